From an optimization exercise on the open Yosys and OpenROAD flow, aimed at small area, a short achievable clock period and few clock cycles per item; shortcuts taken in it are not production practice. At most, simulation tests tie the RTL to the original design; equivalence was not proved. Order is by start time. A run may have started before the one above it ended, and the first run may already hold edits. Not every run is shown, and edits may drop behaviour that the tests do not exercise. No functional check of the RTL was part of runs 2 to 4, 9, 13, 14 and 16. Power figures rest on the tool's default switching activity, not on a simulated workload.

**design/flow/config.mk**
```make
export PLATFORM = sky130hd
export DESIGN_NAME = sha256
export DESIGN_NICKNAME = sha256
export VERILOG_FILES = /design/flow/design.v
export SDC_FILE = /design/flow/constraint.sdc
export NUM_CORES = 4
export LEC_CHECK = 0
export CAP_MARGIN = 20
export CORE_MARGIN = 2
export CORE_UTILIZATION = 25
export PLACE_DENSITY = 0.4
export SLEW_MARGIN = 20
```
**design/flow/constraint.sdc**
```tcl
create_clock -name core_clock -period 12.0 [get_ports {clk}]
set_input_delay 2.4000 -clock core_clock [delete_from_list [all_inputs] [get_ports {clk}]]
set_output_delay 2.4000 -clock core_clock [all_outputs]
set_load 0.01 [all_outputs]
```
**design/flow/design.v**
```verilog
module sha256(
    input clk,
    input reset,
    input [71:0] input_number,
    output done,
    output [255:0] hash,
    output [71:0] answer_number
);
    localparam [6:0] IDLE = 7'h7f;
    localparam [31:0] IV0 = 32'h6a09e667, IV1 = 32'hbb67ae85,
                      IV2 = 32'h3c6ef372, IV3 = 32'ha54ff53a,
                      IV4 = 32'h510e527f, IV5 = 32'h9b05688c,
                      IV6 = 32'h1f83d9ab, IV7 = 32'h5be0cd19;
    reg [71:0]  msg;             
    reg         done_r;
    reg [6:0]   cnt;
    reg         ph_pre, ph_rnd, ph_fin, ph_wmsg;
    reg [31:0]  a, b, c, d, e, f, g, h;
    reg [31:0]  hkw;             
    reg [31:0]  w [0:15];        
    assign done = done_r;
    assign hash = {e, f, g, h, a, b, c, d};
    assign answer_number = msg;
    function [31:0] kc(input [6:0] i);
        case (i)
          7'd0: kc = 32'h428a2f98; 7'd1: kc = 32'h71374491; 7'd2: kc = 32'hb5c0fbcf; 7'd3: kc = 32'he9b5dba5;
          7'd4: kc = 32'h3956c25b; 7'd5: kc = 32'h59f111f1; 7'd6: kc = 32'h923f82a4; 7'd7: kc = 32'hab1c5ed5;
          7'd8: kc = 32'hd807aa98; 7'd9: kc = 32'h12835b01; 7'd10: kc = 32'h243185be; 7'd11: kc = 32'h550c7dc3;
          7'd12: kc = 32'h72be5d74; 7'd13: kc = 32'h80deb1fe; 7'd14: kc = 32'h9bdc06a7; 7'd15: kc = 32'hc19bf174;
          7'd16: kc = 32'he49b69c1; 7'd17: kc = 32'hefbe4786; 7'd18: kc = 32'h0fc19dc6; 7'd19: kc = 32'h240ca1cc;
          7'd20: kc = 32'h2de92c6f; 7'd21: kc = 32'h4a7484aa; 7'd22: kc = 32'h5cb0a9dc; 7'd23: kc = 32'h76f988da;
          7'd24: kc = 32'h983e5152; 7'd25: kc = 32'ha831c66d; 7'd26: kc = 32'hb00327c8; 7'd27: kc = 32'hbf597fc7;
          7'd28: kc = 32'hc6e00bf3; 7'd29: kc = 32'hd5a79147; 7'd30: kc = 32'h06ca6351; 7'd31: kc = 32'h14292967;
          7'd32: kc = 32'h27b70a85; 7'd33: kc = 32'h2e1b2138; 7'd34: kc = 32'h4d2c6dfc; 7'd35: kc = 32'h53380d13;
          7'd36: kc = 32'h650a7354; 7'd37: kc = 32'h766a0abb; 7'd38: kc = 32'h81c2c92e; 7'd39: kc = 32'h92722c85;
          7'd40: kc = 32'ha2bfe8a1; 7'd41: kc = 32'ha81a664b; 7'd42: kc = 32'hc24b8b70; 7'd43: kc = 32'hc76c51a3;
          7'd44: kc = 32'hd192e819; 7'd45: kc = 32'hd6990624; 7'd46: kc = 32'hf40e3585; 7'd47: kc = 32'h106aa070;
          7'd48: kc = 32'h19a4c116; 7'd49: kc = 32'h1e376c08; 7'd50: kc = 32'h2748774c; 7'd51: kc = 32'h34b0bcb5;
          7'd52: kc = 32'h391c0cb3; 7'd53: kc = 32'h4ed8aa4a; 7'd54: kc = 32'h5b9cca4f; 7'd55: kc = 32'h682e6ff3;
          7'd56: kc = 32'h748f82ee; 7'd57: kc = 32'h78a5636f; 7'd58: kc = 32'h84c87814; 7'd59: kc = 32'h8cc70208;
          7'd60: kc = 32'h90befffa; 7'd61: kc = 32'ha4506ceb; 7'd62: kc = 32'hbef9a3f7; 7'd63: kc = 32'hc67178f2;
          7'd64: kc = IV7; 7'd65: kc = IV6; 7'd66: kc = IV5; 7'd67: kc = IV4;
          default: kc = 32'h0;
        endcase
    endfunction
    function [31:0] ivd(input [1:0] i);
        case (i)
          2'd1: ivd = IV3; 2'd2: ivd = IV2; 2'd3: ivd = IV1; default: ivd = IV0;
        endcase
    endfunction
    function [31:0] rotr(input [31:0] x, input integer n);
        rotr = (x >> n) | (x << (32 - n));
    endfunction
    wire [31:0] S0  = rotr(a, 2) ^ rotr(a, 13) ^ rotr(a, 22);
    wire [31:0] S1  = rotr(e, 6) ^ rotr(e, 11) ^ rotr(e, 25);
    wire [31:0] ch  = (e & f) ^ (~e & g);
    wire [31:0] maj = (a & b) | (c & (a | b));
    wire [31:0] a1s = hkw ^ ch ^ maj;
    wire [31:0] a1c = ((hkw & ch) | (maj & (hkw | ch))) << 1;
    wire [31:0] a2s = a1s ^ a1c ^ S1;
    wire [31:0] a2c = ((a1s & a1c) | (S1 & (a1s | a1c))) << 1;
    wire [31:0] a3s = a2s ^ a2c ^ S0;
    wire [31:0] a3c = ((a2s & a2c) | (S0 & (a2s | a2c))) << 1;
    wire [31:0] a_new = a3s + a3c;
    wire [31:0] ex  = ph_fin ? ivd(cnt[1:0]) : hkw;
    wire [31:0] ey  = ch & {32{~ph_fin}};
    wire [31:0] ez  = S1 & {32{~ph_fin}};
    wire [31:0] e1s = ex ^ ey ^ d;
    wire [31:0] e1c = ((ex & ey) | (d & (ex | ey))) << 1;
    wire [31:0] e2s = e1s ^ e1c ^ ez;
    wire [31:0] e2c = ((e1s & e1c) | (ez & (e1s | e1c))) << 1;
    wire [31:0] e_new = e2s + e2c;
    wire [31:0] s0w = rotr(w[14], 7) ^ rotr(w[14], 18) ^ (w[14] >> 3);
    wire [31:0] s1w = rotr(w[1], 17) ^ rotr(w[1], 19) ^ (w[1] >> 10);
    wire [31:0] w1s = w[6] ^ w[15] ^ s0w;
    wire [31:0] w1c = ((w[6] & w[15]) | (s0w & (w[6] | w[15]))) << 1;
    wire [31:0] w2s = w1s ^ w1c ^ s1w;
    wire [31:0] w2c = ((w1s & w1c) | (s1w & (w1s | w1c))) << 1;
    wire [31:0] w_sched = w2s + w2c;
    reg [31:0] w_msg;
    always @(*) begin
        case (cnt[3:0])
          4'd0:  w_msg = msg[39:8];
          4'd1:  w_msg = {msg[7:0], 8'h80, 16'h0};
          4'd14: w_msg = 32'd72;
          default: w_msg = 32'h0;
        endcase
    end
    wire [31:0] w0_next = (cnt == IDLE) ? input_number[71:40]
                        : ph_wmsg ? w_msg : w_sched;
    wire [31:0] hx = ph_pre ? IV7 : g;
    wire [31:0] hy = kc(cnt);
    wire [31:0] hz = w[0] & {32{~cnt[6]}};
    wire [31:0] hkw_next = hx + hy + hz;
    integer j;
    always @(posedge clk) begin
        for (j = 15; j > 0; j = j - 1) w[j] <= w[j-1];
        w[0] <= w0_next;
        hkw <= hkw_next;
    end
    always @(posedge clk) begin
        if (ph_pre) begin
            a <= IV0; b <= IV1; c <= IV2; d <= IV3;
            e <= IV4; f <= IV5; g <= IV6; h <= IV7;
        end else if (ph_rnd | ph_fin) begin
            a <= ph_fin ? hkw : a_new;
            b <= a; c <= b; d <= c;
            e <= e_new;
            f <= e; g <= f; h <= g;
        end
    end
    wire start = (input_number != msg);
    wire [6:0] cnt_next = start ? 7'd0 : (cnt == 7'd68 || cnt == IDLE) ? IDLE : cnt + 7'd1;
    always @(posedge clk or posedge reset) begin
        if (reset) begin
            msg <= 72'h0;
            done_r <= 1'b0;
            cnt <= IDLE;
            ph_pre <= 1'b0;
            ph_rnd <= 1'b0;
            ph_fin <= 1'b0;
            ph_wmsg <= 1'b0;
        end else begin
            msg <= input_number;
            done_r <= start ? 1'b0 : (cnt == 7'd68) ? 1'b1 : done_r;
            cnt <= cnt_next;
            ph_pre  <= (cnt_next == 7'd0);
            ph_rnd  <= (cnt_next >= 7'd1) && (cnt_next <= 7'd64);
            ph_fin  <= (cnt_next >= 7'd65) && (cnt_next <= 7'd68);
            ph_wmsg <= (cnt_next <= 7'd14);
        end
    end
endmodule
```
**design/flow/run.sh**
```bash
#!/bin/bash
# synth_recipe.tcl (not shown) runs the flow's synth.tcl, then flattens the netlist and writes it again
# the make line also repeats each setting of config.mk as NAME=value (left out here)
make -C /OpenROAD-flow-scripts/flow DESIGN_CONFIG=/design/flow/config.mk WORK_HOME=/design/flow/orfs CLKGATE_MAP_FILE= SYNTH_SCRIPT=/design/flow/synth_recipe.tcl finish
```
==> results of run 1 <==
==> path summary, 6_finish.rpt <==
kind / startpoint / slack [ns] / end / cells past startpoint
min in group asynchronous: reset / 1.99 / msg[52] / 2
setup / recovery: cnt[1] / 4.92 / hkw[27] / 21
max in group asynchronous: reset / 8.74 / msg[57] / 3
hold reg to reg: w[10][22] / 0.31 / w[11][22] / 0
hold / removal: w[10][22] / 0.31 / w[11][22] / 0
setup reg to reg: cnt[1] / 4.92 / hkw[27] / 21
==> through the flow <==
step           instance area, um2  total power [mW]  cells  utilization  setup slack, ns
2_1_floorplan               42700             4.571   4499            -            6.588
3_5_place_dp                49220             5.241   6948       0.2904            5.112
5_1_grt                     52660             8.847   7137       0.3108            4.497
3_3_place_gp                49220             5.251   6948       0.2904            5.227
6_report                    52670             8.408   7140       0.3108            4.924
4_1_cts                     52660             8.498   7135       0.3107            5.043
==> registers in the layout, summed over array words and instances (netlist names) <==
name and count:
d 32, a 32, w 512, hkw 32, done_r 1, g 32
e 32, ph_fin 1, ph_rnd 1, msg 72, cnt 7, h 32
ph_wmsg 1, b 32, ph_pre 1, f 32, c 32
==> placed cells by master (no fill, tap or decap), drive strengths merged, types with 16 or more instances in the layout <==
cell	netlist	routed
or3	16	16
or2	28	28
nand3	132	132
dfrtp	77	77
and3	25	25
mux2i	39	39
nand4	21	21
o21ai	161	161
nor3	65	65
a31oi	48	48
nor2	205	205
o31ai	17	17
nand2b	21	21
o21a	25	25
nor2b	40	40
clkinv	1	28
xnor2	271	271
fa	248	248
a21oi	311	311
a21o	63	63
nor4	22	22
maj3	16	16
dfxtp	800	800
nand2	628	628
buf	34	79
ha	143	143
a211oi	50	50
mux2	18	18
a22oi	21	21
and2	27	27
clkbuf	216	146
o211ai	42	42
inv	359	363
clkdlybuf4s50	0	402
xor2	147	147
==> metal layers <==
| metal | part of all wire | GRT usage |
|---|---|---|
| met1 | 0.45 | 0.2950 |
| met2 | 0.47 | 0.3538 |
| met3 | 0.048 | 0.02831 |
| met4 | 0.030 | 0.06442 |
| met5 | 0.000068 | 0 |
==> cells by family after synthesis <==
logic type	after synthesis
flops	884
buf+inv	610
mux	61
xor+xnor	418
simple gates	1256
fa+ha+maj	407
compound gates	863
==> layout make-up <==
cell class | count | area (um2)
clock buffers | 146 | 2938
well taps | 2218 | 2775
repair buffers | 481 | 4642
clock inverters | 41 | 504.2
multi-input cells | 3005 | 22310
flip-flops and latches | 884 | 18140
inverters | 360 | 1358
fillers | 17600 | 116800
diodes | 5 | 12.51
==> report_power, final <==
group | internal, mW | switching [mW] | total, mW | leakage [nW]
registers | 3.06 | 0.118 | 3.18 | 7.63
logic | 0.824 | 1.21 | 2.03 | 12.1
clock network | 1.85 | 1.35 | 3.20 | 1.69
total | 5.73 | 2.68 | 8.41 | 21.4
==> results.cfg, run 1 <==
[run_status]
status = complete, no violations

[critical_path]
worstSetupPathType = reg -> reg
cp_slowest_stage_delay_ns = 0.98
start_kind = flip-flop
crit_buf_inv = 3
end_kind = flip-flop
crit_chain = inv_1 > ha_1 > inv_1 > nand2_1 > a21oi_1 > o311ai_0 > o311a_1 > o21ai_0 > fa_1 > inv_1 > ha_1 > fa_1 > a21oi_1 > nor2_1 > o31ai_1 > a21oi_1 > o31ai_4 > o21ai_2 > a21o_1 > a21oi_2 > xnor2_1
slowest_stage = ha_1
crit_fanout = 18
cp.arrival_ns = 7.73
required_ns = 12.65
crit_family = compound AO/OA/AOI/OAI gates

[routing]
drt_iter0_drc = 3032
vias_per_cell = 4.730
drtAntennaViolNets = 0
wl_per_cell_um = 26.81
drt-total-wl_um = 191400
drt-pass1-iter-count = 6
vias = 33770
drcViolationCount = 0

[synth]
synth_flop_cell = dfxtp_1
synth_top_cells_by_count = dfxtp_1, nand2_1, inv_1
ys_types = 88
synth_compound_area_frac = 0.1276
synth_top_family_by_area = adder cells
synth.ff_latch_count = 884
yosysMostFrequentCell = dfxtp_1
ys_warn_count = 2
yosysTopAreaCellShare = 0.3751
syn_area_per_cell_um2 = 9.491
ys_seq_area_frac = 0.4245
synth_edf_count = 0
synth_largest_area_cell = dfxtp_1
synth_xor_area_frac = 0.08574
yosys.area_share.simple = 0.1305
synthAdderAreaFrac = 0.1619
syn_inst = 4499
synthArstFlopShare = 0.09502
synthMuxAreaShare = 0.01600
synthTopCellsByArea = dfxtp_1, fa_1, xnor2_1, nand2_1, dfrtp_1
synth_area_um2 = 42700

[sta]
finalMaxSlewViolations = 0
setup_violations = 0
totalNegativeSetupSlack_ns = 0
slew_headroom = 0.2254
finalHoldViolations = 0
finClkSkew_ns = 0.03622
max_freq_ghz = 0.1413
rsz0062_at_grt = no
min_period_ns = 7.076
fin_crit_sh = 0.5897
hold_slack_ns = 0.3120
tightest_slew_ns = 1.150

[global_routing]
grt_max_degree = 145
grt_antenna_before_repair = 8
grt_pass1_wl_um = 266900
grt.overflow.total = 0
gr-usage-all-layers = 0.2159
grt_pass1_vias = 33470

[die]
dieArea_um2 = 174100
rows = 151
die_w_um = 417.3
fp.dieH_um = 417.3
core_region_area_um2 = 169500
ios = 403
initial_core_util = 0.2520

[flow_run]
drv_cap = 0

[cts]
cts.sinks = 884
tritoncts = done
clkLatencyLatePin_ns = 0.74
htreeDepth = 3
cts_resized = 0
clkTransAtPathRegs_ns = 0.07
post-cts-setup-buffers = 0
postCtsHoldBufs = 0
clk_path_buf_depth = 3
cts-root-buf = clkbuf_16
cts_buffers = 101

[layout]
drive_gt1_frac = 0.06671
nNetsFinal = 5298
syn_to_final_growth_pct = 23.36

[worst_hold_path]
hold_class = reg -> reg

[power]
vdd.ir_drop.worst_v = 0.0001227
p_leak_nw = 21.44
p_per_area_nw_per_um2 = 159.6

[placed_design]
routabilityCongestion = 0.9246
io_buffers = 402
hpwl_um = 149300
Testbench counts, summed over its fixed seeds: cycles 26,880, items 384.
==> run 2: changes to the inputs <==
--- a/design/flow/design.v
+++ b/design/flow/design.v
@@ -18,4 +18,6 @@
     reg [31:0]  a, b, c, d, e, f, g, h;
     reg [31:0]  hkw;             
+    reg [31:0]  kr;              
+    reg [3:0]   fsel;            
     reg [31:0]  w [0:15];        
     assign done = done_r;
@@ -44,9 +46,6 @@
         endcase
     endfunction
-    function [31:0] ivd(input [1:0] i);
-        case (i)
-          2'd1: ivd = IV3; 2'd2: ivd = IV2; 2'd3: ivd = IV1; default: ivd = IV0;
-        endcase
-    endfunction
+    wire [31:0] ivd = ({32{fsel[0]}} & IV3) | ({32{fsel[1]}} & IV2) |
+                      ({32{fsel[2]}} & IV1) | ({32{fsel[3]}} & IV0);
     function [31:0] rotr(input [31:0] x, input integer n);
         rotr = (x >> n) | (x << (32 - n));
@@ -63,5 +62,5 @@
     wire [31:0] a3c = ((a2s & a2c) | (S0 & (a2s | a2c))) << 1;
     wire [31:0] a_new = a3s + a3c;
-    wire [31:0] ex  = ph_fin ? ivd(cnt[1:0]) : hkw;
+    wire [31:0] ex  = ph_fin ? ivd : hkw;
     wire [31:0] ey  = ch & {32{~ph_fin}};
     wire [31:0] ez  = S1 & {32{~ph_fin}};
@@ -90,5 +89,5 @@
                         : ph_wmsg ? w_msg : w_sched;
     wire [31:0] hx = ph_pre ? IV7 : g;
-    wire [31:0] hy = kc(cnt);
+    wire [31:0] hy = kr;
     wire [31:0] hz = w[0] & {32{~cnt[6]}};
     wire [31:0] hkw_next = hx + hy + hz;
@@ -98,4 +97,5 @@
         w[0] <= w0_next;
         hkw <= hkw_next;
+        kr <= kc(cnt + 7'd1);    
     end
     always @(posedge clk) begin
@@ -121,4 +121,5 @@
             ph_fin <= 1'b0;
             ph_wmsg <= 1'b0;
+            fsel <= 4'b0;
         end else begin
             msg <= input_number;
@@ -129,4 +130,5 @@
             ph_fin  <= (cnt_next >= 7'd65) && (cnt_next <= 7'd68);
             ph_wmsg <= (cnt_next <= 7'd14);
+            fsel <= {cnt_next == 7'd68, cnt_next == 7'd67, cnt_next == 7'd66, cnt_next == 7'd65};
         end
     end
--- a/design/flow/config.mk
+++ b/design/flow/config.mk
@@ -8,5 +8,6 @@
 export CAP_MARGIN = 20
 export CORE_MARGIN = 2
-export CORE_UTILIZATION = 25
-export PLACE_DENSITY = 0.4
+export CORE_UTILIZATION = 50
+export PLACE_DENSITY = 0.6
+export SETUP_SLACK_MARGIN = 5
 export SLEW_MARGIN = 20
==> run 2 against run 1 <==
Global-route usage is 14 points higher. Clock-buffer cell count is 20 lower. Die area is 48% lower. Sequential cell count is 36 higher. Still clean. Design area is 1.0% lower. Synthesized area is 3.2% higher.
==> results.cfg, run 2 <==
[run_status]
status = complete, no violations

[sta]
setup_violations = 0
max_freq_ghz = 0.1748
rsz0062_at_grt = no
finClkSkew_ns = 0.04705
totalNegativeSetupSlack_ns = 0
finalMaxSlewViolations = 0
slew_headroom = 0.1381
fin_crit_sh = 0.4767
tightest_slew_ns = 1.284
min_period_ns = 5.720
finalHoldViolations = 0
worst_slack_ns = 6.280

[critical_path]
end_kind = flip-flop
crit_fanout = 7
crit_family = adder cells
required_ns = 12.54
cpMostUsedCell = fa_1
cp_slowest_stage_delay_ns = 0.70
start_kind = flip-flop
cp.arrival_ns = 6.26
worstSetupPathType = reg -> reg
crit_chain = mux2i_1 > fa_1 > fa_1 > fa_1 > inv_1 > ha_1 > inv_1 > fa_1 > nor2b_1 > o31ai_1 > a21oi_1 > o21ai_1 > o41a_1 > o21ai_2 > a31oi_1 > o21bai_1 > xnor2_1 > a21oi_1
crit_buf_inv = 2
slowest_stage = mux2i_1

[die]
fp.dieH_um = 300.9
rows = 108
core_region_area_um2 = 87020
ios = 403
initial_core_util = 0.5066
dieArea_um2 = 90560
die_w_um = 300.9

[synth]
syn_area_per_cell_um2 = 9.528
synthTopCellsByArea = dfxtp_1, fa_1, xnor2_1, nand2_1, dfrtp_1
ys_warn_count = 2
synth_area_um2 = 44090
ys_seq_area_frac = 0.4280
synth_edf_count = 0
yosysTopAreaCellShare = 0.3778
yosysMostFrequentCell = dfxtp_1
ys_types = 97
synth_largest_area_cell = dfxtp_1
synth_flop_cell = dfxtp_1
syn_inst = 4627
synth_top_cells_by_count = dfxtp_1, nand2_1, inv_1
synth.ff_latch_count = 920
synthArstFlopShare = 0.09565

[layout]
drive_gt1_frac = 0.05759
final_core_util = 0.5990
largest_reg_flops = 512
final_common_cell = dfxtp_1
syn_to_final_growth_pct = 18.25
top_register = w
final_cell_mix = dfxtp_1, nand2_1, clkdlybuf4s50_1
reg_top3 = w x512, msg x72
nNetsFinal = 5362

[power]
vdd.ir_drop.worst_v = 0.0001571
p_per_area_nw_per_um2 = 161.1
p_leak_nw = 21.89

[flow_run]
drv_cap = 0

[global_routing]
grt_pass1_vias = 32780
grt_antenna_before_repair = 9
grt.overflow.total = 0
gr-usage-all-layers = 0.3589
grt_pass1_wl_um = 235600
grt_max_degree = 104

[placed_design]
pre_cts_ws_ns = 6.441
io_buffers = 402
hpwl_um = 127000
routabilityCongestion = 0.9859

[routing]
vias_per_cell = 5.734
drt-pass1-iter-count = 6
drt_iter0_drc = 4433
drcViolationCount = 0
drtAntennaViolNets = 0
drt-total-wl_um = 164600
vias = 35120
wl_per_cell_um = 26.88

[cts]
htreeDepth = 3
clk_path_buf_depth = 3
cts_buffers = 93
tritoncts = done
post-cts-setup-buffers = 0
postCtsHoldBufs = 0
clkTransAtPathRegs_ns = 0.07
cts.sinks = 920
cts_resized = 0
cts-root-buf = clkbuf_16
clkLatencyLatePin_ns = 0.70

[worst_hold_path]
hold_class = reg -> reg
==> run 2: metal layers <==
metal	up-vias	part of all wire	track usage
li1	15820	-	-
met1	17080	0.45	0.5429
met2	1932	0.41	0.5038
met3	283	0.11	0.08968
met4	8	0.031	0.1014
met5	-	0.00032	0
==> run 2: report_power, final <==
group	internal (mW)	switching [mW]	total (mW)
sequential	3.18	0.108	3.29
combinational	0.875	1.25	2.12
clock	1.71	1.28	2.99
==> run 2: cell families after synthesis <==
| logic type | after synthesis | share of synthesized area |
|---|---|---|
| adders and majority gates | 411 | 0.1583 |
| buffers and inverters | 654 | 0.05611 |
| muxes | 46 | 0.01118 |
| AOI/OAI and AO/OA | 929 | 0.1349 |
| DFF | 920 | 0.4280 |
| xor gates and xnor gates | 441 | 0.08795 |
| and+or+nand+nor | 1226 | 0.1236 |
==> run 2: stage by stage <==
step                      cells  cell area, um2  hold WS [ns]  total power [mW]
after floorplan            4627           44090        0.3096             4.778
after global placement     5953           48930        0.3097             5.396
after detailed placement   5953           48930        0.3121             5.388
after CTS                  6121           52120        0.3109             8.374
after global routing       6121           52120        0.3142             8.753
final                      6124           52130        0.3132             8.401
==> run 2: cell type report <==
cell class / instances / area (um2)
well taps: 1155 / 1445
multi-input cells: 3053 / 22840
repair buffers: 444 / 4339
flip-flops and latches: 920 / 18870
clock buffers: 126 / 2674
inverters: 381 / 1435
clock inverters: 42 / 514.2
fillers: 7683 / 34890
diodes: 3 / 7.507
==> run 2: final timing paths <==
path | from | slack, ns | cells after the start | to
worst max register to register | e[1] | 6.28 | 18 | a[31]
worst min register to register | w[4][2] | 0.31 | 0 | w[5][2]
worst min-delay path | w[4][2] | 0.31 | 0 | w[5][2]
min in group asynchronous | reset | 2.04 | 2 | msg[46]
max in group asynchronous | reset | 8.67 | 3 | ph_pre
worst max-delay path | e[1] | 6.28 | 18 | a[31]
==> run 3: changes to the inputs <==
==> design/flow/flow/run.sh (new file) <==
#!/bin/bash
set -uo pipefail
cd "$(dirname "$0")/.."
bash standard.sh \
  "BUFFER_PORTS_ARGS=-buffer_cell sky130_fd_sc_hd__buf_1" \
  SETUP_SLACK_MARGIN=7.5 \
  finish > standard.log 2>&1
==> design/flow/standard.sh (new file) <==
#!/bin/bash
# synth_recipe.tcl (not shown) runs the flow's synth.tcl, then flattens the netlist and writes it again
# the make line also repeats each setting of config.mk as NAME=value (left out here)
make -C /OpenROAD-flow-scripts/flow DESIGN_CONFIG=/design/flow/config.mk WORK_HOME=/design/flow/orfs CLKGATE_MAP_FILE= SYNTH_SCRIPT=/design/flow/synth_recipe.tcl "${@:-finish}"
--- a/design/flow/config.mk
+++ b/design/flow/config.mk
@@ -10,4 +10,3 @@
 export CORE_UTILIZATION = 50
 export PLACE_DENSITY = 0.6
-export SETUP_SLACK_MARGIN = 5
 export SLEW_MARGIN = 20
removed: design/flow/run.sh
==> run 3 against run 2 <==
Critical endpoint is now a[30]. Non-clock buffer count increased by 97. Wire length increased by 0.33%. Power increased by 4.1%. Global-route usage decreased by 0.30 points. Fmax increased by 19%. Worst setup slack improved by 0.92 ns. Design area decreased by 0.25%. Die area unchanged. Critical path depth unchanged. Still clean on timing, DRC and antenna. Clock power increased by 1%.
==> results.cfg, run 3 <==
[synth]
synth_edf_count = 0
ys_warn_count = 2
synthTopCellsByArea = dfxtp_1, fa_1, xnor2_1, nand2_1, dfrtp_1
synthArstFlopShare = 0.09565
synth_top_cells_by_count = dfxtp_1, nand2_1, inv_1
syn_area_per_cell_um2 = 9.528
synth_area_um2 = 44090
synth_largest_area_cell = dfxtp_1
yosysMostFrequentCell = dfxtp_1
yosysTopAreaCellShare = 0.3778
synth.ff_latch_count = 920
synth_flop_cell = dfxtp_1
ys_seq_area_frac = 0.4280
syn_inst = 4627
ys_types = 97

[global_routing]
grt_max_degree = 186
gr-usage-all-layers = 0.3559
grt_antenna_before_repair = 3
grt_pass1_wl_um = 234900
grt_pass1_vias = 33350
grt.overflow.total = 0

[run_status]
status = complete, no violations

[cts]
cts.sinks = 920
htreeDepth = 3
postCtsHoldBufs = 0
tritoncts = done
cts-root-buf = clkbuf_16
clk_path_buf_depth = 3
cts_buffers = 91
clkLatencyLatePin_ns = 0.69
clkTransAtPathRegs_ns = 0.06

[worst_hold_path]
hp-start = w[11][20]
hold_end = w[12][20]
hold_class = reg -> reg
whs_path_depth = 0

[sta]
totalNegativeSetupSlack_ns = 0
worst_slack_ns = 7.199
setup_violations = 0
max_freq_ghz = 0.2083
fin_crit_sh = 0.4001
finalHoldViolations = 0
rsz0062_at_grt = yes
finClkSkew_ns = 0.07928
tightest_slew_ns = 1.036
slew_headroom = 0.3090
finalMaxSlewViolations = 0
min_period_ns = 4.801

[critical_path]
r2r_slack_ns = 7.20
worstSetupPathType = reg -> reg
end_kind = flip-flop
start_kind = flip-flop
crit_fanout = 3
required_ns = 12.49
r2r-start = e[2]
cp.arrival_ns = 5.30
r2r_end = a[30]
r2r_cells = 18

[layout]
nNetsFinal = 5457
reg_top3 = w x512, msg x72
top_register = w
largest_reg_flops = 512
final.fill_count = 7701
final_common_cell = dfxtp_1
syn_to_final_growth_pct = 17.95
final_cell_mix = dfxtp_1, nand2_1, buf_1
drive_gt1_frac = 0.1258

[die]
dieArea_um2 = 90560
fp.dieH_um = 300.9
core_region_area_um2 = 87020
initial_core_util = 0.5066
rows = 108
die_w_um = 300.9
ios = 403

[routing]
drt-pass1-iter-count = 8
drcViolationCount = 0
vias = 35670
wl_per_cell_um = 26.55
drt_iter0_drc = 4775
drtAntennaViolNets = 0
vias_per_cell = 5.734
drt-total-wl_um = 165200

[power]
p_leak_nw = 21.58
vdd.ir_drop.worst_v = 0.0001430
p_per_area_nw_per_um2 = 168.1

[placed_design]
pre_cts_ws_ns = 6.252
hpwl_um = 124100
io_buffers = 402
routabilityCongestion = 0.9818

[flow_run]
drv_cap = 0
## run 3: changes by cell type in the layout (fill, tap and decap cells not counted), sizes merged
cell	previous run	this run
bufbuf	0	2
diode	3	1
clkinvlp	4	6
inv	379	382
bufinv	6	10
clkbuf	126	123
clkinv	34	32
buf	42	536
clkdlybuf4s50	402	0
## run 3: routing by layer
metal / vias up / GRT usage / share of wire
li1: 16020 / - / -
met1: 17540 / 0.5348 / 0.44
met2: 1853 / 0.5136 / 0.42
met3: 256 / 0.08405 / 0.11
met4: 0 / 0.08718 / 0.028
met5: - / 0 / 0
## run 3: worst max-delay path, cell delays in order, from the launching register on
cell and delay [ns]:
dfxtp_4 0.36, mux2i_4 0.24, fa_1 0.55, inv_1 0.05
fa_1 0.52, inv_2 0.05, fa_1 0.54, inv_2 0.06
ha_4 0.21, a211o_1 0.32, o211ai_4 0.12, a21oi_4 0.10
a2111oi_4 0.35, o21bai_2 0.16, a311o_1 0.36, a221oi_2 0.29
nor3b_1 0.08, a31oi_1 0.15, o21ai_1 0.08
## run 3: per-stage QoR
step | cells | hold WS [ns] | power [mW] | utilization | instance area [um2]
floorplan | 4627 | 0.3096 | 4.783 | - | 44170
global placement | 5965 | 0.3096 | 5.392 | 0.5349 | 46540
detailed placement | 5965 | 0.3121 | 5.381 | 0.5349 | 46540
CTS | 6185 | 0.2899 | 8.552 | 0.5885 | 51210
global route | 6219 | 0.2859 | 9.117 | 0.5975 | 51990
finish | 6220 | 0.2875 | 8.742 | 0.5975 | 52000
## run 3: worst max-delay path by stage
stage	startpoint	end	slack, ns	depth (start not counted)
floorplan	ph_fin	e[29]	7.37	20
global placement	ph_fin	e[29]	6.42	17
detailed placement	ph_fin	e[29]	6.25	17
CTS	g[1]	a[31]	7.19	19
global route	g[1]	a[31]	7.05	19
finish	e[2]	a[30]	7.20	18
## run 3: layout make-up
cell class,count,area (um2),share of cell area
clock buffers,120,2537,0.04880
repair buffers,541,2836,0.05455
diodes,1,2.502,0.00004813
inverters,381,1444,0.02777
multi-input cells,3053,23910,0.4599
clock inverters,49,708.2,0.01362
well taps,1155,1445,0.02779
flip-flops and latches,920,19110,0.3676
## run 3: where the power goes
group          leakage, nW  internal (mW)  total, mW  switching (mW)
registers             7.94           3.17       3.28           0.105
clock network         1.58           1.74       3.03            1.29
logic                 12.1           1.04       2.44            1.39
total                 21.6           5.95       8.74            2.79
## run 3: cells by family after synthesis
logic type | Yosys count | share of synthesized area
AND/OR/NAND/NOR | 1226 | 0.1236
AO/OA/AOI/OAI | 929 | 0.1349
flip-flops | 920 | 0.4280
buffers and inverters | 654 | 0.05611
XOR/XNOR | 441 | 0.08795
adder cells (fa/ha/maj) | 411 | 0.1583
multiplexers | 46 | 0.01118
## run 3: what timing repair did
item                       4_1_cts  5_1_grt
buffers inserted                49       31
setup endpoints to repair       96       56
gates resized for setup        262      118
gates cloned                     2        3
pin swaps                       45       73
==> run 4: changes to the inputs <==
--- a/design/flow/config.mk
+++ b/design/flow/config.mk
@@ -6,4 +6,5 @@
 export NUM_CORES = 4
 export LEC_CHECK = 0
+export ABC_AREA = 1
 export CAP_MARGIN = 20
 export CORE_MARGIN = 2
==> run 4 against run 3 <==
Critical path depth is 1 higher. First-iteration DRC count grew 16%. Fmax grew 7.1%. Largest power group unchanged. Synthesized cell count is 22% higher. Still clean on timing, DRC and antenna.
==> results.cfg, run 4 <==
[die]
rows = 111
initial_core_util = 0.5045
fp.dieH_um = 307.9
die_w_um = 307.9
dieArea_um2 = 94790
ios = 403
core_region_area_um2 = 91520

[layout]
drive_gt1_frac = 0.06197
final_cell_mix = nand2_1, inv_1, dfxtp_1
syn_to_final_growth_pct = 13.84
reg_top3 = w x512, msg x72
final.fill_count = 8568
nNetsFinal = 6442
top_register = w
final_common_cell = nand2_1
fin_area_um2 = 52560
largest_reg_flops = 512

[synth]
synth_top_cells_by_count = nand2_1, dfxtp_1, inv_1
yosysMostFrequentCell = nand2_1
ys_seq_area_frac = 0.4086
synth_edf_count = 0
synth_area_um2 = 46170
synthTopCellsByArea = dfxtp_1, fa_1, nand2_1, inv_1, o21ai_0
synth_largest_area_cell = dfxtp_1
syn_area_per_cell_um2 = 8.188
syn_inst = 5639
synth_flop_cell = dfxtp_1
ys_warn_count = 2
synthArstFlopShare = 0.09565
ys_types = 61
synth.ff_latch_count = 920
yosysTopAreaCellShare = 0.3607

[sta]
finClkSkew_ns = 0.05225
hold_slack_ns = 0.2911
fin_crit_sh = 0.3737
setup_violations = 0
finalHoldViolations = 0
totalNegativeSetupSlack_ns = 0
tightest_slew_ns = 1.141
min_period_ns = 4.484
finalMaxSlewViolations = 0
rsz0062_at_grt = yes
max_freq_ghz = 0.2230
slew_headroom = 0.2395

[global_routing]
grt_antenna_before_repair = 6
grt.overflow.total = 0
grt_pass1_vias = 37220
grtUsageMet3 = 0.1055
grt_pass1_wl_um = 254000
grt_busiest_layer = met1
gr-usage-met2 = 0.5225
grt_max_degree = 196
gr-usage-all-layers = 0.3693
met1_usage = 0.5394

[critical_path]
worstSetupPathType = reg -> reg
required_ns = 12.59
r2r_slack_ns = 7.52
cp.arrival_ns = 5.07
crit_fanout = 5
start_kind = flip-flop
end_kind = flip-flop

[flow_run]
drv_cap = 0

[power]
vdd.ir_drop.worst_v = 0.0001251
p_per_area_nw_per_um2 = 172.1
p_leak_nw = 24.18

[cts]
clkLatencyLatePin_ns = 0.72
clk_path_buf_depth = 3
cts.sinks = 920
tritoncts = done
htreeDepth = 3
cts-root-buf = clkbuf_16
postCtsHoldBufs = 0
cts_buffers = 97
clkTransAtPathRegs_ns = 0.06

[worst_hold_path]
hold_class = reg -> reg

[run_status]
status = complete, no violations

[routing]
drt_iter0_drc = 5557
vias_per_cell = 5.537
vias = 40080
drt-total-wl_um = 178800
drcViolationCount = 0
wl_per_cell_um = 24.70
drtAntennaViolNets = 0
drt-pass1-iter-count = 8

[placed_design]
place_area_um2 = 48580
hpwl_um = 139100
io_buffers = 402
routabilityCongestion = 1.028
==> run 4: per-layer routing <==
layer / wire, um / vias to the layer above / part of all wire
met5: 13 / - / 0.000073
met4: 5887 / 2 / 0.033
met3: 20390 / 316 / 0.11
met2: 74560 / 2187 / 0.42
met1: 77980 / 19140 / 0.44
li1: - / 18440 / -
==> run 4: worst max-delay path: stages, from the launching register on <==
cell,delay [ns]
dfxtp_2,0.45
inv_2,0.16
or2_2,0.32
nand2_1,0.19
fa_1,0.47
fa_1,0.52
inv_1,0.05
fa_1,0.51
inv_1,0.05
ha_1,0.37
inv_1,0.12
o21ai_0,0.16
a21oi_2,0.23
nor2_1,0.07
nor3_2,0.21
nand3_1,0.21
inv_1,0.09
nand2_1,0.06
nand3_1,0.06
a21oi_1,0.07
==> run 4: final timing paths <==
kind	startpoint	to	cells past startpoint
max in group asynchronous	reset	ph_pre	3
worst max register to register	g[24]	a[31]	19
min in group asynchronous	reset	msg[15]	2
worst min register to register	w[2][16]	w[3][16]	0
worst min-delay path	w[2][16]	w[3][16]	0
worst max-delay path	g[24]	a[31]	19
==> run 4: repair_timing <==
item,CTS,global route
pin swaps,0,2
setup buffers,5,4
gates cloned,1,0
resized for setup,43,98
endpoints found under the setup margin,61,50
==> run 4: area by class of cell <==
type / instances / area (um2) / area share
diodes: 2 / 5.005 / 0.00009522
clock buffers: 124 / 2700 / 0.05137
clock inverters: 53 / 808.3 / 0.01538
inverters: 841 / 3176 / 0.06042
multi-input cells: 3668 / 23520 / 0.4475
flip-flops and latches: 920 / 18930 / 0.3601
well taps: 1186 / 1484 / 0.02823
repair buffers: 445 / 1939 / 0.03690
==> run 4: stage by stage <==
stage	cells	power, mW	setup slack (ns)	utilization
global placement	7050	5.746	6.451	0.5308
CTS	7233	8.980	7.485	0.5713
detailed placement	7050	5.746	6.409	0.5308
floorplan	5639	4.918	7.857	-
finish	7239	9.047	7.516	0.5743
global route	7237	9.444	7.482	0.5742
==> run 4: cell families after synthesis <==
kind of cell,share of synthesized area
mux,0.0004336
compound gates,0.1197
xor+xnor,0.06642
fa+ha+maj,0.1509
buf+inv,0.08726
flops,0.4086
simple gates,0.1667
==> run 4: where the power goes <==
part | switching, mW | internal (mW) | total [mW]
clock | 1.36 | 1.87 | 3.23
combinational | 1.68 | 0.840 | 2.52
sequential | 0.117 | 3.18 | 3.30
total | 3.16 | 5.89 | 9.05
==> run 5: changes to the inputs <==
==> design/flow/design.v (replaced) <==
module sha256(
    input clk,
    input reset,
    input [71:0] input_number,
    output done,
    output [255:0] hash,
    output [71:0] answer_number
);
    localparam [31:0] IV0 = 32'h6a09e667, IV1 = 32'hbb67ae85,
                      IV2 = 32'h3c6ef372, IV3 = 32'ha54ff53a,
                      IV4 = 32'h510e527f, IV5 = 32'h9b05688c,
                      IV6 = 32'h1f83d9ab, IV7 = 32'h5be0cd19;
    reg [71:0]  msg;             
    reg         done_r;
    reg [7:0]   lo;              
    reg [8:0]   hi;              
    reg         ph_pre, ph_rnd, ph_fin, ph_wmsg, idle;
    reg [31:0]  a, b, c, d, e, f, g, h;
    reg [31:0]  hkw;             
    reg [31:0]  w [0:15];        
    assign done = done_r;
    assign hash = {e, f, g, h, a, b, c, d};
    assign answer_number = msg;
    wire [31:0] kc;
    assign kc[0] = (hi[0] & (lo[1] | lo[2] | lo[3] | lo[4] | lo[5] | lo[7])) | (hi[1] & (lo[1] | lo[3] | lo[6])) | (hi[2] & (lo[0] | lo[4])) | (hi[3] & (lo[1] | lo[3] | lo[4] | lo[5] | lo[6] | lo[7])) | (hi[4] & (lo[0] | lo[3] | lo[5] | lo[7])) | (hi[5] & (lo[0] | lo[1] | lo[3] | lo[4] | lo[6])) | (hi[6] & (lo[3] | lo[4] | lo[6] | lo[7])) | (hi[7] & (lo[1] | lo[5] | lo[6])) | (hi[8] & (lo[0] | lo[1] | lo[3]));
    assign kc[1] = (hi[0] & (lo[2] | lo[4])) | (hi[1] & (lo[2] | lo[3] | lo[5] | lo[6])) | (hi[2] & (lo[1] | lo[2] | lo[4] | lo[5] | lo[7])) | (hi[3] & (lo[0] | lo[3] | lo[4] | lo[5] | lo[7])) | (hi[4] & (lo[3] | lo[5] | lo[6])) | (hi[5] & (lo[1] | lo[3])) | (hi[6] & (lo[0] | lo[4] | lo[5] | lo[6] | lo[7])) | (hi[7] & (lo[0] | lo[1] | lo[4] | lo[5] | lo[6] | lo[7])) | (hi[8] & (lo[1] | lo[3]));
    assign kc[2] = (hi[0] & (lo[2] | lo[3] | lo[6] | lo[7])) | (hi[1] & (lo[2] | lo[4] | lo[5] | lo[6] | lo[7])) | (hi[2] & (lo[1] | lo[2] | lo[3] | lo[4] | lo[6])) | (hi[3] & (lo[1] | lo[3] | lo[5] | lo[7])) | (hi[4] & (lo[0] | lo[2] | lo[4] | lo[6] | lo[7])) | (hi[5] & (lo[5] | lo[6])) | (hi[6] & (lo[0] | lo[2] | lo[3] | lo[6])) | (hi[7] & (lo[0] | lo[1] | lo[2] | lo[6])) | (hi[8] & (lo[2] | lo[3]));
    assign kc[3] = (hi[0] & (lo[0] | lo[2] | lo[4])) | (hi[1] & (lo[0] | lo[2] | lo[5])) | (hi[2] & (lo[3] | lo[4] | lo[5] | lo[6] | lo[7])) | (hi[3] & (lo[1] | lo[2])) | (hi[4] & (lo[1] | lo[2] | lo[5] | lo[6])) | (hi[5] & (lo[1] | lo[4])) | (hi[6] & (lo[1] | lo[2] | lo[5] | lo[6])) | (hi[7] & (lo[0] | lo[1] | lo[3] | lo[4] | lo[5])) | (hi[8] & (lo[0] | lo[1] | lo[2] | lo[3]));
    assign kc[4] = (hi[0] & (lo[0] | lo[1] | lo[4] | lo[5] | lo[7])) | (hi[1] & (lo[0] | lo[2] | lo[4] | lo[5] | lo[7])) | (hi[2] & (lo[6] | lo[7])) | (hi[3] & (lo[0] | lo[4] | lo[6])) | (hi[4] & (lo[1] | lo[2] | lo[3] | lo[4] | lo[5])) | (hi[5] & (lo[2] | lo[4] | lo[7])) | (hi[6] & (lo[0] | lo[3] | lo[4] | lo[7])) | (hi[7] & (lo[2] | lo[4] | lo[6] | lo[7])) | (hi[8] & (lo[0] | lo[3]));
    assign kc[5] = (hi[0] & (lo[3] | lo[5] | lo[6])) | (hi[1] & (lo[2] | lo[4] | lo[5] | lo[6] | lo[7])) | (hi[2] & (lo[4] | lo[5])) | (hi[3] & (lo[1] | lo[4] | lo[7])) | (hi[4] & (lo[1] | lo[2] | lo[5] | lo[6])) | (hi[5] & (lo[0] | lo[2] | lo[3] | lo[5] | lo[7])) | (hi[6] & (lo[3] | lo[4] | lo[7])) | (hi[7] & (lo[0] | lo[1] | lo[4] | lo[5] | lo[6] | lo[7])) | (hi[8] & (lo[1] | lo[3]));
    assign kc[6] = (hi[0] & (lo[2] | lo[4] | lo[5] | lo[7])) | (hi[1] & (lo[3] | lo[4] | lo[5] | lo[7])) | (hi[2] & (lo[0] | lo[2] | lo[3] | lo[4] | lo[6] | lo[7])) | hi[3] | (hi[4] & (lo[2] | lo[4])) | (hi[5] & (lo[1] | lo[2] | lo[7])) | (hi[6] & (lo[2] | lo[5] | lo[6] | lo[7])) | (hi[7] & (lo[0] | lo[1] | lo[4] | lo[5] | lo[6] | lo[7])) | (hi[8] & (lo[3]));
    assign kc[7] = (hi[0] & (lo[0] | lo[1] | lo[2] | lo[3] | lo[5] | lo[6] | lo[7])) | (hi[1] & (lo[0] | lo[2] | lo[3] | lo[5] | lo[6])) | (hi[2] & (lo[0] | lo[1] | lo[2] | lo[3] | lo[5] | lo[6] | lo[7])) | (hi[3] & (lo[2] | lo[3] | lo[4])) | (hi[4] & (lo[0] | lo[2] | lo[5] | lo[7])) | (hi[5] & (lo[0] | lo[3] | lo[6])) | (hi[6] & (lo[3] | lo[4] | lo[7])) | (hi[7] & (lo[0] | lo[4] | lo[5] | lo[6] | lo[7])) | (hi[8] & (lo[1] | lo[2]));
    assign kc[8] = (hi[0] & (lo[0] | lo[2] | lo[3] | lo[5])) | (hi[1] & (lo[1] | lo[2] | lo[3] | lo[4] | lo[5] | lo[7])) | (hi[2] & (lo[0] | lo[1] | lo[2] | lo[3] | lo[6])) | (hi[3] & (lo[0] | lo[2] | lo[3] | lo[4] | lo[5] | lo[6] | lo[7])) | (hi[4] & (lo[1] | lo[2] | lo[3] | lo[4] | lo[6])) | (hi[5] & (lo[2] | lo[3] | lo[6])) | (hi[6] & (lo[0] | lo[2] | lo[7])) | (hi[7] & (lo[1] | lo[4] | lo[6])) | (hi[8] & (lo[0] | lo[1]));
    assign kc[9] = (hi[0] & (lo[0] | lo[2] | lo[3] | lo[4] | lo[6] | lo[7])) | (hi[1] & (lo[0] | lo[1] | lo[6])) | (hi[2] & (lo[1])) | (hi[3] & (lo[1] | lo[2] | lo[3] | lo[4] | lo[6])) | (hi[4] & (lo[0] | lo[4] | lo[5])) | (hi[5] & (lo[1] | lo[2] | lo[5])) | (hi[6] & (lo[2] | lo[5] | lo[6] | lo[7])) | (hi[7] & (lo[0] | lo[1] | lo[3] | lo[4] | lo[6])) | (hi[8] & (lo[3]));
    assign kc[10] = (hi[0] & (lo[0] | lo[1] | lo[7])) | (hi[1] & (lo[2] | lo[3] | lo[4] | lo[6])) | (hi[2] & (lo[1] | lo[2] | lo[4] | lo[5])) | (hi[3] & (lo[1] | lo[2] | lo[3])) | (hi[4] & (lo[2] | lo[3] | lo[7])) | (hi[5] & (lo[1] | lo[5] | lo[6])) | (hi[6] & (lo[1] | lo[2] | lo[3] | lo[4] | lo[7])) | (hi[7] & (lo[4] | lo[5])) | (hi[8] & (lo[0]));
    assign kc[11] = (hi[0] & (lo[0] | lo[2] | lo[3] | lo[7])) | (hi[1] & (lo[0] | lo[1] | lo[3] | lo[4])) | (hi[2] & (lo[0] | lo[2] | lo[4] | lo[6] | lo[7])) | (hi[3] & (lo[3] | lo[4] | lo[7])) | (hi[4] & (lo[0] | lo[2] | lo[3] | lo[5] | lo[6] | lo[7])) | (hi[5] & (lo[0] | lo[2] | lo[4])) | (hi[6] & (lo[1] | lo[3] | lo[4] | lo[5] | lo[6] | lo[7])) | (hi[7] & (lo[2] | lo[4] | lo[5] | lo[7])) | (hi[8] & (lo[0] | lo[1] | lo[2]));
    assign kc[12] = (hi[0] & (lo[2] | lo[3] | lo[5] | lo[7])) | (hi[1] & (lo[1] | lo[3] | lo[4] | lo[5] | lo[7])) | (hi[2] & (lo[2])) | (hi[3] & (lo[0] | lo[3] | lo[5])) | (hi[4] & (lo[4])) | (hi[5] & (lo[3] | lo[6])) | (hi[6] & (lo[2] | lo[3])) | (hi[7] & (lo[2] | lo[4] | lo[7])) | (hi[8] & (lo[1] | lo[3]));
    assign kc[13] = (hi[0] & (lo[0] | lo[2])) | (hi[1] & (lo[0] | lo[3] | lo[5] | lo[7])) | (hi[2] & (lo[0] | lo[3] | lo[4] | lo[6])) | (hi[3] & (lo[2] | lo[3] | lo[6] | lo[7])) | (hi[4] & (lo[1] | lo[2] | lo[4] | lo[7])) | (hi[5] & (lo[0] | lo[1] | lo[4] | lo[6] | lo[7])) | (hi[6] & (lo[1] | lo[2] | lo[3] | lo[5] | lo[7])) | (hi[7] & (lo[1] | lo[2] | lo[4] | lo[5] | lo[6] | lo[7])) | (hi[8] & (lo[2]));
    assign kc[14] = (hi[0] & (lo[1] | lo[2] | lo[3] | lo[4] | lo[7])) | (hi[1] & (lo[1] | lo[3] | lo[4] | lo[7])) | (hi[2] & (lo[0] | lo[1])) | (hi[3] & (lo[0] | lo[1] | lo[3] | lo[6])) | (hi[4] & (lo[2] | lo[4] | lo[6])) | (hi[5] & (lo[0] | lo[1] | lo[3] | lo[4])) | (hi[6] & (lo[0] | lo[1] | lo[2] | lo[6] | lo[7])) | (hi[7] & (lo[1] | lo[2] | lo[4] | lo[5] | lo[7])) | (hi[8] & (lo[0] | lo[1] | lo[2] | lo[3]));
    assign kc[15] = (hi[0] & (lo[2] | lo[3] | lo[4] | lo[6])) | (hi[1] & (lo[0] | lo[2] | lo[5] | lo[7])) | (hi[2] & (lo[2] | lo[3] | lo[5] | lo[6] | lo[7])) | (hi[3] & (lo[1] | lo[5])) | (hi[4] & (lo[6])) | (hi[5] & (lo[0] | lo[2] | lo[4] | lo[7])) | (hi[6] & (lo[0] | lo[3] | lo[5] | lo[6])) | (hi[7] & (lo[0] | lo[4] | lo[6])) | (hi[8] & (lo[0] | lo[1]));
    assign kc[16] = (hi[0] & (lo[1] | lo[3] | lo[5] | lo[6])) | (hi[1] & (lo[0] | lo[1] | lo[2] | lo[7])) | (hi[2] & (lo[0] | lo[2] | lo[4] | lo[7])) | (hi[3] & (lo[1] | lo[2] | lo[3] | lo[5] | lo[7])) | (hi[4] & (lo[0] | lo[1])) | (hi[5] & (lo[0] | lo[2] | lo[5])) | (hi[6] & (lo[1])) | (hi[7] & (lo[0] | lo[1] | lo[3] | lo[6] | lo[7])) | (hi[8] & (lo[1] | lo[2]));
    assign kc[17] = (hi[0] & (lo[0] | lo[1] | lo[4] | lo[6])) | (hi[1] & (lo[0] | lo[1] | lo[4] | lo[5] | lo[7])) | (hi[2] & (lo[0] | lo[1])) | (hi[3] & (lo[0] | lo[2] | lo[5] | lo[6])) | (hi[4] & (lo[0] | lo[1] | lo[4] | lo[5] | lo[6] | lo[7])) | (hi[5] & (lo[0] | lo[1] | lo[2] | lo[4] | lo[6] | lo[7])) | (hi[6] & (lo[1] | lo[7])) | (hi[7] & (lo[0] | lo[3] | lo[4])) | (hi[8] & (lo[1] | lo[3]));
    assign kc[18] = (hi[0] & (lo[1] | lo[3] | lo[4] | lo[6] | lo[7])) | (hi[1] & (lo[0] | lo[3] | lo[4] | lo[5] | lo[6])) | (hi[2] & (lo[1] | lo[3] | lo[5])) | (hi[3] & (lo[0] | lo[5])) | (hi[4] & (lo[0] | lo[2])) | (hi[5] & (lo[0] | lo[3] | lo[6])) | (hi[6] & (lo[0] | lo[1] | lo[4] | lo[6] | lo[7])) | (hi[7] & (lo[0] | lo[1] | lo[3] | lo[4])) | (hi[8] & (lo[2] | lo[3]));
    assign kc[19] = (hi[0] & (lo[0] | lo[6] | lo[7])) | (hi[1] & (lo[3] | lo[4] | lo[5] | lo[6] | lo[7])) | (hi[2] & (lo[0] | lo[1] | lo[3] | lo[4] | lo[7])) | (hi[3] & (lo[0] | lo[3] | lo[6] | lo[7])) | (hi[4] & (lo[1] | lo[2] | lo[3] | lo[4] | lo[5])) | (hi[5] & (lo[0] | lo[1] | lo[2] | lo[3] | lo[5] | lo[6] | lo[7])) | (hi[6] & (lo[2] | lo[4] | lo[5] | lo[6] | lo[7])) | (hi[7] & (lo[0] | lo[2] | lo[4] | lo[6])) | (hi[8] & (lo[3]));
    assign kc[20] = (hi[0] & (lo[1] | lo[3] | lo[4] | lo[5] | lo[6] | lo[7])) | (hi[1] & (lo[2] | lo[4] | lo[5] | lo[6] | lo[7])) | (hi[2] & (lo[0] | lo[1] | lo[5] | lo[6] | lo[7])) | (hi[3] & (lo[0] | lo[1] | lo[3])) | (hi[4] & (lo[0] | lo[1] | lo[3] | lo[7])) | (hi[5] & (lo[0] | lo[1] | lo[4] | lo[5])) | (hi[6] & (lo[1] | lo[3] | lo[4] | lo[5] | lo[6])) | (hi[7] & (lo[4] | lo[5] | lo[6] | lo[7]));
    assign kc[21] = (hi[0] & (lo[1] | lo[3] | lo[5] | lo[6])) | (hi[1] & (lo[2] | lo[4])) | (hi[2] & (lo[1] | lo[4] | lo[5] | lo[6] | lo[7])) | (hi[3] & (lo[0] | lo[1] | lo[4] | lo[5] | lo[7])) | (hi[4] & (lo[0] | lo[2] | lo[3] | lo[5] | lo[7])) | (hi[5] & (lo[0] | lo[3] | lo[7])) | (hi[6] & (lo[0] | lo[1] | lo[3] | lo[7])) | (hi[7] & (lo[1] | lo[4] | lo[6] | lo[7])) | (hi[8] & (lo[0]));
    assign kc[22] = (hi[0] & (lo[2] | lo[4] | lo[5])) | (hi[1] & (lo[5] | lo[6])) | (hi[2] & (lo[2] | lo[4] | lo[5] | lo[7])) | (hi[3] & (lo[3] | lo[4] | lo[6])) | (hi[4] & (lo[5] | lo[6] | lo[7])) | (hi[5] & (lo[2] | lo[3] | lo[7])) | (hi[6] & (lo[2] | lo[5])) | (hi[7] & (lo[2] | lo[3] | lo[5] | lo[6] | lo[7])) | (hi[8] & (lo[0]));
    assign kc[23] = (hi[0] & (lo[0] | lo[2] | lo[3] | lo[5])) | (hi[1] & (lo[1] | lo[4] | lo[5] | lo[6] | lo[7])) | (hi[2] & (lo[0] | lo[1] | lo[2] | lo[4] | lo[6] | lo[7])) | (hi[3] & (lo[4] | lo[5] | lo[6])) | (hi[4] & (lo[0] | lo[6])) | (hi[5] & (lo[0] | lo[4] | lo[5])) | (hi[6] & (lo[0] | lo[3] | lo[5] | lo[6])) | (hi[7] & (lo[0] | lo[1] | lo[2] | lo[3] | lo[4] | lo[6])) | (hi[8] & (lo[0] | lo[1]));
    assign kc[24] = (hi[0] & (lo[1] | lo[2] | lo[3] | lo[4] | lo[5] | lo[7])) | (hi[1] & (lo[3] | lo[6] | lo[7])) | (hi[2] & (lo[1] | lo[2] | lo[4])) | (hi[3] & (lo[3] | lo[5])) | (hi[4] & (lo[0] | lo[2] | lo[3] | lo[4] | lo[6])) | (hi[5] & (lo[3] | lo[4])) | (hi[6] & (lo[0] | lo[2] | lo[4] | lo[6])) | (hi[8] & (lo[0] | lo[1] | lo[2] | lo[3]));
    assign kc[25] = (hi[0] & (lo[0] | lo[6] | lo[7])) | (hi[1] & (lo[1] | lo[4] | lo[6])) | (hi[2] & (lo[1] | lo[2] | lo[5] | lo[7])) | (hi[3] & (lo[3] | lo[4] | lo[6])) | (hi[4] & (lo[0] | lo[1] | lo[3] | lo[5] | lo[7])) | (hi[5] & (lo[0] | lo[2] | lo[3] | lo[5])) | (hi[6] & (lo[1] | lo[2] | lo[5] | lo[6])) | (hi[7] & (lo[6] | lo[7])) | (hi[8] & (lo[0] | lo[1] | lo[2]));
    assign kc[26] = (hi[0] & (lo[2])) | (hi[1] & (lo[2] | lo[3])) | (hi[2] & (lo[0] | lo[1] | lo[2] | lo[3] | lo[4] | lo[6] | lo[7])) | (hi[3] & (lo[3] | lo[4] | lo[5] | lo[6] | lo[7])) | (hi[4] & (lo[0] | lo[1] | lo[2] | lo[4] | lo[5])) | (hi[5] & (lo[3] | lo[5] | lo[6])) | (hi[6] & (lo[1] | lo[2] | lo[3] | lo[5])) | (hi[7] & (lo[0] | lo[2] | lo[3] | lo[5] | lo[6] | lo[7])) | (hi[8] & (lo[1]));
    assign kc[27] = (hi[0] & (lo[3] | lo[4] | lo[5] | lo[7])) | (hi[1] & (lo[0] | lo[6])) | (hi[2] & (lo[1] | lo[2] | lo[4] | lo[5] | lo[6])) | (hi[3] & (lo[0] | lo[1] | lo[3])) | (hi[4] & (lo[1] | lo[2])) | (hi[5] & (lo[1])) | (hi[6] & (lo[0] | lo[1] | lo[4] | lo[5] | lo[6] | lo[7])) | (hi[7] & (lo[1] | lo[3] | lo[6])) | (hi[8] & (lo[0] | lo[1] | lo[2]));
    assign kc[28] = (hi[0] & (lo[1] | lo[2] | lo[4] | lo[5] | lo[6])) | (hi[1] & (lo[0] | lo[1] | lo[3] | lo[4] | lo[6])) | (hi[2] & (lo[6] | lo[7])) | (hi[3] & (lo[0] | lo[2] | lo[3] | lo[5] | lo[7])) | (hi[4] & (lo[3] | lo[5] | lo[7])) | (hi[5] & (lo[4] | lo[5] | lo[6] | lo[7])) | (hi[6] & (lo[0] | lo[1] | lo[3] | lo[4] | lo[6])) | (hi[7] & (lo[0] | lo[1] | lo[4] | lo[6])) | (hi[8] & (lo[0] | lo[1] | lo[2] | lo[3]));
    assign kc[29] = (hi[0] & (lo[1] | lo[2] | lo[3] | lo[4] | lo[7])) | (hi[1] & (lo[2] | lo[4])) | (hi[2] & (lo[0] | lo[1] | lo[3] | lo[4] | lo[7])) | (hi[3] & (lo[1] | lo[2] | lo[3])) | (hi[4] & (lo[0] | lo[1] | lo[4] | lo[5])) | (hi[5] & (lo[0] | lo[1] | lo[6])) | (hi[6] & (lo[2] | lo[3] | lo[4] | lo[7])) | (hi[7] & (lo[0] | lo[1] | lo[5] | lo[6]));
    assign kc[30] = (hi[0] & (lo[0] | lo[1] | lo[3] | lo[5])) | (hi[1] & (lo[0] | lo[3] | lo[4] | lo[7])) | (hi[2] & (lo[0] | lo[1] | lo[5] | lo[6] | lo[7])) | (hi[3] & (lo[4] | lo[5])) | (hi[4] & (lo[2] | lo[3] | lo[4] | lo[5])) | (hi[5] & (lo[2] | lo[3] | lo[4] | lo[5] | lo[6])) | (hi[6] & (lo[5] | lo[6] | lo[7])) | (hi[7] & (lo[0] | lo[1] | lo[7])) | (hi[8] & (lo[0] | lo[3]));
    assign kc[31] = (hi[0] & (lo[2] | lo[3] | lo[6] | lo[7])) | (hi[1] & (lo[0] | lo[5] | lo[6] | lo[7])) | (hi[2] & (lo[0] | lo[1])) | (hi[3] & (lo[0] | lo[1] | lo[2] | lo[3] | lo[4] | lo[5])) | (hi[4] & (lo[6] | lo[7])) | (hi[5] & (lo[0] | lo[1] | lo[2] | lo[3] | lo[4] | lo[5] | lo[6])) | (hi[7] & (lo[2] | lo[3] | lo[4] | lo[5] | lo[6] | lo[7])) | (hi[8] & (lo[2]));
    function [31:0] rotr(input [31:0] x, input integer n);
        rotr = (x >> n) | (x << (32 - n));
    endfunction
    function [31:0] add_bk(input [31:0] x, input [31:0] y);
        reg [31:0] gg, pp, G, P;
        integer i, l, st;
        begin
            gg = x & y; pp = x ^ y;
            G = gg; P = pp;
            for (l = 0; l < 5; l = l + 1) begin
                st = 1 << l;
                for (i = 31; i >= 0; i = i - 1) if (i % (2*st) == 2*st - 1) begin
                    G[i] = G[i] | (P[i] & G[i-st]);
                    P[i] = P[i] & P[i-st];
                end
            end
            for (l = 3; l >= 0; l = l - 1) begin
                st = 1 << l;
                for (i = 31; i >= 0; i = i - 1) if (i >= 3*st - 1 && i % (2*st) == st - 1) begin
                    G[i] = G[i] | (P[i] & G[i-st]);
                    P[i] = P[i] & P[i-st];
                end
            end
            add_bk = pp ^ {G[30:0], 1'b0};
        end
    endfunction
    wire [31:0] S0  = rotr(a, 2) ^ rotr(a, 13) ^ rotr(a, 22);
    wire [31:0] S1  = rotr(e, 6) ^ rotr(e, 11) ^ rotr(e, 25);
    wire [31:0] ch  = (e & f) ^ (~e & g);
    wire [31:0] maj = (a & b) | (c & (a | b));
    wire [31:0] t1s = hkw ^ ch ^ S1;
    wire [31:0] t1c = ((hkw & ch) | (S1 & (hkw | ch))) << 1;
    wire [31:0] a2s = t1s ^ t1c ^ maj;
    wire [31:0] a2c = ((t1s & t1c) | (maj & (t1s | t1c))) << 1;
    wire [31:0] a3s = a2s ^ a2c ^ S0;
    wire [31:0] a3c = ((a2s & a2c) | (S0 & (a2s | a2c))) << 1;
    wire [31:0] a_new = a3s + a3c;
    wire [31:0] ivd = ({32{lo[1]}} & IV3) | ({32{lo[2]}} & IV2) |
                      ({32{lo[3]}} & IV1) | ({32{lo[4]}} & IV0);
    wire [31:0] ex  = ph_fin ? ivd : t1s;
    wire [31:0] ey  = t1c & {32{~ph_fin}};
    wire [31:0] e2s = ex ^ ey ^ d;
    wire [31:0] e2c = ((ex & ey) | (d & (ex | ey))) << 1;
    wire [31:0] e_new = e2s + e2c;
    wire [31:0] s0w = rotr(w[14], 7) ^ rotr(w[14], 18) ^ (w[14] >> 3);
    wire [31:0] s1w = rotr(w[1], 17) ^ rotr(w[1], 19) ^ (w[1] >> 10);
    wire [31:0] w1s = w[6] ^ w[15] ^ s0w;
    wire [31:0] w1c = ((w[6] & w[15]) | (s0w & (w[6] | w[15]))) << 1;
    wire [31:0] w2s = w1s ^ w1c ^ s1w;
    wire [31:0] w2c = ((w1s & w1c) | (s1w & (w1s | w1c))) << 1;
    wire [31:0] w_sched = w2s + w2c;
    wire [31:0] w_msg = ({32{hi[0] & lo[0]}} & msg[39:8]) |
                        ({32{hi[0] & lo[1]}} & {msg[7:0], 8'h80, 16'h0}) |
                        ({32{hi[1] & lo[6]}} & 32'd72);
    wire [31:0] w0_next = idle ? input_number[71:40]
                        : ph_wmsg ? w_msg : w_sched;
    wire [31:0] hx = ph_pre ? IV7 : g;
    wire [31:0] hz = w[0] & {32{~hi[8]}};
    wire [31:0] h1s = hx ^ kc ^ hz;
    wire [31:0] h1c = ((hx & kc) | (hz & (hx | kc))) << 1;
    wire [31:0] hkw_next = h1s + h1c;
    integer j;
    always @(posedge clk) begin
        for (j = 15; j > 0; j = j - 1) w[j] <= w[j-1];
        w[0] <= w0_next;
        hkw <= hkw_next;
    end
    always @(posedge clk) begin
        if (ph_pre) begin
            a <= IV0; b <= IV1; c <= IV2; d <= IV3;
            e <= IV4; f <= IV5; g <= IV6; h <= IV7;
        end else if (ph_rnd | ph_fin) begin
            a <= ph_fin ? hkw : a_new;
            b <= a; c <= b; d <= c;
            e <= e_new;
            f <= e; g <= f; h <= g;
        end
    end
    wire start = (input_number != msg);
    wire c64 = hi[8] & lo[0];
    wire c68 = hi[8] & lo[4];
    always @(posedge clk) begin
        if (start) begin
            lo <= 8'd1;
            hi <= 9'd1;
        end else begin
            lo <= {lo[6:0], lo[7]};
            if (lo[7]) hi <= {hi[7:0], hi[8]};
        end
    end
    always @(posedge clk or posedge reset) begin
        if (reset) begin
            msg <= 72'h0;
            done_r <= 1'b0;
            ph_pre <= 1'b0;
            ph_rnd <= 1'b0;
            ph_fin <= 1'b0;
            ph_wmsg <= 1'b0;
            idle <= 1'b1;
        end else begin
            msg <= input_number;
            done_r <= start ? 1'b0 : (ph_fin & c68) ? 1'b1 : done_r;
            ph_pre <= start;
            ph_rnd <= ~start & (ph_pre | (ph_rnd & ~c64));
            ph_fin <= ~start & ((ph_rnd & c64) | (ph_fin & ~c68));
            idle <= ~start & (idle | (ph_fin & c68));
            ph_wmsg <= start | (~start & (ph_pre | ph_rnd) & (hi[0] | (hi[1] & ~lo[6] & ~lo[7])));
        end
    end
endmodule
--- a/design/flow/config.mk
+++ b/design/flow/config.mk
@@ -9,5 +9,7 @@
 export CAP_MARGIN = 20
 export CORE_MARGIN = 2
-export CORE_UTILIZATION = 50
-export PLACE_DENSITY = 0.6
+export CORE_UTILIZATION = 60
+export CTS_BUF_LIST = sky130_fd_sc_hd__clkbuf_8
+export CTS_CLUSTER_SIZE = 30
+export PLACE_DENSITY = 0.7
 export SLEW_MARGIN = 20
==> run 5 against run 4 <==
Clock power fell by 16%. Highest routed layer unchanged. Worst setup slack gained 0.039 ns. Critical endpoint is now e[25]. Clock skew increased by 0.022 ns.
==> results.cfg, run 5 <==
[routing]
wl_per_cell_um = 26.07
drtAntennaViolNets = 0
drt-total-wl_um = 169000
vias = 39060
drcViolationCount = 0
drt-pass1-iter-count = 9
vias_per_cell = 6.025
drt_iter0_drc = 5761

[power]
p_switching_mw = 3.037
p_per_area_nw_per_um2 = 171.1
p_sw_frac = 0.3662
p_total_mw = 8.293
internal-power_mw = 5.257
p_leak_nw = 21.65
combPwrFrac = 0.287
vdd.ir_drop.worst_v = 0.0001688
seqPwrFrac = 0.385
pwr-share-clk = 0.328

[critical_path]
crit_chain = buf_16 > clkinv_1 > buf_8 > nor2_2 > nand2_1 > o21ai_0 > fa_1 > inv_1 > ha_1 > a21oi_1 > a21boi_0 > a21boi_0 > nand3_1 > nand2_1 > nand3_1 > nand2_1 > inv_1
slowest_stage = fa_1
crit_fanout = 59
end_kind = flip-flop
cp_slowest_stage_delay_ns = 0.48
cpMostUsedCell = nand2_1
r2r-start = ph_fin
r2r_end = e[25]
crit_family = compound AO/OA/AOI/OAI gates
r2r_cells = 17
cp.arrival_ns = 5.19
r2r_slack_ns = 7.55
crit_buf_inv = 5
required_ns = 12.74
worstSetupPathType = reg -> reg
start_kind = flip-flop

[worst_hold_path]
hold_end = w[9][22]
hp-start = w[8][22]
whs_path_depth = 0
hold_class = reg -> reg

[layout]
drive_gt1_frac = 0.07109
final.fill_count = 5630
top_register = w
post_layout_nonfiller_instances = 6484
largest_reg_flops = 512
fin_area_um2 = 48470
syn_to_final_growth_pct = 12.59
final_common_cell = nand2_1
final_core_util = 0.6804
nNetsFinal = 5850
reg_top3 = w x512, msg x72
final_cell_mix = nand2_1, dfxtp_1, inv_1

[global_routing]
met1_usage = 0.5944
gr-usage-met2 = 0.6519
grt_antenna_before_repair = 4
grt_pass1_wl_um = 241600
gr-usage-all-layers = 0.4452
grt_busiest_layer = met2
grt.overflow.total = 0
grtUsageMet3 = 0.1471
grt_max_degree = 137
grt_pass1_vias = 37190

[sta]
slew_headroom = 0.2455
hold_slack_ns = 0.2824
max_freq_ghz = 0.2250
worst_slack_ns = 7.555
finalMaxSlewViolations = 0
setup_violations = 0
tightest_slew_ns = 1.132
fin_crit_sh = 0.3704
rsz0062_at_grt = yes
finalHoldViolations = 0
totalNegativeSetupSlack_ns = 0
min_period_ns = 4.445
finClkSkew_ns = 0.07391

[synth]
yosysMostFrequentCell = nand2_1
synth_largest_area_cell = dfxtp_1
ys_types = 65
synth_top_cells_by_count = nand2_1, dfxtp_1, inv_1
yosysTopAreaCellShare = 0.3799
syn_area_per_cell_um2 = 8.492
synthArstFlopShare = 0.08715
synth_flop_cell = dfxtp_1
ys_seq_area_frac = 0.4253
synth.ff_latch_count = 895
synth_edf_count = 0
syn_inst = 5070
synth_area_um2 = 43050
synthTopCellsByArea = dfxtp_1, fa_1, nand2_1, inv_1, dfrtp_1
ys_warn_count = 2

[placed_design]
dp_cells = 6234
place_area_um2 = 45080
pre_cts_ws_ns = 6.907
hpwl_um = 127500
routabilityCongestion = 1.105
io_buffers = 402

[cts]
cts_buffers = 139
clk_path_buf_depth = 3
tritoncts = done
htreeDepth = 4
clkTransAtPathRegs_ns = 0.07
clkLatencyLatePin_ns = 0.86
cts.sinks = 895
cts-root-buf = clkbuf_8

[run_status]
status = complete, no violations

[die]
ios = 403
core_region_area_um2 = 71240
rows = 98
fp.dieH_um = 271.9
dieArea_um2 = 73920
initial_core_util = 0.6043
die_w_um = 271.9

[flow_run]
drv_cap = 0
## run 5: cell types whose count changed in the layout (fill, tap and decap cells not counted), moves of 27 or more
| cell | change |
|---|---|
| nor2_1 | -80 |
| fa_1 | -33 |
| clkbuf_8 | +143 |
| clkbuf_16 | -97 |
| o21ai_0 | -49 |
| a31oi_1 | -27 |
| nand2_1 | -169 |
| inv_1 | -141 |
| nand4_1 | +29 |
## run 5: how the worst max path moves through the flow
stage | slack, ns | cells past startpoint | startpoint | end
finish | 7.55 | 17 | ph_fin | e[25]
detailed placement | 6.91 | 18 | ph_fin | e[27]
global route | 7.42 | 18 | e[5] | a[16]
floorplan | 7.61 | 1 | reset | done_r
CTS | 7.52 | 23 | e[26] | a[29]
global placement | 6.93 | 17 | ph_fin | e[25]
## run 5: worst reg2reg max path, cell delays in order, from the launching register on
cell,delay (ns)
dfrtp_2,0.40
buf_16,0.21
clkinv_1,0.17
buf_8,0.22
nor2_2,0.47
nand2_1,0.32
o21ai_0,0.24
fa_1,0.48
inv_1,0.07
ha_1,0.32
a21oi_1,0.36
a21boi_0,0.38
a21boi_0,0.33
nand3_1,0.12
nand2_1,0.06
nand3_1,0.06
nand2_1,0.11
inv_1,0.04
## run 5: area by class of cell
class                   count  area (um2)  area share
multi-input cells        3300       21610      0.4457
flip-flops and latches    895       18370      0.3790
inverters                 661        2506     0.05170
clock buffers             159        2188     0.04514
repair buffers            437        1837     0.03789
well taps                 950        1189     0.02452
clock inverters            75       757.0     0.01562
diodes                      6       15.01   0.0003097
repair inverters            1       5.005   0.0001032
## run 5: kinds of logic (layout without fill, tap and decap cells)
group | after synthesis | after routing | synth area share
simple gates | 1656 | 1656 | 0.1613
compound gates | 895 | 895 | 0.1140
flops | 895 | 895 | 0.4253
buf+inv | 875 | 1333 | 0.07832
fa+ha+maj | 370 | 370 | 0.1437
xor+xnor | 366 | 366 | 0.07446
mux | 13 | 13 | 0.003022
other cells | 0 | 6 | 0
## run 5: timing repair
action | in CTS | in global routing
buffers inserted | 0 | 8
resized for setup | 18 | 90
pin swaps | 0 | 4
gates cloned | 0 | 2
endpoints found under the setup margin | 37 | 64
hold buffers | 0 | 0
## run 5: power groups by stage
stage	Sequential (mW)	Clock (mW)	Combinational, mW
5_1_grt	3.19	2.86	2.56
2_1_floorplan	3.21	0	1.50
6_report	3.19	2.72	2.38
4_1_cts	3.19	2.73	2.26
3_3_place_gp	3.24	0	2.19
3_5_place_dp	3.25	0	2.22
## run 5: per-layer routing
layer	part of all wire	vias up
met4	0.059	4
li1	-	16850
met2	0.42	3027
met3	0.14	673
met1	0.38	18510
met5	0.00011	-
Testbench counts for the RTL of run 5, summed over its fixed seeds: cycles 26,880, items 384.
==> run 6: changes to the inputs <==
--- a/design/flow/config.mk
+++ b/design/flow/config.mk
@@ -9,7 +9,5 @@
 export CAP_MARGIN = 20
 export CORE_MARGIN = 2
-export CORE_UTILIZATION = 60
-export CTS_BUF_LIST = sky130_fd_sc_hd__clkbuf_8
-export CTS_CLUSTER_SIZE = 30
-export PLACE_DENSITY = 0.7
+export CORE_UTILIZATION = 50
+export PLACE_DENSITY = 0.6
 export SLEW_MARGIN = 20
==> run 6 against run 5 <==
Combinational power barely moved. Clock skew fell by 0.017 ns. Register-to-register slack barely moved. Sequential share of layout area fell by 0.53 points. Global-route usage fell by 6.5 points. Highest routed layer unchanged. Fmax barely moved. Via count fell by 4.0%. Non-clock buffer count rose by 11. Largest cell class unchanged. Final cell count rose by 2.1%. Critical path type unchanged. Largest power group unchanged.
==> results.cfg, run 6 <==
[global_routing]
grt_max_degree = 111
gr-usage-all-layers = 0.3805
grt_pass1_vias = 35430
grt_antenna_before_repair = 5
grt_pass1_wl_um = 246800
grt.overflow.total = 0

[routing]
drt-total-wl_um = 171400
vias = 37500
drt-pass1-iter-count = 8
vias_per_cell = 5.667
drcViolationCount = 0
wl_per_cell_um = 25.91
drtAntennaViolNets = 0
drt_iter0_drc = 5205

[critical_path]
cp_slowest_stage_delay_ns = 0.62
cpMostUsedCell = fa_1
cp.arrival_ns = 5.09
end_kind = flip-flop
r2r-start = g[23]
startpoint = g[23]
slowest_stage = fa_1
crit_chain = inv_1 > o21ai_1 > fa_1 > fa_1 > fa_1 > ha_1 > nand2_1 > nor2_1 > inv_1 > nor2_1 > and3_1 > nand2_1 > nand4_1 > nand3_1 > a21oi_1
r2r_slack_ns = 7.56
crit_fanout = 5
r2r_end = a[26]
r2r_cells = 15
required_ns = 12.65
setup.worst_path.end = a[26]
start_kind = flip-flop
worstSetupPathType = reg -> reg

[sta]
slew_headroom = 0.2754
finalHoldViolations = 0
tightest_slew_ns = 1.087
finClkSkew_ns = 0.05667
totalNegativeSetupSlack_ns = 0
min_period_ns = 4.444
rsz0062_at_grt = yes
max_freq_ghz = 0.2250
finalMaxSlewViolations = 0
setup_violations = 0
fin_crit_sh = 0.3703

[cts]
cts_buffers = 90
clk_path_buf_depth = 3
postCtsHoldBufs = 0
tritoncts = done
clkTransAtPathRegs_ns = 0.07
cts.sinks = 895
htreeDepth = 3
clkLatencyLatePin_ns = 0.73
cts-root-buf = clkbuf_16

[die]
rows = 107
core_region_area_um2 = 85280
fp.dieH_um = 297.4
dieArea_um2 = 88470
die_w_um = 297.4
ios = 403
initial_core_util = 0.5048

[power]
p_per_area_nw_per_um2 = 176.7
p_leak_nw = 21.70
vdd.ir_drop.worst_v = 0.0001427

[placed_design]
io_buffers = 402
hpwl_um = 134000
dp_cells = 6434
routabilityCongestion = 1.053
place_area_um2 = 45370

[synth]
synthArstFlopShare = 0.08715
ys_warn_count = 2
ys_seq_area_frac = 0.4253
synth_largest_area_cell = dfxtp_1
synth_area_um2 = 43050
syn_area_per_cell_um2 = 8.492
yosysMostFrequentCell = nand2_1
synth_top_cells_by_count = nand2_1, dfxtp_1, inv_1
synth_edf_count = 0
synth.ff_latch_count = 895
synthTopCellsByArea = dfxtp_1, fa_1, nand2_1, inv_1, dfrtp_1
yosysTopAreaCellShare = 0.3799
syn_inst = 5070
ys_types = 65
synth_flop_cell = dfxtp_1

[layout]
post_layout_nonfiller_instances = 6617
top_register = w
syn_to_final_growth_pct = 14.16
num_antenna_cells = 0
final_cell_mix = nand2_1, dfxtp_1, inv_1
fin_area_um2 = 49150
largest_reg_flops = 512
drive_gt1_frac = 0.06724
nNetsFinal = 5811
reg_top3 = w x512, msg x72
final_common_cell = nand2_1

[run_status]
status = complete, no violations

[worst_hold_path]
hold_class = reg -> reg

[flow_run]
drv_cap = 0
## run 6: layer usage
layer,track usage,share of wire,vias up
met2,0.5463,0.41,2232
met3,0.1129,0.12,419
met4,0.1389,0.043,12
li1,-,-,16770
met1,0.5404,0.42,18070
met5,0,0.00040,-
## run 6: worst min path at each step
stage                    from        end  depth (start not counted)
floorplan             w[9][0]   w[10][0]                          0
global placement     w[2][28]   w[3][28]                          0
detailed placement  w[13][10]  w[14][10]                          0
CTS                  w[4][10]   w[5][10]                          0
global route         w[5][27]   w[6][27]                          0
finish               w[4][10]   w[5][10]                          0
## run 6: through the flow
stage / hold WS (ns) / worst slack [ns] / power [mW] / util
floorplan: 0.3096 / 7.607 / 4.710 / -
global placement: 0.3095 / 7.153 / 5.510 / 0.5320
detailed placement: 0.3121 / 7.115 / 5.507 / 0.5320
CTS: 0.3099 / 7.462 / 8.619 / 0.5719
global route: 0.3194 / 7.435 / 9.051 / 0.5763
finish: 0.2967 / 7.556 / 8.687 / 0.5763
## run 6: cell families after synthesis
| family | share of synthesized area |
|---|---|
| multiplexers | 0.003022 |
| buffers and inverters | 0.07832 |
| XOR/XNOR | 0.07446 |
| AO/OA/AOI/OAI | 0.1140 |
| adder cells (fa/ha/maj) | 0.1437 |
| flip-flops | 0.4253 |
| AND/OR/NAND/NOR | 0.1613 |
## run 6: area by class of cell
type | instances | area [um2]
tap | 1144 | 1431
fill | 7871 | 36130
sequential | 895 | 18370
clock buffer | 121 | 2570
inverter | 661 | 2504
timing repair buffer | 448 | 1913
clock inverter | 48 | 754.5
multi-input combinational | 3300 | 21610
## run 6: worst max-delay path, delay by kind of cell, from the launching register on
family | cells | cell delay [ns]
fa+ha+maj | 4 | 2.05
simple gates | 7 | 1.05
flops | 1 | 0.33
buf+inv | 2 | 0.24
compound gates | 2 | 0.72
## run 6: power breakdown
group / total, mW / switching (mW) / internal [mW] / leakage (nW)
registers: 3.18 / 0.0877 / 3.09 / 7.70
clock network: 3.12 / 1.30 / 1.82 / 1.62
logic: 2.39 / 1.62 / 0.771 / 12.4
total: 8.69 / 3.01 / 5.68 / 21.7
## run 6: repair_timing
item                                    4_1_cts  5_1_grt
endpoints found under the setup margin       22       54
pin swaps                                     0        9
gates resized for setup                      29       78
buffers inserted                              0       13
==> run 7: changes to the inputs <==
--- a/design/flow/design.v
+++ b/design/flow/design.v
@@ -85,10 +85,13 @@
     wire [31:0] ch  = (e & f) ^ (~e & g);
     wire [31:0] maj = (a & b) | (c & (a | b));
-    wire [31:0] t1s = hkw ^ ch ^ S1;
-    wire [31:0] t1c = ((hkw & ch) | (S1 & (hkw | ch))) << 1;
-    wire [31:0] a2s = t1s ^ t1c ^ maj;
-    wire [31:0] a2c = ((t1s & t1c) | (maj & (t1s | t1c))) << 1;
-    wire [31:0] a3s = a2s ^ a2c ^ S0;
-    wire [31:0] a3c = ((a2s & a2c) | (S0 & (a2s | a2c))) << 1;
+    wire [31:0] t1s, t1c_r;
+    csa32 u_t1s (.x(hkw), .y(ch), .z(S1), .s(t1s), .c(t1c_r));
+    wire [31:0] t1c = t1c_r << 1;
+    wire [31:0] a2s, a2c_r;
+    csa32 u_a2s (.x(t1s), .y(t1c), .z(maj), .s(a2s), .c(a2c_r));
+    wire [31:0] a2c = a2c_r << 1;
+    wire [31:0] a3s, a3c_r;
+    csa32 u_a3s (.x(a2s), .y(a2c), .z(S0), .s(a3s), .c(a3c_r));
+    wire [31:0] a3c = a3c_r << 1;
     wire [31:0] a_new = a3s + a3c;
     wire [31:0] ivd = ({32{lo[1]}} & IV3) | ({32{lo[2]}} & IV2) |
@@ -96,14 +99,18 @@
     wire [31:0] ex  = ph_fin ? ivd : t1s;
     wire [31:0] ey  = t1c & {32{~ph_fin}};
-    wire [31:0] e2s = ex ^ ey ^ d;
-    wire [31:0] e2c = ((ex & ey) | (d & (ex | ey))) << 1;
+    wire [31:0] e2s, e2c_r;
+    csa32 u_e2s (.x(ex), .y(ey), .z(d), .s(e2s), .c(e2c_r));
+    wire [31:0] e2c = e2c_r << 1;
     wire [31:0] e_new = e2s + e2c;
     wire [31:0] s0w = rotr(w[14], 7) ^ rotr(w[14], 18) ^ (w[14] >> 3);
     wire [31:0] s1w = rotr(w[1], 17) ^ rotr(w[1], 19) ^ (w[1] >> 10);
-    wire [31:0] w1s = w[6] ^ w[15] ^ s0w;
-    wire [31:0] w1c = ((w[6] & w[15]) | (s0w & (w[6] | w[15]))) << 1;
-    wire [31:0] w2s = w1s ^ w1c ^ s1w;
-    wire [31:0] w2c = ((w1s & w1c) | (s1w & (w1s | w1c))) << 1;
-    wire [31:0] w_sched = w2s + w2c;
+    wire [31:0] w1s, w1c_r;
+    csa32 u_w1s (.x(w[6]), .y(w[15]), .z(s0w), .s(w1s), .c(w1c_r));
+    wire [31:0] w1c = w1c_r << 1;
+    wire [31:0] w2s, w2c_r;
+    csa32 u_w2s (.x(w1s), .y(w1c), .z(s1w), .s(w2s), .c(w2c_r));
+    wire [31:0] w2c = w2c_r << 1;
+    wire [31:0] w_sched;
+    add32bk u_w_sched (.x(w2s), .y(w2c), .s(w_sched));
     wire [31:0] w_msg = ({32{hi[0] & lo[0]}} & msg[39:8]) |
                         ({32{hi[0] & lo[1]}} & {msg[7:0], 8'h80, 16'h0}) |
@@ -113,7 +120,9 @@
     wire [31:0] hx = ph_pre ? IV7 : g;
     wire [31:0] hz = w[0] & {32{~hi[8]}};
-    wire [31:0] h1s = hx ^ kc ^ hz;
-    wire [31:0] h1c = ((hx & kc) | (hz & (hx | kc))) << 1;
-    wire [31:0] hkw_next = h1s + h1c;
+    wire [31:0] h1s, h1c_r;
+    csa32 u_h1s (.x(hx), .y(kc), .z(hz), .s(h1s), .c(h1c_r));
+    wire [31:0] h1c = h1c_r << 1;
+    wire [31:0] hkw_next;
+    add32bk u_hkw_next (.x(h1s), .y(h1c), .s(hkw_next));
     integer j;
     always @(posedge clk) begin
@@ -165,2 +174,127 @@
     end
 endmodule
+module csa32(input [31:0] x, input [31:0] y, input [31:0] z,
+             output [31:0] s, output [31:0] c);
+    assign s = ~(~x ^ y ^ z);
+    assign c = ~((~x & ~y) | (~z & (~x | ~y)));
+endmodule
+module add32bk(input [31:0] x, input [31:0] y, output [31:0] s);
+    wire [31:0] p0 = x ^ y;
+    wire [31:0] g0 = x & y;
+    wire g1_1 = g0[1] | (p0[1] & g0[0]);
+    wire p1_1 = p0[1] & p0[0];
+    wire g1_3 = g0[3] | (p0[3] & g0[2]);
+    wire p1_3 = p0[3] & p0[2];
+    wire g1_5 = g0[5] | (p0[5] & g0[4]);
+    wire p1_5 = p0[5] & p0[4];
+    wire g1_7 = g0[7] | (p0[7] & g0[6]);
+    wire p1_7 = p0[7] & p0[6];
+    wire g1_9 = g0[9] | (p0[9] & g0[8]);
+    wire p1_9 = p0[9] & p0[8];
+    wire g1_11 = g0[11] | (p0[11] & g0[10]);
+    wire p1_11 = p0[11] & p0[10];
+    wire g1_13 = g0[13] | (p0[13] & g0[12]);
+    wire p1_13 = p0[13] & p0[12];
+    wire g1_15 = g0[15] | (p0[15] & g0[14]);
+    wire p1_15 = p0[15] & p0[14];
+    wire g1_17 = g0[17] | (p0[17] & g0[16]);
+    wire p1_17 = p0[17] & p0[16];
+    wire g1_19 = g0[19] | (p0[19] & g0[18]);
+    wire p1_19 = p0[19] & p0[18];
+    wire g1_21 = g0[21] | (p0[21] & g0[20]);
+    wire p1_21 = p0[21] & p0[20];
+    wire g1_23 = g0[23] | (p0[23] & g0[22]);
+    wire p1_23 = p0[23] & p0[22];
+    wire g1_25 = g0[25] | (p0[25] & g0[24]);
+    wire p1_25 = p0[25] & p0[24];
+    wire g1_27 = g0[27] | (p0[27] & g0[26]);
+    wire p1_27 = p0[27] & p0[26];
+    wire g1_29 = g0[29] | (p0[29] & g0[28]);
+    wire p1_29 = p0[29] & p0[28];
+    wire g1_31 = g0[31] | (p0[31] & g0[30]);
+    wire p1_31 = p0[31] & p0[30];
+    wire g2_3 = g1_3 | (p1_3 & g1_1);
+    wire p2_3 = p1_3 & p1_1;
+    wire g2_7 = g1_7 | (p1_7 & g1_5);
+    wire p2_7 = p1_7 & p1_5;
+    wire g2_11 = g1_11 | (p1_11 & g1_9);
+    wire p2_11 = p1_11 & p1_9;
+    wire g2_15 = g1_15 | (p1_15 & g1_13);
+    wire p2_15 = p1_15 & p1_13;
+    wire g2_19 = g1_19 | (p1_19 & g1_17);
+    wire p2_19 = p1_19 & p1_17;
+    wire g2_23 = g1_23 | (p1_23 & g1_21);
+    wire p2_23 = p1_23 & p1_21;
+    wire g2_27 = g1_27 | (p1_27 & g1_25);
+    wire p2_27 = p1_27 & p1_25;
+    wire g2_31 = g1_31 | (p1_31 & g1_29);
+    wire p2_31 = p1_31 & p1_29;
+    wire g3_7 = g2_7 | (p2_7 & g2_3);
+    wire p3_7 = p2_7 & p2_3;
+    wire g3_15 = g2_15 | (p2_15 & g2_11);
+    wire p3_15 = p2_15 & p2_11;
+    wire g3_23 = g2_23 | (p2_23 & g2_19);
+    wire p3_23 = p2_23 & p2_19;
+    wire g3_31 = g2_31 | (p2_31 & g2_27);
+    wire p3_31 = p2_31 & p2_27;
+    wire g4_15 = g3_15 | (p3_15 & g3_7);
+    wire p4_15 = p3_15 & p3_7;
+    wire g4_31 = g3_31 | (p3_31 & g3_23);
+    wire p4_31 = p3_31 & p3_23;
+    wire g5_31 = g4_31 | (p4_31 & g4_15);
+    wire p5_31 = p4_31 & p4_15;
+    wire g6_23 = g3_23 | (p3_23 & g4_15);
+    wire p6_23 = p3_23 & p4_15;
+    wire g7_11 = g2_11 | (p2_11 & g3_7);
+    wire p7_11 = p2_11 & p3_7;
+    wire g7_19 = g2_19 | (p2_19 & g4_15);
+    wire p7_19 = p2_19 & p4_15;
+    wire g7_27 = g2_27 | (p2_27 & g6_23);
+    wire p7_27 = p2_27 & p6_23;
+    wire g8_5 = g1_5 | (p1_5 & g2_3);
+    wire p8_5 = p1_5 & p2_3;
+    wire g8_9 = g1_9 | (p1_9 & g3_7);
+    wire p8_9 = p1_9 & p3_7;
+    wire g8_13 = g1_13 | (p1_13 & g7_11);
+    wire p8_13 = p1_13 & p7_11;
+    wire g8_17 = g1_17 | (p1_17 & g4_15);
+    wire p8_17 = p1_17 & p4_15;
+    wire g8_21 = g1_21 | (p1_21 & g7_19);
+    wire p8_21 = p1_21 & p7_19;
+    wire g8_25 = g1_25 | (p1_25 & g6_23);
+    wire p8_25 = p1_25 & p6_23;
+    wire g8_29 = g1_29 | (p1_29 & g7_27);
+    wire p8_29 = p1_29 & p7_27;
+    wire g9_2 = g0[2] | (p0[2] & g1_1);
+    wire p9_2 = p0[2] & p1_1;
+    wire g9_4 = g0[4] | (p0[4] & g2_3);
+    wire p9_4 = p0[4] & p2_3;
+    wire g9_6 = g0[6] | (p0[6] & g8_5);
+    wire p9_6 = p0[6] & p8_5;
+    wire g9_8 = g0[8] | (p0[8] & g3_7);
+    wire p9_8 = p0[8] & p3_7;
+    wire g9_10 = g0[10] | (p0[10] & g8_9);
+    wire p9_10 = p0[10] & p8_9;
+    wire g9_12 = g0[12] | (p0[12] & g7_11);
+    wire p9_12 = p0[12] & p7_11;
+    wire g9_14 = g0[14] | (p0[14] & g8_13);
+    wire p9_14 = p0[14] & p8_13;
+    wire g9_16 = g0[16] | (p0[16] & g4_15);
+    wire p9_16 = p0[16] & p4_15;
+    wire g9_18 = g0[18] | (p0[18] & g8_17);
+    wire p9_18 = p0[18] & p8_17;
+    wire g9_20 = g0[20] | (p0[20] & g7_19);
+    wire p9_20 = p0[20] & p7_19;
+    wire g9_22 = g0[22] | (p0[22] & g8_21);
+    wire p9_22 = p0[22] & p8_21;
+    wire g9_24 = g0[24] | (p0[24] & g6_23);
+    wire p9_24 = p0[24] & p6_23;
+    wire g9_26 = g0[26] | (p0[26] & g8_25);
+    wire p9_26 = p0[26] & p8_25;
+    wire g9_28 = g0[28] | (p0[28] & g7_27);
+    wire p9_28 = p0[28] & p7_27;
+    wire g9_30 = g0[30] | (p0[30] & g8_29);
+    wire p9_30 = p0[30] & p8_29;
+    wire [31:0] cg = {g5_31, g9_30, g8_29, g9_28, g7_27, g9_26, g8_25, g9_24, g6_23, g9_22, g8_21, g9_20, g7_19, g9_18, g8_17, g9_16, g4_15, g9_14, g8_13, g9_12, g7_11, g9_10, g8_9, g9_8, g3_7, g9_6, g8_5, g9_4, g2_3, g9_2, g1_1, g0[0]};
+    assign s = p0 ^ {cg[30:0], 1'b0};
+endmodule
--- a/design/flow/config.mk
+++ b/design/flow/config.mk
@@ -9,5 +9,8 @@
 export CAP_MARGIN = 20
 export CORE_MARGIN = 2
-export CORE_UTILIZATION = 50
-export PLACE_DENSITY = 0.6
+export CORE_UTILIZATION = 60
+export CTS_BUF_LIST = sky130_fd_sc_hd__clkbuf_8
+export CTS_CLUSTER_SIZE = 30
+export PLACE_DENSITY = 0.7
 export SLEW_MARGIN = 20
+export SYNTH_HIERARCHICAL = 1
==> run 7 against run 6 <==
Non-clock buffer count shrank 6. Clock-buffer cell count grew 47. Critical endpoint unchanged. Worst setup slack lost 0.044 ns. Final cell count shrank 8.8%. Global-route usage grew 5.4 points.
==> results.cfg, run 7 <==
[run_status]
status = complete, no violations

[power]
pwr-share-clk = 0.331
p_sw_frac = 0.3535
seqPwrFrac = 0.392
p_per_area_nw_per_um2 = 173.5
p_switching_mw = 2.898
internal-power_mw = 5.300
vdd.ir_drop.worst_v = 0.0001192
p_total_mw = 8.198
p_leak_nw = 20.57
combPwrFrac = 0.277

[die]
initial_core_util = 0.6068
die_w_um = 267.4
rows = 96
fp.dieH_um = 267.4
dieArea_um2 = 71480
ios = 403
core_region_area_um2 = 68590

[layout]
final_core_util = 0.6889
post_layout_nonfiller_instances = 6036
largest_reg_flops = 512
fin_area_um2 = 47250
nNetsFinal = 5440
top_register = w
final_cell_mix = nand2_1, dfxtp_1, inv_1
drive_gt1_frac = 0.09248
syn_to_final_growth_pct = 13.53
reg_top3 = w x512, msg x72
final_common_cell = nand2_1

[critical_path]
crit_fanout = 4
start_kind = flip-flop
end_kind = flip-flop
worstSetupPathType = reg -> reg
r2r-start = g[7]
startpoint = g[7]
cp.arrival_ns = 5.23
required_ns = 12.74

[sta]
slew_headroom = 0.2550
worst_slack_ns = 7.513
finalHoldViolations = 0
hold_slack_ns = 0.3056
finalMaxSlewViolations = 0
tightest_slew_ns = 1.118
max_freq_ghz = 0.2229
finClkSkew_ns = 0.05764
setup_violations = 0
rsz0062_at_grt = yes
fin_crit_sh = 0.3739
min_period_ns = 4.487
totalNegativeSetupSlack_ns = 0

[worst_hold_path]
hold_class = reg -> reg
hp-start = w[5][30]

[placed_design]
routabilityCongestion = 1.109
dp_cells = 5762
hpwl_um = 118200
io_buffers = 402
pre_cts_ws_ns = 7.183
place_area_um2 = 43610

[routing]
vias = 35300
drt_iter0_drc = 4911
wl_per_cell_um = 26.09
drcViolationCount = 0
vias_per_cell = 5.847
drt-total-wl_um = 157500
drtAntennaViolNets = 0
drt-pass1-iter-count = 7

[cts]
clkTransAtPathRegs_ns = 0.07
clk_path_buf_depth = 3
tritoncts = done
clkLatencyLatePin_ns = 0.84
htreeDepth = 4
cts.sinks = 895
cts-root-buf = clkbuf_8
cts_buffers = 140

[global_routing]
grt.overflow.total = 0
grt_pass1_wl_um = 223700
grt_antenna_before_repair = 7
grt_max_degree = 129
gr-usage-all-layers = 0.4341
grt_pass1_vias = 33550

[synth]
synthMuxAreaShare = 0
synth_area_um2 = 41620
syn_area_per_cell_um2 = 9.029
synth_compound_area_frac = 0.09398
synth_flop_cell = dfxtp_1
synthTopCellsByArea = dfxtp_1, fa_1, nand2_1, xnor2_1, dfrtp_1
yosysMostFrequentCell = nand2_1
synth_edf_count = 0
synth_top_family_by_area = adder cells
yosysTopAreaCellShare = 0.3930
ys_warn_count = 9
synth.ff_latch_count = 895
ys_types = 62
synth_top_cells_by_count = nand2_1, dfxtp_1, inv_1
ys_seq_area_frac = 0.4399
syn_inst = 4609
synthAdderAreaFrac = 0.1673
synthArstFlopShare = 0.08715
yosys.area_share.simple = 0.1601
synth_xor_area_frac = 0.07619
synth_largest_area_cell = dfxtp_1

[flow_run]
drv_cap = 0
run 7: cell count changes after synthesis, moves of 12 or more:
cell	before	now
xnor2_1	220	293
nor2_1	402	354
nor3_1	36	17
mux2i_1	13	0
xor2_1	146	69
o21ai_0	360	310
nand3_1	214	190
a21oi_1	383	265
inv_1	643	433
nand2_2	4	22
or2_2	18	6
a22oi_1	3	21
fa_1	217	258
run 7: repair_timing:
action | CTS | global route
gates resized for setup | 21 | 150
pin swaps | 0 | 26
gates cloned | 0 | 1
setup buffers | 0 | 16
hold buffers | 0 | 0
endpoints found under the setup margin | 35 | 64
run 7: kinds of logic after synthesis:
logic type / after synthesis
AO/OA/AOI/OAI: 710
XOR/XNOR: 362
adder cells (fa/ha/maj): 408
buffers and inverters: 659
flip-flops: 895
other: 1
AND/OR/NAND/NOR: 1574
run 7: routing by layer:
layer	vias to the layer above	track usage	part of all wire
met5	-	0	0.00029
met4	8	0.2108	0.055
met3	523	0.1532	0.14
met2	2441	0.6198	0.42
met1	16860	0.5855	0.39
li1	15460	-	-
run 7: final cells by class:
class | instances | area [um2]
inverter | 450 | 1735
fill | 5494 | 21340
timing repair inverter | 1 | 5.005
timing repair buffer | 442 | 1843
tap | 931 | 1165
clock buffer | 168 | 2312
multi-input combinational | 3060 | 21120
sequential | 895 | 18410
clock inverter | 88 | 661.9
antenna | 1 | 2.502
run 7: worst paths after layout:
kind / end / cells past startpoint / slack, ns
max reg2reg: a[26] / 16 / 7.51
min: w[6][30] / 0 / 0.31
max: a[26] / 16 / 7.51
max in group asynchronous: ph_pre / 3 / 9.66
min reg2reg: w[6][30] / 0 / 0.31
min in group asynchronous: msg[5] / 3 / 1.74
run 7: power by group through the flow:
stage / Sequential (mW) / Combinational, mW / Clock, mW
floorplan: 3.21 / 1.41 / 0
global placement: 3.26 / 2.08 / 0
detailed placement: 3.27 / 2.11 / 0
CTS: 3.20 / 2.16 / 2.73
global route: 3.21 / 2.46 / 2.87
finish: 3.21 / 2.27 / 2.71
run 7: critical path: stages (launching register included):
cell	delay [ns]
dfxtp_1	0.35
inv_1	0.18
o21ai_1	0.47
fa_1	0.54
fa_1	0.50
fa_1	0.52
ha_1	0.36
nand2_1	0.17
inv_1	0.06
nand2_1	0.06
nand2_1	0.10
nand3b_1	0.33
nand2_1	0.19
nand2_1	0.08
nand2_1	0.08
nand3_1	0.19
a21oi_1	0.21
run 7: modules after synthesis, one instance, submodules excluded:
module / cells / flops+latches / cell area [um2] / times used
sha256: 4039 / 895 / 34450 / 1
add32bk: 173 / 0 / 1341 / 2
csa32: 32 / 0 / 640.6 / 7
Testbench counts for the RTL of run 7, summed over its fixed seeds: cycles 26,880, items 384.
==> run 8: changes to the inputs <==
==> design/flow/flow/run.sh (replaced) <==
#!/bin/bash
set -uo pipefail
cd "$(dirname "$0")/.."
bash standard.sh \
  "BUFFER_PORTS_ARGS=-buffer_cell sky130_fd_sc_hd__buf_1" \
  SETUP_SLACK_MARGIN=7.9 \
  finish > standard.log 2>&1
--- a/design/flow/config.mk
+++ b/design/flow/config.mk
@@ -9,8 +9,8 @@
 export CAP_MARGIN = 20
 export CORE_MARGIN = 2
-export CORE_UTILIZATION = 60
+export CORE_UTILIZATION = 45
 export CTS_BUF_LIST = sky130_fd_sc_hd__clkbuf_8
 export CTS_CLUSTER_SIZE = 30
-export PLACE_DENSITY = 0.7
+export PLACE_DENSITY = 0.55
 export SLEW_MARGIN = 20
 export SYNTH_HIERARCHICAL = 1
==> run 8 against run 7 <==
Still clean. Critical path depth down 1. Clock-buffer cell count up 20. Sequential power about the same. Non-clock buffer count increased by 93. Sequential share of layout area shrank 2.0 points. Die area up 33%. Register-to-register slack better by 0.36 ns. First-iteration DRC count shrank 27%. Via count shrank 2.1%. Fmax increased by 8.7%. Critical endpoint is now hkw[31]. Largest cell class unchanged. Largest power group unchanged.
==> results.cfg, run 8 <==
[sta]
slew_headroom = 0.2409
worst_slack_ns = 7.870
totalNegativeSetupSlack_ns = 0
setup_violations = 0
tightest_slew_ns = 1.139
finalHoldViolations = 0
finalMaxSlewViolations = 0
min_period_ns = 4.130
max_freq_ghz = 0.2421
hold_slack_ns = 0.3000
finClkSkew_ns = 0.04432
rsz0062_at_grt = yes
fin_crit_sh = 0.3442

[critical_path]
r2r_cells = 15
r2r-start = hi[7]
end_kind = flip-flop
r2r_end = hkw[31]
cp.arrival_ns = 4.87
crit_fanout = 26
worstSetupPathType = reg -> reg
r2r_slack_ns = 7.87
required_ns = 12.74
start_kind = flip-flop

[placed_design]
hpwl_um = 126400
io_buffers = 402
pre_cts_ws_ns = 6.997
routabilityCongestion = 1.048

[layout]
syn_to_final_growth_pct = 20.67
reg_top3 = w x512, msg x72
final_common_cell = nand2_1
final_cell_mix = nand2_1, dfxtp_1, inv_1
top_register = w
nNetsFinal = 5541
drive_gt1_frac = 0.1670
largest_reg_flops = 512

[routing]
wl_met3_um = 15380
drt-total-wl_um = 163300
drt-pass1-iter-count = 8
routed.top_layer = met4
m1WireLength_um = 67700
wl_met2_um = 71840
drtAntennaViolNets = 0
vias_per_cell = 5.397
wl_per_cell_um = 25.52
drcViolationCount = 0
vias = 34540
drt_iter0_drc = 3577

[power]
internal-power_mw = 5.521
p_switching_mw = 2.804
p_sw_frac = 0.3369
seqPwrFrac = 0.384
combPwrFrac = 0.283
pwr-share-clk = 0.333
vdd.ir_drop.worst_v = 0.0001077
p_leak_nw = 21.35
p_per_area_nw_per_um2 = 165.8

[synth]
synth_flop_cell = dfxtp_1
synth_edf_count = 0
syn_area_per_cell_um2 = 9.029
synth_top_cells_by_count = nand2_1, dfxtp_1, inv_1
ys_seq_area_frac = 0.4399
ys_warn_count = 9
synth_largest_area_cell = dfxtp_1
yosysMostFrequentCell = nand2_1
ys_types = 62
synth.ff_latch_count = 895
synthArstFlopShare = 0.08715
syn_inst = 4609
yosysTopAreaCellShare = 0.3930
synthTopCellsByArea = dfxtp_1, fa_1, nand2_1, xnor2_1, dfrtp_1
synth_area_um2 = 41620

[cts]
cts-root-buf = clkbuf_8
htreeDepth = 4
clk_path_buf_depth = 3
postCtsHoldBufs = 0
tritoncts = done
cts.sinks = 895
clkLatencyLatePin_ns = 0.85
cts_buffers = 147
clkTransAtPathRegs_ns = 0.07

[die]
ios = 403
initial_core_util = 0.4540
die_w_um = 308.1
fp.dieH_um = 308.1
rows = 111
core_region_area_um2 = 91660
dieArea_um2 = 94930

[flow_run]
drv_cap = 0

[global_routing]
grt_pass1_vias = 33420
grt_pass1_wl_um = 231700
gr-usage-all-layers = 0.3400
grt_max_degree = 142
grt.overflow.total = 0
grt_antenna_before_repair = 5

[run_status]
status = complete, no violations

[worst_hold_path]
hold_end = w[9][5]
whs_path_depth = 0
hp-start = w[8][5]
hold_class = reg -> reg
run 8: cell type report:
| cell class | count | area, um2 |
|---|---|---|
| Fill cell | 8574 | 41440 |
| Multi-Input combinational cell | 3060 | 22610 |
| Sequential cell | 895 | 18550 |
| Timing Repair Buffer | 535 | 2623 |
| Clock buffer | 188 | 2587 |
| Inverter | 450 | 1822 |
| Tap cell | 1186 | 1484 |
| Clock inverter | 79 | 514.2 |
| Timing Repair inverter | 2 | 10.01 |
| Antenna cell | 4 | 10.01 |
run 8: how the worst max path moves through the flow:
stage / start / end / depth (start not counted)
floorplan: e[6] / a[29] / 19
global placement: lo[7] / hkw[31] / 19
detailed placement: lo[7] / hkw[31] / 19
CTS: hi[1] / hkw[31] / 20
global route: e[8] / a[30] / 18
finish: hi[7] / hkw[31] / 15
run 8: repair_timing:
action,in CTS,in global routing
setup buffers,44,58
cloned,1,1
resized for setup,287,310
hold endpoints to repair,0,0
pin swaps,51,120
endpoints found under the setup margin,134,82
run 8: logic make-up after synthesis:
group,Yosys count,share of synthesized area
buf+inv,659,0.06242
flops,895,0.4399
compound gates,710,0.09398
simple gates,1574,0.1601
other cells,1,0.00009011
fa+ha+maj,408,0.1673
xor+xnor,362,0.07619
run 8: critical path, stage by stage (launching register included):
cell,delay (ns)
dfxtp_1,0.30
buf_4,0.36
clkinvlp_4,0.40
o21ai_0,0.66
a221oi_1,0.10
o2111ai_1,0.23
fa_1,0.47
ha_1,0.33
nand2_1,0.10
nor2_1,0.05
a211oi_1,0.25
nand2_2,0.12
nand2_2,0.07
nand2_2,0.05
fa_1,0.38
xnor2_1,0.13
run 8: per-module statistics from Yosys, one instance, submodules excluded:
| module | times used | cells inside | flip-flops and latches | area (um2) |
|---|---|---|---|---|
| add32bk | 2 | 173 | 0 | 1341 |
| sha256 | 1 | 4039 | 895 | 34450 |
| csa32 | 7 | 32 | 0 | 640.6 |
run 8: power groups by stage:
stage,registers [mW],logic (mW),clock network (mW)
after floorplan,3.21,1.41,0
after global placement,3.26,2.06,0
after detailed placement,3.26,2.06,0
after CTS,3.20,2.12,2.84
after global routing,3.20,2.59,2.96
final,3.19,2.36,2.77
run 8: per-stage QoR:
| stage | instances | cell area (um2) | power [mW] | utilization |
|---|---|---|---|---|
| finish | 6399 | 50220 | 8.325 | 0.5479 |
| global route | 6396 | 50210 | 8.751 | 0.5478 |
| CTS | 6336 | 48320 | 8.150 | 0.5272 |
| detailed placement | 6024 | 43990 | 5.323 | 0.4799 |
| global placement | 6024 | 43990 | 5.323 | 0.4799 |
| floorplan | 4614 | 41640 | 4.625 | - |
run 8: per-layer routing:
metal | vias up | global-route usage
met1 | 16610 | 0.4598
met3 | 427 | 0.07737
li1 | 15690 | -
met2 | 1803 | 0.5196
met4 | 0 | 0.1520
met5 | - | 0
==> run 9: changes to the inputs <==
--- a/design/flow/design.v
+++ b/design/flow/design.v
@@ -94,5 +94,6 @@
     csa32 u_a3s (.x(a2s), .y(a2c), .z(S0), .s(a3s), .c(a3c_r));
     wire [31:0] a3c = a3c_r << 1;
-    wire [31:0] a_new = a3s + a3c;
+    wire [31:0] a_new;
+    add32 u_a_new (.x(a3s), .y(a3c), .s(a_new));
     wire [31:0] ivd = ({32{lo[1]}} & IV3) | ({32{lo[2]}} & IV2) |
                       ({32{lo[3]}} & IV1) | ({32{lo[4]}} & IV0);
@@ -102,5 +103,6 @@
     csa32 u_e2s (.x(ex), .y(ey), .z(d), .s(e2s), .c(e2c_r));
     wire [31:0] e2c = e2c_r << 1;
-    wire [31:0] e_new = e2s + e2c;
+    wire [31:0] e_new;
+    add32 u_e_new (.x(e2s), .y(e2c), .s(e_new));
     wire [31:0] s0w = rotr(w[14], 7) ^ rotr(w[14], 18) ^ (w[14] >> 3);
     wire [31:0] s1w = rotr(w[1], 17) ^ rotr(w[1], 19) ^ (w[1] >> 10);
@@ -299,2 +301,5 @@
     assign s = p0 ^ {cg[30:0], 1'b0};
 endmodule
+module add32(input [31:0] x, input [31:0] y, output [31:0] s);
+    assign s = x + y;
+endmodule
==> design/flow/flow/run.sh (replaced) <==
#!/bin/bash
set -uo pipefail
cd "$(dirname "$0")/.."
bash standard.sh \
  "BUFFER_PORTS_ARGS=-buffer_cell sky130_fd_sc_hd__buf_1" \
  SETUP_SLACK_MARGIN=7.8 \
  finish > standard.log 2>&1
==> run 9 against run 8 <==
First-iteration DRC count rose by 26%. Via count up 4.2%. Sequential share of layout area shrank 0.46 points. Critical path depth fell by 13. Non-clock buffer count shrank 3. Design area increased by 1.1%. Clock-buffer cell count rose by 4. Sequential cell count is the same.
==> results.cfg, run 9 <==
[run_status]
status = complete, no violations

[synth]
ys_types = 53
ys_warn_count = 9
synth_area_um2 = 42380
yosysMostFrequentCell = nand2_1
synthTopCellsByArea = dfxtp_1, fa_1, nand2_1, xnor2_1, inv_1
ys_seq_area_frac = 0.4320
synth_edf_count = 0
syn_inst = 4905
synth_flop_cell = dfxtp_1
synth.ff_latch_count = 895
yosysTopAreaCellShare = 0.3859
synth_largest_area_cell = dfxtp_1
synth_top_cells_by_count = nand2_1, dfxtp_1, inv_1
syn_area_per_cell_um2 = 8.641
synthArstFlopShare = 0.08715

[critical_path]
start_kind = flip-flop
worstSetupPathType = reg -> out
crit_fanout = 6
r2r_slack_ns = 7.87
cp.arrival_ns = 1.76
r2r_cells = 17
r2r_end = a[30]
required_ns = 9.60
startpoint = a[20]
r2r-start = e[14]
setup.worst_path.end = hash[116]
end_kind = primary output

[worst_hold_path]
whs_path_depth = 0
hold_class = reg -> reg

[routing]
vias_per_cell = 5.329
wl_per_cell_um = 25.37
drt_iter0_drc = 4510
drcViolationCount = 0
vias = 36000
drtAntennaViolNets = 0
drt-total-wl_um = 171400
drt-pass1-iter-count = 7

[power]
p_per_area_nw_per_um2 = 173.4
vdd.ir_drop.worst_v = 0.0001401
p_leak_nw = 22.58

[flow_run]
drv_cap = 0

[die]
rows = 112
ios = 403
fp.dieH_um = 310.9
core_region_area_um2 = 93330
initial_core_util = 0.4541
dieArea_um2 = 96660
die_w_um = 310.9

[sta]
rsz0062_at_grt = yes
slew_headroom = 0.2898
max_freq_ghz = 0.2404
worst_slack_ns = 7.840
fin_crit_sh = 0.3466
finalHoldViolations = 0
hold_slack_ns = 0.2955
tightest_slew_ns = 1.065
totalNegativeSetupSlack_ns = 0
setup_violations = 0
min_period_ns = 4.160
finalMaxSlewViolations = 0
finClkSkew_ns = 0.04244

[placed_design]
routabilityCongestion = 1.038
dp_cells = 6383
io_buffers = 402
hpwl_um = 132600
pre_cts_ws_ns = 7.358

[layout]
final_common_cell = nand2_1
largest_reg_flops = 512
top_register = w
post_layout_nonfiller_instances = 6756
final_cell_mix = nand2_1, dfxtp_1, inv_1
nNetsFinal = 5832
drive_gt1_frac = 0.1466
syn_to_final_growth_pct = 19.83
reg_top3 = w x512, msg x72

[cts]
tritoncts = done
clkTransAtPathRegs_ns = 0.07
cts_buffers = 150
htreeDepth = 4
clk_path_buf_depth = 3
cts-root-buf = clkbuf_8
clkLatencyLatePin_ns = 0.87
cts.sinks = 895

[global_routing]
grt_pass1_vias = 33960
gr-usage-all-layers = 0.3455
grt_max_degree = 136
grt_antenna_before_repair = 12
grt.overflow.total = 0
grt_pass1_wl_um = 241400
==> run 9: cell types whose count changed after synthesis, moves of 11 or more <==
cell / previous run / this run
nand2_1: 866 / 1104
nor2_1: 354 / 473
inv_1: 433 / 525
a21oi_1: 265 / 186
o21ai_0: 310 / 271
nand3_1: 190 / 167
nand2_2: 22 / 40
xnor2_1: 293 / 276
a31oi_1: 8 / 24
o31ai_1: 2 / 16
nand4_1: 54 / 41
o21ai_1: 12 / 1
==> run 9: kinds of logic after synthesis <==
group | Yosys count | share of synthesized area
and+or+nand+nor | 1904 | 0.1848
DFF | 895 | 0.4320
buffers and inverters | 758 | 0.06961
AOI/OAI and AO/OA | 602 | 0.07947
adders and majority gates | 410 | 0.1648
xor gates and xnor gates | 335 | 0.06923
other | 1 | 0.00008848
==> run 9: layout make-up <==
type / count / area (um2)
well taps: 1254 / 1569
repair buffers: 532 / 2633
inverters: 542 / 2180
clock inverters: 78 / 716.9
multi-input cells: 3259 / 22510
diodes: 4 / 10.01
clock buffers: 192 / 2643
flip-flops and latches: 895 / 18530
fillers: 8854 / 42540
==> run 9: power breakdown <==
part / switching [mW] / total (mW) / leakage [nW] / internal (mW)
registers: 0.106 / 3.20 / 7.72 / 3.09
clock network: 1.33 / 2.97 / 1.86 / 1.64
logic: 1.68 / 2.64 / 13.0 / 0.956
==> run 9: worst min-delay path by stage <==
stage | startpoint | to | slack, ns
2_1_floorplan | w[9][0] | w[10][0] | 0.31
3_3_place_gp | w[11][5] | w[12][5] | 0.31
3_5_place_dp | w[13][8] | w[14][8] | 0.31
4_1_cts | w[13][26] | w[14][26] | 0.29
5_1_grt | w[13][26] | w[14][26] | 0.30
6_report | w[13][26] | w[14][26] | 0.30
==> run 9: per-layer routing <==
metal | vias up | wire [um] | global-route usage
li1 | 16360 | - | -
met1 | 17230 | 74300 | 0.5028
met2 | 2041 | 71110 | 0.4912
met3 | 369 | 18940 | 0.08778
met4 | 8 | 7018 | 0.1288
met5 | - | 52 | 0
==> run 9: critical path, cell delays in order, from the launching register on <==
cell     delay (ns)
dfxtp_1        0.46
buf_4          0.26
buf_1          0.17
==> run 9: per-stage QoR <==
step / total power, mW / cell area (um2) / util
after global placement: 5.647 / 44840 / 0.4804
after global routing: 9.233 / 50790 / 0.5442
after CTS: 8.654 / 48880 / 0.5238
final: 8.809 / 50790 / 0.5442
after floorplan: 4.731 / 42410 / -
after detailed placement: 5.650 / 44840 / 0.4804
==> run 9: Yosys stat by module (local to each module, per instance) <==
module	cells inside	area (um2)	flops+latches	times used
csa32	32	640.6	0	7
sha256	3353	30490	895	1
add32	491	2364	0	2
add32bk	173	1341	0	2
==> run 9: repair_timing <==
action                     4_1_cts  5_1_grt
hold endpoints to repair         0        0
setup buffers                   30       67
gates resized for setup        186      315
hold buffers                     0        0
gates cloned                     0        2
pin swaps                        9       82
setup endpoints to repair       98       72
==> run 10: changes to the inputs <==
--- a/design/flow/design.v
+++ b/design/flow/design.v
@@ -94,6 +94,5 @@
     csa32 u_a3s (.x(a2s), .y(a2c), .z(S0), .s(a3s), .c(a3c_r));
     wire [31:0] a3c = a3c_r << 1;
-    wire [31:0] a_new;
-    add32 u_a_new (.x(a3s), .y(a3c), .s(a_new));
+    wire [31:0] a_new = a3s + a3c;
     wire [31:0] ivd = ({32{lo[1]}} & IV3) | ({32{lo[2]}} & IV2) |
                       ({32{lo[3]}} & IV1) | ({32{lo[4]}} & IV0);
@@ -103,6 +102,5 @@
     csa32 u_e2s (.x(ex), .y(ey), .z(d), .s(e2s), .c(e2c_r));
     wire [31:0] e2c = e2c_r << 1;
-    wire [31:0] e_new;
-    add32 u_e_new (.x(e2s), .y(e2c), .s(e_new));
+    wire [31:0] e_new = e2s + e2c;
     wire [31:0] s0w = rotr(w[14], 7) ^ rotr(w[14], 18) ^ (w[14] >> 3);
     wire [31:0] s1w = rotr(w[1], 17) ^ rotr(w[1], 19) ^ (w[1] >> 10);
@@ -301,5 +299,2 @@
     assign s = p0 ^ {cg[30:0], 1'b0};
 endmodule
-module add32(input [31:0] x, input [31:0] y, output [31:0] s);
-    assign s = x + y;
-endmodule
==> design/flow/flow/run.sh (replaced) <==
#!/bin/bash
set -uo pipefail
cd "$(dirname "$0")/.."
bash standard.sh \
  "BUFFER_PORTS_ARGS=-buffer_cell sky130_fd_sc_hd__buf_1" \
  SETUP_SLACK_MARGIN=7.7 \
  finish > standard.log 2>&1
==> run 10 against run 9 <==
Critical path depth rose by 13. Register-to-register slack worse by 0.17 ns. First-iteration DRC count fell by 18%. Fmax is 3.4% lower. Clock-buffer cell count down 4. Non-clock buffer count is 61 lower. Final cell count shrank 6.3%. Critical path type is now reg -> reg. Core utilization is 1.7 points lower. Worst setup slack got worse by 0.14 ns.
==> results.cfg, run 10 <==
[cts]
cts-root-buf = clkbuf_8
clkTransAtPathRegs_ns = 0.06
clk_path_buf_depth = 3
cts_buffers = 147
cts.sinks = 895
htreeDepth = 4
postCtsHoldBufs = 0
clkLatencyLatePin_ns = 0.84
tritoncts = done

[synth]
ys_seq_area_frac = 0.4399
synth_largest_area_cell = dfxtp_1
synth_top_cells_by_count = nand2_1, dfxtp_1, inv_1
synth.ff_latch_count = 895
synth_area_um2 = 41620
yosysTopAreaCellShare = 0.3930
synthTopCellsByArea = dfxtp_1, fa_1, nand2_1, xnor2_1, dfrtp_1
synthArstFlopShare = 0.08715
syn_area_per_cell_um2 = 9.029
yosysMostFrequentCell = nand2_1
syn_inst = 4609
ys_types = 62
synth_edf_count = 0
synth_flop_cell = dfxtp_1
ys_warn_count = 9

[sta]
setup_violations = 0
fin_crit_sh = 0.3587
worst_slack_ns = 7.696
slew_headroom = 0.2446
finalHoldViolations = 0
finalMaxSlewViolations = 0
max_freq_ghz = 0.2324
rsz0062_at_grt = yes
min_period_ns = 4.304
finClkSkew_ns = 0.04201
totalNegativeSetupSlack_ns = 0
tightest_slew_ns = 1.133

[critical_path]
r2r_slack_ns = 7.70
cp_slowest_stage_delay_ns = 0.78
slowest_stage = fa_1
crit_chain = inv_1 > o21ai_0 > fa_1 > fa_1 > fa_1 > ha_1 > inv_1 > nor3_1 > nand2_1 > nor2_1 > nor2_1 > nand3_1 > nand3_1 > nand2_1 > nand2_1
crit_fanout = 5
required_ns = 12.71
cp.arrival_ns = 5.01
worstSetupPathType = reg -> reg
start_kind = flip-flop
end_kind = flip-flop

[routing]
drt_iter0_drc = 3680
drcViolationCount = 0
wl_per_cell_um = 25.56
vias = 34210
vias_per_cell = 5.404
drt-pass1-iter-count = 7
drtAntennaViolNets = 0
drt-total-wl_um = 161800

[power]
vdd.ir_drop.worst_v = 0.0001061
p_leak_nw = 20.80
p_per_area_nw_per_um2 = 167.8

[die]
initial_core_util = 0.4540
rows = 111
fp.dieH_um = 308.1
core_region_area_um2 = 91660
die_w_um = 308.1
ios = 403
dieArea_um2 = 94930

[worst_hold_path]
hold_class = reg -> reg

[placed_design]
pre_cts_ws_ns = 6.997
io_buffers = 402
routabilityCongestion = 1.048
hpwl_um = 126400

[run_status]
status = complete, no violations

[layout]
multi_input_area_um2 = 21410
regArea_um2 = 18480
nNetsFinal = 5476
drive_gt1_frac = 0.1159
final_cell_mix = nand2_1, dfxtp_1, inv_1
final.fill_count = 8808
final_common_cell = nand2_1
top_register = w
reg_top3 = w x512, msg x72
largest_reg_flops = 512
syn_to_final_growth_pct = 16.15

[global_routing]
grt_antenna_before_repair = 5
grt_max_degree = 142
grt.overflow.total = 0
gr-usage-all-layers = 0.3384
grt_pass1_wl_um = 230600
grt_pass1_vias = 33160

[flow_run]
drv_cap = 0
[run 10: area by class of cell]
class / count / area share
antenna: 1 / 0.00005177
clock buffer: 188 / 0.05353
clock inverter: 79 / 0.01064
inverter: 450 / 0.03683
multi-input combinational: 3060 / 0.4430
sequential: 895 / 0.3823
tap: 1186 / 0.03070
timing repair buffer: 471 / 0.04289
timing repair inverter: 1 / 0.0001035
[run 10: modules after synthesis (local to each module, per instance)]
module,flops+latches,cells
add32bk,0,173
sha256,895,4039
csa32,0,32
[run 10: worst paths after layout]
path | start | end | cells after the start
setup / recovery | g[29] | a[30] | 15
hold / removal | w[8][5] | w[9][5] | 0
setup reg to reg | g[29] | a[30] | 15
hold reg to reg | w[8][5] | w[9][5] | 0
max in group asynchronous | reset | msg[56] | 3
min in group asynchronous | reset | msg[31] | 2
[run 10: stage by stage]
step / instance area [um2] / std cells / total power, mW / util / hold WS [ns]
final: 48340 / 6331 / 8.110 / 0.5273 / 0.3018
after global routing: 48340 / 6331 / 8.535 / 0.5273 / 0.3010
after CTS: 47440 / 6303 / 8.122 / 0.5176 / 0.3005
after detailed placement: 43990 / 6024 / 5.323 / 0.4799 / 0.3121
after global placement: 43990 / 6024 / 5.323 / 0.4799 / 0.3096
after floorplan: 41640 / 4614 / 4.625 / - / 0.3096
[run 10: where the power goes]
group,switching (mW),internal [mW]
logic,1.35,0.792
registers,0.104,3.09
clock network,1.26,1.51
total,2.72,5.39
[run 10: critical path: cells and delay by family (launching register included)]
kind                     cells  cell delay, ns
adder cells (fa/ha/maj)      4            2.13
AO/OA/AOI/OAI                1            0.27
AND/OR/NAND/NOR              8            1.05
buffers and inverters        2            0.42
flip-flops                   1            0.31
[run 10: kinds of logic (layout without fill, tap and decap cells)]
family	after synthesis	in the layout	share of synthesized area
compound gates	710	710	0.09398
xor+xnor	362	362	0.07619
fa+ha+maj	408	408	0.1673
buf+inv	659	1189	0.06242
flops	895	895	0.4399
other cells	1	7	0.00009011
simple gates	1574	1574	0.1601
[run 10: metal layers]
metal  wire length (um)  vias up  GRT usage  share of wire
li1                   -    15550          -              -
met1              67990    16510     0.4575           0.42
met2              71320     1779     0.5195           0.44
met3              14810      374    0.07600          0.091
met4               7695        2     0.1475          0.048
met5                 13        -          0       0.000080
[run 10: what timing repair did]
action / in CTS / in global routing
pin swaps: 8 / 42
endpoints found under the setup margin: 83 / 59
gates cloned: 1 / 0
resized for setup: 104 / 196
setup buffers: 11 / 27
Testbench counts for the RTL of run 10, summed over its fixed seeds: cycles 26,880, items 384.
==> run 11: changes to the inputs <==
--- a/design/flow/config.mk
+++ b/design/flow/config.mk
@@ -10,6 +10,6 @@
 export CORE_MARGIN = 2
 export CORE_UTILIZATION = 45
-export CTS_BUF_LIST = sky130_fd_sc_hd__clkbuf_8
-export CTS_CLUSTER_SIZE = 30
+export CTS_BUF_LIST = sky130_fd_sc_hd__clkbuf_4
+export CTS_CLUSTER_SIZE = 20
 export PLACE_DENSITY = 0.55
 export SLEW_MARGIN = 20
==> run 11 against run 10 <==
Still clean. Largest cell class unchanged. Clock-buffer cell count is 136 higher. Clock skew rose by 0.065 ns. Clock power is 7.6% lower. Power is 2.3% lower. Critical path depth fell by 1.
==> results.cfg, run 11 <==
[synth]
synthArstFlopShare = 0.08715
ys_warn_count = 9
synth_area_um2 = 41620
synth_xor_area_frac = 0.07619
synth_top_cells_by_count = nand2_1, dfxtp_1, inv_1
synthMuxAreaShare = 0
ys_types = 62
yosys.area_share.simple = 0.1601
synth.ff_latch_count = 895
synth_compound_area_frac = 0.09398
yosysMostFrequentCell = nand2_1
synth_flop_cell = dfxtp_1
synth_top_family_by_area = adder cells
yosysTopAreaCellShare = 0.3930
synth_edf_count = 0
synthTopCellsByArea = dfxtp_1, fa_1, nand2_1, xnor2_1, dfrtp_1
synth_largest_area_cell = dfxtp_1
syn_area_per_cell_um2 = 9.029
ys_seq_area_frac = 0.4399
syn_inst = 4609
synthAdderAreaFrac = 0.1673

[die]
core_region_area_um2 = 91660
rows = 111
die_w_um = 308.1
initial_core_util = 0.4540
fp.dieH_um = 308.1
dieArea_um2 = 94930
ios = 403

[global_routing]
grt.overflow.total = 0
grt_antenna_before_repair = 7
grt_pass1_vias = 33890
gr-usage-all-layers = 0.3408
grt_pass1_wl_um = 232700
grt_max_degree = 142

[layout]
nNetsFinal = 5567
top_register = w
final_common_cell = nand2_1
drive_gt1_frac = 0.1561
largest_reg_flops = 512
post_layout_nonfiller_instances = 6484
reg_top3 = w x512, msg x72
final.fill_count = 8869
syn_to_final_growth_pct = 16.55
final_cell_mix = nand2_1, dfxtp_1, inv_1

[sta]
slew_headroom = 0.2421
tightest_slew_ns = 1.137
rsz0062_at_grt = yes
totalNegativeSetupSlack_ns = 0
finalMaxSlewViolations = 0
setup_violations = 0
finalHoldViolations = 0
max_freq_ghz = 0.2320
min_period_ns = 4.311
finClkSkew_ns = 0.1075
fin_crit_sh = 0.3592

[placed_design]
hpwl_um = 126400
routabilityCongestion = 1.048
dp_cells = 6024
io_buffers = 402

[routing]
drt-pass1-iter-count = 8
drt_iter0_drc = 3753
drtAntennaViolNets = 0
drt-total-wl_um = 162900
vias = 34810
drcViolationCount = 0
wl_per_cell_um = 25.13
vias_per_cell = 5.368

[critical_path]
required_ns = 13.05
start_kind = flip-flop
slowest_stage = fa_2
crit_fanout = 8
end_kind = flip-flop
worstSetupPathType = reg -> reg
crit_chain = xnor2_1 > xor2_1 > fa_2 > fa_1 > fa_1 > ha_1 > nand2_1 > nor2_1 > nand3_1 > nand3b_1 > nand2_1 > nand3_1 > nand3_1 > a21oi_1
cp.arrival_ns = 5.36
cpMostUsedCell = nand3_1
cp_slowest_stage_delay_ns = 0.58

[cts]
clkLatencyLatePin_ns = 1.18
clk_path_buf_depth = 3
cts-root-buf = clkbuf_4
tritoncts = done
clkTransAtPathRegs_ns = 0.07
cts.sinks = 895
htreeDepth = 4
cts_buffers = 224

[power]
seqPwrFrac = 0.403
p_switching_mw = 2.732
p_sw_frac = 0.3447
vdd.ir_drop.worst_v = 0.0001029
pwr-share-clk = 0.323
internal-power_mw = 5.194
combPwrFrac = 0.274
p_per_area_nw_per_um2 = 163.4
p_leak_nw = 20.82

[worst_hold_path]
hold_class = reg -> reg

[run_status]
status = complete, no violations

[flow_run]
drv_cap = 0
-- run 11: cell counts after synthesis --
No cell type changed its count.
-- run 11: kinds of logic after synthesis --
kind of cell	count (synthesis)
other	1
DFF	895
AOI/OAI and AO/OA	710
and+or+nand+nor	1574
buffers and inverters	659
adders and majority gates	408
xor gates and xnor gates	362
-- run 11: what timing repair did --
action	CTS	global route
pin swaps	8	50
setup buffers	26	26
gates resized for setup	218	194
setup endpoints to repair	176	59
hold endpoints to repair	0	0
gates cloned	1	0
hold buffers	0	0
-- run 11: routing by layer --
layer  global-route usage  share of wire  vias up
met2               0.5228           0.44     1836
met4               0.1502          0.046        2
met3              0.08170          0.095      384
met5                    0       0.000080        -
li1                     -              -    15870
met1               0.4571           0.42    16710
-- run 11: area by class of cell --
| type | instances | area, um2 | area share |
|---|---|---|---|
| tap | 1186 | 1484 | 0.03059 |
| sequential | 895 | 18570 | 0.3829 |
| clock inverter | 76 | 449.2 | 0.009261 |
| multi-input combinational | 3060 | 21510 | 0.4435 |
| inverter | 450 | 1790 | 0.03691 |
| clock buffer | 324 | 2432 | 0.05015 |
| timing repair inverter | 1 | 5.005 | 0.0001032 |
| timing repair buffer | 485 | 2243 | 0.04625 |
| antenna | 7 | 17.52 | 0.0003612 |
-- run 11: critical path, delay by kind of cell, from the launching register on --
| kind | cells | cell delay (ns) |
|---|---|---|
| AO/OA/AOI/OAI | 1 | 0.19 |
| adder cells (fa/ha/maj) | 4 | 1.89 |
| flip-flops | 1 | 0.41 |
| AND/OR/NAND/NOR | 7 | 1.11 |
| XOR/XNOR | 2 | 0.61 |
-- run 11: power by group through the flow --
stage	clock network [mW]	logic [mW]	registers, mW
2_1_floorplan	0	1.41	3.21
3_3_place_gp	0	2.06	3.26
3_5_place_dp	0	2.06	3.26
4_1_cts	2.63	2.09	3.19
5_1_grt	2.79	2.40	3.20
6_report	2.56	2.17	3.19
-- run 11: final timing paths --
check	start	end	slack, ns	depth (start not counted)
setup / recovery	e[12]	a[26]	7.69	14
hold / removal	w[2][12]	w[3][12]	0.27	0
setup reg to reg	e[12]	a[26]	7.69	14
hold reg to reg	w[2][12]	w[3][12]	0.27	0
max in group asynchronous	reset	msg[27]	9.47	3
min in group asynchronous	reset	msg[69]	1.29	2
-- run 11: through the flow --
step | instance area, um2 | power, mW | hold slack [ns] | worst slack [ns] | utilization
2_1_floorplan | 41640 | 4.625 | 0.3096 | 8.129 | -
3_3_place_gp | 43990 | 5.323 | 0.3096 | 6.942 | 0.4799
3_5_place_dp | 43990 | 5.323 | 0.3121 | 6.997 | 0.4799
4_1_cts | 47570 | 7.914 | 0.2694 | 7.555 | 0.5190
5_1_grt | 48490 | 8.386 | 0.2819 | 7.645 | 0.5290
6_report | 48500 | 7.926 | 0.2684 | 7.689 | 0.5291
-- run 11: per-module statistics from Yosys (local to each module, per instance) --
module	times used	area [um2]	cells inside
csa32	7	640.6	32
sha256	1	34450	4039
add32bk	2	1341	173
==> run 12: changes to the inputs <==
--- a/design/flow/design.v
+++ b/design/flow/design.v
@@ -16,4 +16,5 @@
     reg [8:0]   hi;              
     reg         ph_pre, ph_rnd, ph_fin, ph_wmsg, idle;
+    reg         ph_sh;           
     reg [31:0]  a, b, c, d, e, f, g, h;
     reg [31:0]  hkw;             
@@ -131,14 +132,17 @@
         hkw <= hkw_next;
     end
+    function [31:0] pick(input [31:0] v_sh, input [31:0] v_hold, input [31:0] v_iv);
+        pick = ({32{ph_sh}} & v_sh) | ({32{idle}} & v_hold) | ({32{ph_pre}} & v_iv);
+    endfunction
     always @(posedge clk) begin
-        if (ph_pre) begin
-            a <= IV0; b <= IV1; c <= IV2; d <= IV3;
-            e <= IV4; f <= IV5; g <= IV6; h <= IV7;
-        end else if (ph_rnd | ph_fin) begin
-            a <= ph_fin ? hkw : a_new;
-            b <= a; c <= b; d <= c;
-            e <= e_new;
-            f <= e; g <= f; h <= g;
-        end
+        a <= ({32{ph_rnd}} & a_new) | ({32{ph_fin}} & hkw) |
+             ({32{idle}} & a) | ({32{ph_pre}} & IV0);
+        b <= pick(a, b, IV1);
+        c <= pick(b, c, IV2);
+        d <= pick(c, d, IV3);
+        e <= pick(e_new, e, IV4);
+        f <= pick(e, f, IV5);
+        g <= pick(f, g, IV6);
+        h <= pick(g, h, IV7);
     end
     wire start = (input_number != msg);
@@ -161,4 +165,5 @@
             ph_rnd <= 1'b0;
             ph_fin <= 1'b0;
+            ph_sh <= 1'b0;
             ph_wmsg <= 1'b0;
             idle <= 1'b1;
@@ -169,4 +174,5 @@
             ph_rnd <= ~start & (ph_pre | (ph_rnd & ~c64));
             ph_fin <= ~start & ((ph_rnd & c64) | (ph_fin & ~c68));
+            ph_sh <= ~start & (ph_pre | ph_rnd | (ph_fin & ~c68));
             idle <= ~start & (idle | (ph_fin & c68));
             ph_wmsg <= start | (~start & (ph_pre | ph_rnd) & (hi[0] | (hi[1] & ~lo[6] & ~lo[7])));
--- a/design/flow/config.mk
+++ b/design/flow/config.mk
@@ -10,6 +10,6 @@
 export CORE_MARGIN = 2
 export CORE_UTILIZATION = 45
-export CTS_BUF_LIST = sky130_fd_sc_hd__clkbuf_4
-export CTS_CLUSTER_SIZE = 20
+export CTS_BUF_LIST = sky130_fd_sc_hd__clkbuf_8
+export CTS_CLUSTER_SIZE = 30
 export PLACE_DENSITY = 0.55
 export SLEW_MARGIN = 20
==> run 12 against run 11 <==
Still clean. Wire length up 1.2%. Clock-buffer cell count down 140. First-iteration DRC count up 2.5%. Critical path depth down 13. Worst hold slack better by 0.044 ns. Sequential share of layout area up 0.19 points. Combinational power about the same. Power up 3.6%. Non-clock buffer count down 3. Core utilization up 0.25 points. Sequential power about the same. Design area down 0.89%. Critical endpoint is now hash[96].
==> results.cfg, run 12 <==
[synth]
yosysTopAreaCellShare = 0.3969
synthArstFlopShare = 0.08817
yosysMostFrequentCell = nand2_1
synth.ff_latch_count = 896
synth_flop_cell = dfxtp_1
syn_inst = 4483
synth_top_cells_by_count = nand2_1, dfxtp_1, inv_1
ys_seq_area_frac = 0.4449
synth_edf_count = 0
syn_area_per_cell_um2 = 9.193
synth_largest_area_cell = dfxtp_1
ys_warn_count = 9
synthTopCellsByArea = dfxtp_1, fa_1, nand2_1, xnor2_1, dfrtp_1
synth_area_um2 = 41210
ys_types = 59

[sta]
finalMaxSlewViolations = 0
rsz0062_at_grt = yes
setup_violations = 0
totalNegativeSetupSlack_ns = 0
finClkSkew_ns = 0.04667
max_freq_ghz = 0.2359
tightest_slew_ns = 1.065
slew_headroom = 0.2897
finalHoldViolations = 0
fin_crit_sh = 0.3533
min_period_ns = 4.239

[global_routing]
grt.overflow.total = 0
grt_antenna_before_repair = 8
grt_pass1_wl_um = 235000
grt_pass1_vias = 32720
gr-usage-all-layers = 0.3482
grt_max_degree = 89

[routing]
drt_iter0_drc = 3847
drcViolationCount = 0
vias = 34030
wl_per_cell_um = 26.50
drtAntennaViolNets = 0
drt-pass1-iter-count = 6
vias_per_cell = 5.472
drt-total-wl_um = 164800

[critical_path]
required_ns = 9.60
start_kind = flip-flop
crit_chain = buf_1
cp.arrival_ns = 1.84
crit_fanout = 7
crit_family = flip-flops
slowest_stage = dfxtp_1
end_kind = primary output
r2r_cells = 15
worst-path-stages = 1
worstSetupPathType = reg -> out
crit_buf_inv = 1
cp_slowest_stage_delay_ns = 0.77

[die]
die_w_um = 306.6
fp.dieH_um = 306.6
dieArea_um2 = 94020
ios = 403
rows = 110
initial_core_util = 0.4557
core_region_area_um2 = 90420

[cts]
clkTransAtPathRegs_ns = 0.06
cts_buffers = 148
clk_path_buf_depth = 3
cts-root-buf = clkbuf_8
cts.sinks = 896
clkLatencyLatePin_ns = 0.87
tritoncts = done
postCtsHoldBufs = 0
htreeDepth = 4

[power]
vdd.ir_drop.worst_v = 0.0001202
p_per_area_nw_per_um2 = 170.9
p_leak_nw = 20.99

[placed_design]
routabilityCongestion = 1.045
hpwl_um = 128900
io_buffers = 402

[layout]
drive_gt1_frac = 0.1197
final_cell_mix = nand2_1, dfxtp_1, inv_1
final_core_util = 0.5316
reg_top3 = w x512, msg x72
syn_to_final_growth_pct = 16.65
final_common_cell = nand2_1
largest_reg_flops = 512
nNetsFinal = 5372
top_register = w

[worst_hold_path]
whs_path_depth = 0
hold_class = reg -> reg

[flow_run]
drv_cap = 0

[run_status]
status = complete, no violations
[run 12: worst paths after layout]
kind                            from        end  slack (ns)
min in group asynchronous      reset    msg[15]        1.62
max reg2reg                    g[23]      a[28]        7.82
max in group asynchronous      reset      ph_sh        9.11
min                        w[11][20]  w[12][20]        0.31
min reg2reg                w[11][20]  w[12][20]        0.31
max                             a[0]   hash[96]        7.76
[run 12: cell type report]
| class | instances | area (um2) |
|---|---|---|
| Fill cell | 8567 | 42350 |
| Clock inverter | 83 | 646.9 |
| Antenna cell | 4 | 10.01 |
| Timing Repair Buffer | 482 | 2166 |
| Tap cell | 1176 | 1471 |
| Inverter | 507 | 1986 |
| Sequential cell | 896 | 18500 |
| Clock buffer | 184 | 2532 |
| Multi-Input combinational cell | 2887 | 20760 |
[run 12: kinds of logic after synthesis]
logic type / after synthesis / share of synthesized area
XOR/XNOR: 311 / 0.06610
buffers and inverters: 705 / 0.06652
adder cells (fa/ha/maj): 405 / 0.1682
AND/OR/NAND/NOR: 1444 / 0.1475
AO/OA/AOI/OAI: 721 / 0.1067
other: 1 / 0.00009100
flip-flops: 896 / 0.4449
[run 12: per-stage QoR]
step | power (mW) | cells | instance area, um2 | setup WS [ns] | hold slack, ns
final | 8.214 | 6219 | 48070 | 7.761 | 0.3119
after CTS | 8.179 | 6178 | 47110 | 7.639 | 0.3163
after global placement | 5.297 | 5900 | 43630 | 6.904 | 0.3095
after global routing | 8.641 | 6219 | 48070 | 7.620 | 0.3237
after detailed placement | 5.304 | 5901 | 43640 | 6.970 | 0.3121
after floorplan | 4.550 | 4488 | 41230 | 8.150 | 0.3096
[run 12: timing repair]
item,in CTS,in global routing
hold endpoints to repair,0,0
setup endpoints to repair,73,58
buffers inserted,10,37
gates resized for setup,89,200
pin swaps,6,47
[run 12: layer usage]
| metal | vias to the layer above | GRT usage | wire length [um] | part of all wire |
|---|---|---|---|---|
| met5 | - | 0 | 48 | 0.00029 |
| met4 | 8 | 0.1310 | 7017 | 0.043 |
| met3 | 372 | 0.09414 | 17610 | 0.11 |
| met2 | 1749 | 0.4979 | 68390 | 0.41 |
| met1 | 16570 | 0.5008 | 71750 | 0.44 |
| li1 | 15340 | - | - | - |
[run 12: power by group]
part           switching [mW]  internal (mW)  leakage [nW]
Combinational            1.38          0.775          11.5
Sequential              0.110           3.10          7.73
Clock                    1.33           1.53          1.77
[run 12: modules after synthesis, one instance, submodules excluded]
module   copies in the design  cells  cell area, um2
sha256                      1   3913           34040
add32bk                     2    173            1341
csa32                       7     32           640.6
Testbench counts for the RTL of run 12, summed over its fixed seeds: cycles 26,880, items 384.
==> run 13: changes to the inputs <==
--- a/design/flow/design.v
+++ b/design/flow/design.v
@@ -17,4 +17,5 @@
     reg         ph_pre, ph_rnd, ph_fin, ph_wmsg, idle;
     reg         ph_sh;           
+    reg         ph_wsch;         
     reg [31:0]  a, b, c, d, e, f, g, h;
     reg [31:0]  hkw;             
@@ -117,6 +118,6 @@
                         ({32{hi[0] & lo[1]}} & {msg[7:0], 8'h80, 16'h0}) |
                         ({32{hi[1] & lo[6]}} & 32'd72);
-    wire [31:0] w0_next = idle ? input_number[71:40]
-                        : ph_wmsg ? w_msg : w_sched;
+    wire [31:0] w0_next = ({32{idle}} & input_number[71:40]) |
+                          ({32{ph_wmsg}} & w_msg) | ({32{ph_wsch}} & w_sched);
     wire [31:0] hx = ph_pre ? IV7 : g;
     wire [31:0] hz = w[0] & {32{~hi[8]}};
@@ -166,4 +167,5 @@
             ph_fin <= 1'b0;
             ph_sh <= 1'b0;
+            ph_wsch <= 1'b0;
             ph_wmsg <= 1'b0;
             idle <= 1'b1;
@@ -177,4 +179,5 @@
             idle <= ~start & (idle | (ph_fin & c68));
             ph_wmsg <= start | (~start & (ph_pre | ph_rnd) & (hi[0] | (hi[1] & ~lo[6] & ~lo[7])));
+            ph_wsch <= ~start & (ph_pre | ph_rnd | ph_fin) & ~((ph_pre | ph_rnd) & (hi[0] | (hi[1] & ~lo[6] & ~lo[7]))) & ~(ph_fin & c68);
         end
     end
==> design/flow/flow/run.sh (replaced) <==
#!/bin/bash
set -uo pipefail
cd "$(dirname "$0")/.."
bash standard.sh \
  "BUFFER_PORTS_ARGS=-buffer_cell sky130_fd_sc_hd__buf_1" \
  SETUP_SLACK_MARGIN=7.8 \
  finish > standard.log 2>&1
==> run 13 against run 12 <==
Via count down 0.37%. Sequential cell count is 1 higher. Final cell count decreased by 0.40%. Register-to-register slack better by 0.04 ns. Core utilization increased by 0.89 points. Non-clock buffer count rose by 9. Worst hold slack got worse by 0.0015 ns. Fmax rose by 1.9%. First-iteration DRC count down 1.9%. Design area up 1.5%. Global-route usage up 0.68 points.
==> results.cfg, run 13 <==
[synth]
synth.ff_latch_count = 897
synth_largest_area_cell = dfxtp_1
synthTopCellsByArea = dfxtp_1, fa_1, nand2_1, xnor2_1, dfrtp_1
synth_edf_count = 0
yosysTopAreaCellShare = 0.3975
syn_area_per_cell_um2 = 9.268
synthArstFlopShare = 0.08919
syn_inst = 4439
ys_warn_count = 9
yosysMostFrequentCell = nand2_1
synth_flop_cell = dfxtp_1
ys_seq_area_frac = 0.4462
synth_area_um2 = 41140
synth_top_cells_by_count = nand2_1, dfxtp_1, inv_1
ys_types = 61

[placed_design]
dp_cells = 5854
place_area_um2 = 43530
routabilityCongestion = 1.012
io_buffers = 402
hpwl_um = 131500

[die]
ios = 403
core_region_area_um2 = 90290
fp.dieH_um = 306.4
die_w_um = 306.4
initial_core_util = 0.4557
dieArea_um2 = 93860
rows = 110

[power]
p_switching_mw = 2.824
p_sw_frac = 0.3392
p_total_mw = 8.326
p_per_area_nw_per_um2 = 170.6
combPwrFrac = 0.265
vdd.ir_drop.worst_v = 0.0001167
p_leak_nw = 21.14
seqPwrFrac = 0.385
pwr-share-clk = 0.350
internal-power_mw = 5.502

[critical_path]
cp.arrival_ns = 1.76
crit_buf_inv = 1
crit_family = flip-flops
end_kind = primary output
r2r_end = a[27]
start_kind = flip-flop
worstSetupPathType = reg -> out
cp_slowest_stage_delay_ns = 0.67
slowest_stage = dfxtp_1
crit_fanout = 7
r2r_slack_ns = 7.86
r2r-start = e[2]
required_ns = 9.60
r2r_cells = 15
crit_chain = buf_1

[cts]
cts_buffers = 150
clkLatencyLatePin_ns = 0.86
tritoncts = done
cts-root-buf = clkbuf_8
cts.sinks = 897
clk_path_buf_depth = 3
clkTransAtPathRegs_ns = 0.06
postCtsHoldBufs = 0
htreeDepth = 4

[sta]
finClkSkew_ns = 0.04781
max_freq_ghz = 0.2403
min_period_ns = 4.161
totalNegativeSetupSlack_ns = 0
finalMaxSlewViolations = 0
slew_headroom = 0.3269
setup_violations = 0
tightest_slew_ns = 1.010
fin_crit_sh = 0.3468
rsz0062_at_grt = yes
hold_slack_ns = 0.3104
finalHoldViolations = 0

[layout]
final_common_cell = nand2_1
reg_top3 = w x512, msg x72
post_layout_nonfiller_instances = 6194
top_register = w
drive_gt1_frac = 0.1420
largest_reg_flops = 512
fin_area_um2 = 48800
final_cell_mix = nand2_1, dfxtp_1, inv_1
nNetsFinal = 5345
syn_to_final_growth_pct = 18.62

[worst_hold_path]
hold_end = w[11][5]
hp-start = w[10][5]
hold_class = reg -> reg
whs_path_depth = 0

[routing]
vias_per_cell = 5.474
drtAntennaViolNets = 0
vias = 33910
drt-total-wl_um = 168300
drt-pass1-iter-count = 6
drt_iter0_drc = 3775
wl_per_cell_um = 27.17
drcViolationCount = 0

[run_status]
status = complete, no violations

[global_routing]
grt_max_degree = 81
grt_pass1_wl_um = 238000
grt.overflow.total = 0
grt_pass1_vias = 32590
grt_antenna_before_repair = 10
gr-usage-all-layers = 0.3551

[flow_run]
drv_cap = 0
## run 13: cell count changes after synthesis, moves of 8 or more
cell	delta
o21ai_0	-31
xor2_1	+9
o21ai_1	-12
nand3_1	+24
a21oi_1	-11
inv_1	-35
nor2_4	+8
clkbuf_1	-13
buf_1	+14
a221oi_1	-10
## run 13: worst max-delay path by stage
stage | endpoint | start | depth (start not counted) | slack (ns)
after floorplan | a[29] | e[11] | 21 | 8.15
after global placement | hkw[31] | lo[7] | 22 | 6.88
after detailed placement | hkw[31] | lo[7] | 22 | 6.93
after CTS | hkw[31] | hi[8] | 15 | 7.75
after global routing | hkw[31] | hi[5] | 20 | 7.74
final | hash[118] | a[22] | 1 | 7.84
## run 13: metal layers
| metal | vias to the layer above | GRT usage | part of all wire |
|---|---|---|---|
| li1 | 15240 | - | - |
| met1 | 16650 | 0.5195 | 0.44 |
| met2 | 1703 | 0.5117 | 0.42 |
| met3 | 302 | 0.08779 | 0.10 |
| met4 | 10 | 0.1147 | 0.032 |
| met5 | - | 0 | 0.00036 |
## run 13: power groups by stage
| stage | clock (mW) | combinational (mW) | sequential, mW |
|---|---|---|---|
| finish | 2.92 | 2.20 | 3.21 |
| global route | 3.12 | 2.41 | 3.22 |
| CTS | 2.97 | 2.05 | 3.21 |
| detailed placement | 0 | 2.01 | 3.28 |
| global placement | 0 | 2.02 | 3.28 |
| floorplan | 0 | 1.33 | 3.22 |
## run 13: logic make-up after synthesis
kind of cell	synth area share
AOI/OAI and AO/OA	0.09890
xor gates and xnor gates	0.06940
adders and majority gates	0.1685
buffers and inverters	0.06323
DFF	0.4462
other	0.00009115
and+or+nand+nor	0.1537
## run 13: repair_timing
item                       CTS  global route
buffers inserted            13            51
setup endpoints to repair  102            53
pin swaps                   14            65
gates cloned                 0             1
gates resized for setup    154           276
hold endpoints to repair     0             0
## run 13: through the flow
| step | utilization | setup slack (ns) |
|---|---|---|
| finish | 0.5405 | 7.839 |
| floorplan | - | 8.151 |
| global route | 0.5405 | 7.745 |
| detailed placement | 0.4822 | 6.933 |
| global placement | 0.4822 | 6.877 |
| CTS | 0.5234 | 7.751 |
## run 13: layout make-up
class,instances,area (um2)
repair buffers,491,2225
repair inverters,1,5.005
well taps,1176,1471
flip-flops and latches,897,18590
clock inverters,86,710.7
clock buffers,185,2546
multi-input cells,2879,21340
inverters,475,1908
diodes,4,10.01
fillers,8466,41480
## run 13: Yosys stat by module (local to each module, per instance)
module	cells inside	flip-flops and latches
csa32	32	0
sha256	3869	897
add32bk	173	0
==> run 14: changes to the inputs <==
--- a/design/flow/design.v
+++ b/design/flow/design.v
@@ -17,5 +17,4 @@
     reg         ph_pre, ph_rnd, ph_fin, ph_wmsg, idle;
     reg         ph_sh;           
-    reg         ph_wsch;         
     reg [31:0]  a, b, c, d, e, f, g, h;
     reg [31:0]  hkw;             
@@ -96,5 +95,6 @@
     csa32 u_a3s (.x(a2s), .y(a2c), .z(S0), .s(a3s), .c(a3c_r));
     wire [31:0] a3c = a3c_r << 1;
-    wire [31:0] a_new = a3s + a3c;
+    wire [31:0] a_new;
+    add32 u_a_new (.x(a3s), .y(a3c), .s(a_new));
     wire [31:0] ivd = ({32{lo[1]}} & IV3) | ({32{lo[2]}} & IV2) |
                       ({32{lo[3]}} & IV1) | ({32{lo[4]}} & IV0);
@@ -104,5 +104,6 @@
     csa32 u_e2s (.x(ex), .y(ey), .z(d), .s(e2s), .c(e2c_r));
     wire [31:0] e2c = e2c_r << 1;
-    wire [31:0] e_new = e2s + e2c;
+    wire [31:0] e_new;
+    add32 u_e_new (.x(e2s), .y(e2c), .s(e_new));
     wire [31:0] s0w = rotr(w[14], 7) ^ rotr(w[14], 18) ^ (w[14] >> 3);
     wire [31:0] s1w = rotr(w[1], 17) ^ rotr(w[1], 19) ^ (w[1] >> 10);
@@ -118,6 +119,6 @@
                         ({32{hi[0] & lo[1]}} & {msg[7:0], 8'h80, 16'h0}) |
                         ({32{hi[1] & lo[6]}} & 32'd72);
-    wire [31:0] w0_next = ({32{idle}} & input_number[71:40]) |
-                          ({32{ph_wmsg}} & w_msg) | ({32{ph_wsch}} & w_sched);
+    wire [31:0] w0_next = idle ? input_number[71:40]
+                        : ph_wmsg ? w_msg : w_sched;
     wire [31:0] hx = ph_pre ? IV7 : g;
     wire [31:0] hz = w[0] & {32{~hi[8]}};
@@ -167,5 +168,4 @@
             ph_fin <= 1'b0;
             ph_sh <= 1'b0;
-            ph_wsch <= 1'b0;
             ph_wmsg <= 1'b0;
             idle <= 1'b1;
@@ -179,5 +179,4 @@
             idle <= ~start & (idle | (ph_fin & c68));
             ph_wmsg <= start | (~start & (ph_pre | ph_rnd) & (hi[0] | (hi[1] & ~lo[6] & ~lo[7])));
-            ph_wsch <= ~start & (ph_pre | ph_rnd | ph_fin) & ~((ph_pre | ph_rnd) & (hi[0] | (hi[1] & ~lo[6] & ~lo[7]))) & ~(ph_fin & c68);
         end
     end
@@ -308,2 +307,5 @@
     assign s = p0 ^ {cg[30:0], 1'b0};
 endmodule
+module add32(input [31:0] x, input [31:0] y, output [31:0] s);
+    assign s = x + y;
+endmodule
==> design/flow/flow/run.sh (replaced) <==
#!/bin/bash
set -uo pipefail
cd "$(dirname "$0")/.."
bash standard.sh \
  "BUFFER_PORTS_ARGS=-buffer_cell sky130_fd_sc_hd__buf_1" \
  SETUP_SLACK_MARGIN=7.7 \
  finish > standard.log 2>&1
==> run 14 against run 13 <==
Clock power about the same. Still clean on timing, DRC and antenna. Wire length down 1.0%. Final cell count up 4.4%. Largest power group unchanged. Clock skew up 0.019 ns. Critical path depth up 17. Synthesized area up 2.1%. Fmax down 2.0%. Worst hold slack worse by 0.032 ns. Global-route usage down 1.2 points. Synthesized cell count up 4.7%. Combinational power up 6%. First-iteration DRC count up 1.6%.
==> results.cfg, run 14 <==
[sta]
hold_slack_ns = 0.2780
finalHoldViolations = 0
tightest_slew_ns = 1.110
max_freq_ghz = 0.2355
setup_violations = 0
worst_slack_ns = 7.754
finalMaxSlewViolations = 0
slew_headroom = 0.2600
fin_crit_sh = 0.3538
totalNegativeSetupSlack_ns = 0
rsz0062_at_grt = yes
min_period_ns = 4.246
finClkSkew_ns = 0.06673

[layout]
final_common_cell = nand2_1
top_register = w
final.fill_count = 8856
final_core_util = 0.5314
post_layout_nonfiller_instances = 6469
syn_to_final_growth_pct = 17.55
drive_gt1_frac = 0.1298
fin_area_um2 = 49370
nNetsFinal = 5552
largest_reg_flops = 512
reg_top3 = w x512, msg x72
final_cell_mix = nand2_1, dfxtp_1, inv_1

[global_routing]
grt_pass1_wl_um = 231400
gr-usage-all-layers = 0.3429
grt_max_degree = 97
grt_antenna_before_repair = 16
grt.overflow.total = 0
grt_pass1_vias = 31860

[synth]
yosysTopAreaCellShare = 0.3894
synth_area_um2 = 42000
syn_inst = 4648
synthAdderAreaFrac = 0.1663
syn_area_per_cell_um2 = 9.037
ys_seq_area_frac = 0.4365
synthArstFlopShare = 0.08817
synthTopCellsByArea = dfxtp_1, fa_1, nand2_1, xnor2_1, inv_1
synthMuxAreaShare = 0.0005362
ys_warn_count = 9
ys_types = 58
synth_xor_area_frac = 0.06985
synth_edf_count = 0
yosysMostFrequentCell = nand2_1
synth_compound_area_frac = 0.09637
synth_top_family_by_area = adder cells
synth.ff_latch_count = 896
synth_flop_cell = dfxtp_1
yosys.area_share.simple = 0.1560
synth_largest_area_cell = dfxtp_1
synth_top_cells_by_count = nand2_1, dfxtp_1, inv_1

[die]
core_region_area_um2 = 92910
fp.dieH_um = 309.5
ios = 403
dieArea_um2 = 95800
die_w_um = 309.5
rows = 112
initial_core_util = 0.4521

[routing]
drt-total-wl_um = 166600
vias_per_cell = 5.288
drt_iter0_drc = 3837
drcViolationCount = 0
drt-pass1-iter-count = 6
wl_per_cell_um = 25.75
vias = 34210
drtAntennaViolNets = 0

[cts]
htreeDepth = 4
cts-root-buf = clkbuf_8
cts.sinks = 896
tritoncts = done
clkTransAtPathRegs_ns = 0.07
cts_buffers = 149
clk_path_buf_depth = 3
postCtsHoldBufs = 0
clkLatencyLatePin_ns = 0.87

[critical_path]
r2r-start = g[14]
crit_chain = inv_1 > o21ai_2 > fa_1 > fa_1 > fa_1 > ha_1 > nand2_1 > inv_1 > nand2_1 > nand2_1 > nand2_1 > nand2_1 > a21oi_1 > nand2_1 > nand2_1 > nand2_1 > a21oi_1 > nand3_1
crit_buf_inv = 2
required_ns = 12.72
crit_fanout = 4
cp.arrival_ns = 4.96
r2r_slack_ns = 7.75
r2r_cells = 18
cpMostUsedCell = nand2_1
crit_family = adder cells
start_kind = flip-flop
end_kind = flip-flop
worstSetupPathType = reg -> reg
r2r_end = a[27]
cp_slowest_stage_delay_ns = 0.71
worst-path-stages = 18
startpoint = g[14]
slowest_stage = fa_1

[power]
p_leak_nw = 22.06
p_total_mw = 8.464
vdd.ir_drop.worst_v = 0.00009593
p_per_area_nw_per_um2 = 171.4

[placed_design]
hpwl_um = 130900
io_buffers = 402
place_area_um2 = 44550
pre_cts_ws_ns = 7.378
dp_cells = 6152
routabilityCongestion = 1.013

[worst_hold_path]
hold_class = reg -> reg
hold_end = w[4][17]
hp-start = w[3][17]
whs_path_depth = 0

[run_status]
status = complete, no violations

[flow_run]
drv_cap = 0
[run 14: cell count changes in the layout (fill, tap and decap cells not counted), moves of 16 or more]
cell     delta
dfxtp_4    -26
inv_1     +122
nand2_1    +85
nand2_2    +18
nand3_1    -52
nor2_1     +28
o21ai_1    +16
xnor2_2    -19
[run 14: cells by family after synthesis]
family,after synthesis
other cells,1
fa+ha+maj,410
compound gates,650
mux,2
simple gates,1550
buf+inv,804
flops,896
xor+xnor,335
[run 14: worst max-delay path by stage]
stage,end
5_1_grt,a[25]
3_5_place_dp,hkw[31]
3_3_place_gp,hkw[31]
6_report,a[27]
2_1_floorplan,a[16]
4_1_cts,hkw[31]
[run 14: cell type report]
type / instances / area (um2) / area share
well taps: 1254 / 1569 / 0.03178
diodes: 6 / 15.01 / 0.0003041
repair buffers: 487 / 2268 / 0.04595
multi-input cells: 2955 / 21410 / 0.4337
flip-flops and latches: 896 / 18480 / 0.3743
clock inverters: 81 / 787.0 / 0.01594
inverters: 611 / 2379 / 0.04818
clock buffers: 179 / 2464 / 0.04990
[run 14: report_power, final]
| group | internal (mW) | total (mW) | switching, mW |
|---|---|---|---|
| Combinational | 0.836 | 2.33 | 1.50 |
| Clock | 1.60 | 2.93 | 1.32 |
| Sequential | 3.10 | 3.20 | 0.107 |
[run 14: modules after synthesis, one instance, submodules excluded]
| module | flip-flops and latches | area (um2) | times used |
|---|---|---|---|
| add32bk | 0 | 1341 | 2 |
| sha256 | 896 | 30110 | 1 |
| add32 | 0 | 2364 | 2 |
| csa32 | 0 | 640.6 | 7 |
[run 14: routing by layer]
metal	track usage	wire length [um]	share of wire
met5	0	41	0.00025
met4	0.1057	5209	0.031
met3	0.09973	17000	0.10
met2	0.4778	68260	0.41
met1	0.5075	76060	0.46
[run 14: what timing repair did]
item | CTS | global route
buffers inserted | 5 | 46
gates resized for setup | 75 | 250
pin swaps | 3 | 34
endpoints found under the setup margin | 59 | 72
cloned | 0 | 0
==> run 15: changes to the inputs <==
--- a/design/flow/design.v
+++ b/design/flow/design.v
@@ -95,6 +95,5 @@
     csa32 u_a3s (.x(a2s), .y(a2c), .z(S0), .s(a3s), .c(a3c_r));
     wire [31:0] a3c = a3c_r << 1;
-    wire [31:0] a_new;
-    add32 u_a_new (.x(a3s), .y(a3c), .s(a_new));
+    wire [31:0] a_new = a3s + a3c;
     wire [31:0] ivd = ({32{lo[1]}} & IV3) | ({32{lo[2]}} & IV2) |
                       ({32{lo[3]}} & IV1) | ({32{lo[4]}} & IV0);
@@ -104,6 +103,5 @@
     csa32 u_e2s (.x(ex), .y(ey), .z(d), .s(e2s), .c(e2c_r));
     wire [31:0] e2c = e2c_r << 1;
-    wire [31:0] e_new;
-    add32 u_e_new (.x(e2s), .y(e2c), .s(e_new));
+    wire [31:0] e_new = e2s + e2c;
     wire [31:0] s0w = rotr(w[14], 7) ^ rotr(w[14], 18) ^ (w[14] >> 3);
     wire [31:0] s1w = rotr(w[1], 17) ^ rotr(w[1], 19) ^ (w[1] >> 10);
@@ -307,5 +305,2 @@
     assign s = p0 ^ {cg[30:0], 1'b0};
 endmodule
-module add32(input [31:0] x, input [31:0] y, output [31:0] s);
-    assign s = x + y;
-endmodule
==> design/flow/flow/run.sh (replaced) <==
#!/bin/bash
set -uo pipefail
cd "$(dirname "$0")/.."
bash standard.sh \
  "BUFFER_PORTS_ARGS=-buffer_cell sky130_fd_sc_hd__buf_1" \
  SETUP_SLACK_MARGIN=7.8 \
  finish > standard.log 2>&1
--- a/design/flow/config.mk
+++ b/design/flow/config.mk
@@ -9,8 +9,8 @@
 export CAP_MARGIN = 20
 export CORE_MARGIN = 2
-export CORE_UTILIZATION = 45
+export CORE_UTILIZATION = 40
 export CTS_BUF_LIST = sky130_fd_sc_hd__clkbuf_8
 export CTS_CLUSTER_SIZE = 30
-export PLACE_DENSITY = 0.55
+export PLACE_DENSITY = 0.5
 export SLEW_MARGIN = 20
 export SYNTH_HIERARCHICAL = 1
==> run 15 against run 14 <==
Core utilization is 5.3 points lower. Fmax is 2.5% higher. Clock skew is 0.031 ns lower. Via count is 1.1% lower. Clock-buffer cell count is 2 higher. Sequential share of layout area is 0.57 points higher. Worst setup slack better by 0.10 ns. Non-clock buffer count is 13 higher. First-iteration DRC count is 9.4% lower. Power is 3.9% lower. Largest cell class unchanged.
==> results.cfg, run 15 <==
[sta]
totalNegativeSetupSlack_ns = 0
setup_violations = 0
fin_crit_sh = 0.3452
tightest_slew_ns = 1.159
finClkSkew_ns = 0.03598
min_period_ns = 4.143
finalMaxSlewViolations = 0
rsz0062_at_grt = yes
max_freq_ghz = 0.2414
slew_headroom = 0.2276
finalHoldViolations = 0

[synth]
synth_flop_cell = dfxtp_1
syn_area_per_cell_um2 = 9.193
ys_warn_count = 9
synth_largest_area_cell = dfxtp_1
synth_edf_count = 0
ys_seq_area_frac = 0.4449
synth.ff_latch_count = 896
synthArstFlopShare = 0.08817
ys_types = 59
yosysMostFrequentCell = nand2_1
synthTopCellsByArea = dfxtp_1, fa_1, nand2_1, xnor2_1, dfrtp_1
synth_area_um2 = 41210
syn_inst = 4483
yosysTopAreaCellShare = 0.3969
synth_top_cells_by_count = nand2_1, dfxtp_1, inv_1

[die]
fp.dieH_um = 325.0
core_region_area_um2 = 102000
initial_core_util = 0.4039
ios = 403
rows = 117
die_w_um = 325.0
dieArea_um2 = 105600

[routing]
drtAntennaViolNets = 0
drt_iter0_drc = 3476
drcViolationCount = 0
vias = 33820
wl_met2_um = 73870
drt-pass1-iter-count = 6
wl_per_cell_um = 26.31
wl_met3_um = 14680
m1WireLength_um = 74010
vias_per_cell = 5.260
drt-total-wl_um = 169200
routed.top_layer = met5

[layout]
final_common_cell = nand2_1
nNetsFinal = 5392
largest_reg_flops = 512
drive_gt1_frac = 0.1319
syn_to_final_growth_pct = 18.44
final_core_util = 0.4784
final.fill_count = 9985
reg_top3 = w x512, msg x72
top_register = w
fin_area_um2 = 48810
final_cell_mix = nand2_1, dfxtp_1, inv_1

[worst_hold_path]
hp-start = w[5][17]
hold_end = w[6][17]
hold_class = reg -> reg
whs_path_depth = 0

[critical_path]
r2r_slack_ns = 7.87
crit_fanout = 7
crit_buf_inv = 1
end_kind = primary output
r2r_end = hkw[21]
worstSetupPathType = reg -> out
r2r_cells = 21
r2r-start = hi[4]
crit_chain = buf_1
cp.arrival_ns = 1.74
start_kind = flip-flop
required_ns = 9.60
cp_slowest_stage_delay_ns = 0.68
crit_family = flip-flops
slowest_stage = dfxtp_1

[placed_design]
place_area_um2 = 43920
io_buffers = 402
routabilityCongestion = 1.004
hpwl_um = 131600

[power]
p_total_mw = 8.136
p_per_area_nw_per_um2 = 166.7
p_leak_nw = 21.18
vdd.ir_drop.worst_v = 0.00009397

[cts]
cts.sinks = 896
clkTransAtPathRegs_ns = 0.07
clk_path_buf_depth = 3
postCtsHoldBufs = 0
tritoncts = done
clkLatencyLatePin_ns = 0.86
cts_buffers = 150
htreeDepth = 4
cts-root-buf = clkbuf_8

[run_status]
status = complete, no violations

[global_routing]
grt_pass1_wl_um = 238200
grt.overflow.total = 0
grt_antenna_before_repair = 8
grt_pass1_vias = 32470
grt_max_degree = 190
gr-usage-all-layers = 0.3137

[flow_run]
drv_cap = 0
[run 15: cell types whose count changed after synthesis, sizes merged, moves of 22 or more]
cell | previous run | this run
clkbuf | 140 | 163
xor2 | 80 | 54
nand3 | 120 | 142
inv | 606 | 500
nor2 | 332 | 288
nand2 | 1022 | 916
a21oi | 185 | 211
o21ai | 249 | 286
[run 15: logic make-up after synthesis]
family                   synth area share
AND/OR/NAND/NOR                    0.1475
flip-flops                         0.4449
AO/OA/AOI/OAI                      0.1067
buffers and inverters             0.06652
adder cells (fa/ha/maj)            0.1682
XOR/XNOR                          0.06610
other                          0.00009100
[run 15: cell type report]
type | instances | area [um2] | area share
Clock inverter | 86 | 633.1 | 0.01297
Clock buffer | 181 | 2491 | 0.05104
Timing Repair Buffer | 500 | 2405 | 0.04927
Tap cell | 1368 | 1712 | 0.03507
Sequential cell | 896 | 18540 | 0.3799
Multi-Input combinational cell | 2887 | 21020 | 0.4307
Inverter | 507 | 1989 | 0.04076
Antenna cell | 4 | 10.01 | 0.0002051
[run 15: worst max path at each step]
| stage | from | to | slack, ns | cells after the start |
|---|---|---|---|---|
| 5_1_grt | w[14][1] | w[0][22] | 7.74 | 18 |
| 6_report | a[29] | hash[125] | 7.86 | 1 |
| 3_5_place_dp | input_number[65] | ph_wmsg | 7.12 | 9 |
| 3_3_place_gp | input_number[65] | ph_wmsg | 7.14 | 9 |
| 4_1_cts | e[0] | a[29] | 7.74 | 19 |
| 2_1_floorplan | e[11] | a[29] | 8.15 | 21 |
[run 15: per-layer routing]
layer,GRT usage,up-vias
li1,-,15370
met1,0.4426,16520
met2,0.4745,1612
met3,0.06446,318
met4,0.1137,2
met5,0,-
[run 15: power breakdown]
group,total [mW],leakage [nW],switching (mW),internal [mW]
combinational,2.14,11.7,1.33,0.808
clock,2.79,1.78,1.32,1.47
sequential,3.20,7.73,0.109,3.10
total,8.14,21.2,2.77,5.37
[run 15: Yosys stat by module (local to each module, per instance)]
| module | times used | flops+latches | area, um2 | cells inside |
|---|---|---|---|---|
| csa32 | 7 | 0 | 640.6 | 32 |
| add32bk | 2 | 0 | 1341 | 173 |
| sha256 | 1 | 896 | 34040 | 3913 |
[run 15: metrics by stage]
step	setup WS, ns	hold WS [ns]	std cells
after floorplan	8.150	0.3096	4488
final	7.857	0.3077	6429
after global placement	7.139	0.3096	6097
after CTS	7.737	0.3061	6373
after detailed placement	7.121	0.3121	6097
after global routing	7.744	0.3062	6428
[run 15: what timing repair did]
item,4_1_cts,5_1_grt
pin swaps,10,75
setup buffers,9,52
setup endpoints to repair,106,58
gates resized for setup,135,243
Testbench counts for the RTL of run 15, summed over its fixed seeds: cycles 26,880, items 384.
==> run 16: changes to the inputs <==
--- a/design/flow/design.v
+++ b/design/flow/design.v
@@ -17,4 +17,5 @@
     reg         ph_pre, ph_rnd, ph_fin, ph_wmsg, idle;
     reg         ph_sh;           
+    reg         ph_wsch;         
     reg [31:0]  a, b, c, d, e, f, g, h;
     reg [31:0]  hkw;             
@@ -117,6 +118,6 @@
                         ({32{hi[0] & lo[1]}} & {msg[7:0], 8'h80, 16'h0}) |
                         ({32{hi[1] & lo[6]}} & 32'd72);
-    wire [31:0] w0_next = idle ? input_number[71:40]
-                        : ph_wmsg ? w_msg : w_sched;
+    wire [31:0] w0_next = ({32{idle}} & input_number[71:40]) |
+                          ({32{ph_wmsg}} & w_msg) | ({32{ph_wsch}} & w_sched);
     wire [31:0] hx = ph_pre ? IV7 : g;
     wire [31:0] hz = w[0] & {32{~hi[8]}};
@@ -166,4 +167,5 @@
             ph_fin <= 1'b0;
             ph_sh <= 1'b0;
+            ph_wsch <= 1'b0;
             ph_wmsg <= 1'b0;
             idle <= 1'b1;
@@ -177,4 +179,5 @@
             idle <= ~start & (idle | (ph_fin & c68));
             ph_wmsg <= start | (~start & (ph_pre | ph_rnd) & (hi[0] | (hi[1] & ~lo[6] & ~lo[7])));
+            ph_wsch <= ~start & (ph_pre | ph_rnd | ph_fin) & ~((ph_pre | ph_rnd) & (hi[0] | (hi[1] & ~lo[6] & ~lo[7]))) & ~(ph_fin & c68);
         end
     end
==> run 16 against run 15 <==
Worst setup slack got worse by 0.050 ns. Final cell count increased by 0.19%. Clock power increased by 8.2%. Worst hold slack got worse by 0.013 ns. Clock-buffer cell count increased by 14. Fmax decreased by 1.2%. Still clean on timing, DRC and antenna.
==> results.cfg, run 16 <==
[run_status]
status = complete, no violations

[routing]
drtAntennaViolNets = 0
vias = 33960
drt_iter0_drc = 3375
drt-total-wl_um = 171600
vias_per_cell = 5.272
drcViolationCount = 0
drt-pass1-iter-count = 6
wl_per_cell_um = 26.64

[critical_path]
cp_slowest_stage_delay_ns = 0.45
crit_chain = buf_4 > buf_1
end_kind = primary output
crit_buf_inv = 2
start_kind = flip-flop
cp.arrival_ns = 1.79
required_ns = 9.60
crit_fanout = 6
worstSetupPathType = reg -> out
crit_family = buffers and inverters
slowest_stage = dfxtp_1

[layout]
largest_reg_flops = 512
post_layout_nonfiller_instances = 6441
final_cell_mix = nand2_1, dfxtp_1, inv_1
syn_to_final_growth_pct = 20.53
final_common_cell = nand2_1
top_register = w
drive_gt1_frac = 0.1555
nNetsFinal = 5399
reg_top3 = w x512, msg x72
fin_area_um2 = 49590

[sta]
setup_violations = 0
min_period_ns = 4.193
totalNegativeSetupSlack_ns = 0
finalMaxSlewViolations = 0
slew_headroom = 0.2253
tightest_slew_ns = 1.162
finClkSkew_ns = 0.04862
rsz0062_at_grt = yes
fin_crit_sh = 0.3494
finalHoldViolations = 0
max_freq_ghz = 0.2385

[cts]
clk_path_buf_depth = 3
cts-root-buf = clkbuf_8
cts_buffers = 153
clkTransAtPathRegs_ns = 0.06
cts.sinks = 897
tritoncts = done
clkLatencyLatePin_ns = 0.86
htreeDepth = 4

[synth]
yosysTopAreaCellShare = 0.3975
synth_area_um2 = 41140
ys_warn_count = 9
yosysMostFrequentCell = nand2_1
ys_seq_area_frac = 0.4462
syn_inst = 4439
synthArstFlopShare = 0.08919
synth_edf_count = 0
synth_flop_cell = dfxtp_1
synth_largest_area_cell = dfxtp_1
synth_top_cells_by_count = nand2_1, dfxtp_1, inv_1
synth.ff_latch_count = 897
ys_types = 61
synthTopCellsByArea = dfxtp_1, fa_1, nand2_1, xnor2_1, dfrtp_1
syn_area_per_cell_um2 = 9.268

[die]
initial_core_util = 0.4038
dieArea_um2 = 105400
core_region_area_um2 = 101900
rows = 117
fp.dieH_um = 324.7
ios = 403
die_w_um = 324.7

[placed_design]
routabilityCongestion = 0.9873
dp_cells = 6053
io_buffers = 402
place_area_um2 = 43820
hpwl_um = 133900

[global_routing]
grt_pass1_wl_um = 241200
grt_max_degree = 95
grt_antenna_before_repair = 7
gr-usage-all-layers = 0.3183
grt.overflow.total = 0
grt_pass1_vias = 32300

[power]
p_leak_nw = 21.35
p_total_mw = 8.332
p_per_area_nw_per_um2 = 168.0
vdd.ir_drop.worst_v = 0.0001220

[flow_run]
drv_cap = 0

[worst_hold_path]
hold_class = reg -> reg
## run 16: cell count changes after synthesis, moves of 8 or more
| cell | before | now |
|---|---|---|
| a21oi_1 | 208 | 197 |
| o21ai_1 | 16 | 4 |
| nand3_1 | 142 | 166 |
| xor2_1 | 54 | 63 |
| a221oi_1 | 30 | 20 |
| nor2_4 | 11 | 19 |
| o21ai_0 | 270 | 239 |
| clkbuf_1 | 162 | 149 |
| buf_1 | 9 | 23 |
| inv_1 | 484 | 449 |
## run 16: modules after synthesis, one instance, submodules excluded
module	area (um2)	copies in the design	flops+latches	cells inside
add32bk	1341	2	0	173
sha256	33980	1	897	3869
csa32	640.6	7	0	32
## run 16: through the flow
step	utilization	hold WS (ns)	worst slack [ns]
floorplan	-	0.3096	8.151
global placement	0.4301	0.3096	6.786
detailed placement	0.4301	0.3121	6.798
CTS	0.4673	0.2923	7.738
global route	0.4867	0.3066	7.733
finish	0.4867	0.2947	7.807
## run 16: power breakdown
group,internal [mW],switching (mW)
Sequential,3.10,0.113
Combinational,0.798,1.30
Clock,1.70,1.32
## run 16: logic make-up (layout without fill, tap and decap cells)
family / after synthesis / count (layout) / share of synthesized area
compound gates: 657 / 657 / 0.09890
xor+xnor: 326 / 326 / 0.06940
fa+ha+maj: 405 / 405 / 0.1685
buf+inv: 668 / 1290 / 0.06323
flops: 897 / 897 / 0.4462
other cells: 1 / 12 / 0.00009115
simple gates: 1485 / 1486 / 0.1537
## run 16: final cells by class
| type | instances | area [um2] |
|---|---|---|
| antenna | 6 | 15.01 |
| clock buffer | 195 | 2684 |
| clock inverter | 78 | 720.7 |
| fill | 9980 | 52300 |
| inverter | 475 | 1913 |
| multi-input combinational | 2880 | 21330 |
| sequential | 897 | 18560 |
| tap | 1368 | 1712 |
| timing repair buffer | 542 | 2658 |
## run 16: worst paths after layout
kind / from / end / slack [ns] / cells after the start
min in group asynchronous: reset / msg[37] / 1.49 / 2
setup / recovery: a[1] / hash[97] / 7.81 / 2
hold / removal: w[3][23] / w[4][23] / 0.29 / 0
setup reg to reg: lo[5] / hkw[23] / 7.85 / 20
max in group asynchronous: reset / ph_pre / 9.12 / 3
hold reg to reg: w[3][23] / w[4][23] / 0.29 / 0
## run 16: timing repair
action / CTS / global route
buffers inserted: 5 / 103
gates resized for setup: 156 / 280
hold buffers: 0 / 0
gates cloned: 0 / 1
pin swaps: 10 / 68
endpoints found under the setup margin: 98 / 53
## run 16: worst reg2reg max path, stage by stage, from the launching register on
cell and delay (ns):
dfxtp_1 0.35, buf_8 0.18, nor2_4 0.19, buf_4 0.14
nand2_4 0.11, a22oi_1 0.32, nand4_1 0.38, fa_1 0.57
fa_1 0.42, nand2_1 0.07, nand2_1 0.06, nand3_1 0.09
nand2_2 0.08, nand2_1 0.08, nand2_2 0.10, inv_2 0.09
nor2_2 0.04, nor2_2 0.14, o21bai_2 0.08, fa_1 0.37
xor2_1 0.16
## run 16: routing by layer
metal  track usage  up-vias  part of all wire
li1              -    15340                 -
met1        0.4537    16590              0.44
met2        0.4667     1699              0.42
met3       0.08122      322              0.10
met4        0.1098        6             0.036
met5             0        -           0.00021
==> run 17: changes to the inputs <==
--- a/design/flow/design.v
+++ b/design/flow/design.v
@@ -17,5 +17,4 @@
     reg         ph_pre, ph_rnd, ph_fin, ph_wmsg, idle;
     reg         ph_sh;           
-    reg         ph_wsch;         
     reg [31:0]  a, b, c, d, e, f, g, h;
     reg [31:0]  hkw;             
@@ -118,6 +117,6 @@
                         ({32{hi[0] & lo[1]}} & {msg[7:0], 8'h80, 16'h0}) |
                         ({32{hi[1] & lo[6]}} & 32'd72);
-    wire [31:0] w0_next = ({32{idle}} & input_number[71:40]) |
-                          ({32{ph_wmsg}} & w_msg) | ({32{ph_wsch}} & w_sched);
+    wire [31:0] w0_next = idle ? input_number[71:40]
+                        : ph_wmsg ? w_msg : w_sched;
     wire [31:0] hx = ph_pre ? IV7 : g;
     wire [31:0] hz = w[0] & {32{~hi[8]}};
@@ -167,5 +166,4 @@
             ph_fin <= 1'b0;
             ph_sh <= 1'b0;
-            ph_wsch <= 1'b0;
             ph_wmsg <= 1'b0;
             idle <= 1'b1;
@@ -179,5 +177,4 @@
             idle <= ~start & (idle | (ph_fin & c68));
             ph_wmsg <= start | (~start & (ph_pre | ph_rnd) & (hi[0] | (hi[1] & ~lo[6] & ~lo[7])));
-            ph_wsch <= ~start & (ph_pre | ph_rnd | ph_fin) & ~((ph_pre | ph_rnd) & (hi[0] | (hi[1] & ~lo[6] & ~lo[7]))) & ~(ph_fin & c68);
         end
     end
--- a/design/flow/config.mk
+++ b/design/flow/config.mk
@@ -9,8 +9,8 @@
 export CAP_MARGIN = 20
 export CORE_MARGIN = 2
-export CORE_UTILIZATION = 40
+export CORE_UTILIZATION = 35
 export CTS_BUF_LIST = sky130_fd_sc_hd__clkbuf_8
 export CTS_CLUSTER_SIZE = 30
-export PLACE_DENSITY = 0.5
+export PLACE_DENSITY = 0.45
 export SLEW_MARGIN = 20
 export SYNTH_HIERARCHICAL = 1
==> run 17 against run 16 <==
Global-route usage shrank 3.0 points. Still clean on timing, DRC and antenna. Final cell count up 2.7%. Largest cell class unchanged. Critical path depth up 23. Sequential share of layout area grew 0.22 points.
==> results.cfg, run 17 <==
[run_status]
status = complete, no violations

[sta]
finalMaxSlewViolations = 0
finalHoldViolations = 0
slew_headroom = 0.2924
setup_violations = 0
fin_crit_sh = 0.3467
rsz0062_at_grt = yes
tightest_slew_ns = 1.061
worst_slack_ns = 7.840
totalNegativeSetupSlack_ns = 0
finClkSkew_ns = 0.05246
max_freq_ghz = 0.2404
min_period_ns = 4.160

[critical_path]
worst-path-stages = 25
r2r_cells = 25
cp_slowest_stage_delay_ns = 0.60
r2r_end = hkw[31]
end_kind = flip-flop
startpoint = lo[2]
crit_family = simple AND/OR/NAND/NOR gates
required_ns = 12.76
setup.worst_path.end = hkw[31]
start_kind = flip-flop
crit_buf_inv = 4
cpMostUsedCell = nand2_2
cp.arrival_ns = 4.92
r2r_slack_ns = 7.84
worstSetupPathType = reg -> reg
slowest_stage = fa_1
crit_fanout = 14
r2r-start = lo[2]

[placed_design]
routabilityCongestion = 0.9864
io_buffers = 402
dp_cells = 6258
pre_cts_ws_ns = 6.996
place_area_um2 = 44150
hpwl_um = 137600

[flow_run]
drv_cap = 0

[global_routing]
grt_antenna_before_repair = 6
grt.overflow.total = 0
grt_busiest_layer = met2
gr-usage-met2 = 0.4472
grtUsageMet3 = 0.05352
gr-usage-all-layers = 0.2883
grt_pass1_vias = 33310
grt_pass1_wl_um = 248100
grt_max_degree = 188
met1_usage = 0.3982

[cts]
htreeDepth = 4
clkLatencyLatePin_ns = 0.88
clk_path_buf_depth = 3
tritoncts = done
cts.sinks = 896
clkTransAtPathRegs_ns = 0.08
cts-root-buf = clkbuf_8
cts_buffers = 155

[synth]
synth_edf_count = 0
syn_area_per_cell_um2 = 9.193
ys_seq_area_frac = 0.4449
synth_area_um2 = 41210
ys_types = 59
synth_largest_area_cell = dfxtp_1
yosysMostFrequentCell = nand2_1
synthArstFlopShare = 0.08817
synthTopCellsByArea = dfxtp_1, fa_1, nand2_1, xnor2_1, dfrtp_1
ys_warn_count = 9
yosysTopAreaCellShare = 0.3969
synth_flop_cell = dfxtp_1
syn_inst = 4483
synth_top_cells_by_count = nand2_1, dfxtp_1, inv_1
synth.ff_latch_count = 896

[power]
p_leak_nw = 21.36
p_per_area_nw_per_um2 = 166.6
vdd.ir_drop.worst_v = 0.0001095

[layout]
final.fill_count = 11740
fin_area_um2 = 49290
nNetsFinal = 5411
drive_gt1_frac = 0.1373
post_layout_nonfiller_instances = 6616
top_register = w
final_common_cell = nand2_1
largest_reg_flops = 512
reg_top3 = w x512, msg x72
syn_to_final_growth_pct = 19.60
final_cell_mix = nand2_1, dfxtp_1, inv_1

[die]
core_region_area_um2 = 116500
fp.dieH_um = 347.1
ios = 403
die_w_um = 347.1
initial_core_util = 0.3537
dieArea_um2 = 120500
rows = 125

[routing]
drt_iter0_drc = 3030
vias_per_cell = 5.093
drt-total-wl_um = 176100
wl_per_cell_um = 26.61
vias = 33690
drcViolationCount = 0
drtAntennaViolNets = 0
drt-pass1-iter-count = 5

[worst_hold_path]
hold_class = reg -> reg
## run 17: cell count changes in the layout (fill, tap and decap cells not counted), sizes merged, moves of 9 or more
cell / delta
o21ai: +42
nand3: -25
buf: -29
clkinvlp: -13
a221oi: +10
inv: +62
xor2: -9
a21oi: +12
## run 17: cell type report
type | count | area [um2] | share of cell area
tap | 1524 | 1907 | 0.03869
multi-input combinational | 2888 | 21130 | 0.4288
timing repair buffer | 513 | 2427 | 0.04925
antenna | 7 | 17.52 | 0.0003554
inverter | 507 | 1967 | 0.03991
sequential | 896 | 18550 | 0.3764
clock inverter | 91 | 669.4 | 0.01358
clock buffer | 190 | 2615 | 0.05306
## run 17: kinds of logic after synthesis
logic type | share of synthesized area
flip-flops | 0.4449
buffers and inverters | 0.06652
AO/OA/AOI/OAI | 0.1067
other | 0.00009100
XOR/XNOR | 0.06610
AND/OR/NAND/NOR | 0.1475
adder cells (fa/ha/maj) | 0.1682
## run 17: metrics by stage
step	util	hold WS, ns	power [mW]
2_1_floorplan	-	0.3096	4.550
3_3_place_gp	0.3790	0.3095	5.226
3_5_place_dp	0.3790	0.3121	5.224
4_1_cts	0.4121	0.2914	8.191
5_1_grt	0.4230	0.3046	8.651
6_report	0.4230	0.2963	8.209
## run 17: modules after synthesis (local to each module, per instance)
module / flip-flops and latches / cell area [um2] / cells
csa32: 0 / 640.6 / 32
add32bk: 0 / 1341 / 173
sha256: 896 / 34040 / 3913
## run 17: worst register-to-register path, delay by kind of cell (launching register included)
family          cells  cell delay [ns]
xor+xnor            1             0.13
compound gates      2             0.35
buf+inv             4             0.49
simple gates       15             1.52
flops               1             0.32
fa+ha+maj           3             1.22
## run 17: worst min-delay path by stage
stage	startpoint	slack, ns	depth (start not counted)	endpoint
after floorplan	w[9][0]	0.31	0	w[10][0]
after global placement	w[12][24]	0.31	0	w[13][24]
after detailed placement	w[13][22]	0.31	0	w[14][22]
after CTS	w[5][17]	0.29	0	w[6][17]
after global routing	w[2][14]	0.30	0	w[3][14]
final	w[10][6]	0.30	0	w[11][6]
## run 17: timing repair
item | 4_1_cts | 5_1_grt
setup buffers | 24 | 45
gates resized for setup | 158 | 235
hold buffers | 0 | 0
pin swaps | 21 | 66
endpoints found under the setup margin | 129 | 65
gates cloned | 1 | 0
endpoints found under the hold margin | 0 | 0
## run 17: report_power, final
part,switching [mW],internal (mW),total [mW]
clock,1.35,1.57,2.92
combinational,1.30,0.785,2.08
sequential,0.111,3.10,3.21
total,2.76,5.45,8.21
## run 17: metal layers
layer  up-vias  wire length [um]
met4         0              6139
met3       308             12620
li1      15410                 -
met5         -                 0
met1     16560             78440
met2      1419             78860
Testbench counts for the RTL of run 17, summed over its fixed seeds: cycles 26,880, items 384.
==> run 18: changes to the inputs <==
==> design/flow/flow/run.sh (replaced) <==
#!/bin/bash
set -uo pipefail
cd "$(dirname "$0")/.."
bash standard.sh \
  "BUFFER_PORTS_ARGS=-buffer_cell sky130_fd_sc_hd__buf_1" \
  SETUP_SLACK_MARGIN=7.95 \
  finish > standard.log 2>&1
--- a/design/flow/config.mk
+++ b/design/flow/config.mk
@@ -9,8 +9,8 @@
 export CAP_MARGIN = 20
 export CORE_MARGIN = 2
-export CORE_UTILIZATION = 35
+export CORE_UTILIZATION = 40
 export CTS_BUF_LIST = sky130_fd_sc_hd__clkbuf_8
 export CTS_CLUSTER_SIZE = 30
-export PLACE_DENSITY = 0.45
+export PLACE_DENSITY = 0.5
 export SLEW_MARGIN = 20
 export SYNTH_HIERARCHICAL = 1
==> run 18 against run 17 <==
Largest cell class unchanged. Worst hold slack gained 0.011 ns. Critical path depth shrank 4. Wire length shrank 3.0%. Sequential power is essentially flat. Critical path type unchanged. Still clean on timing, DRC and antenna. First-iteration DRC count grew 20%. Synthesized area is the same. Sequential cell count is the same. Fmax grew 3.0%.
==> results.cfg, run 18 <==
[sta]
max_freq_ghz = 0.2476
fin_crit_sh = 0.3366
totalNegativeSetupSlack_ns = 0
tightest_slew_ns = 1.327
slew_headroom = 0.1152
setup_violations = 0
finalMaxSlewViolations = 0
min_period_ns = 4.039
rsz0062_at_grt = yes
finClkSkew_ns = 0.03338
finalHoldViolations = 0

[cts]
clkLatencyLatePin_ns = 0.87
clkTransAtPathRegs_ns = 0.06
htreeDepth = 4
postCtsHoldBufs = 0
cts.sinks = 896
tritoncts = done
cts_buffers = 150
clk_path_buf_depth = 3
cts-root-buf = clkbuf_8

[layout]
final_core_util = 0.4942
final_cell_mix = nand2_1, dfxtp_1, inv_1
final.fill_count = 9856
nNetsFinal = 5464
drive_gt1_frac = 0.1809
fin_area_um2 = 50420
syn_to_final_growth_pct = 22.35
final_common_cell = nand2_1
multi_input_area_um2 = 21930
regArea_um2 = 18630
reg_top3 = w x512, msg x72
largest_reg_flops = 512
top_register = w

[critical_path]
worstSetupPathType = reg -> reg
cp_slowest_stage_delay_ns = 0.56
crit_buf_inv = 3
r2r_end = hkw[31]
crit_chain = buf_12 > nor2_1 > buf_6 > inv_1 > nor2_2 > o21ai_1 > nor4_1 > nand4_1 > fa_2 > ha_1 > a21o_1 > nand3_1 > nand2_1 > a21oi_4 > nand2_4 > nand2_2 > nand2_2 > nand2_2 > nand2_2 > fa_2 > xnor2_1
crit_family = simple AND/OR/NAND/NOR gates
start_kind = flip-flop
cpMostUsedCell = nand2_2
r2r_cells = 21
end_kind = flip-flop
r2r-start = lo[0]
crit_fanout = 7
r2r_slack_ns = 7.96
required_ns = 12.74
cp.arrival_ns = 4.78
slowest_stage = fa_2

[die]
core_region_area_um2 = 102000
die_w_um = 325.0
ios = 403
initial_core_util = 0.4039
dieArea_um2 = 105600
rows = 117
fp.dieH_um = 325.0

[routing]
drt-pass1-iter-count = 6
vias_per_cell = 5.262
drtAntennaViolNets = 0
vias = 34200
wl_per_cell_um = 26.28
drt_iter0_drc = 3624
drt-total-wl_um = 170800
drcViolationCount = 0

[synth]
yosysMostFrequentCell = nand2_1
synth_largest_area_cell = dfxtp_1
synth_area_um2 = 41210
syn_area_per_cell_um2 = 9.193
ys_seq_area_frac = 0.4449
synth_top_cells_by_count = nand2_1, dfxtp_1, inv_1
synthTopCellsByArea = dfxtp_1, fa_1, nand2_1, xnor2_1, dfrtp_1
ys_warn_count = 9
synth.ff_latch_count = 896
synthArstFlopShare = 0.08817
synth_edf_count = 0
synth_flop_cell = dfxtp_1
ys_types = 59
syn_inst = 4483
yosysTopAreaCellShare = 0.3969

[global_routing]
grt_pass1_vias = 32720
gr-usage-all-layers = 0.3152
grt_pass1_wl_um = 239400
grt_antenna_before_repair = 8
grt.overflow.total = 0
grt_max_degree = 190

[placed_design]
hpwl_um = 131600
routabilityCongestion = 1.004
io_buffers = 402
place_area_um2 = 43920

[worst_hold_path]
whs_path_depth = 0
hold_class = reg -> reg
hp-start = w[5][17]
hold_end = w[6][17]

[power]
p_per_area_nw_per_um2 = 165.6
vdd.ir_drop.worst_v = 0.00009403
p_leak_nw = 21.72

[run_status]
status = complete, no violations

[flow_run]
drv_cap = 0
run 18: logic make-up (layout without fill, tap and decap cells):
group / Yosys count / after routing / share of synthesized area
and+or+nand+nor: 1444 / 1444 / 0.1475
DFF: 896 / 896 / 0.4449
AOI/OAI and AO/OA: 721 / 721 / 0.1067
buffers and inverters: 705 / 1346 / 0.06652
adders and majority gates: 405 / 405 / 0.1682
xor gates and xnor gates: 311 / 311 / 0.06610
other: 1 / 9 / 0.00009100
run 18: metal layers:
metal,up-vias,track usage,share of wire
met3,370,0.06610,0.089
met5,-,0,0.00040
met4,10,0.1181,0.044
li1,15500,-,-
met1,16710,0.4426,0.43
met2,1613,0.4765,0.43
run 18: repair_timing:
action	CTS	global route
cloned	0	2
setup endpoints to repair	167	77
buffers inserted	39	92
pin swaps	41	137
gates resized for setup	349	307
run 18: worst max-delay path by stage:
| stage | from | to | slack, ns | cells after the start |
|---|---|---|---|---|
| final | lo[0] | hkw[31] | 7.96 | 21 |
| after global routing | w[14][18] | w[0][20] | 7.79 | 19 |
| after CTS | e[7] | a[29] | 7.85 | 20 |
| after detailed placement | input_number[65] | ph_wmsg | 7.12 | 9 |
| after global placement | input_number[65] | ph_wmsg | 7.14 | 9 |
| after floorplan | e[11] | a[29] | 8.15 | 21 |
run 18: per-module statistics from Yosys, one instance, submodules excluded:
module	cells	copies in the design	flops+latches	area (um2)
add32bk	173	2	0	1341
sha256	3913	1	896	34040
csa32	32	7	0	640.6
run 18: power breakdown:
| part | switching (mW) | internal (mW) | total (mW) |
|---|---|---|---|
| registers | 0.109 | 3.09 | 3.20 |
| logic | 1.41 | 0.944 | 2.36 |
| clock network | 1.33 | 1.47 | 2.79 |
run 18: metrics by stage:
step | cells | power [mW] | hold slack, ns | setup WS, ns
global placement | 6097 | 5.238 | 0.3096 | 7.139
CTS | 6403 | 8.163 | 0.3061 | 7.853
detailed placement | 6097 | 5.241 | 0.3121 | 7.121
floorplan | 4488 | 4.550 | 0.3096 | 8.150
global route | 6499 | 8.790 | 0.3093 | 7.789
finish | 6500 | 8.348 | 0.3072 | 7.961
run 18: worst register-to-register path, stage by stage (launching register included):
cell and delay (ns):
dfxtp_2 0.33, buf_12 0.14, nor2_1 0.14, buf_6 0.19, inv_1 0.15, nor2_2 0.17, o21ai_1 0.13, nor4_1 0.33
nand4_1 0.34, fa_2 0.56, ha_1 0.20, a21o_1 0.19, nand3_1 0.07, nand2_1 0.08, a21oi_4 0.14, nand2_4 0.08
nand2_2 0.06, nand2_2 0.06, nand2_2 0.08, nand2_2 0.05, fa_2 0.33, xnor2_1 0.12
run 18: area by class of cell:
type | instances | area share
clock inverter | 86 | 0.01256
inverter | 507 | 0.03960
timing repair buffer | 571 | 0.05978
multi-input combinational | 2887 | 0.4349
timing repair inverter | 1 | 0.0001489
sequential | 896 | 0.3695
antenna | 3 | 0.0001489
clock buffer | 181 | 0.04941
tap | 1368 | 0.03395

[static timing again, ports no longer ideal]
How much do the figures lean on ideal ports? The routed layouts below were timed once more, with nothing changed but the port constraints.
Step 1, drivers: a clkbuf_16 drives clk and a buf_2 each remaining input, both assumed.
Step 2 adds t to the input delays and takes it off the output delays; t is the mean of the earliest and latest rising clock arrival at the registers after step 1. Input paths then give back, and output paths get back, about the clock's delay inside the block.
Three values: ideal ports, drivers, drivers and shift; two values: the first two.
| run | t, ns | slack for setup (ns) | clock arrival spread, ns |
|---|---|---|---|
| run 1 | 0.804 | 4.924 / 4.924 / 4.924 | 0.037 / 0.038 |
| run 2 | 0.744 | 6.280 / 6.280 / 6.280 | 0.047 / 0.047 |
| run 3 | 0.719 | 7.199 / 7.199 / 7.007 | 0.079 / 0.079 |
| run 4 | 0.770 | 7.516 / 7.516 / 7.076 | 0.055 / 0.055 |
| run 5 | 0.891 | 7.555 / 7.555 / 7.393 | 0.076 / 0.076 |
| run 6 | 0.776 | 7.556 / 7.556 / 7.302 | 0.059 / 0.059 |
| run 7 | 0.882 | 7.513 / 7.513 / 7.513 | 0.057 / 0.058 |
| run 8 | 0.893 | 7.870 / 7.863 / 7.226 | 0.046 / 0.045 |
| run 9 | 0.921 | 7.840 / 7.765 / 7.509 | 0.046 / 0.047 |
| run 10 | 0.893 | 7.696 / 7.696 / 7.232 | 0.043 / 0.043 |
| run 11 | 1.202 | 7.689 / 7.659 / 7.266 | 0.111 / 0.110 |
| run 12 | 0.913 | 7.761 / 7.689 / 7.376 | 0.046 / 0.047 |
| run 13 | 0.920 | 7.839 / 7.762 / 7.600 | 0.066 / 0.066 |
| run 14 | 0.912 | 7.754 / 7.736 / 7.543 | 0.067 / 0.067 |
| run 15 | 0.922 | 7.857 / 7.781 / 7.114 | 0.038 / 0.038 |
| run 16 | 0.916 | 7.807 / 7.731 / 7.123 | 0.051 / 0.052 |
| run 17 | 0.925 | 7.840 / 7.791 / 7.165 | 0.053 / 0.053 |
| run 18 | 0.917 | 7.961 / 7.933 / 7.345 | 0.035 / 0.036 |
After both steps every run listed still meets setup and hold. The setup slack of run 15, which loses most, moves by -0.076 ns with the drivers and by -0.743 ns with both steps.
